What follows belongs to an exercise in optimizing a design on an open flow for small area, a short achievable clock period and few clock cycles per item; a production flow would make more cautious choices. RTL that was checked went through simulation tests only; none was proved equivalent to the original. Runs are listed by start time; runs that overlapped did not see each other's results, and the first one shown may already differ from the original design. Not every run is shown, and edits may drop behaviour that the tests do not exercise. For runs 2, 4, 7 to 11, 17 to 25, 29, 30 and 35, only the layout was checked, not whether the RTL still works. Power figures rest on the tool's default switching activity, not on a simulated workload.

==> flow/design.v <==
module bubble_sort_unit(
    input wire       CLK,
    input wire       RST,
    input wire       start_i,
    input wire  [8-1:0] in_data0_i,
    input wire  [8-1:0] in_data1_i,
    input wire  [8-1:0] in_data2_i,
    input wire  [8-1:0] in_data3_i,
    input wire  [8-1:0] in_data4_i,
    input wire  [8-1:0] in_data5_i,
    input wire  [8-1:0] in_data6_i,
    input wire  [8-1:0] in_data7_i,
    input wire  [8-1:0] in_data8_i,
    output wire [8-1:0] out_data0_o,
    output wire [8-1:0] out_data1_o,
    output wire [8-1:0] out_data2_o,
    output wire [8-1:0] out_data3_o,
    output wire [8-1:0] out_data4_o,
    output wire [8-1:0] out_data5_o,
    output wire [8-1:0] out_data6_o,
    output wire [8-1:0] out_data7_o,
    output wire [8-1:0] out_data8_o,
    output reg valid_o
);
    reg     [8-1:0] data0_r, data1_r, data2_r, data3_r, data4_r, data5_r, data6_r, data7_r, data8_r;
    wire    [8-1:0] data0_w, data1_w, data2_w, data3_w, data4_w, data5_w, data6_w, data7_w, data8_w;
    assign data0_w = data0_r;
    assign data1_w = data1_r;
    assign data2_w = data2_r;
    assign data3_w = data3_r;
    assign data4_w = data4_r;
    assign data5_w = data5_r;
    assign data6_w = data6_r;
    assign data7_w = data7_r;
    assign data8_w = data8_r;
    assign out_data0_o = data0_r;
    assign out_data1_o = data1_r;
    assign out_data2_o = data2_r;
    assign out_data3_o = data3_r;
    assign out_data4_o = data4_r;
    assign out_data5_o = data5_r;
    assign out_data6_o = data6_r;
    assign out_data7_o = data7_r;
    assign out_data8_o = data8_r;
    wire [2:0]  count_i_w;
    wire        increment_i_w;
    wire        clear_i_w;
    reg         increment_i_r, clear_i_r;
    assign increment_i_w    = increment_i_r;
    assign clear_i_w        = clear_i_r;
    counter_3_bit counter_i (
        .CLK(CLK),
        .RST(RST),
        .increment_i(increment_i_w),
        .clear_i(clear_i_w),
        .count_o(count_i_w)
    );
    wire [2:0] count_j_w;
    wire increment_j_w;
    wire clear_j_w;
    reg increment_j_r, clear_j_r;
    assign increment_j_w = increment_j_r;
    assign clear_j_w = clear_j_r;
    counter_3_bit counter_j (
        .CLK(CLK),
        .RST(RST),
        .increment_i(increment_j_w),
        .clear_i(clear_j_w),
        .count_o(count_j_w)
    );
    reg [1:0] state_r, next_state_r;
    wire [1:0] state_w, next_state_w;
    assign state_w = state_r;
    assign next_state_w = next_state_r;
    localparam IDLE = 2'b00;
    localparam SORT = 2'b01;
    localparam DONE = 2'b10;
    always @(posedge CLK or negedge RST) begin
        if (!RST) begin
            state_r <= IDLE;
        end else begin
            state_r <= next_state_w;
        end
    end
    always @(state_w or start_i or count_i_w or count_j_w) begin
        case (state_w)
            IDLE: begin
                if (start_i) begin
                    next_state_r = SORT;
                end else begin
                    next_state_r = IDLE;
                end
            end
            SORT: begin
                if ((count_i_w==3'd7) && (count_j_w == 3'd0)) begin
                    next_state_r = DONE;
                end else begin
                    next_state_r = SORT;
                end
            end
            DONE: begin
                if (!start_i) begin
                    next_state_r = IDLE;
                end else begin
                    next_state_r = DONE;
                end
            end
            default: begin
                next_state_r = IDLE;
            end
        endcase
    end
    wire [3:0] last_j_w;
    assign last_j_w = 3'd7 - count_i_w;
    wire swap_w;
    reg  swap_r;
    assign swap_w = swap_r;
    wire init_input_w;
    reg  init_input_r;
    assign init_input_w = init_input_r;
    always @(state_w or count_j_w or last_j_w) begin
        case (state_w)
            IDLE: begin
                valid_o         = 1'b0;
                increment_i_r   = 1'b0;
                increment_j_r   = 1'b0;
                clear_i_r       = 1'b1;
                clear_j_r       = 1'b1;
                swap_r          = 1'b0;
                init_input_r    = 1'b1;
            end
            SORT: begin
                valid_o         = 1'b0;
                swap_r          = 1'b1;
                init_input_r    = 1'b0;
                if (count_j_w == last_j_w) begin
                    increment_i_r   = 1'b1;
                    increment_j_r   = 1'b0;
                    clear_i_r       = 1'b0;
                    clear_j_r       = 1'b1;
                end
                else begin
                    increment_i_r   = 1'b0;
                    increment_j_r   = 1'b1;
                    clear_i_r       = 1'b0;
                    clear_j_r       = 1'b0;
                end
            end
            DONE: begin
                valid_o         = 1'b1;
                init_input_r    = 1'b0;
                increment_i_r   = 1'b0;
                increment_j_r   = 1'b0;
                clear_i_r       = 1'b1;
                clear_j_r       = 1'b1;
                swap_r          = 1'b0;
            end
            default: begin
                valid_o         = 1'b0;
                init_input_r    = 1'b0;
                increment_i_r   = 1'b0;
                increment_j_r   = 1'b0;
                clear_i_r       = 1'b0;
                clear_j_r       = 1'b0;
                swap_r          = 1'b0;
            end
        endcase
    end
    wire [8-1:0] swap_in_j_w, swap_in_j_incr_w;
    assign swap_in_j_w =       (count_j_w == 3'd0) ? data0_w : 
                               (count_j_w == 3'd1) ? data1_w :
                               (count_j_w == 3'd2) ? data2_w :
                               (count_j_w == 3'd3) ? data3_w :
                               (count_j_w == 3'd4) ? data4_w :
                               (count_j_w == 3'd5) ? data5_w :
                               (count_j_w == 3'd6) ? data6_w : 
                                                     data7_w ;
    assign swap_in_j_incr_w =  (count_j_w == 3'd0) ? data1_w : 
                               (count_j_w == 3'd1) ? data2_w :
                               (count_j_w == 3'd2) ? data3_w :
                               (count_j_w == 3'd3) ? data4_w :
                               (count_j_w == 3'd4) ? data5_w :
                               (count_j_w == 3'd5) ? data6_w :
                               (count_j_w == 3'd6) ? data7_w : 
                                                     data8_w ;
    wire [8-1:0] max_w, min_w;
    compare_two compare_i (
        .a_i(swap_in_j_w),
        .b_i(swap_in_j_incr_w),
        .max_o(max_w),
        .min_o(min_w)
    );
    always @(posedge CLK or negedge RST) begin
        if(!RST) begin
            data0_r <= 8'b0;
            data1_r <= 8'b0;
            data2_r <= 8'b0;
            data3_r <= 8'b0;
            data4_r <= 8'b0;
            data5_r <= 8'b0;
            data6_r <= 8'b0;
            data7_r <= 8'b0;
            data8_r <= 8'b0;
        end
        else begin
            if (init_input_w) begin
                data0_r <= in_data0_i;
                data1_r <= in_data1_i;
                data2_r <= in_data2_i;
                data3_r <= in_data3_i;
                data4_r <= in_data4_i;
                data5_r <= in_data5_i;
                data6_r <= in_data6_i;
                data7_r <= in_data7_i;
                data8_r <= in_data8_i;
            end
            else begin
                if(swap_w) begin
                    case (count_j_w)
                        3'd0: begin
                            data0_r <= min_w;
                            data1_r <= max_w;
                            data2_r <= data2_w;
                            data3_r <= data3_w;
                            data4_r <= data4_w;
                            data5_r <= data5_w;
                            data6_r <= data6_w;
                            data7_r <= data7_w;
                            data8_r <= data8_w;
                        end
                        3'd1: begin
                            data0_r <= data0_w;
                            data1_r <= min_w;
                            data2_r <= max_w;
                            data3_r <= data3_w;
                            data4_r <= data4_w;
                            data5_r <= data5_w;
                            data6_r <= data6_w;
                            data7_r <= data7_w;
                            data8_r <= data8_w;
                        end
                        3'd2: begin
                            data0_r <= data0_w;
                            data1_r <= data1_w;
                            data2_r <= min_w;
                            data3_r <= max_w;
                            data4_r <= data4_w;
                            data5_r <= data5_w;
                            data6_r <= data6_w;
                            data7_r <= data7_w;
                            data8_r <= data8_w;
                        end
                        3'd3: begin
                            data0_r <= data0_w;
                            data1_r <= data1_w;
                            data2_r <= data2_w;
                            data3_r <= min_w;
                            data4_r <= max_w;
                            data5_r <= data5_w;
                            data6_r <= data6_w;
                            data7_r <= data7_w;
                            data8_r <= data8_w;
                        end
                        3'd4: begin
                            data0_r <= data0_w;
                            data1_r <= data1_w;
                            data2_r <= data2_w;
                            data3_r <= data3_w;
                            data4_r <= min_w;
                            data5_r <= max_w;
                            data6_r <= data6_w;
                            data7_r <= data7_w;
                            data8_r <= data8_w;
                        end
                        3'd5: begin
                            data0_r <= data0_w;
                            data1_r <= data1_w;
                            data2_r <= data2_w;
                            data3_r <= data3_w;
                            data4_r <= data4_w;
                            data5_r <= min_w;
                            data6_r <= max_w;
                            data7_r <= data7_w;
                            data8_r <= data8_w;
                        end
                        3'd6: begin
                            data0_r <= data0_w;
                            data1_r <= data1_w;
                            data2_r <= data2_w;
                            data3_r <= data3_w;
                            data4_r <= data4_w;
                            data5_r <= data5_w;
                            data6_r <= min_w;
                            data7_r <= max_w;
                            data8_r <= data8_w;
                        end
                        3'd7: begin
                            data0_r <= data0_w;
                            data1_r <= data1_w;
                            data2_r <= data2_w;
                            data3_r <= data3_w;
                            data4_r <= data4_w;
                            data5_r <= data5_w;
                            data6_r <= data6_w;
                            data7_r <= min_w;
                            data8_r <= max_w;
                        end
                        default: begin
                            data0_r <= data0_w;
                            data1_r <= data1_w;
                            data2_r <= data2_w;
                            data3_r <= data3_w;
                            data4_r <= data4_w;
                            data5_r <= data5_w;
                            data6_r <= data6_w;
                            data7_r <= data7_w;
                            data8_r <= data8_w;
                        end
                    endcase
                end
                else begin
                    data0_r <= data0_w;
                    data1_r <= data1_w;
                    data2_r <= data2_w;
                    data3_r <= data3_w;
                    data4_r <= data4_w;
                    data5_r <= data5_w;
                    data6_r <= data6_w;
                    data7_r <= data7_w;
                    data8_r <= data8_w;
                end
            end
        end
    end
endmodule
module compare_two(
    input wire [8-1:0] a_i,
    input wire [8-1:0] b_i,
    output wire [8-1:0] max_o,
    output wire [8-1:0] min_o
);
    assign max_o = (a_i > b_i) ? a_i : b_i;
    assign min_o = (a_i < b_i) ? a_i : b_i;
endmodule
module counter_3_bit(
    input wire CLK,
    input wire RST,
    input wire increment_i,
    input wire clear_i,
    output wire [2:0] count_o
);
    reg [2:0] count_r;
    assign count_o = count_r;
    always @(posedge CLK or negedge RST) begin
        if (!RST) begin
            count_r <= 3'b000;
        end else begin
            if (clear_i) begin
                count_r <= 3'b000;
            end else begin
                if (increment_i) begin
                    count_r <= count_o + 3'b001;
                end
                else begin
                    count_r <= count_o;
                end
            end
        end
    end
endmodule
==> flow/run.sh <==
#!/bin/bash
# synth_recipe.tcl (not shown) runs the flow's synth.tcl, then flattens the netlist and writes it again
# the make line also repeats each setting of config.mk as NAME=value (left out here)
make -C /OpenROAD-flow-scripts/flow DESIGN_CONFIG=/design/flow/config.mk WORK_HOME=/design/flow/orfs CLKGATE_MAP_FILE= SYNTH_SCRIPT=/design/flow/synth_recipe.tcl finish
==> flow/config.mk <==
export PLATFORM = sky130hd
export DESIGN_NAME = bubble_sort_unit
export DESIGN_NICKNAME = bubble_sort_unit
export VERILOG_FILES = /design/flow/design.v
export SDC_FILE = /design/flow/constraint.sdc
export NUM_CORES = 4
export LEC_CHECK = 0
export CAP_MARGIN = 20
export CORE_MARGIN = 2
export CORE_UTILIZATION = 40
export SLEW_MARGIN = 20
==> flow/constraint.sdc <==
create_clock -name core_clock -period 5.0 [get_ports {CLK}]
set_input_delay 1.0000 -clock core_clock [delete_from_list [all_inputs] [get_ports {CLK}]]
set_output_delay 1.0000 -clock core_clock [all_outputs]
set_load 0.01 [all_outputs]
==> flow_summary.toml, run 1 <==
[route]
wl_met2_um = 13300
num_vias = 7837
ant_nets = 0
dr.max_layer_used = "met4"
drt-initial-drc-count = 774
wl_met1_um = 13400
dr.pass1.iters = 5
vias_per_cell = 6.53
drc = 0
detail_route.wl_per_cell_um = 25.5
wl_met3_um = 3030
drt_wl_total_um = 30600

[grt]
grt_antenna_before_repair = 0
grt_use_total_pct = 33.9
grt_max_degree = 84
grt_pass1_vias = 7664
grt_pass1_wl_um = 46200
grt_overflow = 0

[critical_path]
cp.required_ns = 5.16
cp_cell_sequence = "inv_1, ha_2, or3_4, o21ai_2, o221ai_1, mux2i_2, inv_2, ha_1, and3_4, a221oi_2, o21a_1, buf_4, nor3_2, nor2_2, a221oi_1"
crit_path_end_kind = "flop"
path_delay_family = "compound AO/OA/AOI/OAI gates"
path_buf_inv = 3
slowest_delay_ns = 0.53
worst_path_max_delay_cell = "or3_4"
cp.arrival_ns = 4.85
path_max_fanout = 24
start_kind = "flop"
worst-setup-path-type = "reg2reg"

[finish]
final_cells = 1201
syn_to_final_growth_pct = 29.9
num-nets-final = 1067
final_cell_mix = "146 x clkdlybuf4s50_1, 85 x nand2_1, 79 x dfrtp_1, 66 x nor2_1, 58 x a21oi_1"
diodes = 0
fill_cells = 1610
final_common_cell = "clkdlybuf4s50_1"
drive_gt1_share_pct = 12.5

[synthesis]
synth_top_family_by_area = "compound AO/OA/AOI/OAI gates"
synth_compound_area_share_pct = 33.9
syn_area_um2 = 6800
synth_fa_ha_area_share_pct = 2.94
async_flop_share_pct = 100
synth-simple-area-share_pct = 23.8
synth_ff_type = "dfrtp_1"
seq_area_frac_synth_pct = 29.4
yosysUniqueCellTypes = 85
ys_warn_count = 2
avgSynthCellArea_um2 = 8.07
syn_inst = 843
muxShareOfSynthArea_pct = 2.57
synth_edf_count = 0
ys_ff_latch = 80
synth_xor_area_share_pct = 0.386
syn-num-nets = 934

[clock_network]
cts_root_buf = "clkbuf_16"
cts.sinks = 80
clk_path_buf_depth = 2
clock_latency_ns = 0.36
hold_buffers = 0
path_clk_slew_ns = 0.07
numCtsBuffers = 9
cts_tree = "yes"
htreeDepth = 3

[min_path]
hp-class = "reg2reg"

[floorplan]
start_util_pct = 41.0
die_area_um2 = 18100
die_y_um = 134
core-area_um2 = 16600
fp-row-count = 47
io_pins = 148
die_w_um = 134

[sta]
setup_tns_ns = 0
hold_viol = 0
fin_skew_ns = 0.0121
fin_crit_ns = 4.68
fmax_mhz = 214
whs_ns = 0.562
rsz0062_at_grt = "no"
post-route-period-util_pct = 93.6
timing.final.max_slew_violations = 0
setup_viol = 0
worstMarginPinSlew_ns = 1.12
relSlewSlack_pct = 24.5

[placement]
port_buffers = 147
placedCellCount = 1184
place.gp.congestion = 0.986
hpwl_um = 23100

[flow_run]
drv_cap = 0

[outcome]
status = "no timing/DRC/antenna violations"
[worst paths after layout]
check,slack (ns),cells past startpoint,startpoint,to
min in group asynchronous,0.62,1,RST,data8_r[6]
setup / recovery,0.32,15,counter_j.count_r[0],data4_r[3]
setup reg to reg,0.32,15,counter_j.count_r[0],data4_r[3]
hold / removal,0.56,1,counter_i.count_r[0],counter_i.count_r[0]
max in group asynchronous,3.39,2,RST,counter_j.count_r[2]
hold reg to reg,0.56,1,counter_i.count_r[0],counter_i.count_r[0]
[Yosys cell counts (4+ instances only)]
cell      count  share of area, %
inv_2         5              0.28
o31ai_1      12               1.3
nor4_1        4              0.37
o22a_1        4              0.51
o22ai_1      50               4.6
o221a_2       4              0.66
mux2_2        4              0.66
a32o_1        5              0.74
nand3b_1     11               1.2
clkbuf_1     25               1.4
a21o_1        7              0.77
nand2_1      85               4.7
nor2b_1      19               1.7
or2_2         8              0.74
and3_1       11               1.0
or3_1         7              0.64
a21oi_2       7              0.90
a211oi_1     12               1.3
ha_1         16               2.9
o211ai_1      9              0.99
nor3b_1       8              0.88
a311oi_1      6              0.77
and2_1        5              0.46
dfrtp_1      80                29
a31oi_1      11               1.0
buf_2        21               1.5
nor2_1       70               3.9
a221oi_1     43               5.5
mux2i_1       8               1.2
nand2b_1     22               2.0
buf_4        13               1.4
nand3_1      22               1.6
o21ai_0      32               2.4
a22o_1        5              0.64
inv_1        30               1.7
a21oi_1      58               4.3
nor3_1       23               1.7
[repair_timing]
action                                  in CTS  in global routing
gates resized for setup                      0                  5
buffers inserted                             0                  1
endpoints found under the setup margin       0                 18
[final cells by class]
| cell class | instances | area, µm² | area share [%] |
|---|---|---|---|
| inverter | 35 | 131 | 1.49 |
| sequential | 80 | 2000 | 22.7 |
| multi-input combinational | 663 | 4360 | 49.3 |
| clock buffer | 10 | 239 | 2.70 |
| timing repair buffer | 187 | 1780 | 20.2 |
| clock inverter | 6 | 51.3 | 0.580 |
| tap | 220 | 275 | 3.11 |
[state kept, by name, summed over array words and instances, names as in the netlist]
name,cells
data0_r,8
data1_r,8
data2_r,8
data3_r,8
data4_r,8
data5_r,8
data6_r,8
data7_r,8
data8_r,8
counter_i.count_r,3
counter_j.count_r,3
state_r,2
[kinds of logic after synthesis]
| family | after synthesis |
|---|---|
| AOI/OAI and AO/OA | 314 |
| adders and majority gates | 16 |
| buffers and inverters | 100 |
| muxes | 15 |
| DFF | 80 |
| and+or+nand+nor | 315 |
| xor gates and xnor gates | 3 |
[stage by stage]
stage                     utilization, %  worst slack (ns)  instance area [µm²]
after global routing                53.3           0.00373                 8840
final                               53.3             0.318                 8840
after global placement              51.4             0.383                 8520
after floorplan                        -              1.11                 6800
after CTS                           53.2             0.144                 8810
after detailed placement            51.4             0.187                 8520
[layer usage]
metal / track usage, % / vias up
met5: 0 / -
met4: 12.4 / 0
met3: 6.42 / 59
met2: 49.7 / 467
met1: 49.3 / 3837
li1: - / 3474
Testbench counts, summed over its fixed seeds: cycles 93,592, items 2,400.
Power of run 1 is not shown: default switching activity piles up to over one toggle a cycle in this logic, so the estimate is an artifact.
==> run 2, diff against run 1 <==
==> flow/design.v (replaced) <==
module bubble_sort_unit(
    input wire       CLK,
    input wire       RST,
    input wire       start_i,
    input wire  [8-1:0] in_data0_i,
    input wire  [8-1:0] in_data1_i,
    input wire  [8-1:0] in_data2_i,
    input wire  [8-1:0] in_data3_i,
    input wire  [8-1:0] in_data4_i,
    input wire  [8-1:0] in_data5_i,
    input wire  [8-1:0] in_data6_i,
    input wire  [8-1:0] in_data7_i,
    input wire  [8-1:0] in_data8_i,
    output wire [8-1:0] out_data0_o,
    output wire [8-1:0] out_data1_o,
    output wire [8-1:0] out_data2_o,
    output wire [8-1:0] out_data3_o,
    output wire [8-1:0] out_data4_o,
    output wire [8-1:0] out_data5_o,
    output wire [8-1:0] out_data6_o,
    output wire [8-1:0] out_data7_o,
    output wire [8-1:0] out_data8_o,
    output wire valid_o
);
    localparam W = 8;
    localparam IDLE = 2'd0;
    localparam SORT = 2'd1;
    localparam DONE = 2'd2;
    reg [1:0] state_r;
    reg [1:0] pass_r;
    reg [W-1:0] d_r [0:8];
    wire load_w = (state_r == IDLE);
    wire [W-1:0] in_w [0:8];
    assign in_w[0] = in_data0_i;
    assign in_w[1] = in_data1_i;
    assign in_w[2] = in_data2_i;
    assign in_w[3] = in_data3_i;
    assign in_w[4] = in_data4_i;
    assign in_w[5] = in_data5_i;
    assign in_w[6] = in_data6_i;
    assign in_w[7] = in_data7_i;
    assign in_w[8] = in_data8_i;
    wire [W-1:0] a_w [0:8];
    wire [W-1:0] m_w [0:8];
    wire [W-1:0] b_w [0:8];
    wire [3:0]   swap_b_w;
    genvar i;
    generate
        for (i = 0; i < 8; i = i + 2) begin : layer_a
            wire s = d_r[i] > d_r[i+1];
            assign a_w[i]   = s ? d_r[i+1] : d_r[i];
            assign a_w[i+1] = s ? d_r[i]   : d_r[i+1];
        end
        assign a_w[8] = d_r[8];
        for (i = 0; i < 9; i = i + 1) begin : sel
            assign m_w[i] = load_w ? in_w[i] : a_w[i];
        end
        assign b_w[0] = m_w[0];
        for (i = 1; i < 9; i = i + 2) begin : layer_b
            wire s = m_w[i] > m_w[i+1];
            assign swap_b_w[i/2] = s;
            assign b_w[i]   = s ? m_w[i+1] : m_w[i];
            assign b_w[i+1] = s ? m_w[i]   : m_w[i+1];
        end
        for (i = 0; i < 9; i = i + 1) begin : regs
            always @(posedge CLK) d_r[i] <= b_w[i];
        end
    endgenerate
    wire sorted_w = ~|swap_b_w;
    always @(posedge CLK or negedge RST) begin
        if (!RST) begin
            state_r <= IDLE;
            pass_r  <= 2'd0;
        end else begin
            case (state_r)
                IDLE: begin
                    pass_r <= 2'd0;
                    if (start_i) state_r <= SORT;
                end
                SORT: begin
                    pass_r <= pass_r + 2'd1;
                    if (sorted_w || pass_r == 2'd3) state_r <= DONE;
                end
                default: begin
                    if (!start_i) state_r <= IDLE;
                end
            endcase
        end
    end
    assign valid_o = (state_r == DONE);
    assign out_data0_o = d_r[0];
    assign out_data1_o = d_r[1];
    assign out_data2_o = d_r[2];
    assign out_data3_o = d_r[3];
    assign out_data4_o = d_r[4];
    assign out_data5_o = d_r[5];
    assign out_data6_o = d_r[6];
    assign out_data7_o = d_r[7];
    assign out_data8_o = d_r[8];
endmodule
==> flow_summary.toml, run 2 <==
[outcome]
status = "no timing/DRC/antenna violations"

[sta]
worstMarginPinSlew_ns = 0.878
timing.final.max_slew_violations = 0
rsz0062_at_grt = "no"
setup_viol = 0
relSlewSlack_pct = 41.5
fin_crit_ns = 4.44
hold_viol = 0
fmax_mhz = 225
fin_skew_ns = 0.00815
post-route-period-util_pct = 88.9
setup_tns_ns = 0

[synthesis]
avgSynthCellArea_um2 = 8.58
synth_area_leaders = "dfxtp_1 21%, ha_1 13%, mux2_2 4.8%"
synth_edf_count = 8
netlist.area_leader.share_pct = 20.8
syn_inst = 718
async_flop_share_pct = 5.26
synth_commonest_cells = "68 x nor2_1, 65 x ha_1, 64 x dfxtp_1, 58 x o21ai_0, 50 x inv_1"
seq_area_frac_synth_pct = 26.3
yosysTopAreaCell = "dfxtp_1"
syn_area_um2 = 6160
synth_ff_type = "dfxtp_1"
ys_warn_count = 2
yosysUniqueCellTypes = 64
yosysMostFrequentCell = "nor2_1"
ys_ff_latch = 76
syn-num-nets = 858

[flow_run]
drv_cap = 0

[clock_network]
post_cts_buffers = 0
cts.sinks = 76
path_clk_slew_ns = 0.06
htreeDepth = 3
cts_root_buf = "clkbuf_16"
clk_path_buf_depth = 2
cts_tree = "yes"
cts_resized = 0
clock_latency_ns = 0.35
hold_buffers = 0
numCtsBuffers = 9

[route]
dr.pass1.iters = 5
drt-initial-drc-count = 330
vias_per_cell = 5.85
ant_nets = 0
drt_wl_total_um = 18800
drc = 0
detail_route.wl_per_cell_um = 18.1
num_vias = 6093

[finish]
largest_reg_flops = 72
final_area_um2 = 8050
final_cell_mix = "147 x clkdlybuf4s50_1, 67 x nor2_1, 65 x ha_1, 64 x dfxtp_1, 58 x o21ai_0"
largestRegisters = "d_r (72), pass_r (2), state_r (2)"
fin_util_pct = 53.1
drive_gt1_share_pct = 12.7
syn_to_final_growth_pct = 30.7
final_common_cell = "clkdlybuf4s50_1"
diodes = 0
largest_register = "d_r"
num-nets-final = 988

[grt]
grt_max_degree = 34
grt_antenna_before_repair = 0
grt_pass1_wl_um = 30300
grt_overflow = 0
grt_pass1_vias = 6016
grt_use_total_pct = 23.0

[floorplan]
core-area_um2 = 15100
die_w_um = 128
io_pins = 148
die_y_um = 128
start_util_pct = 40.7
fp-row-count = 45
die_area_um2 = 16400

[critical_path]
cp.required_ns = 5.23
crit_path_end_kind = "flop"
path_max_fanout = 24
cp.arrival_ns = 4.67
start_kind = "flop"
worst-setup-path-type = "reg2reg"

[placement]
place_area_um2 = 7740
place.gp.congestion = 0.881
port_buffers = 147
hpwl_um = 14600

[min_path]
hp-class = "reg2reg"
==> run 2: worst max-delay path, stage by stage (launching register included) <==
cell and delay, ns:
dfxtp_1 0.42, inv_1 0.08, ha_1 0.30, o21ai_0 0.19, a21oi_1 0.12, o21a_2 0.28
o21a_1 0.33, a221oi_1 0.50, nor2_1 0.11, ha_1 0.34, and4b_1 0.20, a211oi_1 0.23
o221ai_1 0.15, o21ai_1 0.39, buf_4 0.36, o21ai_0 0.12, o32ai_1 0.19
==> run 2: layout make-up <==
type                       count  area [µm²]
clock buffer                  11         253
sequential                    76        1620
tap                          188         235
clock inverter                 5        50.0
multi-input combinational    552        4140
inverter                      50         188
fill                        1370        7100
timing repair buffer         159        1560
==> run 2: worst paths after layout <==
path	start	endpoint	slack [ns]	cells after the start
worst max-delay path	d_r[3][2]	d_r[4][5]	0.56	16
worst min-delay path	pass_r[0]	pass_r[0]	0.50	1
worst max register to register	d_r[3][2]	d_r[4][5]	0.56	16
worst min register to register	pass_r[0]	pass_r[0]	0.50	1
max in group asynchronous	RST	pass_r[0]	3.89	1
min in group asynchronous	RST	pass_r[1]	0.89	1
==> run 2: per-stage QoR <==
| step | cells | setup WS [ns] | hold WS (ns) |
|---|---|---|---|
| after floorplan | 718 | 1.40 | 0.457 |
| after global placement | 1025 | 0.724 | 0.478 |
| after detailed placement | 1025 | 0.594 | 0.498 |
| after CTS | 1041 | 0.563 | 0.504 |
| after global routing | 1041 | 0.232 | 0.564 |
| final | 1041 | 0.555 | 0.503 |
==> run 2: kinds of logic after synthesis <==
logic type | synth area share (%)
AO/OA/AOI/OAI | 32.8
multiplexers | 5.41
buffers and inverters | 6.64
flip-flops | 26.3
AND/OR/NAND/NOR | 15.6
adder cells (fa/ha/maj) | 13.2
==> run 2: per-layer routing <==
layer / track usage [%] / wire (µm) / vias up
li1: - / - / 2979
met1: 29.6 / 8470 / 2891
met2: 37.9 / 8850 / 188
met3: 5.43 / 1010 / 35
met4: 8.08 / 482 / 0
met5: 0 / 0 / -
Power of run 2 is left out for the same reason.
==> run 3, diff against run 2 <==
--- a/flow/design.v
+++ b/flow/design.v
@@ -27,7 +27,7 @@
     localparam SORT = 2'd1;
     localparam DONE = 2'd2;
     reg [1:0] state_r;
-    reg [1:0] pass_r;
+    reg       phase_r;
     reg [W-1:0] d_r [0:8];
     wire load_w = (state_r == IDLE);
     wire [W-1:0] in_w [0:8];
@@ -40,46 +40,42 @@
     assign in_w[6] = in_data6_i;
     assign in_w[7] = in_data7_i;
     assign in_w[8] = in_data8_i;
-    wire [W-1:0] a_w [0:8];
-    wire [W-1:0] m_w [0:8];
-    wire [W-1:0] b_w [0:8];
-    wire [3:0]   swap_b_w;
+    wire [7:0] gt_w;
+    wire [8:0] take_r_w, take_l_w;
     genvar i;
     generate
-        for (i = 0; i < 8; i = i + 2) begin : layer_a
-            wire s = d_r[i] > d_r[i+1];
-            assign a_w[i]   = s ? d_r[i+1] : d_r[i];
-            assign a_w[i+1] = s ? d_r[i]   : d_r[i+1];
+        for (i = 0; i < 8; i = i + 1) begin : cmp
+            assign gt_w[i] = d_r[i] > d_r[i+1];
+            assign take_r_w[i]   = gt_w[i] & (phase_r == i[0]);
+            assign take_l_w[i+1] = gt_w[i] & (phase_r == i[0]);
         end
-        assign a_w[8] = d_r[8];
-        for (i = 0; i < 9; i = i + 1) begin : sel
-            assign m_w[i] = load_w ? in_w[i] : a_w[i];
-        end
-        assign b_w[0] = m_w[0];
-        for (i = 1; i < 9; i = i + 2) begin : layer_b
-            wire s = m_w[i] > m_w[i+1];
-            assign swap_b_w[i/2] = s;
-            assign b_w[i]   = s ? m_w[i+1] : m_w[i];
-            assign b_w[i+1] = s ? m_w[i]   : m_w[i+1];
-        end
+        assign take_r_w[8] = 1'b0;
+        assign take_l_w[0] = 1'b0;
         for (i = 0; i < 9; i = i + 1) begin : regs
-            always @(posedge CLK) d_r[i] <= b_w[i];
+            always @(posedge CLK) begin
+                if (load_w)
+                    d_r[i] <= in_w[i];
+                else if (take_r_w[i])
+                    d_r[i] <= d_r[(i+1) % 9];
+                else if (take_l_w[i])
+                    d_r[i] <= d_r[(i+8) % 9];
+            end
         end
     endgenerate
-    wire sorted_w = ~|swap_b_w;
+    wire sorted_w = ~|gt_w;
     always @(posedge CLK or negedge RST) begin
         if (!RST) begin
             state_r <= IDLE;
-            pass_r  <= 2'd0;
+            phase_r <= 1'b0;
         end else begin
             case (state_r)
                 IDLE: begin
-                    pass_r <= 2'd0;
+                    phase_r <= 1'b0;
                     if (start_i) state_r <= SORT;
                 end
                 SORT: begin
-                    pass_r <= pass_r + 2'd1;
-                    if (sorted_w || pass_r == 2'd3) state_r <= DONE;
+                    phase_r <= ~phase_r;
+                    if (sorted_w) state_r <= DONE;
                 end
                 default: begin
                     if (!start_i) state_r <= IDLE;
==> flow_summary.toml, run 3 <==
[floorplan]
start_util_pct = 40.5
io_pins = 148
fp-row-count = 42
die_w_um = 119
core-area_um2 = 13100
die_area_um2 = 14200
die_y_um = 119

[flow_run]
drv_cap = 0

[sta]
setup_viol = 0
post-route-period-util_pct = 58.6
worstMarginPinSlew_ns = 1.06
hold_viol = 0
timing.final.max_slew_violations = 0
fin_crit_ns = 2.93
fmax_mhz = 341
rsz0062_at_grt = "no"
setup_tns_ns = 0
relSlewSlack_pct = 29.4
fin_skew_ns = 0.00857

[placement]
port_buffers = 147
placedCellCount = 856
hpwl_um = 12600
place.gp.congestion = 0.827

[critical_path]
crit_path_end_kind = "flop"
cp.arrival_ns = 2.93
cp.required_ns = 5.00
start_kind = "flop"
path_max_fanout = 10
worst-setup-path-type = "reg2reg"

[outcome]
status = "no timing/DRC/antenna violations"

[grt]
grt_max_degree = 97
grt_pass1_vias = 4700
grt_overflow = 0
grt_antenna_before_repair = 0
grt_use_total_pct = 23.7
grt_pass1_wl_um = 25800

[finish]
largest_register = "d_r"
diodes = 0
num-nets-final = 832
fin_util_pct = 55.5
final_cells = 874
largestRegisters = "d_r (72), state_r (2), phase_r (1)"
final_common_cell = "clkdlybuf4s50_1"
syn_to_final_growth_pct = 37.2
largest_reg_flops = 72
fill_cells = 1141
final_cell_mix = "147 x clkdlybuf4s50_1, 72 x edfxtp_1, 68 x inv_1, 64 x ha_1, 63 x nand2_1"
drive_gt1_share_pct = 4.58

[clock_network]
post_cts_buffers = 0
cts_root_buf = "clkbuf_16"
numCtsBuffers = 9
cts_tree = "yes"
clock_latency_ns = 0.35
path_clk_slew_ns = 0.06
cts.sinks = 75
cts_resized = 0
clk_path_buf_depth = 2
hold_buffers = 0
htreeDepth = 3

[synthesis]
syn_area_um2 = 5300
synth_ff_type = "edfxtp_1"
yosysTopAreaCell = "edfxtp_1"
seq_area_frac_synth_pct = 42.2
synth_area_leaders = "edfxtp_1 41%, ha_1 15%, mux2i_1 11%"
async_flop_share_pct = 4.00
synth_edf_count = 72
syn_inst = 551
avgSynthCellArea_um2 = 9.61
yosysMostFrequentCell = "edfxtp_1"
synth_commonest_cells = "72 x edfxtp_1, 68 x inv_1, 64 x ha_1, 63 x nand2_1, 59 x o21ai_0"
yosysUniqueCellTypes = 28
syn-num-nets = 690
netlist.area_leader.share_pct = 40.8
ys_warn_count = 2
ys_ff_latch = 75

[route]
ant_nets = 0
num_vias = 4637
drt_wl_total_um = 16300
dr.pass1.iters = 4
vias_per_cell = 5.31
drc = 0
drt-initial-drc-count = 252
detail_route.wl_per_cell_um = 18.6

[min_path]
hp-class = "reg2reg"
[run 3: cell types whose count changed after synthesis, sizes merged, moves of 19 or more]
cell	change
dfxtp	-64
edfxtp	+64
mux2i	+52
nor2	-48
o22ai	-28
mux2	-26
a21o	-25
a221oi	-23
o32ai	-20
nand2	+19
[run 3: kinds of logic (layout without fill, tap and decap cells)]
group,Yosys count,after routing,synth area share (%)
AOI/OAI and AO/OA,135,135,13.9
muxes,56,56,10.6
adders and majority gates,65,65,15.3
DFF,75,75,42.2
and+or+nand+nor,129,129,11.1
buffers and inverters,91,238,6.94
[run 3: critical path: stages, from the launching register on]
cell and delay [ns]:
edfxtp_1 0.48, inv_1 0.08, ha_1 0.29, nor2b_1 0.12
o211ai_1 0.08, a21o_1 0.19, a211oi_2 0.86, or3_1 0.48
[run 3: path summary, 6_finish.rpt]
check / from / to / slack (ns) / depth (start not counted)
worst min-delay path: state_r[1] / state_r[1] / 0.59 / 2
worst min register to register: state_r[1] / state_r[1] / 0.59 / 2
worst max-delay path: d_r[6][1] / d_r[6][5] / 2.07 / 7
max in group asynchronous: RST / phase_r / 4.01 / 1
worst max register to register: d_r[6][1] / d_r[6][5] / 2.07 / 7
min in group asynchronous: RST / state_r[0] / 0.84 / 1
[run 3: final cells by class]
class | count | area, µm² | area share [%]
clock inverters | 7 | 92.6 | 1.27
multi-input cells | 385 | 2710 | 37.3
well taps | 176 | 220 | 3.03
clock buffers | 9 | 225 | 3.10
inverters | 68 | 255 | 3.51
flip-flops and latches | 75 | 2240 | 30.8
repair buffers | 154 | 1520 | 21.0
[run 3: stage by stage]
step	hold slack [ns]	setup WS, ns	instance area [µm²]
final	0.594	2.07	7270
after global routing	0.634	1.91	7270
after CTS	0.586	1.82	7250
after detailed placement	0.571	1.83	6930
after global placement	0.569	1.94	6930
after floorplan	0.481	2.47	5300
[run 3: routing by layer]
metal	track usage, %	share of wire, %	up-vias
li1	-	-	2261
met1	31.1	44	2218
met2	38.5	48	141
met3	5.36	6.2	17
met4	8.26	1.9	0
met5	0	0	-
Testbench counts for the RTL of run 3, summed over its fixed seeds: cycles 26,749, items 2,400.
Power of run 3 is not shown: the default activity estimate is doubtful for this run.
==> run 4, diff against run 3 <==
==> flow/design.v (replaced) <==
module bubble_sort_unit(
    input wire       CLK,
    input wire       RST,
    input wire       start_i,
    input wire  [8-1:0] in_data0_i,
    input wire  [8-1:0] in_data1_i,
    input wire  [8-1:0] in_data2_i,
    input wire  [8-1:0] in_data3_i,
    input wire  [8-1:0] in_data4_i,
    input wire  [8-1:0] in_data5_i,
    input wire  [8-1:0] in_data6_i,
    input wire  [8-1:0] in_data7_i,
    input wire  [8-1:0] in_data8_i,
    output wire [8-1:0] out_data0_o,
    output wire [8-1:0] out_data1_o,
    output wire [8-1:0] out_data2_o,
    output wire [8-1:0] out_data3_o,
    output wire [8-1:0] out_data4_o,
    output wire [8-1:0] out_data5_o,
    output wire [8-1:0] out_data6_o,
    output wire [8-1:0] out_data7_o,
    output wire [8-1:0] out_data8_o,
    output wire valid_o
);
    localparam W = 8;
    reg held_r;
    reg [W-1:0] d_r [0:8];
    wire [W-1:0] in_w [0:8];
    assign in_w[0] = in_data0_i;
    assign in_w[1] = in_data1_i;
    assign in_w[2] = in_data2_i;
    assign in_w[3] = in_data3_i;
    assign in_w[4] = in_data4_i;
    assign in_w[5] = in_data5_i;
    assign in_w[6] = in_data6_i;
    assign in_w[7] = in_data7_i;
    assign in_w[8] = in_data8_i;
    wire [W-1:0] x_w [0:8];
    wire [8:0]   before_w [0:8];
    wire [3:0]   rank_w [0:8];
    wire [W-1:0] out_w [0:8];
    genvar i, j, k;
    generate
        for (i = 0; i < 9; i = i + 1) begin : val
            assign x_w[i] = held_r ? d_r[i] : in_w[i];
            always @(posedge CLK) d_r[i] <= x_w[i];
        end
        for (i = 0; i < 9; i = i + 1) begin : cmp_i
            for (j = 0; j < 9; j = j + 1) begin : cmp_j
                if (j < i) begin : lo
                    assign before_w[i][j] = ~before_w[j][i];
                end else if (j == i) begin : eq
                    assign before_w[i][j] = 1'b0;
                end else begin : hi
                    assign before_w[i][j] = x_w[j] < x_w[i];
                end
            end
            assign rank_w[i] = before_w[i][0] + before_w[i][1] + before_w[i][2]
                             + before_w[i][3] + before_w[i][4] + before_w[i][5]
                             + before_w[i][6] + before_w[i][7] + before_w[i][8];
        end
        for (k = 0; k < 9; k = k + 1) begin : pick
            wire [W-1:0] term [0:8];
            for (i = 0; i < 9; i = i + 1) begin : src
                assign term[i] = (rank_w[i] == k) ? x_w[i] : {W{1'b0}};
            end
            assign out_w[k] = term[0] | term[1] | term[2] | term[3] | term[4]
                            | term[5] | term[6] | term[7] | term[8];
        end
    endgenerate
    always @(posedge CLK or negedge RST) begin
        if (!RST) held_r <= 1'b0;
        else      held_r <= start_i;
    end
    assign valid_o = start_i & RST;
    assign out_data0_o = out_w[0];
    assign out_data1_o = out_w[1];
    assign out_data2_o = out_w[2];
    assign out_data3_o = out_w[3];
    assign out_data4_o = out_w[4];
    assign out_data5_o = out_w[5];
    assign out_data6_o = out_w[6];
    assign out_data7_o = out_w[7];
    assign out_data8_o = out_w[8];
endmodule
==> flow_summary.toml, run 4 <==
[synthesis]
netlist.area_leader.share_pct = 24.0
seq_area_frac_synth_pct = 10.1
synth_edf_count = 0
ys_ff_latch = 73
avgSynthCellArea_um2 = 8.43
async_flop_share_pct = 1.37
syn_inst = 1724
yosysMostFrequentCell = "ha_1"
synth_ff_type = "dfxtp_1"
yosysUniqueCellTypes = 74
synth_commonest_cells = "279 x ha_1, 164 x nor2_1, 157 x nor3_1, 95 x a221oi_1, 88 x a21o_1"
syn-num-nets = 2114
syn_area_um2 = 14500
synth_area_leaders = "ha_1 24%, dfxtp_1 9.9%, a221oi_1 5.7%"
ys_warn_count = 2
yosysTopAreaCell = "ha_1"

[outcome]
tool.error = "[ERROR GRT-0232] Routing congestion too high. Check the congestion heatmap in the GUI."
lastStage = "global routing"
status = "aborted with a tool error"

[sta]
worstEndpointType = "top-level output"
grt-worst-endpoint = "out_data4_o[5]"

[floorplan]
io_pins = 148
die_y_um = 195
die_w_um = 195
start_util_pct = 40.7
fp-row-count = 69

[clock_network]
cts.sinks = 73
htreeDepth = 3
hold_buffers = 0
clk_path_buf_depth = 2
numCtsBuffers = 9
cts_root_buf = "clkbuf_16"

[placement]
place_area_um2 = 22200
port_buffers = 147
placedCellCount = 2876
place.gp.congestion = 1.19
hpwl_um = 82600

[grt]
grt_max_degree = 16
grt_overflow = 14
grt_use_total_pct = 73.3
run 4: cell types whose count changed after synthesis, moves of 54 or more:
cell / before / now
ha_1: 64 / 279
nor3_1: 0 / 157
nor2_1: 21 / 164
a221oi_1: 0 / 95
a21o_1: 3 / 88
a22oi_1: 0 / 83
dfxtp_1: 0 / 72
edfxtp_1: 72 / 0
o21ai_0: 59 / 5
run 4: worst max-delay path by stage:
stage                           to  cells after the start  slack, ns
floorplan           out_data4_o[5]                     18      -1.67
detailed placement  out_data1_o[3]                     22      -3.47
CTS                 out_data4_o[6]                     25      -2.47
global placement    out_data1_o[3]                     19      -3.37
run 4: repair_timing:
action,4_1_cts
gates resized for setup,892
cloned,6
endpoints found under the setup margin,72
hold endpoints to repair,0
buffers inserted,162
pin swaps,236
run 4: stage by stage:
step | worst slack, ns | hold slack (ns) | util [%]
CTS | -2.47 | 0.563 | 74.5
global placement | -3.37 | 0.539 | 62.2
floorplan | -1.67 | 0.558 | -
detailed placement | -3.47 | 0.539 | 62.2
run 4: kinds of logic after synthesis:
kind of cell | Yosys count | synth area share (%)
and+or+nand+nor | 582 | 19.8
AOI/OAI and AO/OA | 523 | 28.4
adders and majority gates | 315 | 29.0
buffers and inverters | 164 | 4.91
DFF | 73 | 10.1
muxes | 67 | 7.77
run 4: metal layers:
| layer | GRT overflow | global-route usage, % |
|---|---|---|
| met4 | 7 | 69.4 |
| met1 | 1 | 73.8 |
| met2 | 6 | 88.3 |
| met3 | 0 | 60.4 |
| met5 | 0 | 34.5 |
==> run 5, diff against run 4 <==
==> flow/design.v: back to that of run 3 <==
--- a/flow/config.mk
+++ b/flow/config.mk
@@ -5,7 +5,9 @@
 export SDC_FILE = /design/flow/constraint.sdc
 export NUM_CORES = 4
 export LEC_CHECK = 0
+export ABC_CLOCK_PERIOD_IN_PS = 2000
 export CAP_MARGIN = 20
 export CORE_MARGIN = 2
 export CORE_UTILIZATION = 40
+export SETUP_SLACK_MARGIN = 3.0
 export SLEW_MARGIN = 20
==> flow_summary.toml, run 5 <==
[outcome]
status = "no timing/DRC/antenna violations"

[finish]
diodes = 0
num-nets-final = 1016
largest_register = "d_r"
syn_to_final_growth_pct = 74.9
fill_cells = 944
multi_input_area_um2 = 3190
final_common_cell = "buf_4"
drive_gt1_share_pct = 39.4
final_cell_mix = "115 x buf_4, 109 x buf_6, 74 x clkdlybuf4s50_1, 72 x edfxtp_1, 63 x nand2_1"
register_area_um2 = 2240
largestRegisters = "d_r (72), state_r (2), phase_r (1)"
largest_reg_flops = 72

[min_path]
hold_end = "state_r[1]"
hp-class = "reg2reg"
hold_start = "state_r[1]"
hold_depth = 3

[sta]
relSlewSlack_pct = 30.4
fin_skew_ns = 0.00597
worstMarginPinSlew_ns = 1.04
timing.final.max_slew_violations = 0
setup_tns_ns = 0
fin_crit_ns = 2.39
fmax_mhz = 418
hold_viol = 0
setup_viol = 0
post-route-period-util_pct = 47.9
rsz0062_at_grt = "yes"

[critical_path]
start_kind = "flop"
path_max_fanout = 6
ff2ff_path_depth = 9
cp.required_ns = 5.07
rr_endpoint = "d_r[6][1]"
cp.arrival_ns = 2.47
worst-setup-path-type = "reg2reg"
r2r_slack_ns = 2.61
r2r-start = "d_r[7][1]"
crit_path_end_kind = "flop"

[synthesis]
seq_area_frac_synth_pct = 42.2
netlist.area_leader.share_pct = 40.8
synth_area_leaders = "edfxtp_1 41%, ha_1 15%, mux2i_1 11%"
yosysUniqueCellTypes = 28
async_flop_share_pct = 4.00
ys_warn_count = 2
synth_edf_count = 72
synth_commonest_cells = "72 x edfxtp_1, 68 x inv_1, 64 x ha_1, 63 x nand2_1, 59 x o21ai_0"
yosysTopAreaCell = "edfxtp_1"
yosysMostFrequentCell = "edfxtp_1"
syn-num-nets = 690
avgSynthCellArea_um2 = 9.61
synth_ff_type = "edfxtp_1"
ys_ff_latch = 75
syn_inst = 551
syn_area_um2 = 5300

[flow_run]
drv_cap = 0

[clock_network]
hold_buffers = 0
htreeDepth = 3
cts.sinks = 75
cts_tree = "yes"
clk_path_buf_depth = 2
numCtsBuffers = 9
clock_latency_ns = 0.35
path_clk_slew_ns = 0.06
cts_root_buf = "clkbuf_16"

[grt]
grt_use_total_pct = 27.0
grt_antenna_before_repair = 0
grt_max_degree = 38
grt_pass1_wl_um = 29400
grt_overflow = 0
grt_pass1_vias = 5448

[floorplan]
start_util_pct = 40.5
core-area_um2 = 13100
die_y_um = 119
die_w_um = 119
fp-row-count = 42
io_pins = 148
die_area_um2 = 14200

[route]
drc = 0
drt-initial-drc-count = 416
num_vias = 5566
dr.pass1.iters = 5
vias_per_cell = 5.27
detail_route.wl_per_cell_um = 19.2
ant_nets = 0
drt_wl_total_um = 20300

[placement]
hpwl_um = 12700
place.gp.congestion = 0.868
port_buffers = 147
[run 5: cell count changes after synthesis, sizes merged, moves of 72 or more]
cell	delta
a221oi	-95
nor2	-144
a21o	-85
nor3	-158
dfxtp	-72
a22oi	-83
edfxtp	+72
ha	-215
[run 5: kinds of logic after synthesis]
group | after synthesis | share of synthesized area, %
AOI/OAI and AO/OA | 135 | 13.9
muxes | 56 | 10.6
buffers and inverters | 91 | 6.94
and+or+nand+nor | 129 | 11.1
DFF | 75 | 42.2
adders and majority gates | 65 | 15.3
[run 5: cell type report]
type / count / area share (%)
inverters: 68 / 2.78
repair buffers: 337 / 33.0
flip-flops and latches: 75 / 24.2
multi-input cells: 386 / 34.4
well taps: 176 / 2.38
clock inverters: 3 / 0.689
clock buffers: 12 / 2.55
[run 5: worst max-delay path by stage]
stage	start	to	depth (start not counted)
floorplan	d_r[7][1]	d_r[6][0]	8
global placement	d_r[4][1]	d_r[3][2]	7
detailed placement	d_r[4][1]	d_r[3][2]	7
CTS	d_r[5][1]	d_r[5][5]	9
global route	d_r[5][1]	d_r[5][5]	9
finish	d_r[7][1]	d_r[6][1]	9
[run 5: what timing repair did]
action                                  in CTS  in global routing
endpoints found under the hold margin        0                  0
pin swaps                                   21                 30
gates resized for setup                    377                105
buffers inserted                           151                 33
endpoints found under the setup margin     203                193
gates cloned                                 2                  0
[run 5: per-stage QoR]
stage	cell area, µm²	hold slack [ns]	setup WS [ns]	util (%)	cells
4_1_cts	8650	0.620	2.69	66.1	1024
3_3_place_gp	7000	0.570	2.06	53.5	856
5_1_grt	9270	0.701	2.54	70.8	1057
3_5_place_dp	7000	0.565	1.95	53.5	856
6_report	9270	0.676	2.61	70.8	1057
2_1_floorplan	5360	0.481	2.90	-	551
[run 5: worst max-delay path, cell delays in order, from the launching register on]
cell	delay, ns
edfxtp_1	0.50
inv_2	0.11
ha_4	0.28
nor2b_4	0.12
o211ai_1	0.09
a21o_1	0.22
a211oi_4	0.31
buf_6	0.19
mux2i_1	0.21
a21oi_1	0.09
[run 5: per-layer routing]
metal / GRT usage [%] / wire [µm]
met5: 0 / 0
met4: 8.56 / 522
met3: 4.93 / 1260
met2: 44.9 / 9800
met1: 35.6 / 8700
Testbench counts for the RTL of run 5, summed over its fixed seeds: cycles 26,749, items 2,400.
Power of run 5 is not shown: the default activity estimate is doubtful for this run.
==> run 6, diff against run 5 <==
==> flow/flow/run.sh (new file) <==
#!/bin/bash
# The standard layout, with the port buffers made from the smallest buffer cell.
set -euo pipefail
bash standard.sh 'BUFFER_PORTS_ARGS=-buffer_cell sky130_fd_sc_hd__buf_1' finish > standard_flow.log 2>&1
==> flow/standard.sh (new file) <==
#!/bin/bash
# synth_recipe.tcl (not shown) runs the flow's synth.tcl, then flattens the netlist and writes it again
# the make line also repeats each setting of config.mk as NAME=value (left out here)
make -C /OpenROAD-flow-scripts/flow DESIGN_CONFIG=/design/flow/config.mk WORK_HOME=/design/flow/orfs CLKGATE_MAP_FILE= SYNTH_SCRIPT=/design/flow/synth_recipe.tcl "${@:-finish}"
--- a/flow/config.mk
+++ b/flow/config.mk
@@ -5,9 +5,7 @@
 export SDC_FILE = /design/flow/constraint.sdc
 export NUM_CORES = 4
 export LEC_CHECK = 0
-export ABC_CLOCK_PERIOD_IN_PS = 2000
 export CAP_MARGIN = 20
 export CORE_MARGIN = 2
 export CORE_UTILIZATION = 40
-export SETUP_SLACK_MARGIN = 3.0
 export SLEW_MARGIN = 20
removed: flow/run.sh
==> flow_summary.toml, run 6 <==
[grt]
grt_pass1_wl_um = 24400
grt_overflow = 0
grt_antenna_before_repair = 0
grt_pass1_vias = 4614
grt_max_degree = 67
grt_use_total_pct = 22.3

[sta]
fin_crit_ns = 2.93
post-route-period-util_pct = 58.7
worst_slack_ns = 2.07
setup_viol = 0
whs_ns = 0.460
fin_skew_ns = 0.00588
rsz0062_at_grt = "no"
fmax_mhz = 341
hold_viol = 0
timing.final.max_slew_violations = 0
worstMarginPinSlew_ns = 1.05
setup_tns_ns = 0
relSlewSlack_pct = 29.8

[outcome]
status = "no timing/DRC/antenna violations"

[finish]
diodes = 0
final_cell_mix = "147 x buf_1, 72 x edfxtp_1, 68 x inv_1, 64 x ha_1, 63 x nand2_1"
drive_gt1_share_pct = 4.02
num-nets-final = 831
fill_cells = 1262
multi_input_area_um2 = 2720
largestRegisters = "d_r (72), state_r (2), phase_r (1)"
register_area_um2 = 2240
final_common_cell = "buf_1"
largest_register = "d_r"
fin_util_pct = 48.4
syn_to_final_growth_pct = 19.6
largest_reg_flops = 72

[synthesis]
avgSynthCellArea_um2 = 9.61
syn-num-nets = 690
netlist.area_leader.share_pct = 40.8
seq_area_frac_synth_pct = 42.2
synth_edf_count = 72
synth_area_leaders = "edfxtp_1 41%, ha_1 15%, mux2i_1 11%"
yosysTopAreaCell = "edfxtp_1"
yosysUniqueCellTypes = 28
synth_commonest_cells = "72 x edfxtp_1, 68 x inv_1, 64 x ha_1, 63 x nand2_1, 59 x o21ai_0"
synth_ff_type = "edfxtp_1"
yosysMostFrequentCell = "edfxtp_1"
syn_inst = 551
ys_warn_count = 2
ys_ff_latch = 75
async_flop_share_pct = 4.00
syn_area_um2 = 5300

[critical_path]
r2r_slack_ns = 2.07
crit_path_end_kind = "flop"
path_max_fanout = 10
ff2ff_path_depth = 5
rr_endpoint = "d_r[7][2]"
r2r-start = "d_r[6][6]"
worst-setup-path-type = "reg2reg"
setup.worst_path.end = "d_r[7][2]"
cp.required_ns = 5.00
crit_start = "d_r[6][6]"
cp.arrival_ns = 2.93
start_kind = "flop"

[clock_network]
cts_resized = 0
clock_latency_ns = 0.35
hold_buffers = 0
numCtsBuffers = 9
cts_tree = "yes"
cts_root_buf = "clkbuf_16"
post_cts_buffers = 0
path_clk_slew_ns = 0.06
htreeDepth = 3
cts.sinks = 75
clk_path_buf_depth = 2

[route]
drt_wl_total_um = 15500
dr.pass1.iters = 5
num_vias = 4704
detail_route.wl_per_cell_um = 17.7
ant_nets = 0
drc = 0
drt-initial-drc-count = 224
vias_per_cell = 5.39

[floorplan]
fp-row-count = 42
core-area_um2 = 13100
die_area_um2 = 14200
io_pins = 148
die_w_um = 119
die_y_um = 119
start_util_pct = 40.5

[placement]
port_buffers = 147
hpwl_um = 11900
dp_slack_ns = 1.87
place.gp.congestion = 0.845

[flow_run]
drv_cap = 0

[min_path]
hp-class = "in2async"
## run 6: cell counts after synthesis
No cell type changed its count.
## run 6: routing by layer
layer | share of wire (%) | global-route usage [%]
met4 | 2.2 | 6.40
met3 | 7.4 | 6.66
met2 | 46 | 35.3
met5 | 0 | 0
met1 | 44 | 29.6
## run 6: kinds of logic (layout without fill, tap and decap cells)
kind of cell / Yosys count / in the layout / share of synthesized area (%)
buf+inv: 91 / 237 / 6.94
fa+ha+maj: 65 / 65 / 15.3
simple gates: 129 / 129 / 11.1
flops: 75 / 75 / 42.2
compound gates: 135 / 135 / 13.9
mux: 56 / 56 / 10.6
## run 6: worst max-delay path, cell delays in order (launching register included)
cell,delay [ns]
edfxtp_1,0.53
ha_1,0.38
nand4_1,0.15
a21o_1,0.22
a211oi_2,0.81
or3_1,0.49
## run 6: how the worst min path moves through the flow
stage / cells past startpoint / startpoint / slack, ns / endpoint
2_1_floorplan: 2 / state_r[1] / 0.48 / state_r[1]
3_3_place_gp: 2 / state_r[1] / 0.56 / state_r[1]
3_5_place_dp: 2 / state_r[1] / 0.57 / state_r[1]
4_1_cts: 1 / RST / 0.45 / phase_r
5_1_grt: 1 / RST / 0.47 / state_r[0]
6_report: 1 / RST / 0.46 / state_r[1]
## run 6: final cells by class
cell class                 count  area share [%]
multi-input combinational    385            42.9
sequential                    75            35.3
timing repair buffer         153            9.42
inverter                      68            4.03
clock buffer                   9            3.56
tap                          176            3.48
clock inverter                 7            1.30
## run 6: stage by stage
stage / cells / area (µm²)
2_1_floorplan: 551 / 5300
3_3_place_gp: 853 / 6000
3_5_place_dp: 854 / 6000
4_1_cts: 870 / 6310
5_1_grt: 873 / 6330
6_report: 873 / 6330
Power of run 6 is not shown: the default activity estimate is doubtful for this run.
==> run 7, diff against run 6 <==
==> flow/design.v (replaced) <==
module bubble_sort_unit(
    input wire       CLK,
    input wire       RST,
    input wire       start_i,
    input wire  [8-1:0] in_data0_i,
    input wire  [8-1:0] in_data1_i,
    input wire  [8-1:0] in_data2_i,
    input wire  [8-1:0] in_data3_i,
    input wire  [8-1:0] in_data4_i,
    input wire  [8-1:0] in_data5_i,
    input wire  [8-1:0] in_data6_i,
    input wire  [8-1:0] in_data7_i,
    input wire  [8-1:0] in_data8_i,
    output wire [8-1:0] out_data0_o,
    output wire [8-1:0] out_data1_o,
    output wire [8-1:0] out_data2_o,
    output wire [8-1:0] out_data3_o,
    output wire [8-1:0] out_data4_o,
    output wire [8-1:0] out_data5_o,
    output wire [8-1:0] out_data6_o,
    output wire [8-1:0] out_data7_o,
    output wire [8-1:0] out_data8_o,
    output wire valid_o
);
    localparam W = 8;
    reg         busy_r;
    reg         phase_r;
    reg [W-1:0] d_r [0:8];
    reg [7:0]   gt_r;
    wire [W-1:0] in_w [0:8];
    assign in_w[0] = in_data0_i;
    assign in_w[1] = in_data1_i;
    assign in_w[2] = in_data2_i;
    assign in_w[3] = in_data3_i;
    assign in_w[4] = in_data4_i;
    assign in_w[5] = in_data5_i;
    assign in_w[6] = in_data6_i;
    assign in_w[7] = in_data7_i;
    assign in_w[8] = in_data8_i;
    wire [8:0]   take_r_w, take_l_w;
    wire [W-1:0] nx_w [0:8];
    genvar i;
    generate
        for (i = 0; i < 8; i = i + 1) begin : sw
            assign take_r_w[i]   = gt_r[i] & (phase_r == i[0]);
            assign take_l_w[i+1] = gt_r[i] & (phase_r == i[0]);
        end
        assign take_r_w[8] = 1'b0;
        assign take_l_w[0] = 1'b0;
        for (i = 0; i < 9; i = i + 1) begin : regs
            assign nx_w[i] = !busy_r      ? in_w[i] :
                             take_r_w[i]  ? d_r[(i+1) % 9] :
                             take_l_w[i]  ? d_r[(i+8) % 9] :
                                            d_r[i];
            always @(posedge CLK) d_r[i] <= nx_w[i];
        end
        for (i = 0; i < 8; i = i + 1) begin : cmp
            always @(posedge CLK) gt_r[i] <= nx_w[i] > nx_w[i+1];
        end
    endgenerate
    always @(posedge CLK or negedge RST) begin
        if (!RST) begin
            busy_r  <= 1'b0;
            phase_r <= 1'b0;
        end else begin
            busy_r  <= start_i;
            phase_r <= busy_r & ~phase_r;
        end
    end
    assign valid_o = busy_r & ~|gt_r;
    assign out_data0_o = d_r[0];
    assign out_data1_o = d_r[1];
    assign out_data2_o = d_r[2];
    assign out_data3_o = d_r[3];
    assign out_data4_o = d_r[4];
    assign out_data5_o = d_r[5];
    assign out_data6_o = d_r[6];
    assign out_data7_o = d_r[7];
    assign out_data8_o = d_r[8];
endmodule
==> flow_summary.toml, run 7 <==
[clock_network]
post_cts_buffers = 0
cts.sinks = 82
cts_tree = "yes"
numCtsBuffers = 9
htreeDepth = 3
clk_path_buf_depth = 2
hold_buffers = 0
clock_latency_ns = 0.35
path_clk_slew_ns = 0.06
cts_root_buf = "clkbuf_16"
cts_resized = 0

[synthesis]
syn_area_um2 = 6470
synth_edf_count = 0
synth_ff_type = "dfxtp_1"
synth_area_leaders = "dfxtp_1 25%, mux2i_1 18%, ha_1 8.5%"
seq_area_frac_synth_pct = 25.5
syn-num-nets = 836
yosysUniqueCellTypes = 57
async_flop_share_pct = 2.44
netlist.area_leader.share_pct = 24.7
avgSynthCellArea_um2 = 9.03
ys_warn_count = 2
synth_commonest_cells = "119 x mux2i_1, 80 x dfxtp_1, 67 x inv_1, 58 x a21oi_1, 44 x ha_1"
yosysTopAreaCell = "dfxtp_1"
yosysMostFrequentCell = "mux2i_1"
ys_ff_latch = 82
syn_inst = 717

[critical_path]
worst-setup-path-type = "reg2reg"
cp.arrival_ns = 3.46
cp_common_cell = "a21o_1"
cp.required_ns = 5.23
crit_path_end_kind = "flop"
path_delay_family = "compound AO/OA/AOI/OAI gates"
path_max_fanout = 74
slowest_delay_ns = 0.97
cp_cell_sequence = "nand2b_1, o22ai_1, or3_1, o21ai_0, inv_1, ha_1, a21o_1, a21o_1, a21o_1, a211o_1, a31oi_1, a211oi_1"
start_kind = "flop"
path_buf_inv = 1
worst_path_max_delay_cell = "dfrtp_4"

[power]
p_int_mw = 2.27
power.switching_mw = 1.68
p_sw_share_pct = 42.6
seqPwrFrac_pct = 32.9
clock_power_share_pct = 17.4
powerDensity_nw_per_um2 = 535
ir_drop_v = 0.000198
p_leak_nw = 3.32
combPwrFrac_pct = 49.7

[finish]
final_cell_mix = "147 x buf_1, 119 x mux2i_1, 80 x dfxtp_1, 67 x inv_1, 58 x a21oi_1"
largest_reg_flops = 72
largest_register = "d_r"
fill_cells = 1631
drive_gt1_share_pct = 8.82
final_area_um2 = 7380
multi_input_area_um2 = 4310
largestRegisters = "d_r (72), gt_r (8)"
num-nets-final = 953
final_common_cell = "buf_1"
diodes = 0
syn_to_final_growth_pct = 14.0
register_area_um2 = 1660

[sta]
relSlewSlack_pct = 31.6
rsz0062_at_grt = "no"
hold_viol = 0
setup_viol = 0
post-route-period-util_pct = 64.6
worstMarginPinSlew_ns = 1.02
setup_tns_ns = 0
fin_skew_ns = 0.00670
timing.final.max_slew_violations = 0
fin_crit_ns = 3.23
fmax_mhz = 310

[floorplan]
start_util_pct = 40.9
core-area_um2 = 15800
die_area_um2 = 17200
fp-row-count = 46
die_w_um = 131
io_pins = 148
die_y_um = 131

[grt]
grt_pass1_vias = 5435
grt_overflow = 0
grt_max_degree = 114
grt_pass1_wl_um = 27300
grt_use_total_pct = 19.2
grt_antenna_before_repair = 0

[route]
num_vias = 5447
vias_per_cell = 5.16
drt-initial-drc-count = 363
drt_wl_total_um = 16300
detail_route.wl_per_cell_um = 15.5
ant_nets = 0
drc = 0
dr.pass1.iters = 4

[min_path]
hp-class = "in2async"

[placement]
hpwl_um = 12500
port_buffers = 147
place_area_um2 = 7070
place.gp.congestion = 0.789

[flow_run]
drv_cap = 0

[outcome]
status = "no timing/DRC/antenna violations"
-- run 7: cell types whose count changed in the layout (fill, tap and decap cells not counted), moves of 26 or more --
cell	before	now
dfxtp_1	0	80
a211oi_1	0	36
edfxtp_1	72	0
mux2i_1	56	119
o21ai_0	59	14
mux2_2	0	39
nor2b_1	9	35
nand2_1	63	12
-- run 7: through the flow --
step | power (mW) | instances | utilization [%] | setup slack [ns] | hold WS [ns]
after floorplan | 2.79 | 717 | - | 2.00 | 0.591
after global placement | 3.25 | 1039 | 44.7 | 1.81 | 0.574
after detailed placement | 3.27 | 1039 | 44.7 | 1.79 | 0.585
after CTS | 3.97 | 1055 | 46.6 | 1.78 | 0.431
after global routing | 4.30 | 1055 | 46.6 | 1.54 | 0.446
final | 3.95 | 1055 | 46.6 | 1.77 | 0.437
-- run 7: path summary, 6_finish.rpt --
| check | startpoint | to | slack, ns | cells past startpoint |
|---|---|---|---|---|
| setup reg to reg | phase_r | gt_r[2] | 1.77 | 12 |
| hold reg to reg | d_r[8][1] | d_r[8][1] | 0.59 | 2 |
| setup / recovery | phase_r | gt_r[2] | 1.77 | 12 |
| max in group asynchronous | RST | phase_r | 4.41 | 1 |
| min in group core_clock | d_r[8][1] | d_r[8][1] | 0.59 | 2 |
| hold / removal | RST | busy_r | 0.44 | 1 |
-- run 7: worst register-to-register path: cells and delay by family (launching register included) --
kind / cells / cell delay [ns]
buf+inv: 1 / 0.08
simple gates: 2 / 0.61
compound gates: 8 / 1.20
fa+ha+maj: 1 / 0.28
flops: 1 / 0.97
-- run 7: routing by layer --
layer  share of wire (%)  GRT usage [%]
met5                   0              0
met4                 1.3           5.86
met3                 4.5           3.86
met2                  45           29.9
met1                  50           26.7
-- run 7: logic make-up (layout without fill, tap and decap cells) --
| kind of cell | after synthesis | count (layout) | share of synthesized area (%) |
|---|---|---|---|
| DFF | 82 | 82 | 25.5 |
| buffers and inverters | 110 | 232 | 7.87 |
| AOI/OAI and AO/OA | 166 | 166 | 16.8 |
| adders and majority gates | 53 | 53 | 10.0 |
| and+or+nand+nor | 115 | 115 | 9.74 |
| xor gates and xnor gates | 28 | 28 | 3.79 |
| muxes | 163 | 163 | 26.3 |
-- run 7: layout make-up --
cell class,instances,share of cell area (%)
flip-flops and latches,82,22.5
inverters,67,3.41
repair buffers,149,7.85
clock inverters,5,0.712
well taps,216,3.66
clock buffers,11,3.43
multi-input cells,525,58.4
-- run 7: power groups by stage --
stage	logic, mW	registers (mW)	clock network, mW
final	1.96	1.30	0.686
after global routing	2.22	1.36	0.726
after CTS	1.97	1.30	0.701
after detailed placement	1.96	1.31	0
after global placement	1.94	1.31	0
after floorplan	1.69	1.10	0
==> run 8, diff against run 7 <==
--- a/flow/design.v
+++ b/flow/design.v
@@ -39,6 +39,25 @@
     assign in_w[8] = in_data8_i;
     wire [8:0]   take_r_w, take_l_w;
     wire [W-1:0] nx_w [0:8];
+    function automatic gt8(input [7:0] a, input [7:0] b);
+        reg [7:0] g1, e1;
+        reg [3:0] g2, e2;
+        reg [1:0] g3, e3;
+        integer n;
+        begin
+            g1 = a & ~b;
+            e1 = ~(a ^ b);
+            for (n = 0; n < 4; n = n + 1) begin
+                g2[n] = g1[2*n+1] | (e1[2*n+1] & g1[2*n]);
+                e2[n] = e1[2*n+1] & e1[2*n];
+            end
+            for (n = 0; n < 2; n = n + 1) begin
+                g3[n] = g2[2*n+1] | (e2[2*n+1] & g2[2*n]);
+                e3[n] = e2[2*n+1] & e2[2*n];
+            end
+            gt8 = g3[1] | (e3[1] & g3[0]);
+        end
+    endfunction
     genvar i;
     generate
         for (i = 0; i < 8; i = i + 1) begin : sw
@@ -55,7 +74,7 @@
             always @(posedge CLK) d_r[i] <= nx_w[i];
         end
         for (i = 0; i < 8; i = i + 1) begin : cmp
-            always @(posedge CLK) gt_r[i] <= nx_w[i] > nx_w[i+1];
+            always @(posedge CLK) gt_r[i] <= gt8(nx_w[i], nx_w[i+1]);
         end
     endgenerate
     always @(posedge CLK or negedge RST) begin
==> flow_summary.toml, run 8 <==
[synthesis]
async_flop_share_pct = 2.44
synth_area_leaders = "dfxtp_1 27%, mux2i_1 16%, ha_1 10%"
synth_commonest_cells = "94 x mux2i_1, 80 x dfxtp_1, 64 x a21oi_1, 58 x inv_1, 48 x ha_1"
syn_inst = 661
seq_area_frac_synth_pct = 27.8
yosysTopAreaCell = "dfxtp_1"
yosysUniqueCellTypes = 45
yosysMostFrequentCell = "mux2i_1"
syn_area_um2 = 5930
syn-num-nets = 784
ys_ff_latch = 82
ys_warn_count = 2
netlist.area_leader.share_pct = 27.0
synth_ff_type = "dfxtp_1"
avgSynthCellArea_um2 = 8.97
synth_edf_count = 0

[finish]
register_area_um2 = 1660
largest_reg_flops = 72
drive_gt1_share_pct = 10.3
num-nets-final = 904
largest_register = "d_r"
final_cell_mix = "147 x buf_1, 94 x mux2i_1, 80 x dfxtp_1, 64 x a21oi_1, 58 x inv_1"
final_common_cell = "buf_1"
fill_cells = 1483
syn_to_final_growth_pct = 14.7
final_area_um2 = 6800
multi_input_area_um2 = 3830
diodes = 0
largestRegisters = "d_r (72), gt_r (8)"

[grt]
grt_overflow = 0
grt_max_degree = 61
grt_use_total_pct = 18.8
grt_pass1_wl_um = 24400
grt_antenna_before_repair = 0
grt_pass1_vias = 5000

[clock_network]
hold_buffers = 0
post_cts_buffers = 0
cts_tree = "yes"
path_clk_slew_ns = 0.07
clock_latency_ns = 0.34
numCtsBuffers = 9
cts.sinks = 82
clk_path_buf_depth = 2
cts_resized = 0
htreeDepth = 3
cts_root_buf = "clkbuf_16"

[critical_path]
worst_path_max_delay_cell = "dfrtp_4"
cp.arrival_ns = 2.12
crit_start = "busy_r"
worst-setup-path-type = "reg2out"
r2r-start = "phase_r"
setup.worst_path.end = "valid_o"
cp_cell_sequence = "inv_2, nor4_1, buf_1"
slowest_delay_ns = 0.87
ff2ff_path_depth = 9
cp.required_ns = 4.00
start_kind = "flop"
r2r_slack_ns = 1.99
path_max_fanout = 53
rr_endpoint = "gt_r[0]"
crit_path_end_kind = "primary output"

[route]
num_vias = 5169
vias_per_cell = 5.33
drc = 0
ant_nets = 0
drt-initial-drc-count = 213
detail_route.wl_per_cell_um = 15.8
dr.pass1.iters = 4
drt_wl_total_um = 15400

[sta]
hold_viol = 0
rsz0062_at_grt = "no"
fmax_mhz = 320
setup_viol = 0
timing.final.max_slew_violations = 0
setup_tns_ns = 0
post-route-period-util_pct = 62.4
worstMarginPinSlew_ns = 1.02
fin_crit_ns = 3.12
fin_skew_ns = 0.0110
relSlewSlack_pct = 31.8

[floorplan]
fp-row-count = 44
io_pins = 148
core-area_um2 = 14500
die_w_um = 126
die_y_um = 126
start_util_pct = 40.8
die_area_um2 = 15800

[power]
powerDensity_nw_per_um2 = 532
ir_drop_v = 0.000201
p_leak_nw = 3.02

[flow_run]
drv_cap = 0

[min_path]
hp-class = "in2async"

[placement]
port_buffers = 147
hpwl_um = 11800
place_area_um2 = 6510
place.gp.congestion = 0.833

[outcome]
status = "no timing/DRC/antenna violations"
run 8: changes by cell type after synthesis, sizes merged, moves of 6 or more:
cell    delta
a211oi    +10
o22ai      +6
maj3       -7
a21oi     +12
nor2b     +10
a21o      -20
mux2i     -27
xor2      -10
xnor2     -12
inv        -6
run 8: worst min path at each step:
stage              start   endpoint  slack [ns]  depth (start not counted)
2_1_floorplan  d_r[7][0]  d_r[8][0]        0.57                          2
5_1_grt              RST     busy_r        0.46                          1
3_5_place_dp   d_r[0][7]  d_r[0][7]        0.58                          2
4_1_cts              RST     busy_r        0.45                          1
6_report             RST     busy_r        0.46                          1
3_3_place_gp   d_r[0][1]  d_r[0][1]        0.58                          2
run 8: kinds of logic after synthesis:
group	count (synthesis)	synth area share, %
AOI/OAI and AO/OA	161	17.6
xor gates and xnor gates	6	0.886
adders and majority gates	50	10.5
buffers and inverters	102	7.60
DFF	82	27.8
muxes	139	24.4
and+or+nand+nor	121	11.1
run 8: report_power, final:
group	switching, mW	internal [mW]	leakage [nW]	total [mW]
clock	0.259	0.362	0.139	0.620
sequential	0.446	0.853	0.697	1.30
combinational	0.834	0.866	2.19	1.70
total	1.54	2.08	3.02	3.62
run 8: stage by stage:
step | utilization [%] | hold slack (ns) | worst slack (ns) | instances | total power [mW]
after floorplan | - | 0.571 | 2.52 | 661 | 2.56
after global placement | 44.8 | 0.577 | 2.16 | 953 | 2.94
after detailed placement | 44.8 | 0.584 | 1.99 | 953 | 2.99
after CTS | 46.7 | 0.454 | 1.86 | 969 | 3.64
after global routing | 46.8 | 0.464 | 1.73 | 970 | 3.95
final | 46.8 | 0.457 | 1.88 | 970 | 3.62
run 8: worst max-delay path: cells and delay by family (launching register included):
kind / cells / cell delay [ns]
flops: 1 / 0.87
buf+inv: 2 / 0.48
simple gates: 1 / 0.42
run 8: layout make-up:
cell class                      instances  share of cell area (%)
Inverter                               61                    3.37
Multi-Input combinational cell        477                    56.3
Sequential cell                        82                    24.4
Tap cell                              184                    3.38
Clock buffer                           13                    3.83
Clock inverter                          3                   0.221
Timing Repair Buffer                  150                    8.55
run 8: metal layers:
layer  part of all wire, %  vias to the layer above  GRT usage [%]
li1                      -                     2614              -
met4                   1.2                        0           5.17
met2                    45                      115           30.3
met1                    49                     2426           25.4
met3                   5.0                       14           4.29
met5                     0                        -              0
==> run 9, diff against run 8 <==
--- a/flow/config.mk
+++ b/flow/config.mk
@@ -8,4 +8,5 @@
 export CAP_MARGIN = 20
 export CORE_MARGIN = 2
 export CORE_UTILIZATION = 40
+export SETUP_SLACK_MARGIN = 2.6
 export SLEW_MARGIN = 20
==> flow_summary.toml, run 9 <==
[synthesis]
netlist.area_leader.share_pct = 27.0
yosysTopAreaCell = "dfxtp_1"
synth_area_leaders = "dfxtp_1 27%, mux2i_1 16%, ha_1 10%"
synth_ff_type = "dfxtp_1"
synth_commonest_cells = "94 x mux2i_1, 80 x dfxtp_1, 64 x a21oi_1, 58 x inv_1, 48 x ha_1"
async_flop_share_pct = 2.44
yosysUniqueCellTypes = 45
yosysMostFrequentCell = "mux2i_1"
syn_inst = 661
syn_area_um2 = 5930
avgSynthCellArea_um2 = 8.97
ys_warn_count = 2
ys_ff_latch = 82
synth_edf_count = 0
syn-num-nets = 784
seq_area_frac_synth_pct = 27.8

[critical_path]
crit_path_end_kind = "primary output"
cp.required_ns = 4.00
worst-setup-path-type = "reg2out"
slowest_delay_ns = 0.36
start_kind = "flop"
r2r_slack_ns = 2.68
worst_path_max_delay_cell = "dfxtp_4"
path_max_fanout = 2
cp.arrival_ns = 1.43
cp_cell_sequence = "nor4_4, nand2_1, nor4_2, buf_2"

[sta]
setup_tns_ns = 0
relSlewSlack_pct = 63.4
setup_viol = 0
hold_viol = 0
timing.final.max_slew_violations = 0
worstMarginPinSlew_ns = 0.549
fin_crit_ns = 2.43
rsz0062_at_grt = "yes"
post-route-period-util_pct = 48.6
fin_skew_ns = 0.00468
fmax_mhz = 412

[power]
p_leak_nw = 3.17
finalPower_mw = 3.91
powerDensity_nw_per_um2 = 547
ir_drop_v = 0.000224

[placement]
port_buffers = 147
placedCellCount = 954
place.gp.congestion = 0.875
hpwl_um = 11700
place_area_um2 = 6530

[floorplan]
die_w_um = 126
core-area_um2 = 14500
io_pins = 148
fp-row-count = 44
die_area_um2 = 15800
die_y_um = 126
start_util_pct = 40.8

[clock_network]
clock_latency_ns = 0.34
htreeDepth = 3
cts_tree = "yes"
clk_path_buf_depth = 2
numCtsBuffers = 9
cts_root_buf = "clkbuf_16"
cts.sinks = 82
hold_buffers = 0
path_clk_slew_ns = 0.06

[route]
detail_route.wl_per_cell_um = 16.8
drt_wl_total_um = 16600
dr.pass1.iters = 5
vias_per_cell = 5.37
num_vias = 5285
ant_nets = 0
drc = 0
drt-initial-drc-count = 256

[finish]
drive_gt1_share_pct = 14.8
final_common_cell = "buf_1"
final_area_um2 = 7140
syn_to_final_growth_pct = 20.5
num-nets-final = 918
final_cell_mix = "146 x buf_1, 94 x mux2i_1, 72 x dfxtp_1, 62 x a21oi_1, 58 x inv_1"
largest_register = "d_r"
fill_cells = 1408
diodes = 0
final_cells = 984
largestRegisters = "d_r (72), gt_r (8)"
largest_reg_flops = 72

[grt]
grt_overflow = 0
grt_antenna_before_repair = 0
grt_pass1_vias = 5307
grt_max_degree = 36
grt_use_total_pct = 20.5
grt_pass1_wl_um = 26200

[min_path]
hp-class = "in2async"

[flow_run]
drv_cap = 0

[outcome]
status = "no timing/DRC/antenna violations"
==> run 9: cell types whose count changed in the layout (fill, tap and decap cells not counted), moves of 3 or more <==
cell,change
a211oi_2,+7
buf_4,+4
a211oi_1,-7
dfxtp_1,-8
buf_6,+7
dfxtp_4,+7
bufinv_16,+3
==> run 9: through the flow <==
stage	utilization (%)	hold WS [ns]	setup WS [ns]
floorplan	-	0.571	2.63
global placement	44.9	0.570	2.18
detailed placement	44.9	0.592	2.17
CTS	48.4	0.433	2.49
global route	49.2	0.431	2.48
finish	49.2	0.436	2.57
==> run 9: final timing paths <==
kind,to,from,depth (start not counted)
setup / recovery,valid_o,gt_r[3],4
hold / removal,busy_r,RST,1
setup reg to reg,gt_r[3],gt_r[2],11
hold reg to reg,d_r[8][0],d_r[7][0],2
max in group asynchronous,phase_r,RST,1
min in group core_clock,d_r[8][0],d_r[7][0],2
==> run 9: timing repair <==
item	CTS	global route
setup endpoints to repair	9	9
pin swaps	0	1
gates resized for setup	21	21
buffers inserted	11	3
==> run 9: power by group <==
part,switching (mW),internal [mW]
clock network,0.276,0.486
registers,0.367,0.874
logic,0.990,0.917
==> run 9: area by class of cell <==
type,count,area [µm²],area share [%]
multi-input cells,477,3910,54.7
flip-flops and latches,82,1690,23.6
repair buffers,164,759,10.6
well taps,184,230,3.22
clock buffers,10,229,3.20
inverters,61,229,3.20
clock inverters,6,105,1.47
==> run 9: kinds of logic after synthesis <==
group / synth area share [%]
adder cells (fa/ha/maj): 10.5
multiplexers: 24.4
XOR/XNOR: 0.886
buffers and inverters: 7.60
AND/OR/NAND/NOR: 11.1
flip-flops: 27.8
AO/OA/AOI/OAI: 17.6
==> run 9: worst max-delay path, delay by kind of cell, from the launching register on <==
| kind | cells | cell delay [ns] |
|---|---|---|
| and+or+nand+nor | 3 | 0.55 |
| buffers and inverters | 1 | 0.19 |
| DFF | 1 | 0.36 |
==> run 9: routing by layer <==
layer	GRT usage, %	routed length [µm]
met1	27.1	7990
met2	32.8	7490
met3	5.31	832
met4	6.33	261
met5	0	0
==> run 10, diff against run 9 <==
--- a/flow/design.v
+++ b/flow/design.v
@@ -23,10 +23,13 @@
     output wire valid_o
 );
     localparam W = 8;
-    reg         busy_r;
-    reg         phase_r;
+    localparam IDLE = 2'd0;
+    localparam SORT = 2'd1;
+    localparam DONE = 2'd2;
+    reg [1:0] state_r;
+    reg [1:0] pass_r;
     reg [W-1:0] d_r [0:8];
-    reg [7:0]   gt_r;
+    wire load_w = (state_r == IDLE);
     wire [W-1:0] in_w [0:8];
     assign in_w[0] = in_data0_i;
     assign in_w[1] = in_data1_i;
@@ -37,8 +40,10 @@
     assign in_w[6] = in_data6_i;
     assign in_w[7] = in_data7_i;
     assign in_w[8] = in_data8_i;
-    wire [8:0]   take_r_w, take_l_w;
-    wire [W-1:0] nx_w [0:8];
+    wire [W-1:0] a_w [0:8];
+    wire [W-1:0] m_w [0:8];
+    wire [W-1:0] b_w [0:8];
+    wire [3:0]   swap_b_w;
     function automatic gt8(input [7:0] a, input [7:0] b);
         reg [7:0] g1, e1;
         reg [3:0] g2, e2;
@@ -60,33 +65,48 @@
     endfunction
     genvar i;
     generate
-        for (i = 0; i < 8; i = i + 1) begin : sw
-            assign take_r_w[i]   = gt_r[i] & (phase_r == i[0]);
-            assign take_l_w[i+1] = gt_r[i] & (phase_r == i[0]);
+        for (i = 0; i < 8; i = i + 2) begin : layer_a
+            wire s = gt8(d_r[i], d_r[i+1]);
+            assign a_w[i]   = s ? d_r[i+1] : d_r[i];
+            assign a_w[i+1] = s ? d_r[i]   : d_r[i+1];
         end
-        assign take_r_w[8] = 1'b0;
-        assign take_l_w[0] = 1'b0;
+        assign a_w[8] = d_r[8];
+        for (i = 0; i < 9; i = i + 1) begin : sel
+            assign m_w[i] = load_w ? in_w[i] : a_w[i];
+        end
+        assign b_w[0] = m_w[0];
+        for (i = 1; i < 9; i = i + 2) begin : layer_b
+            wire s = gt8(m_w[i], m_w[i+1]);
+            assign swap_b_w[i/2] = s;
+            assign b_w[i]   = s ? m_w[i+1] : m_w[i];
+            assign b_w[i+1] = s ? m_w[i]   : m_w[i+1];
+        end
         for (i = 0; i < 9; i = i + 1) begin : regs
-            assign nx_w[i] = !busy_r      ? in_w[i] :
-                             take_r_w[i]  ? d_r[(i+1) % 9] :
-                             take_l_w[i]  ? d_r[(i+8) % 9] :
-                                            d_r[i];
-            always @(posedge CLK) d_r[i] <= nx_w[i];
-        end
-        for (i = 0; i < 8; i = i + 1) begin : cmp
-            always @(posedge CLK) gt_r[i] <= gt8(nx_w[i], nx_w[i+1]);
+            always @(posedge CLK) d_r[i] <= b_w[i];
         end
     endgenerate
+    wire sorted_w = ~|swap_b_w;
     always @(posedge CLK or negedge RST) begin
         if (!RST) begin
-            busy_r  <= 1'b0;
-            phase_r <= 1'b0;
+            state_r <= IDLE;
+            pass_r  <= 2'd0;
         end else begin
-            busy_r  <= start_i;
-            phase_r <= busy_r & ~phase_r;
+            case (state_r)
+                IDLE: begin
+                    pass_r <= 2'd0;
+                    if (start_i) state_r <= SORT;
+                end
+                SORT: begin
+                    pass_r <= pass_r + 2'd1;
+                    if (sorted_w || pass_r == 2'd3) state_r <= DONE;
+                end
+                default: begin
+                    if (!start_i) state_r <= IDLE;
+                end
+            endcase
         end
     end
-    assign valid_o = busy_r & ~|gt_r;
+    assign valid_o = (state_r == DONE);
     assign out_data0_o = d_r[0];
     assign out_data1_o = d_r[1];
     assign out_data2_o = d_r[2];
--- a/flow/config.mk
+++ b/flow/config.mk
@@ -8,5 +8,4 @@
 export CAP_MARGIN = 20
 export CORE_MARGIN = 2
 export CORE_UTILIZATION = 40
-export SETUP_SLACK_MARGIN = 2.6
 export SLEW_MARGIN = 20
==> flow_summary.toml, run 10 <==
[outcome]
status = "no timing/DRC/antenna violations"

[critical_path]
crit_path_end_kind = "flop"
slowest_delay_ns = 0.57
path_max_fanout = 16
r2r-start = "d_r[5][3]"
cp.required_ns = 5.23
cp_cell_sequence = "inv_1, ha_1, or3_1, a31oi_1, o21ai_1, a21oi_4, mux2i_1, o21ai_0, ha_1, a21o_1, a21oi_1, nor2_1, nor2_1, nand2_1, a21oi_1, a41oi_2, a31o_1"
cp.arrival_ns = 4.59
path_buf_inv = 1
ff2ff_path_depth = 17
worst_path_max_delay_cell = "a21oi_4"
r2r_slack_ns = 0.64
path_delay_family = "compound AO/OA/AOI/OAI gates"
rr_endpoint = "state_r[0]"
start_kind = "flop"
worst-setup-path-type = "reg2reg"

[clock_network]
cts_root_buf = "clkbuf_16"
cts.sinks = 76
hold_buffers = 0
post_cts_buffers = 0
htreeDepth = 3
clock_latency_ns = 0.34
cts_tree = "yes"
path_clk_slew_ns = 0.07
clk_path_buf_depth = 2
numCtsBuffers = 9
cts_resized = 0

[synthesis]
yosysTopAreaCell = "dfxtp_1"
syn_area_um2 = 5250
netlist.area_leader.share_pct = 24.4
seq_area_frac_synth_pct = 30.9
avgSynthCellArea_um2 = 8.52
synth_edf_count = 8
synth_ff_type = "dfxtp_1"
syn_inst = 616
ys_ff_latch = 76
synth_commonest_cells = "93 x nand2_1, 89 x o21ai_0, 74 x mux2i_1, 64 x dfxtp_1, 62 x inv_1"
syn-num-nets = 748
ys_warn_count = 2
synth_area_leaders = "dfxtp_1 24%, mux2i_1 14%, ha_1 14%"
async_flop_share_pct = 5.26
yosysMostFrequentCell = "nand2_1"
yosysUniqueCellTypes = 51

[flow_run]
drv_cap = 0

[route]
drt-initial-drc-count = 180
drt_wl_total_um = 14100
vias_per_cell = 5.13
drc = 0
detail_route.wl_per_cell_um = 15.2
dr.pass1.iters = 4
ant_nets = 0
num_vias = 4777

[grt]
grt_pass1_vias = 4826
grt_overflow = 0
grt_max_degree = 58
grt_pass1_wl_um = 23300
grt_use_total_pct = 20.4
grt_antenna_before_repair = 0

[sta]
timing.final.max_slew_violations = 0
setup_viol = 0
worst_slack_ns = 0.642
rsz0062_at_grt = "no"
fin_skew_ns = 0.00902
relSlewSlack_pct = 53.6
fmax_mhz = 229
post-route-period-util_pct = 87.2
setup_tns_ns = 0
worstMarginPinSlew_ns = 0.695
fin_crit_ns = 4.36
hold_viol = 0

[finish]
drive_gt1_share_pct = 6.59
register_area_um2 = 1620
largestRegisters = "d_r (72), pass_r (2), state_r (2)"
fill_cells = 1294
largest_register = "d_r"
diodes = 0
multi_input_area_um2 = 3290
final_common_cell = "buf_1"
syn_to_final_growth_pct = 20.7
num-nets-final = 886
final_cell_mix = "147 x buf_1, 93 x nand2_1, 89 x o21ai_0, 74 x mux2i_1, 64 x dfxtp_1"
largest_reg_flops = 72

[floorplan]
core-area_um2 = 12700
io_pins = 148
die_w_um = 119
fp-row-count = 41
start_util_pct = 41.2
die_area_um2 = 14100
die_y_um = 119

[min_path]
hp-class = "in2async"

[placement]
place.gp.congestion = 0.868
port_buffers = 147
hpwl_um = 11300
dp_slack_ns = 0.670
## run 10: cell count changes in the layout (fill, tap and decap cells not counted), sizes merged, moves of 27 or more
| cell | change |
|---|---|
| o21ai | +86 |
| nand2 | +76 |
| nor2b | -44 |
| a211oi | -43 |
| a21oi | -42 |
| mux2 | -27 |
## run 10: area by class of cell
class / instances / area share [%]
Clock buffer: 12 / 4.56
Clock inverter: 4 / 1.17
Timing Repair Buffer: 154 / 9.74
Inverter: 62 / 3.67
Tap cell: 172 / 3.40
Sequential cell: 76 / 25.6
Multi-Input combinational cell: 451 / 51.9
## run 10: kinds of logic (layout without fill, tap and decap cells)
family	after synthesis	count (layout)	synth area share, %
AOI/OAI and AO/OA	155	155	17.5
and+or+nand+nor	144	144	12.3
muxes	95	95	19.1
buffers and inverters	89	232	6.63
DFF	76	76	30.9
adders and majority gates	57	57	13.6
## run 10: how the worst max path moves through the flow
stage	startpoint	to	slack (ns)	depth (start not counted)
2_1_floorplan	d_r[3][2]	d_r[2][3]	0.92	17
3_3_place_gp	d_r[3][2]	state_r[0]	0.78	17
3_5_place_dp	d_r[3][2]	state_r[0]	0.67	17
4_1_cts	d_r[5][3]	d_r[5][1]	0.65	15
5_1_grt	d_r[5][2]	state_r[0]	0.22	17
6_report	d_r[5][3]	state_r[0]	0.64	17
## run 10: metal layers
layer | part of all wire, % | GRT usage (%) | vias to the layer above | wire [µm]
met2 | 46 | 34.4 | 134 | 6540
li1 | - | - | 2437 | -
met3 | 6.1 | 5.50 | 18 | 862
met5 | 0 | 0 | - | 0
met4 | 1.5 | 5.43 | 0 | 216
met1 | 46 | 25.5 | 2188 | 6490
## run 10: metrics by stage
step	area (µm²)	util, %	hold WS, ns	cells
after floorplan	5250	-	0.457	616
after global placement	5970	46.9	0.480	915
after detailed placement	5970	46.9	0.496	915
after CTS	6330	49.8	0.483	931
after global routing	6330	49.8	0.485	931
final	6330	49.8	0.487	931
Power of run 10 is left out: the tool's default activity adds up to more than one toggle a clock period on the data nets, which glitch-free logic cannot reach.
==> run 11, diff against run 10 <==
--- a/flow/config.mk
+++ b/flow/config.mk
@@ -8,4 +8,5 @@
 export CAP_MARGIN = 20
 export CORE_MARGIN = 2
 export CORE_UTILIZATION = 40
+export SETUP_SLACK_MARGIN = 2.0
 export SLEW_MARGIN = 20
==> flow_summary.toml, run 11 <==
[synthesis]
syn_inst = 616
syn-num-nets = 748
synth_ff_type = "dfxtp_1"
ys_ff_latch = 76
async_flop_share_pct = 5.26
netlist.area_leader.share_pct = 24.4
synth_edf_count = 8
synth_commonest_cells = "93 x nand2_1, 89 x o21ai_0, 74 x mux2i_1, 64 x dfxtp_1, 62 x inv_1"
seq_area_frac_synth_pct = 30.9
yosysUniqueCellTypes = 51
yosysTopAreaCell = "dfxtp_1"
syn_area_um2 = 5250
avgSynthCellArea_um2 = 8.52
synth_area_leaders = "dfxtp_1 24%, mux2i_1 14%, ha_1 14%"
yosysMostFrequentCell = "nand2_1"
ys_warn_count = 2

[finish]
largest_register = "d_r"
largestRegisters = "d_r (72), pass_r (2), state_r (2)"
drive_gt1_share_pct = 32.1
fin_util_pct = 62.4
final_common_cell = "buf_1"
largest_reg_flops = 72
diodes = 0
fill_cells = 1129
final_area_um2 = 7940
syn_to_final_growth_pct = 51.3
final_cell_mix = "147 x buf_1, 91 x nand2_1, 61 x mux2i_1, 53 x buf_4, 52 x inv_1"
num-nets-final = 977

[route]
vias_per_cell = 5.26
ant_nets = 0
num_vias = 5373
dr.pass1.iters = 4
detail_route.wl_per_cell_um = 16.7
drt_wl_total_um = 17100
drt-initial-drc-count = 213
drc = 0

[floorplan]
die_y_um = 119
core-area_um2 = 12700
start_util_pct = 41.2
fp-row-count = 41
io_pins = 148
die_area_um2 = 14100
die_w_um = 119

[critical_path]
rr_endpoint = "d_r[5][1]"
ff2ff_path_depth = 17
r2r-start = "d_r[5][1]"
cp.arrival_ns = 3.84
r2r_slack_ns = 1.39
crit_path_end_kind = "flop"
cp_cell_sequence = "inv_2, ha_4, or3_4, a31oi_4, o21ai_2, a21oi_4, buf_12, mux2i_4, o21ai_2, ha_1, nand4_1, nor2_4, o211ai_1, mux2i_2, buf_4, a21o_4, mux2_4"
path_max_fanout = 8
worst_path_max_delay_cell = "or3_4"
slowest_delay_ns = 0.39
start_kind = "flop"
cp_common_cell = "o21ai_2"
worst-setup-path-type = "reg2reg"
cp.required_ns = 5.23

[sta]
post-route-period-util_pct = 72.2
hold_viol = 0
setup_tns_ns = 0
fin_skew_ns = 0.00660
worstMarginPinSlew_ns = 0.815
setup_viol = 0
timing.final.max_slew_violations = 0
relSlewSlack_pct = 45.7
fin_crit_ns = 3.61
rsz0062_at_grt = "yes"
fmax_mhz = 277

[clock_network]
cts.sinks = 76
clk_path_buf_depth = 2
numCtsBuffers = 9
path_clk_slew_ns = 0.06
cts_tree = "yes"
hold_buffers = 0
clock_latency_ns = 0.35
cts_root_buf = "clkbuf_16"
htreeDepth = 3

[outcome]
status = "no timing/DRC/antenna violations"

[grt]
grt_pass1_wl_um = 26300
grt_overflow = 0
grt_use_total_pct = 23.1
grt_antenna_before_repair = 0
grt_max_degree = 60
grt_pass1_vias = 5395

[placement]
port_buffers = 147
place.gp.congestion = 0.859
hpwl_um = 11200
place_area_um2 = 6110

[flow_run]
drv_cap = 0

[min_path]
hp-class = "in2async"
## run 11: changes by cell type in the layout (fill, tap and decap cells not counted), moves of 20 or more
| cell | change |
|---|---|
| buf_4 | +47 |
| dfxtp_1 | -26 |
| o21ai_0 | -66 |
| buf_6 | +36 |
| dfxtp_2 | +20 |
| o21ai_2 | +27 |
| o21ai_1 | +38 |
## run 11: area by class of cell
class | count | area [µm²] | area share [%]
clock buffers | 10 | 229 | 2.88
clock inverters | 6 | 111 | 1.40
inverters | 62 | 235 | 2.96
multi-input cells | 454 | 4010 | 50.5
flip-flops and latches | 76 | 1670 | 21.0
well taps | 172 | 215 | 2.71
repair buffers | 242 | 1470 | 18.5
## run 11: logic make-up (layout without fill, tap and decap cells)
kind of cell	after synthesis	count (layout)	synth area share (%)
fa+ha+maj	57	57	13.6
simple gates	144	144	12.3
mux	95	95	19.1
flops	76	76	30.9
compound gates	155	158	17.5
buf+inv	89	320	6.63
## run 11: what timing repair did
item	in CTS	in global routing
setup endpoints to repair	66	66
hold endpoints to repair	0	0
pin swaps	41	34
gates cloned	5	1
setup buffers	66	19
resized for setup	129	86
## run 11: layer usage
layer	global-route usage, %	vias to the layer above	wire (µm)
met5	0	-	0
met4	10.3	0	418
met3	4.97	36	977
met2	40.3	154	8610
met1	27.1	2534	7050
li1	-	2649	-
## run 11: worst max path at each step
| stage | start | to | slack [ns] | cells past startpoint |
|---|---|---|---|---|
| 2_1_floorplan | d_r[3][2] | d_r[2][3] | 1.38 | 17 |
| 3_3_place_gp | d_r[2][2] | state_r[0] | 0.79 | 15 |
| 3_5_place_dp | d_r[2][2] | state_r[0] | 0.74 | 15 |
| 4_1_cts | d_r[5][2] | state_r[0] | 1.41 | 18 |
| 5_1_grt | d_r[5][1] | state_r[0] | 1.21 | 18 |
| 6_report | d_r[5][1] | d_r[5][1] | 1.39 | 17 |
## run 11: critical path: cells and delay by family, from the launching register on
family | cells | cell delay (ns)
adders and majority gates | 2 | 0.46
buffers and inverters | 3 | 0.37
AOI/OAI and AO/OA | 6 | 0.86
DFF | 1 | 0.35
muxes | 3 | 0.74
and+or+nand+nor | 3 | 0.71
## run 11: metrics by stage
step | setup WS [ns] | instances | hold slack [ns]
2_1_floorplan | 1.38 | 616 | 0.457
3_3_place_gp | 0.791 | 915 | 0.474
3_5_place_dp | 0.737 | 915 | 0.493
4_1_cts | 1.41 | 1002 | 0.484
5_1_grt | 1.21 | 1022 | 0.497
6_report | 1.39 | 1022 | 0.481
Power of run 11 is left out for the same reason.
==> run 12, diff against run 11 <==
==> flow/design.v (replaced) <==
module bubble_sort_unit(
    input wire       CLK,
    input wire       RST,
    input wire       start_i,
    input wire  [8-1:0] in_data0_i,
    input wire  [8-1:0] in_data1_i,
    input wire  [8-1:0] in_data2_i,
    input wire  [8-1:0] in_data3_i,
    input wire  [8-1:0] in_data4_i,
    input wire  [8-1:0] in_data5_i,
    input wire  [8-1:0] in_data6_i,
    input wire  [8-1:0] in_data7_i,
    input wire  [8-1:0] in_data8_i,
    output wire [8-1:0] out_data0_o,
    output wire [8-1:0] out_data1_o,
    output wire [8-1:0] out_data2_o,
    output wire [8-1:0] out_data3_o,
    output wire [8-1:0] out_data4_o,
    output wire [8-1:0] out_data5_o,
    output wire [8-1:0] out_data6_o,
    output wire [8-1:0] out_data7_o,
    output wire [8-1:0] out_data8_o,
    output wire valid_o
);
    localparam W = 8;
    reg         busy_r;
    reg         phase_r;
    reg [W-1:0] d_r [0:8];
    reg [7:0]   gt_r;
    wire [W-1:0] in_w [0:8];
    assign in_w[0] = in_data0_i;
    assign in_w[1] = in_data1_i;
    assign in_w[2] = in_data2_i;
    assign in_w[3] = in_data3_i;
    assign in_w[4] = in_data4_i;
    assign in_w[5] = in_data5_i;
    assign in_w[6] = in_data6_i;
    assign in_w[7] = in_data7_i;
    assign in_w[8] = in_data8_i;
    wire [8:0]   take_r_w, take_l_w;
    wire [W-1:0] nx_w [0:8];
    function automatic gt8(input [7:0] a, input [7:0] b);
        reg [7:0] g1, e1;
        reg [3:0] g2, e2;
        reg [1:0] g3, e3;
        integer n;
        begin
            g1 = a & ~b;
            e1 = ~(a ^ b);
            for (n = 0; n < 4; n = n + 1) begin
                g2[n] = g1[2*n+1] | (e1[2*n+1] & g1[2*n]);
                e2[n] = e1[2*n+1] & e1[2*n];
            end
            for (n = 0; n < 2; n = n + 1) begin
                g3[n] = g2[2*n+1] | (e2[2*n+1] & g2[2*n]);
                e3[n] = e2[2*n+1] & e2[2*n];
            end
            gt8 = g3[1] | (e3[1] & g3[0]);
        end
    endfunction
    genvar i;
    generate
        for (i = 0; i < 8; i = i + 1) begin : sw
            assign take_r_w[i]   = gt_r[i] & (phase_r == i[0]);
            assign take_l_w[i+1] = gt_r[i] & (phase_r == i[0]);
        end
        assign take_r_w[8] = 1'b0;
        assign take_l_w[0] = 1'b0;
        for (i = 0; i < 9; i = i + 1) begin : regs
            wire s_in = ~busy_r;
            wire s_r  = busy_r & take_r_w[i];
            wire s_l  = busy_r & take_l_w[i];
            wire s_h  = busy_r & ~take_r_w[i] & ~take_l_w[i];
            assign nx_w[i] = ({W{s_in}} & in_w[i])
                           | ({W{s_r}}  & d_r[(i+1) % 9])
                           | ({W{s_l}}  & d_r[(i+8) % 9])
                           | ({W{s_h}}  & d_r[i]);
            always @(posedge CLK) d_r[i] <= nx_w[i];
        end
        for (i = 0; i < 8; i = i + 1) begin : cmp
            always @(posedge CLK) gt_r[i] <= gt8(nx_w[i], nx_w[i+1]);
        end
    endgenerate
    always @(posedge CLK or negedge RST) begin
        if (!RST) begin
            busy_r  <= 1'b0;
            phase_r <= 1'b0;
        end else begin
            busy_r  <= start_i;
            phase_r <= busy_r & ~phase_r;
        end
    end
    assign valid_o = busy_r & ~|gt_r;
    assign out_data0_o = d_r[0];
    assign out_data1_o = d_r[1];
    assign out_data2_o = d_r[2];
    assign out_data3_o = d_r[3];
    assign out_data4_o = d_r[4];
    assign out_data5_o = d_r[5];
    assign out_data6_o = d_r[6];
    assign out_data7_o = d_r[7];
    assign out_data8_o = d_r[8];
endmodule
--- a/flow/config.mk
+++ b/flow/config.mk
@@ -8,5 +8,4 @@
 export CAP_MARGIN = 20
 export CORE_MARGIN = 2
 export CORE_UTILIZATION = 40
-export SETUP_SLACK_MARGIN = 2.0
 export SLEW_MARGIN = 20
==> flow_summary.toml, run 12 <==
[outcome]
status = "no timing/DRC/antenna violations"

[synthesis]
netlist.area_leader.share_pct = 31.4
seq_area_frac_synth_pct = 32.4
yosysUniqueCellTypes = 40
synth_area_leaders = "dfxtp_1 31%, ha_1 14%, a221o_1 7.9%"
ys_warn_count = 2
async_flop_share_pct = 2.44
ys_ff_latch = 82
syn-num-nets = 755
synth_commonest_cells = "93 x inv_1, 80 x dfxtp_1, 61 x nand2_1, 56 x ha_1, 43 x o21ai_0"
synth_ff_type = "dfxtp_1"
syn_area_um2 = 5100
synth_edf_count = 0
yosysTopAreaCell = "dfxtp_1"
syn_inst = 624
yosysMostFrequentCell = "inv_1"
avgSynthCellArea_um2 = 8.17

[finish]
fill_cells = 1317
final_cell_mix = "147 x buf_1, 93 x inv_1, 80 x dfxtp_1, 61 x nand2_1, 56 x ha_1"
largestRegisters = "d_r (72), gt_r (8)"
num-nets-final = 876
largest_reg_flops = 72
diodes = 0
largest_register = "d_r"
syn_to_final_growth_pct = 18.0
drive_gt1_share_pct = 2.53
final_common_cell = "buf_1"
final_area_um2 = 6010

[power]
p_int_mw = 1.75
clock_power_share_pct = 22.7
p_sw_share_pct = 41.8
powerDensity_nw_per_um2 = 500
combPwrFrac_pct = 39.9
ir_drop_v = 0.000193
p_leak_nw = 2.75
seqPwrFrac_pct = 37.4
power.switching_mw = 1.26

[clock_network]
post_cts_buffers = 0
clock_latency_ns = 0.35
cts_resized = 0
hold_buffers = 0
htreeDepth = 3
clk_path_buf_depth = 2
cts_tree = "yes"
cts_root_buf = "clkbuf_16"
numCtsBuffers = 9
path_clk_slew_ns = 0.06
cts.sinks = 82

[sta]
relSlewSlack_pct = 35.4
hold_viol = 0
setup_viol = 0
fmax_mhz = 311
post-route-period-util_pct = 64.4
setup_tns_ns = 0
fin_skew_ns = 0.00719
timing.final.max_slew_violations = 0
worstMarginPinSlew_ns = 0.969
rsz0062_at_grt = "no"
fin_crit_ns = 3.22

[critical_path]
r2r-start = "busy_r"
slowest_delay_ns = 0.80
path_max_fanout = 44
cp_cell_sequence = "nor2b_1, and2_1, nand2_1, o21ai_0, a221oi_1, ha_1, a21oi_1, o21ai_0, a2111oi_0, a2bb2oi_1"
start_kind = "flop"
worst_path_max_delay_cell = "dfrtp_2"
ff2ff_path_depth = 10
path_buf_inv = 0
cp.required_ns = 5.22
path_delay_family = "compound AO/OA/AOI/OAI gates"
crit_path_end_kind = "flop"
worst-setup-path-type = "reg2reg"
r2r_slack_ns = 1.78
rr_endpoint = "gt_r[4]"
cp_common_cell = "o21ai_0"
cp.arrival_ns = 3.44
cp.depth = 10

[route]
vias_per_cell = 5.63
num_vias = 5192
drt_wl_total_um = 16100
detail_route.wl_per_cell_um = 17.4
drc = 0
dr.pass1.iters = 5
drt-initial-drc-count = 437
ant_nets = 0

[floorplan]
die_w_um = 117
core-area_um2 = 12500
start_util_pct = 40.7
die_y_um = 117
io_pins = 148
die_area_um2 = 13700
fp-row-count = 41

[placement]
port_buffers = 147
hpwl_um = 12600
place.gp.congestion = 0.878
place_area_um2 = 5710

[grt]
grt_use_total_pct = 23.5
grt_pass1_vias = 4997
grt_overflow = 0
grt_pass1_wl_um = 24900
grt_antenna_before_repair = 0
grt_max_degree = 45

[flow_run]
drv_cap = 0

[min_path]
hp-class = "in2async"
-- run 12: area by class of cell --
cell class                      instances  area [µm²]  share of cell area (%)
Inverter                               93         349                    5.81
Clock inverter                          4        51.3                   0.853
Tap cell                              172         215                    3.58
Multi-Input combinational cell        410        2930                    48.7
Clock buffer                           12         246                    4.10
Timing Repair Buffer                  149         567                    9.43
Sequential cell                        82        1650                    27.5
-- run 12: cells by family after synthesis --
kind of cell | count (synthesis) | synth area share (%)
multiplexers | 15 | 2.95
AND/OR/NAND/NOR | 134 | 12.1
flip-flops | 82 | 32.4
adder cells (fa/ha/maj) | 56 | 13.7
AO/OA/AOI/OAI | 205 | 28.7
buffers and inverters | 132 | 10.1
-- run 12: worst register-to-register path: cells and delay by family (launching register included) --
kind | cells | cell delay (ns)
AOI/OAI and AO/OA | 6 | 0.98
and+or+nand+nor | 3 | 0.96
DFF | 1 | 0.80
adders and majority gates | 1 | 0.35
-- run 12: how the worst max path moves through the flow --
stage                     startpoint      end  slack, ns
after global placement        busy_r  gt_r[0]       1.91
after CTS                     busy_r  gt_r[4]       1.77
after global routing          busy_r  gt_r[4]       1.43
after detailed placement      busy_r  gt_r[4]       1.79
final                         busy_r  gt_r[4]       1.78
after floorplan              phase_r  gt_r[4]       2.39
-- run 12: metrics by stage --
step / std cells / utilization (%) / setup slack [ns] / power, mW / hold slack (ns)
2_1_floorplan: 624 / - / 2.39 / 1.89 / 0.521
3_3_place_gp: 906 / 45.7 / 1.91 / 2.29 / 0.533
3_5_place_dp: 906 / 45.7 / 1.79 / 2.32 / 0.549
4_1_cts: 922 / 48.0 / 1.77 / 3.01 / 0.449
5_1_grt: 922 / 48.0 / 1.43 / 3.23 / 0.450
6_report: 922 / 48.0 / 1.78 / 3.00 / 0.440
-- run 12: metal layers --
metal  routed length, µm  GRT usage (%)
met5                   0              0
met4                 295           8.47
met3                 906           3.50
met2                7710           40.8
met1                7160           29.8
-- run 12: power groups by stage --
stage / logic, mW / clock network [mW] / registers (mW)
4_1_cts: 1.20 / 0.689 / 1.12
3_5_place_dp: 1.19 / 0 / 1.13
3_3_place_gp: 1.16 / 0 / 1.13
2_1_floorplan: 0.804 / 0 / 1.09
5_1_grt: 1.37 / 0.715 / 1.15
6_report: 1.20 / 0.682 / 1.12
Testbench counts for the RTL of run 12, summed over its fixed seeds: cycles 24,349, items 2,400.
==> run 13, diff against run 12 <==
--- a/flow/config.mk
+++ b/flow/config.mk
@@ -8,4 +8,5 @@
 export CAP_MARGIN = 20
 export CORE_MARGIN = 2
 export CORE_UTILIZATION = 40
+export SETUP_SLACK_MARGIN = 2.6
 export SLEW_MARGIN = 20
==> flow_summary.toml, run 13 <==
[clock_network]
cts_tree = "yes"
clock_latency_ns = 0.35
hold_buffers = 0
path_clk_slew_ns = 0.06
htreeDepth = 3
cts_root_buf = "clkbuf_16"
cts.sinks = 82
clk_path_buf_depth = 2
numCtsBuffers = 9

[route]
drt-initial-drc-count = 581
ant_nets = 0
num_vias = 5697
drt_wl_total_um = 18700
drc = 0
vias_per_cell = 5.83
detail_route.wl_per_cell_um = 19.1
dr.pass1.iters = 6

[finish]
num-nets-final = 932
syn_to_final_growth_pct = 39.4
drive_gt1_share_pct = 19.4
fin_util_pct = 56.7
largestRegisters = "d_r (72), gt_r (8)"
diodes = 0
largest_register = "d_r"
final_cell_mix = "146 x buf_1, 87 x inv_1, 78 x dfxtp_1, 61 x nand2_1, 43 x ha_1"
final_area_um2 = 7100
fill_cells = 1197
final_common_cell = "buf_1"
largest_reg_flops = 72

[synthesis]
yosysTopAreaCell = "dfxtp_1"
syn-num-nets = 755
ys_ff_latch = 82
seq_area_frac_synth_pct = 32.4
synth_area_leaders = "dfxtp_1 31%, ha_1 14%, a221o_1 7.9%"
async_flop_share_pct = 2.44
netlist.area_leader.share_pct = 31.4
syn_area_um2 = 5100
yosysUniqueCellTypes = 40
syn_inst = 624
synth_commonest_cells = "93 x inv_1, 80 x dfxtp_1, 61 x nand2_1, 56 x ha_1, 43 x o21ai_0"
ys_warn_count = 2
yosysMostFrequentCell = "inv_1"
synth_ff_type = "dfxtp_1"
avgSynthCellArea_um2 = 8.17
synth_edf_count = 0

[sta]
fmax_mhz = 411
setup_tns_ns = 0
fin_crit_ns = 2.44
rsz0062_at_grt = "yes"
post-route-period-util_pct = 48.7
fin_skew_ns = 0.00411
setup_viol = 0
whs_ns = 0.438
relSlewSlack_pct = 61.4
hold_viol = 0
worstMarginPinSlew_ns = 0.578
timing.final.max_slew_violations = 0

[grt]
grt_pass1_wl_um = 27800
grt_use_total_pct = 26.5
grt_overflow = 0
grt_max_degree = 42
grt_antenna_before_repair = 0
grt_pass1_vias = 5376

[power]
powerDensity_nw_per_um2 = 488
ir_drop_v = 0.000189
p_leak_nw = 3.16
finalPower_mw = 3.47

[placement]
port_buffers = 147
hpwl_um = 12700
place.gp.congestion = 0.887
place_area_um2 = 5770

[critical_path]
crit_start = "busy_r"
r2r_slack_ns = 2.56
r2r-start = "busy_r"
worst-setup-path-type = "reg2reg"
path_max_fanout = 13
cp.required_ns = 5.22
ff2ff_path_depth = 10
cp.arrival_ns = 2.66
start_kind = "flop"
rr_endpoint = "gt_r[2]"
setup.worst_path.end = "gt_r[2]"
crit_path_end_kind = "flop"

[flow_run]
drv_cap = 0

[outcome]
status = "no timing/DRC/antenna violations"

[floorplan]
io_pins = 148
start_util_pct = 40.7
fp-row-count = 41
die_y_um = 117
die_area_um2 = 13700
core-area_um2 = 12500
die_w_um = 117

[min_path]
hp-class = "in2async"
==> run 13: cell counts after synthesis <==
No cell type changed its count.
==> run 13: critical path, stage by stage, from the launching register on <==
cell and delay, ns:
dfrtp_4 0.53, buf_6 0.16, buf_6 0.16, buf_12 0.16, o21ai_1 0.27, a221oi_4 0.06, buf_4 0.16, ha_1 0.30
a211o_1 0.29, a31oi_1 0.14, o21ai_1 0.08
==> run 13: worst min-delay path by stage <==
stage              start   endpoint  cells past startpoint
3_5_place_dp   d_r[0][0]  d_r[0][0]                      2
3_3_place_gp   d_r[0][0]  d_r[0][0]                      2
6_report             RST     busy_r                      1
4_1_cts              RST     busy_r                      1
2_1_floorplan    phase_r    phase_r                      1
5_1_grt              RST     busy_r                      1
==> run 13: per-stage QoR <==
step | setup slack, ns | std cells
3_5_place_dp | 1.74 | 906
3_3_place_gp | 1.89 | 906
4_1_cts | 2.57 | 963
6_report | 2.56 | 978
5_1_grt | 2.47 | 978
2_1_floorplan | 2.52 | 624
==> run 13: per-layer routing <==
layer	vias up	track usage, %	wire length [µm]
li1	2652	-	-
met1	2731	32.0	7680
met2	276	48.1	9400
met3	38	4.12	1240
met4	0	8.63	375
met5	-	0	0
==> run 13: cells by family after synthesis <==
family | count (synthesis) | synth area share [%]
DFF | 82 | 32.4
and+or+nand+nor | 134 | 12.1
adders and majority gates | 56 | 13.7
buffers and inverters | 132 | 10.1
AOI/OAI and AO/OA | 205 | 28.7
muxes | 15 | 2.95
==> run 13: area by class of cell <==
| type | instances | area (µm²) | share of cell area [%] |
|---|---|---|---|
| Multi-Input combinational cell | 418 | 3540 | 49.8 |
| Sequential cell | 82 | 1660 | 23.4 |
| Timing Repair Buffer | 197 | 1050 | 14.8 |
| Inverter | 93 | 357 | 5.02 |
| Clock buffer | 14 | 274 | 3.86 |
| Tap cell | 172 | 215 | 3.03 |
| Clock inverter | 2 | 10.0 | 0.141 |
==> run 13: report_power, final <==
part,switching (mW),internal [mW]
Sequential,0.326,0.845
Clock,0.276,0.376
Combinational,0.873,0.774
Total,1.47,1.99
==> run 13: what timing repair did <==
action                                  4_1_cts  5_1_grt
pin swaps                                    40       21
endpoints found under the setup margin        9        9
gates resized for setup                      89       48
endpoints found under the hold margin         0        0
buffers inserted                             33       13
gates cloned                                  8        2
==> run 14, diff against run 13 <==
==> flow/flow/run.sh (replaced) <==
#!/bin/bash
# The standard layout, with the port buffers made from the smallest buffer
# cell and a clock tree of smaller buffers without dummy loads.
set -euo pipefail
bash standard.sh \
  'BUFFER_PORTS_ARGS=-buffer_cell sky130_fd_sc_hd__buf_1' \
  'CTS_ARGS=-sink_clustering_enable -repair_clock_nets -dont_use_dummy_load -buf_list sky130_fd_sc_hd__clkbuf_8' \
  finish > standard_flow.log 2>&1
--- a/flow/config.mk
+++ b/flow/config.mk
@@ -8,5 +8,5 @@
 export CAP_MARGIN = 20
 export CORE_MARGIN = 2
 export CORE_UTILIZATION = 40
-export SETUP_SLACK_MARGIN = 2.6
+export SETUP_SLACK_MARGIN = 2.0
 export SLEW_MARGIN = 20
==> flow_summary.toml, run 14 <==
[outcome]
status = "no timing/DRC/antenna violations"

[critical_path]
crit_path_end_kind = "flop"
worst-setup-path-type = "reg2reg"
start_kind = "flop"
cp.arrival_ns = 3.02
slowest_delay_ns = 0.52
path_max_fanout = 15
cp.required_ns = 5.24
worst_path_max_delay_cell = "dfrtp_4"
cp_cell_sequence = "nor2b_1, and2_1, nand2_1, o21ai_0, a221o_1, ha_1, a21oi_1, nor2_1, a211oi_1, o21ai_1"

[clock_network]
cts_root_buf = "clkbuf_8"
numCtsBuffers = 9
cts_tree = "yes"
cts.sinks = 82
path_clk_slew_ns = 0.08
hold_buffers = 0
clock_latency_ns = 0.37
clk_path_buf_depth = 2
htreeDepth = 3

[route]
dr.pass1.iters = 6
drc = 0
vias_per_cell = 5.67
detail_route.wl_per_cell_um = 17.7
num_vias = 5202
ant_nets = 0
drt_wl_total_um = 16300
drt-initial-drc-count = 438

[synthesis]
ys_warn_count = 2
yosysMostFrequentCell = "inv_1"
async_flop_share_pct = 2.44
synth_area_leaders = "dfxtp_1 31%, ha_1 14%, a221o_1 7.9%"
syn-num-nets = 755
synth_ff_type = "dfxtp_1"
synth_compound_area_share_pct = 28.7
synth_xor_area_share_pct = 0
yosysTopAreaCell = "dfxtp_1"
synth_top_family_by_area = "compound AO/OA/AOI/OAI gates"
syn_inst = 624
synth_commonest_cells = "93 x inv_1, 80 x dfxtp_1, 61 x nand2_1, 56 x ha_1, 43 x o21ai_0"
avgSynthCellArea_um2 = 8.17
ys_ff_latch = 82
yosysUniqueCellTypes = 40
syn_area_um2 = 5100
synth-simple-area-share_pct = 12.1
seq_area_frac_synth_pct = 32.4
muxShareOfSynthArea_pct = 2.95
synth_edf_count = 0
synth_fa_ha_area_share_pct = 13.7
netlist.area_leader.share_pct = 31.4

[sta]
post-route-period-util_pct = 55.7
fmax_mhz = 359
timing.final.max_slew_violations = 0
rsz0062_at_grt = "no"
whs_ns = 0.432
setup_viol = 0
fin_skew_ns = 0.0200
setup_tns_ns = 0
hold_viol = 0
worstMarginPinSlew_ns = 0.583
relSlewSlack_pct = 61.1
fin_crit_ns = 2.79

[floorplan]
die_w_um = 117
start_util_pct = 40.7
fp-row-count = 41
die_y_um = 117
io_pins = 148
die_area_um2 = 13700
core-area_um2 = 12500

[grt]
grt_overflow = 0
grt_pass1_vias = 5002
grt_antenna_before_repair = 0
grt_max_degree = 45
grt_pass1_wl_um = 24800
grt_use_total_pct = 23.4

[placement]
place.gp.congestion = 0.878
place_area_um2 = 5710
placedCellCount = 906
port_buffers = 147
hpwl_um = 12600

[finish]
largest_register = "d_r"
final_common_cell = "buf_1"
final_cell_mix = "147 x buf_1, 93 x inv_1, 80 x dfxtp_1, 61 x nand2_1, 56 x ha_1"
largest_reg_flops = 72
num-nets-final = 878
final_cells = 917
final_area_um2 = 5880
syn_to_final_growth_pct = 15.4
drive_gt1_share_pct = 3.09
diodes = 0
largestRegisters = "d_r (72), gt_r (8)"

[power]
p_leak_nw = 2.68
ir_drop_v = 0.000185
powerDensity_nw_per_um2 = 463
finalPower_mw = 2.72

[flow_run]
drv_cap = 0

[min_path]
hp-class = "in2async"
==> run 14: cell types whose count changed in the layout (fill, tap and decap cells not counted), moves of 7 or more <==
cell,delta
a21oi_1,+8
a221oi_2,-12
o21ai_0,+17
buf_4,-33
o21ai_1,-11
ha_4,-11
a221oi_1,+16
a21oi_2,-7
and3_4,-10
buf_6,-8
clkbuf_16,-10
ha_1,+13
==> run 14: critical path, delay by kind of cell, from the launching register on <==
family	cells	cell delay, ns
AND/OR/NAND/NOR	4	1.02
flip-flops	1	0.52
AO/OA/AOI/OAI	5	0.88
adder cells (fa/ha/maj)	1	0.25
==> run 14: repair_timing <==
action | in CTS | in global routing
endpoints found under the setup margin | 7 | 6
setup buffers | 0 | 2
resized for setup | 6 | 3
pin swaps | 0 | 0
==> run 14: logic make-up (layout without fill, tap and decap cells) <==
| group | count (synthesis) | in the layout |
|---|---|---|
| AO/OA/AOI/OAI | 205 | 205 |
| AND/OR/NAND/NOR | 134 | 134 |
| buffers and inverters | 132 | 253 |
| flip-flops | 82 | 82 |
| adder cells (fa/ha/maj) | 56 | 56 |
| multiplexers | 15 | 15 |
==> run 14: per-stage QoR <==
stage               utilization (%)  setup slack, ns
floorplan                         -             2.39
global placement               45.7             1.91
detailed placement             45.7             1.79
CTS                            46.8             2.03
global route                   47.0             2.02
finish                         47.0             2.21
==> run 14: path summary, 6_finish.rpt <==
check / to / depth (start not counted) / startpoint / slack, ns
worst max register to register: gt_r[2] / 10 / busy_r / 2.21
max in group asynchronous: busy_r / 1 / RST / 4.41
worst max-delay path: gt_r[2] / 10 / busy_r / 2.21
worst min register to register: d_r[0][0] / 2 / d_r[0][0] / 0.56
worst min-delay path: busy_r / 1 / RST / 0.43
min in group core_clock: d_r[0][0] / 2 / d_r[0][0] / 0.56
==> run 14: cell type report <==
| class | count | area [µm²] |
|---|---|---|
| Sequential cell | 82 | 1660 |
| Clock buffer | 9 | 124 |
| Multi-Input combinational cell | 410 | 2950 |
| Inverter | 93 | 349 |
| Timing Repair Buffer | 151 | 589 |
| Tap cell | 172 | 215 |
| Fill cell | 1335 | 6640 |
==> run 14: report_power, final <==
| group | switching [mW] | internal [mW] |
|---|---|---|
| Combinational | 0.699 | 0.512 |
| Clock | 0.228 | 0.161 |
| Sequential | 0.281 | 0.842 |
| Total | 1.21 | 1.52 |
==> run 14: metal layers <==
metal	vias to the layer above	routed length, µm	global-route usage [%]
li1	2512	-	-
met3	20	967	3.35
met1	2455	7270	29.7
met5	-	0	0
met2	215	7810	40.5
met4	0	209	8.86
==> run 15, diff against run 14 <==
--- a/flow/config.mk
+++ b/flow/config.mk
@@ -8,5 +8,5 @@
 export CAP_MARGIN = 20
 export CORE_MARGIN = 2
 export CORE_UTILIZATION = 40
-export SETUP_SLACK_MARGIN = 2.0
+export SETUP_SLACK_MARGIN = 2.3
 export SLEW_MARGIN = 20
==> flow_summary.toml, run 15 <==
[outcome]
status = "no timing/DRC/antenna violations"

[min_path]
hp-class = "in2async"

[finish]
final_cell_mix = "147 x buf_1, 93 x inv_1, 80 x dfxtp_1, 61 x nand2_1, 56 x ha_1"
num-nets-final = 885
diodes = 0
drive_gt1_share_pct = 5.72
final_cells = 924
fill_cells = 1333
fin_util_pct = 47.9
largest_register = "d_r"
final_common_cell = "buf_1"
largestRegisters = "d_r (72), gt_r (8)"
largest_reg_flops = 72
syn_to_final_growth_pct = 17.7

[sta]
rsz0062_at_grt = "yes"
fmax_mhz = 389
relSlewSlack_pct = 62.6
setup_viol = 0
worstMarginPinSlew_ns = 0.560
hold_viol = 0
timing.final.max_slew_violations = 0
whs_ns = 0.427
fin_crit_ns = 2.57
setup_tns_ns = 0
fin_skew_ns = 0.0221
post-route-period-util_pct = 51.4

[clock_network]
clock_latency_ns = 0.38
clk_path_buf_depth = 2
htreeDepth = 3
cts_tree = "yes"
numCtsBuffers = 9
cts.sinks = 82
path_clk_slew_ns = 0.09
hold_buffers = 0
cts_root_buf = "clkbuf_8"

[critical_path]
r2r_slack_ns = 2.43
r2r-start = "busy_r"
crit_path_end_kind = "flop"
crit_start = "busy_r"
cp.required_ns = 5.27
cp.arrival_ns = 2.84
ff2ff_path_depth = 9
start_kind = "flop"
rr_endpoint = "gt_r[6]"
worst-setup-path-type = "reg2reg"
path_max_fanout = 35
setup.worst_path.end = "gt_r[6]"

[power]
finalPower_mw = 2.78
p_int_mw = 1.55
p_leak_nw = 2.74
seqPwrFrac_pct = 40.5
combPwrFrac_pct = 45.5
p_sw_share_pct = 44.3
power.switching_mw = 1.23
clock_power_share_pct = 14.0
ir_drop_v = 0.000186
powerDensity_nw_per_um2 = 464

[route]
num_vias = 5241
drt-initial-drc-count = 388
drt_wl_total_um = 16500
vias_per_cell = 5.67
ant_nets = 0
dr.pass1.iters = 5
detail_route.wl_per_cell_um = 17.8
drc = 0

[placement]
placedCellCount = 906
hpwl_um = 12600
place.gp.congestion = 0.878
port_buffers = 147

[floorplan]
core-area_um2 = 12500
die_w_um = 117
start_util_pct = 40.7
io_pins = 148
fp-row-count = 41
die_y_um = 117
die_area_um2 = 13700

[grt]
busiest_layer = "met2"
grt_util_met2_pct = 41.0
grt_pass1_vias = 5041
grt_overflow = 0
grt_max_degree = 39
grtUsageMet3_pct = 3.45
met1_usage_pct = 30.1
grt_antenna_before_repair = 0
grt_pass1_wl_um = 25200
grt_use_total_pct = 23.9

[synthesis]
seq_area_frac_synth_pct = 32.4
netlist.area_leader.share_pct = 31.4
synth_ff_type = "dfxtp_1"
async_flop_share_pct = 2.44
yosysUniqueCellTypes = 40
syn_area_um2 = 5100
avgSynthCellArea_um2 = 8.17
yosysTopAreaCell = "dfxtp_1"
ys_warn_count = 2
synth_area_leaders = "dfxtp_1 31%, ha_1 14%, a221o_1 7.9%"
synth_commonest_cells = "93 x inv_1, 80 x dfxtp_1, 61 x nand2_1, 56 x ha_1, 43 x o21ai_0"
syn-num-nets = 755
synth_edf_count = 0
yosysMostFrequentCell = "inv_1"
ys_ff_latch = 82
syn_inst = 624

[flow_run]
drv_cap = 0
## run 15: cell counts after synthesis
No cell type changed its count.
## run 15: per-layer routing
| metal | wire length, µm | vias to the layer above | part of all wire [%] |
|---|---|---|---|
| met5 | 0 | - | 0 |
| li1 | - | 2526 | - |
| met2 | 7940 | 220 | 48 |
| met3 | 1120 | 29 | 6.8 |
| met1 | 7030 | 2466 | 43 |
| met4 | 365 | 0 | 2.2 |
## run 15: logic make-up (layout without fill, tap and decap cells)
logic type / count (synthesis) / in the layout / synth area share [%]
AOI/OAI and AO/OA: 205 / 205 / 28.7
and+or+nand+nor: 134 / 134 / 12.1
buffers and inverters: 132 / 260 / 10.1
DFF: 82 / 82 / 32.4
adders and majority gates: 56 / 56 / 13.7
muxes: 15 / 15 / 2.95
## run 15: worst min path at each step
stage	end	slack (ns)
4_1_cts	busy_r	0.43
3_3_place_gp	d_r[0][0]	0.53
3_5_place_dp	d_r[0][0]	0.55
6_report	busy_r	0.43
2_1_floorplan	phase_r	0.52
5_1_grt	busy_r	0.44
## run 15: power groups by stage
stage | sequential (mW) | combinational, mW | clock, mW
finish | 1.13 | 1.27 | 0.390
global route | 1.15 | 1.44 | 0.420
CTS | 1.12 | 1.21 | 0.396
detailed placement | 1.13 | 1.19 | 0
global placement | 1.13 | 1.16 | 0
floorplan | 1.09 | 0.804 | 0
## run 15: worst max-delay path, stage by stage, from the launching register on
cell and delay (ns):
dfrtp_4 0.52, buf_4 0.25, and3_1 0.28, a221o_1 0.41, inv_1 0.07, ha_1 0.23, a21oi_1 0.13, o21ai_0 0.15
a2111oi_2 0.33, a21oi_1 0.11
## run 15: metrics by stage
stage / instance area [µm²] / worst slack [ns]
final: 6000 / 2.43
after global routing: 6000 / 2.19
after CTS: 5890 / 2.27
after detailed placement: 5710 / 1.79
after global placement: 5710 / 1.91
after floorplan: 5100 / 2.39
## run 15: repair_timing
action | in CTS | in global routing
cloned | 0 | 0
resized for setup | 12 | 20
endpoints found under the setup margin | 8 | 8
buffers inserted | 2 | 7
pin swaps | 0 | 5
## run 15: final cells by class
type                       count  area (µm²)  area share [%]
clock buffer                   9         124            2.07
inverter                      93         349            5.82
multi-input combinational    410        3010            50.2
sequential                    82        1660            27.6
tap                          172         215            3.59
timing repair buffer         158         639            10.7
==> run 16, diff against run 15 <==
--- a/flow/config.mk
+++ b/flow/config.mk
@@ -8,5 +8,5 @@
 export CAP_MARGIN = 20
 export CORE_MARGIN = 2
 export CORE_UTILIZATION = 40
-export SETUP_SLACK_MARGIN = 2.3
+export SETUP_SLACK_MARGIN = 2.6
 export SLEW_MARGIN = 20
==> flow_summary.toml, run 16 <==
[finish]
final_common_cell = "buf_1"
fill_cells = 1236
drive_gt1_share_pct = 15.1
num-nets-final = 916
diodes = 0
final_cell_mix = "146 x buf_1, 89 x inv_1, 80 x dfxtp_1, 61 x nand2_1, 49 x ha_1"
largestRegisters = "d_r (72), gt_r (8)"
largest_reg_flops = 72
syn_to_final_growth_pct = 32.6
largest_register = "d_r"

[floorplan]
die_w_um = 117
core-area_um2 = 12500
fp-row-count = 41
io_pins = 148
die_area_um2 = 13700
die_y_um = 117
start_util_pct = 40.7

[sta]
worst_slack_ns = 2.60
timing.final.max_slew_violations = 0
rsz0062_at_grt = "yes"
setup_viol = 0
relSlewSlack_pct = 60.9
fmax_mhz = 417
worstMarginPinSlew_ns = 0.587
post-route-period-util_pct = 48.0
fin_crit_ns = 2.40
setup_tns_ns = 0
fin_skew_ns = 0.0108
hold_viol = 0

[synthesis]
yosysMostFrequentCell = "inv_1"
synth_top_family_by_area = "compound AO/OA/AOI/OAI gates"
synth_ff_type = "dfxtp_1"
syn-num-nets = 755
seq_area_frac_synth_pct = 32.4
async_flop_share_pct = 2.44
syn_area_um2 = 5100
yosysUniqueCellTypes = 40
ys_warn_count = 2
synth_area_leaders = "dfxtp_1 31%, ha_1 14%, a221o_1 7.9%"
netlist.area_leader.share_pct = 31.4
avgSynthCellArea_um2 = 8.17
muxShareOfSynthArea_pct = 2.95
synth_fa_ha_area_share_pct = 13.7
yosysTopAreaCell = "dfxtp_1"
synth_edf_count = 0
syn_inst = 624
ys_ff_latch = 82
synth_xor_area_share_pct = 0
synth-simple-area-share_pct = 12.1
synth_compound_area_share_pct = 28.7
synth_commonest_cells = "93 x inv_1, 80 x dfxtp_1, 61 x nand2_1, 56 x ha_1, 43 x o21ai_0"

[placement]
port_buffers = 147
place.gp.congestion = 0.887
dp_slack_ns = 1.74
hpwl_um = 12700

[route]
drc = 0
detail_route.wl_per_cell_um = 18.5
drt-initial-drc-count = 402
vias_per_cell = 5.75
num_vias = 5490
dr.pass1.iters = 5
ant_nets = 0
drt_wl_total_um = 17700

[critical_path]
cp.arrival_ns = 1.40
crit_path_end_kind = "primary output"
rr_endpoint = "gt_r[1]"
worst-setup-path-type = "reg2out"
path_max_fanout = 3
ff2ff_path_depth = 9
start_kind = "flop"
r2r_slack_ns = 2.60
cp.required_ns = 4.00
r2r-start = "busy_r"

[grt]
grt_antenna_before_repair = 0
grt_overflow = 0
grt_pass1_vias = 5196
grt_max_degree = 30
grt_use_total_pct = 25.3
grt_pass1_wl_um = 26700

[power]
ir_drop_v = 0.000177
clock_power_share_pct = 12.8
finalPower_mw = 3.06
seqPwrFrac_pct = 37.7
powerDensity_nw_per_um2 = 453
p_leak_nw = 3.03
p_int_mw = 1.70
combPwrFrac_pct = 49.6
power.switching_mw = 1.36
p_sw_share_pct = 44.4

[clock_network]
htreeDepth = 3
path_clk_slew_ns = 0.07
cts_root_buf = "clkbuf_8"
cts.sinks = 82
clock_latency_ns = 0.37
cts_tree = "yes"
numCtsBuffers = 9
clk_path_buf_depth = 2

[flow_run]
drv_cap = 0

[min_path]
hp-class = "in2async"

[outcome]
status = "no timing/DRC/antenna violations"
==> run 16: cell counts after synthesis <==
No cell type changed its count.
==> run 16: metal layers <==
layer	track usage [%]	up-vias	wire length, µm
met3	3.76	30	1200
met1	30.7	2629	7280
met2	46.0	229	8930
met4	8.00	0	302
met5	0	-	0
li1	-	2602	-
==> run 16: cells by family (layout without fill, tap and decap cells) <==
family                     Yosys count  in the layout
adders and majority gates           56             56
AOI/OAI and AO/OA                  205            205
DFF                                 82             82
muxes                               15             15
and+or+nand+nor                    134            137
buffers and inverters              132            288
==> run 16: metrics by stage <==
| step | util (%) | hold WS [ns] | instance area [µm²] | instances |
|---|---|---|---|---|
| after floorplan | - | 0.521 | 5190 | 624 |
| after global routing | 54.0 | 0.419 | 6760 | 955 |
| after detailed placement | 46.1 | 0.545 | 5770 | 906 |
| after CTS | 51.1 | 0.423 | 6390 | 941 |
| after global placement | 46.1 | 0.539 | 5770 | 906 |
| final | 54.0 | 0.414 | 6760 | 955 |
==> run 16: area by class of cell <==
cell class / instances / area [µm²] / area share, %
Tap cell: 172 / 215 / 3.19
Inverter: 93 / 357 / 5.28
Sequential cell: 82 / 1660 / 24.5
Timing Repair Buffer: 186 / 1040 / 15.4
Multi-Input combinational cell: 413 / 3360 / 49.7
Clock buffer: 9 / 124 / 1.83
==> run 16: worst max path at each step <==
stage / from / to / slack [ns] / depth (start not counted)
after floorplan: phase_r / gt_r[4] / 2.52 / 13
after global placement: busy_r / gt_r[4] / 1.89 / 10
after detailed placement: busy_r / gt_r[4] / 1.74 / 10
after CTS: busy_r / gt_r[1] / 2.57 / 9
after global routing: phase_r / gt_r[4] / 2.49 / 11
final: gt_r[1] / valid_o / 2.60 / 3
==> run 16: critical path, cell delays in order (launching register included) <==
cell and delay (ns):
dfxtp_1 0.35, nor4_2 0.32, and4_4 0.26, buf_6 0.10
==> run 16: repair_timing <==
item	CTS	global route
hold buffers	0	0
hold endpoints to repair	0	0
pin swaps	16	23
gates cloned	4	4
setup endpoints to repair	9	9
setup buffers	22	10
gates resized for setup	77	33
==> run 16: power by group through the flow <==
stage / Clock [mW] / Sequential (mW) / Combinational, mW
2_1_floorplan: 0 / 1.09 / 0.832
3_3_place_gp: 0 / 1.13 / 1.18
3_5_place_dp: 0 / 1.14 / 1.21
4_1_cts: 0.398 / 1.13 / 1.39
5_1_grt: 0.421 / 1.17 / 1.68
6_report: 0.391 / 1.15 / 1.52
==> run 17, diff against run 16 <==
--- a/flow/design.v
+++ b/flow/design.v
@@ -27,6 +27,7 @@
     reg         phase_r;
     reg [W-1:0] d_r [0:8];
     reg [7:0]   gt_r;
+    reg         sorted_r;
     wire [W-1:0] in_w [0:8];
     assign in_w[0] = in_data0_i;
     assign in_w[1] = in_data1_i;
@@ -37,8 +38,6 @@
     assign in_w[6] = in_data6_i;
     assign in_w[7] = in_data7_i;
     assign in_w[8] = in_data8_i;
-    wire [8:0]   take_r_w, take_l_w;
-    wire [W-1:0] nx_w [0:8];
     function automatic gt8(input [7:0] a, input [7:0] b);
         reg [7:0] g1, e1;
         reg [3:0] g2, e2;
@@ -58,6 +57,11 @@
             gt8 = g3[1] | (e3[1] & g3[0]);
         end
     endfunction
+    wire [8:0]   take_r_w, take_l_w;
+    wire [W-1:0] nx_w [0:8];
+    wire [6:0]   gt2_w;
+    wire [5:0]   gt3_w;
+    wire [7:0]   gt_sort_w, gt_in_w, gt_nx_w;
     genvar i;
     generate
         for (i = 0; i < 8; i = i + 1) begin : sw
@@ -77,10 +81,29 @@
                            | ({W{s_h}}  & d_r[i]);
             always @(posedge CLK) d_r[i] <= nx_w[i];
         end
-        for (i = 0; i < 8; i = i + 1) begin : cmp
-            always @(posedge CLK) gt_r[i] <= gt8(nx_w[i], nx_w[i+1]);
+        for (i = 0; i < 7; i = i + 1) begin : cmp2
+            assign gt2_w[i] = gt8(d_r[i], d_r[i+2]);
+        end
+        for (i = 0; i < 6; i = i + 1) begin : cmp3
+            assign gt3_w[i] = gt8(d_r[i], d_r[i+3]);
+        end
+        for (i = 0; i < 8; i = i + 1) begin : nxt
+            if (i == 0) begin : first
+                assign gt_sort_w[i] = (phase_r != i[0]) & (gt_r[0] | gt2_w[0]);
+            end else if (i == 7) begin : last
+                assign gt_sort_w[i] = (phase_r != i[0]) & (gt_r[7] | gt2_w[6]);
+            end else begin : mid
+                assign gt_sort_w[i] = (phase_r != i[0]) &
+                    (gt_r[i] | gt2_w[i] | gt2_w[i-1] | gt3_w[i-1]);
+            end
+            assign gt_in_w[i] = gt8(in_w[i], in_w[i+1]);
+            assign gt_nx_w[i] = busy_r ? gt_sort_w[i] : gt_in_w[i];
         end
     endgenerate
+    always @(posedge CLK) begin
+        gt_r     <= gt_nx_w;
+        sorted_r <= ~|gt_nx_w;
+    end
     always @(posedge CLK or negedge RST) begin
         if (!RST) begin
             busy_r  <= 1'b0;
@@ -90,7 +113,7 @@
             phase_r <= busy_r & ~phase_r;
         end
     end
-    assign valid_o = busy_r & ~|gt_r;
+    assign valid_o = busy_r & sorted_r;
     assign out_data0_o = d_r[0];
     assign out_data1_o = d_r[1];
     assign out_data2_o = d_r[2];
--- a/flow/config.mk
+++ b/flow/config.mk
@@ -8,5 +8,4 @@
 export CAP_MARGIN = 20
 export CORE_MARGIN = 2
 export CORE_UTILIZATION = 40
-export SETUP_SLACK_MARGIN = 2.6
 export SLEW_MARGIN = 20
==> flow_summary.toml, run 17 <==
[outcome]
status = "no timing/DRC/antenna violations"

[clock_network]
path_clk_slew_ns = 0.07
cts_resized = 0
cts_tree = "yes"
cts_root_buf = "clkbuf_8"
numCtsBuffers = 9
clock_latency_ns = 0.39
hold_buffers = 0
htreeDepth = 3
post_cts_buffers = 0
cts.sinks = 83
clk_path_buf_depth = 2

[sta]
post-route-period-util_pct = 56.8
worstMarginPinSlew_ns = 0.828
fin_crit_ns = 2.84
fmax_mhz = 352
setup_viol = 0
fin_skew_ns = 0.0289
rsz0062_at_grt = "no"
relSlewSlack_pct = 44.8
hold_viol = 0
timing.final.max_slew_violations = 0
whs_ns = 0.402
setup_tns_ns = 0

[synthesis]
seq_area_frac_synth_pct = 24.5
netlist.area_leader.share_pct = 27.0
ys_warn_count = 2
yosysMostFrequentCell = "ha_1"
synth_area_leaders = "ha_1 27%, dfxtp_1 24%, nand2_1 7.4%"
syn_inst = 838
synth_ff_type = "dfxtp_1"
syn-num-nets = 1060
syn_area_um2 = 6820
synth_commonest_cells = "147 x ha_1, 134 x nand2_1, 112 x inv_1, 81 x a21oi_1, 81 x dfxtp_1"
avgSynthCellArea_um2 = 8.14
ys_ff_latch = 83
async_flop_share_pct = 2.41
yosysUniqueCellTypes = 55
yosysTopAreaCell = "ha_1"
synth_edf_count = 0

[critical_path]
path_delay_family = "compound AO/OA/AOI/OAI gates"
path_buf_inv = 1
slowest_delay_ns = 0.52
crit_start = "d_r[4][5]"
cp.arrival_ns = 3.13
path_max_fanout = 7
worst-setup-path-type = "reg2reg"
crit_path_end_kind = "flop"
start_kind = "flop"
cp.required_ns = 5.29
r2r-start = "d_r[4][5]"
cp_cell_sequence = "inv_1, ha_1, a2111oi_2, nand2_1, o22ai_1, nand4_1, a221o_1, or4_1, nor4_2"
worst_path_max_delay_cell = "dfxtp_1"

[route]
dr.pass1.iters = 6
dr.max_layer_used = "met4"
detail_route.wl_per_cell_um = 18.1
wl_met1_um = 9670
ant_nets = 0
drc = 0
wl_met3_um = 1140
vias_per_cell = 5.71
drt-initial-drc-count = 586
drt_wl_total_um = 21500
num_vias = 6810
wl_met2_um = 10400

[placement]
hpwl_um = 16700
port_buffers = 147
place.gp.congestion = 0.877
place_area_um2 = 7590

[grt]
grt_pass1_vias = 6454
grt_use_total_pct = 24.2
grt_pass1_wl_um = 34300
grt_antenna_before_repair = 0
grt_overflow = 0
grt_max_degree = 70

[power]
p_leak_nw = 3.70
finalPower_mw = 2.37
powerDensity_nw_per_um2 = 307
ir_drop_v = 0.000136

[finish]
largest_reg_flops = 72
final_cell_mix = "147 x ha_1, 147 x buf_1, 134 x nand2_1, 111 x inv_1"
final_area_um2 = 7710
syn_to_final_growth_pct = 13.1
num-nets-final = 1197
fill_cells = 1754
largest_register = "d_r"
drive_gt1_share_pct = 2.57
diodes = 0
largestRegisters = "d_r (72), gt_r (8)"

[floorplan]
die_y_um = 135
die_w_um = 135
core-area_um2 = 16600
die_area_um2 = 18100
fp-row-count = 47
start_util_pct = 41.0
io_pins = 148

[min_path]
hp-class = "in2async"

[flow_run]
drv_cap = 0
-- run 17: cell types whose count changed in the layout (fill, tap and decap cells not counted), moves of 19 or more --
cell / change
nand4b_1: +20
a222oi_1: +40
nand2_1: +73
inv_1: +22
buf_4: -19
ha_1: +98
a221o_1: -24
a21oi_1: +52
a221oi_1: -21
-- run 17: per-stage QoR --
| stage | util, % | setup WS [ns] | cells |
|---|---|---|---|
| after floorplan | - | 2.21 | 838 |
| after global placement | 45.5 | 1.81 | 1183 |
| after detailed placement | 45.6 | 1.83 | 1184 |
| after CTS | 46.3 | 2.16 | 1193 |
| after global routing | 46.3 | 1.97 | 1193 |
| final | 46.3 | 2.16 | 1193 |
-- run 17: worst register-to-register path: stages (launching register included) --
cell	delay [ns]
dfxtp_1	0.52
inv_1	0.12
ha_1	0.34
a2111oi_2	0.30
nand2_1	0.09
o22ai_1	0.26
nand4_1	0.15
a221o_1	0.36
or4_1	0.48
nor4_2	0.14
-- run 17: layout make-up --
class	count	area (µm²)	area share, %
Inverter	114	428	5.55
Tap cell	220	275	3.57
Clock buffer	9	124	1.61
Timing Repair Buffer	153	597	7.74
Sequential cell	83	1670	21.7
Multi-Input combinational cell	614	4610	59.8
-- run 17: worst paths after layout --
path	end	slack [ns]	depth (start not counted)
hold / removal	busy_r	0.40	1
setup / recovery	sorted_r	2.16	9
max in group asynchronous	busy_r	4.45	1
min in group core_clock	d_r[8][7]	0.51	2
setup reg to reg	sorted_r	2.16	9
hold reg to reg	d_r[8][7]	0.51	2
-- run 17: cells by family (layout without fill, tap and decap cells) --
kind of cell,Yosys count,after routing,synth area share [%]
mux,8,8,1.17
fa+ha+maj,147,147,27.0
compound gates,224,224,23.3
flops,83,83,24.5
simple gates,235,235,16.2
buf+inv,141,276,7.87
-- run 17: metal layers --
layer | GRT usage [%] | vias to the layer above
met1 | 30.6 | 3184
met4 | 6.08 | 0
met5 | 0 | -
li1 | - | 3373
met2 | 42.8 | 228
met3 | 4.24 | 25
-- run 17: report_power, final --
group          switching, mW  internal [mW]  total [mW]
clock                  0.247          0.162       0.408
combinational          0.554          0.413       0.967
sequential             0.220          0.772       0.992
==> run 18, diff against run 17 <==
==> flow/design.v (replaced) <==
module bubble_sort_unit(
    input wire       CLK,
    input wire       RST,
    input wire       start_i,
    input wire  [8-1:0] in_data0_i,
    input wire  [8-1:0] in_data1_i,
    input wire  [8-1:0] in_data2_i,
    input wire  [8-1:0] in_data3_i,
    input wire  [8-1:0] in_data4_i,
    input wire  [8-1:0] in_data5_i,
    input wire  [8-1:0] in_data6_i,
    input wire  [8-1:0] in_data7_i,
    input wire  [8-1:0] in_data8_i,
    output wire [8-1:0] out_data0_o,
    output wire [8-1:0] out_data1_o,
    output wire [8-1:0] out_data2_o,
    output wire [8-1:0] out_data3_o,
    output wire [8-1:0] out_data4_o,
    output wire [8-1:0] out_data5_o,
    output wire [8-1:0] out_data6_o,
    output wire [8-1:0] out_data7_o,
    output wire [8-1:0] out_data8_o,
    output wire valid_o
);
    localparam W = 8;
    reg         busy_r;
    reg         phase_r;
    reg [W-1:0] d_r [0:8];
    reg [7:0]   swap_r;
    reg         sorted_r;
    wire [W-1:0] in_w [0:8];
    assign in_w[0] = in_data0_i;
    assign in_w[1] = in_data1_i;
    assign in_w[2] = in_data2_i;
    assign in_w[3] = in_data3_i;
    assign in_w[4] = in_data4_i;
    assign in_w[5] = in_data5_i;
    assign in_w[6] = in_data6_i;
    assign in_w[7] = in_data7_i;
    assign in_w[8] = in_data8_i;
    function automatic gt8(input [7:0] a, input [7:0] b);
        reg [7:0] g1, e1;
        reg [3:0] g2, e2;
        reg [1:0] g3, e3;
        integer n;
        begin
            g1 = a & ~b;
            e1 = ~(a ^ b);
            for (n = 0; n < 4; n = n + 1) begin
                g2[n] = g1[2*n+1] | (e1[2*n+1] & g1[2*n]);
                e2[n] = e1[2*n+1] & e1[2*n];
            end
            for (n = 0; n < 2; n = n + 1) begin
                g3[n] = g2[2*n+1] | (e2[2*n+1] & g2[2*n]);
                e3[n] = e2[2*n+1] & e2[2*n];
            end
            gt8 = g3[1] | (e3[1] & g3[0]);
        end
    endfunction
    wire [W-1:0] nx_w [0:8];
    wire [7:0]   gt_w;
    wire         phase_nx_w = busy_r & ~phase_r;
    genvar i;
    generate
        for (i = 0; i < 9; i = i + 1) begin : regs
            wire s_r = (i < 8) ? swap_r[i % 8]     : 1'b0;
            wire s_l = (i > 0) ? swap_r[(i + 7) % 8] : 1'b0;
            wire s_h = busy_r & ~s_r & ~s_l;
            assign nx_w[i] = ({W{~busy_r}} & in_w[i])
                           | ({W{s_r}}     & d_r[(i+1) % 9])
                           | ({W{s_l}}     & d_r[(i+8) % 9])
                           | ({W{s_h}}     & d_r[i]);
            always @(posedge CLK) d_r[i] <= nx_w[i];
        end
        for (i = 0; i < 8; i = i + 1) begin : cmp
            assign gt_w[i] = gt8(nx_w[i], nx_w[i+1]);
            always @(posedge CLK)
                swap_r[i] <= start_i & gt_w[i] & (phase_nx_w == i[0]);
        end
    endgenerate
    always @(posedge CLK) sorted_r <= ~|gt_w;
    always @(posedge CLK or negedge RST) begin
        if (!RST) begin
            busy_r  <= 1'b0;
            phase_r <= 1'b0;
        end else begin
            busy_r  <= start_i;
            phase_r <= phase_nx_w;
        end
    end
    assign valid_o = busy_r & sorted_r;
    assign out_data0_o = d_r[0];
    assign out_data1_o = d_r[1];
    assign out_data2_o = d_r[2];
    assign out_data3_o = d_r[3];
    assign out_data4_o = d_r[4];
    assign out_data5_o = d_r[5];
    assign out_data6_o = d_r[6];
    assign out_data7_o = d_r[7];
    assign out_data8_o = d_r[8];
endmodule
--- a/flow/config.mk
+++ b/flow/config.mk
@@ -8,4 +8,5 @@
 export CAP_MARGIN = 20
 export CORE_MARGIN = 2
 export CORE_UTILIZATION = 40
+export SETUP_SLACK_MARGIN = 2.7
 export SLEW_MARGIN = 20
==> flow_summary.toml, run 18 <==
[grt]
grt_max_degree = 21
grt_util_met2_pct = 43.0
grt_use_total_pct = 26.1
grt_overflow = 0
grt_pass1_vias = 4805
busiest_layer = "met2"
grt_pass1_wl_um = 26100
met1_usage_pct = 35.1
grtUsageMet3_pct = 3.80
grt_antenna_before_repair = 0

[sta]
worstMarginPinSlew_ns = 0.631
post-route-period-util_pct = 56.5
timing.final.max_slew_violations = 0
setup_viol = 0
whs_ns = 0.393
rsz0062_at_grt = "yes"
fin_crit_ns = 2.82
setup_tns_ns = 0
fmax_mhz = 354
hold_viol = 0
relSlewSlack_pct = 57.5
fin_skew_ns = 0.0197

[placement]
port_buffers = 147
hpwl_um = 12000
placedCellCount = 766
place.gp.congestion = 0.893

[critical_path]
worst_path_max_delay_cell = "dfrtp_2"
path_delay_family = "compound AO/OA/AOI/OAI gates"
path_max_fanout = 6
rr_endpoint = "sorted_r"
cp.arrival_ns = 3.13
cp.required_ns = 5.31
cp_cell_sequence = "buf_12, nor3b_4, buf_6, a221oi_2, inv_1, ha_4, a211oi_2, a211oi_2, a311oi_2, nand3_1, a2111oi_2, and4_1"
r2r_slack_ns = 2.18
worst-setup-path-type = "reg2reg"
crit_path_end_kind = "flop"
cp_common_cell = "a211oi_2"
start_kind = "flop"
slowest_delay_ns = 0.48
r2r-start = "busy_r"
ff2ff_path_depth = 12
path_buf_inv = 3

[synthesis]
synth_compound_area_share_pct = 32.0
syn-num-nets = 631
ys_warn_count = 2
synth_fa_ha_area_share_pct = 14.7
ys_ff_latch = 83
synth_area_leaders = "dfxtp_1 34%, ha_1 15%, a22o_1 9.7%"
yosysTopAreaCell = "dfxtp_1"
synth_xor_area_share_pct = 0
yosysMostFrequentCell = "dfxtp_1"
seq_area_frac_synth_pct = 35.0
synth_edf_count = 0
synth_top_family_by_area = "compound AO/OA/AOI/OAI gates"
muxShareOfSynthArea_pct = 0
netlist.area_leader.share_pct = 34.0
yosysUniqueCellTypes = 46
syn_inst = 500
avgSynthCellArea_um2 = 9.54
syn_area_um2 = 4770
async_flop_share_pct = 2.41
synth-simple-area-share_pct = 10.4
synth_commonest_cells = "81 x dfxtp_1, 64 x inv_1, 56 x ha_1, 53 x a22o_1, 30 x a221o_1"
synth_ff_type = "dfxtp_1"

[finish]
largest_register = "d_r"
num-nets-final = 814
diodes = 0
syn_to_final_growth_pct = 39.5
largestRegisters = "d_r (72), swap_r (8)"
final_common_cell = "buf_1"
final_cells = 824
largest_reg_flops = 72
drive_gt1_share_pct = 22.5
final_cell_mix = "146 x buf_1, 73 x dfxtp_1, 58 x inv_1, 53 x a22o_1, 44 x ha_1"
fill_cells = 1006

[clock_network]
cts.sinks = 83
numCtsBuffers = 9
cts_root_buf = "clkbuf_8"
cts_tree = "yes"
clk_path_buf_depth = 2
clock_latency_ns = 0.37
path_clk_slew_ns = 0.09
htreeDepth = 3
hold_buffers = 0

[power]
p_int_mw = 2.37
p_leak_nw = 2.85
ir_drop_v = 0.000261
clock_power_share_pct = 8.6
powerDensity_nw_per_um2 = 678
finalPower_mw = 4.52
power.switching_mw = 2.14
p_sw_share_pct = 47.4
combPwrFrac_pct = 58.2
seqPwrFrac_pct = 33.2

[route]
drt-initial-drc-count = 410
dr.pass1.iters = 17
drc = 0
ant_nets = 0
detail_route.wl_per_cell_um = 20.4
num_vias = 4835
drt_wl_total_um = 16800
vias_per_cell = 5.87

[floorplan]
die_y_um = 113
core-area_um2 = 11500
die_area_um2 = 12800
io_pins = 148
start_util_pct = 41.4
die_w_um = 113
fp-row-count = 39

[outcome]
status = "no timing/DRC/antenna violations"

[flow_run]
drv_cap = 0

[min_path]
hp-class = "in2async"
-- run 18: cell count changes in the layout (fill, tap and decap cells not counted), moves of 18 or more --
cell,previous run,this run
nand4b_1,20,0
ha_1,147,44
a21oi_1,81,12
nor2_1,34,9
nand2_1,134,22
buf_6,0,18
inv_1,111,58
a222oi_1,40,0
buf_4,6,25
a22o_1,1,53
-- run 18: metal layers --
layer	part of all wire, %	routed length (µm)	vias up
li1	-	-	2291
met1	44	7430	2334
met2	48	8060	180
met3	5.7	951	30
met4	2.2	377	0
met5	0	0	-
-- run 18: layout make-up --
cell class / count / area (µm²) / area share [%]
well taps: 143 / 179 / 2.69
clock buffers: 9 / 124 / 1.86
flip-flops and latches: 83 / 1690 / 25.3
repair inverters: 1 / 6.26 / 0.0939
inverters: 65 / 251 / 3.78
multi-input cells: 326 / 3260 / 49.0
repair buffers: 197 / 1150 / 17.2
-- run 18: timing repair --
action | in CTS | in global routing
cloned | 5 | 0
pin swaps | 33 | 14
setup endpoints to repair | 10 | 11
gates resized for setup | 77 | 36
setup buffers | 32 | 12
-- run 18: power groups by stage --
stage               sequential (mW)  clock (mW)  combinational (mW)
floorplan                      1.30           0                1.43
global placement               1.44           0                1.99
detailed placement             1.44           0                2.03
CTS                            1.47       0.391                2.43
global route                   1.54       0.424                2.88
finish                         1.50       0.390                2.63
-- run 18: stage by stage --
stage,util (%),instance area (µm²),setup slack (ns)
after floorplan,-,4890,2.16
after global placement,47.8,5510,1.75
after detailed placement,47.8,5510,1.76
after CTS,55.7,6420,2.19
after global routing,57.8,6660,2.00
final,57.8,6660,2.18
-- run 18: cells by family after synthesis --
| kind of cell | Yosys count |
|---|---|
| buffers and inverters | 91 |
| AO/OA/AOI/OAI | 186 |
| AND/OR/NAND/NOR | 84 |
| adder cells (fa/ha/maj) | 56 |
| flip-flops | 83 |
-- run 18: worst max path at each step --
stage | start | end | slack, ns | depth (start not counted)
final | busy_r | sorted_r | 2.18 | 12
after global routing | busy_r | sorted_r | 2.00 | 12
after CTS | busy_r | sorted_r | 2.19 | 11
after detailed placement | swap_r[2] | sorted_r | 1.76 | 10
after global placement | swap_r[2] | sorted_r | 1.75 | 10
after floorplan | in_data7_i[5] | sorted_r | 2.16 | 9
==> run 19, diff against run 18 <==
--- a/flow/config.mk
+++ b/flow/config.mk
@@ -8,5 +8,5 @@
 export CAP_MARGIN = 20
 export CORE_MARGIN = 2
 export CORE_UTILIZATION = 40
-export SETUP_SLACK_MARGIN = 2.7
+export SETUP_SLACK_MARGIN = 2.3
 export SLEW_MARGIN = 20
==> flow_summary.toml, run 19 <==
[floorplan]
die_w_um = 113
io_pins = 148
fp-row-count = 39
die_y_um = 113
die_area_um2 = 12800
core-area_um2 = 11500
start_util_pct = 41.4

[grt]
grt_use_total_pct = 24.9
grt_antenna_before_repair = 0
grt_pass1_wl_um = 24900
grt_pass1_vias = 4678
grt_overflow = 0
grt_max_degree = 24

[power]
ir_drop_v = 0.000231
power.switching_mw = 1.94
p_sw_share_pct = 48.2
clock_power_share_pct = 9.6
p_leak_nw = 2.58
p_int_mw = 2.08
powerDensity_nw_per_um2 = 677
combPwrFrac_pct = 53.8
seqPwrFrac_pct = 36.6
finalPower_mw = 4.02

[finish]
final_cells = 787
num-nets-final = 777
largest_reg_flops = 72
largest_register = "d_r"
drive_gt1_share_pct = 11.2
final_cell_mix = "147 x buf_1, 73 x dfxtp_1, 63 x inv_1, 54 x ha_1, 53 x a22o_1"
final_common_cell = "buf_1"
diodes = 0
syn_to_final_growth_pct = 24.4
largestRegisters = "d_r (72), swap_r (8)"

[synthesis]
synth_ff_type = "dfxtp_1"
ys_ff_latch = 83
syn_inst = 500
yosysUniqueCellTypes = 46
avgSynthCellArea_um2 = 9.54
syn-num-nets = 631
synth_commonest_cells = "81 x dfxtp_1, 64 x inv_1, 56 x ha_1, 53 x a22o_1, 30 x a221o_1"
netlist.area_leader.share_pct = 34.0
yosysMostFrequentCell = "dfxtp_1"
synth_edf_count = 0
synth_area_leaders = "dfxtp_1 34%, ha_1 15%, a22o_1 9.7%"
yosysTopAreaCell = "dfxtp_1"
ys_warn_count = 2
seq_area_frac_synth_pct = 35.0
async_flop_share_pct = 2.41
syn_area_um2 = 4770

[sta]
timing.final.max_slew_violations = 0
whs_ns = 0.398
setup_tns_ns = 0
rsz0062_at_grt = "yes"
relSlewSlack_pct = 59.5
setup_viol = 0
post-route-period-util_pct = 57.5
fmax_mhz = 348
worstMarginPinSlew_ns = 0.601
fin_crit_ns = 2.88
fin_skew_ns = 0.0166
hold_viol = 0

[clock_network]
numCtsBuffers = 9
clock_latency_ns = 0.37
cts.sinks = 83
path_clk_slew_ns = 0.08
clk_path_buf_depth = 2
htreeDepth = 3
cts_tree = "yes"
cts_root_buf = "clkbuf_8"

[placement]
placedCellCount = 766
hpwl_um = 12000
port_buffers = 147
place.gp.congestion = 0.889

[outcome]
status = "no timing/DRC/antenna violations"

[critical_path]
start_kind = "input port"
crit_path_end_kind = "flop"
r2r-start = "busy_r"
cp.arrival_ns = 3.19
path_max_fanout = 2
crit_start = "in_data1_i[2]"
cp.required_ns = 5.31
worst-setup-path-type = "in2reg"

[route]
ant_nets = 0
drt_wl_total_um = 15900
drc = 0
dr.pass1.iters = 15
vias_per_cell = 5.86
drt-initial-drc-count = 335
num_vias = 4615
detail_route.wl_per_cell_um = 20.2

[min_path]
hp-class = "in2async"

[flow_run]
drv_cap = 0
run 19: layout make-up:
type	instances	area [µm²]
well taps	143	179
inverters	65	246
fillers	1125	5580
flip-flops and latches	83	1690
clock buffers	9	124
repair buffers	161	732
multi-input cells	326	2970
run 19: what timing repair did:
action                                  CTS  global route
gates cloned                              2             0
endpoints found under the setup margin    8             5
hold buffers                              0             0
buffers inserted                          8             2
resized for setup                        28            20
pin swaps                                 4             7
run 19: cells by family after synthesis:
| kind of cell | synth area share, % |
|---|---|
| AOI/OAI and AO/OA | 32.0 |
| adders and majority gates | 14.7 |
| buffers and inverters | 7.81 |
| DFF | 35.0 |
| and+or+nand+nor | 10.4 |
run 19: worst paths after layout:
| path | slack [ns] | endpoint | depth (start not counted) |
|---|---|---|---|
| worst min register to register | 0.44 | phase_r | 1 |
| min in group core_clock | 0.44 | phase_r | 1 |
| worst max register to register | 2.14 | sorted_r | 11 |
| worst max-delay path | 2.12 | sorted_r | 11 |
| worst min-delay path | 0.40 | phase_r | 1 |
| max in group asynchronous | 4.46 | busy_r | 1 |
run 19: per-layer routing:
| metal | wire (µm) | vias up | global-route usage, % |
|---|---|---|---|
| met2 | 7710 | 160 | 41.8 |
| met4 | 220 | 0 | 8.78 |
| met5 | 0 | - | 0 |
| met3 | 809 | 15 | 3.86 |
| li1 | - | 2217 | - |
| met1 | 7120 | 2223 | 32.4 |
run 19: worst max-delay path, stage by stage:
cell and delay, ns:
buf_1 0.07, a22o_1 0.22, a221o_1 0.27, buf_4 0.14
ha_1 0.29, o21ai_2 0.14, a211oi_1 0.12, a311oi_2 0.31
nand3_1 0.17, a2111oi_4 0.22, and4_1 0.22
run 19: power groups by stage:
stage / logic, mW / registers (mW) / clock network [mW]
floorplan: 1.38 / 1.29 / 0
global placement: 1.93 / 1.43 / 0
detailed placement: 1.96 / 1.43 / 0
CTS: 2.04 / 1.44 / 0.397
global route: 2.42 / 1.51 / 0.417
finish: 2.16 / 1.47 / 0.386
run 19: per-stage QoR:
stage          cell area [µm²]  util [%]  worst slack (ns)
2_1_floorplan             4820         -              2.16
3_3_place_gp              5440      47.2              1.70
3_5_place_dp              5440      47.2              1.67
4_1_cts                   5790      50.3              2.13
5_1_grt                   5930      51.5              1.98
6_report                  5930      51.5              2.12
==> run 20, diff against run 19 <==
--- a/flow/design.v
+++ b/flow/design.v
@@ -24,10 +24,10 @@
 );
     localparam W = 8;
     reg         busy_r;
-    reg         phase_r;
+    reg         done_r;
+    reg [1:0]   pass_r;
     reg [W-1:0] d_r [0:8];
-    reg [7:0]   swap_r;
-    reg         sorted_r;
+    reg [3:0]   swap_a_r;
     wire [W-1:0] in_w [0:8];
     assign in_w[0] = in_data0_i;
     assign in_w[1] = in_data1_i;
@@ -57,38 +57,54 @@
             gt8 = g3[1] | (e3[1] & g3[0]);
         end
     endfunction
-    wire [W-1:0] nx_w [0:8];
-    wire [7:0]   gt_w;
-    wire         phase_nx_w = busy_r & ~phase_r;
+    wire [W-1:0] m_w [0:8];
+    wire [W-1:0] b_w [0:8];
+    wire [3:0]   swap_b_w;
+    wire [3:0]   swap_a_nx_w;
     genvar i;
     generate
+        for (i = 0; i < 9; i = i + 1) begin : layer_a
+            if (i == 8) begin : lone
+                assign m_w[i] = busy_r ? d_r[8] : in_w[8];
+            end else begin : pair
+                wire s = swap_a_r[i / 2];
+                wire h = busy_r & ~s;
+                assign m_w[i] = ({W{~busy_r}} & in_w[i])
+                              | ({W{s}}       & d_r[i ^ 1])
+                              | ({W{h}}       & d_r[i]);
+            end
+        end
+        assign b_w[0] = m_w[0];
+        for (i = 1; i < 9; i = i + 2) begin : layer_b
+            wire s = gt8(m_w[i], m_w[i+1]);
+            assign swap_b_w[i/2] = s;
+            assign b_w[i]   = s ? m_w[i+1] : m_w[i];
+            assign b_w[i+1] = s ? m_w[i]   : m_w[i+1];
+        end
         for (i = 0; i < 9; i = i + 1) begin : regs
-            wire s_r = (i < 8) ? swap_r[i % 8]     : 1'b0;
-            wire s_l = (i > 0) ? swap_r[(i + 7) % 8] : 1'b0;
-            wire s_h = busy_r & ~s_r & ~s_l;
-            assign nx_w[i] = ({W{~busy_r}} & in_w[i])
-                           | ({W{s_r}}     & d_r[(i+1) % 9])
-                           | ({W{s_l}}     & d_r[(i+8) % 9])
-                           | ({W{s_h}}     & d_r[i]);
-            always @(posedge CLK) d_r[i] <= nx_w[i];
+            always @(posedge CLK) d_r[i] <= b_w[i];
         end
-        for (i = 0; i < 8; i = i + 1) begin : cmp
-            assign gt_w[i] = gt8(nx_w[i], nx_w[i+1]);
-            always @(posedge CLK)
-                swap_r[i] <= start_i & gt_w[i] & (phase_nx_w == i[0]);
+        assign swap_a_nx_w[0] = gt8(m_w[0], m_w[1]) | gt8(m_w[0], m_w[2]);
+        for (i = 1; i < 4; i = i + 1) begin : next_a
+            assign swap_a_nx_w[i] =
+                  gt8(m_w[2*i-1], m_w[2*i+1]) | gt8(m_w[2*i-1], m_w[2*i+2])
+                | gt8(m_w[2*i],   m_w[2*i+1]) | gt8(m_w[2*i],   m_w[2*i+2]);
         end
     endgenerate
-    always @(posedge CLK) sorted_r <= ~|gt_w;
+    always @(posedge CLK) swap_a_r <= {4{start_i}} & swap_a_nx_w;
+    wire sorted_w = ~|swap_b_w | (pass_r == 2'd3);
     always @(posedge CLK or negedge RST) begin
         if (!RST) begin
-            busy_r  <= 1'b0;
-            phase_r <= 1'b0;
+            busy_r <= 1'b0;
+            done_r <= 1'b0;
+            pass_r <= 2'd0;
         end else begin
-            busy_r  <= start_i;
-            phase_r <= phase_nx_w;
+            busy_r <= start_i;
+            done_r <= start_i & (done_r | (busy_r & sorted_w));
+            pass_r <= busy_r ? pass_r + 2'd1 : 2'd0;
         end
     end
-    assign valid_o = busy_r & sorted_r;
+    assign valid_o = done_r;
     assign out_data0_o = d_r[0];
     assign out_data1_o = d_r[1];
     assign out_data2_o = d_r[2];
--- a/flow/config.mk
+++ b/flow/config.mk
@@ -8,5 +8,5 @@
 export CAP_MARGIN = 20
 export CORE_MARGIN = 2
 export CORE_UTILIZATION = 40
-export SETUP_SLACK_MARGIN = 2.3
+export SETUP_SLACK_MARGIN = 1.8
 export SLEW_MARGIN = 20
==> flow_summary.toml, run 20 <==
[sta]
setup_tns_ns = 0
relSlewSlack_pct = 49.1
fin_crit_ns = 3.10
worstMarginPinSlew_ns = 0.764
fin_skew_ns = 0.0214
rsz0062_at_grt = "yes"
fmax_mhz = 322
timing.final.max_slew_violations = 0
hold_viol = 0
post-route-period-util_pct = 62.0
setup_viol = 0

[synthesis]
synth_ff_type = "dfxtp_1"
synth_commonest_cells = "114 x ha_1, 76 x dfxtp_1, 69 x nor2b_1, 55 x mux2i_1, 52 x a21oi_1"
synth_area_leaders = "dfxtp_1 23%, ha_1 22%, mux2i_1 8.4%"
async_flop_share_pct = 5.00
netlist.area_leader.share_pct = 23.3
yosysUniqueCellTypes = 55
yosysMostFrequentCell = "ha_1"
avgSynthCellArea_um2 = 9.46
yosysTopAreaCell = "dfxtp_1"
ys_ff_latch = 80
seq_area_frac_synth_pct = 24.9
ys_warn_count = 2
synth_edf_count = 0
syn_area_um2 = 6520
syn-num-nets = 878
syn_inst = 689

[grt]
grt_pass1_vias = 5582
grt_antenna_before_repair = 0
grt_max_degree = 35
grt_use_total_pct = 21.9
grt_pass1_wl_um = 30200
grt_overflow = 0

[critical_path]
cp_cell_sequence = "buf_4, nor2b_4, a221o_1, inv_1, ha_1, and3_1, o21ai_0, o311a_1, o41a_1, buf_4, and3_4, a41o_1"
worst-setup-path-type = "reg2reg"
path_delay_family = "compound AO/OA/AOI/OAI gates"
crit_path_end_kind = "flop"
slowest_delay_ns = 0.55
r2r_slack_ns = 1.90
path_max_fanout = 9
cp_common_cell = "buf_4"
rr_endpoint = "done_r"
worst_path_max_delay_cell = "dfrtp_4"
start_kind = "flop"
cp.required_ns = 5.32
ff2ff_path_depth = 12
r2r-start = "busy_r"
path_buf_inv = 3
cp.arrival_ns = 3.42

[finish]
num-nets-final = 1042
largest_reg_flops = 72
final_cell_mix = "147 x buf_1, 114 x ha_1, 72 x dfxtp_1, 67 x nor2b_1, 55 x mux2i_1"
largest_register = "d_r"
multi_input_area_um2 = 4530
syn_to_final_growth_pct = 17.0
largestRegisters = "d_r (72), swap_a_r (4), pass_r (2)"
register_area_um2 = 1630
diodes = 0
fill_cells = 1634
drive_gt1_share_pct = 10.9
final_common_cell = "buf_1"

[route]
wl_met1_um = 9860
drt_wl_total_um = 19000
wl_met3_um = 893
ant_nets = 0
drc = 0
drt-initial-drc-count = 363
wl_met2_um = 8110
detail_route.wl_per_cell_um = 17.8
num_vias = 5853
vias_per_cell = 5.49
dr.pass1.iters = 5
dr.max_layer_used = "met4"

[clock_network]
cts_root_buf = "clkbuf_8"
clk_path_buf_depth = 2
path_clk_slew_ns = 0.08
htreeDepth = 3
cts_tree = "yes"
clock_latency_ns = 0.38
hold_buffers = 0
cts.sinks = 80
numCtsBuffers = 9

[placement]
hpwl_um = 14700
place.gp.congestion = 0.888
port_buffers = 147

[floorplan]
fp-row-count = 46
die_y_um = 132
core-area_um2 = 15900
start_util_pct = 41.0
die_area_um2 = 17300
die_w_um = 132
io_pins = 148

[min_path]
hp-class = "in2async"

[outcome]
status = "no timing/DRC/antenna violations"

[flow_run]
drv_cap = 0
## run 20: cell types whose count changed after synthesis, moves of 19 or more
cell / before / now
a21oi_1: 22 / 52
a22o_1: 53 / 0
ha_1: 56 / 114
mux2i_1: 0 / 55
nor2_1: 9 / 28
nor2b_1: 19 / 69
## run 20: final cells by class
cell class / count / share of cell area (%)
clock buffer: 9 / 1.62
timing repair buffer: 184 / 11.5
multi-input combinational: 526 / 59.4
inverter: 52 / 2.62
tap: 216 / 3.54
sequential: 80 / 21.4
## run 20: worst max path at each step
stage                       start        end  slack, ns  depth (start not counted)
floorplan           in_data6_i[7]  d_r[6][1]       1.81                         11
global route               busy_r     done_r       1.78                         11
finish                     busy_r     done_r       1.90                         12
CTS                        busy_r  d_r[6][6]       1.81                         12
global placement           busy_r  d_r[2][6]       1.32                          9
detailed placement    swap_a_r[3]  d_r[6][6]       1.35                         11
## run 20: cells by family (layout without fill, tap and decap cells)
| family | Yosys count | after routing | share of synthesized area, % |
|---|---|---|---|
| compound gates | 186 | 186 | 23.3 |
| xor+xnor | 2 | 2 | 0.269 |
| fa+ha+maj | 118 | 118 | 22.5 |
| buf+inv | 83 | 245 | 6.16 |
| flops | 80 | 80 | 24.9 |
| mux | 56 | 56 | 8.62 |
| simple gates | 164 | 164 | 14.3 |
## run 20: per-layer routing
metal / vias to the layer above / GRT usage [%]
li1: 2937 / -
met1: 2727 / 32.3
met2: 176 / 33.1
met3: 13 / 3.86
met4: 0 / 4.59
met5: - / 0
## run 20: worst register-to-register path, stage by stage, from the launching register on
cell and delay, ns:
dfrtp_4 0.55, buf_4 0.17, nor2b_4 0.15, a221o_1 0.40
inv_1 0.14, ha_1 0.27, and3_1 0.17, o21ai_0 0.23
o311a_1 0.29, o41a_1 0.19, buf_4 0.14, and3_4 0.17
a41o_1 0.18
## run 20: per-stage QoR
| step | instances | hold WS [ns] | utilization (%) | area (µm²) | setup WS, ns |
|---|---|---|---|---|---|
| 5_1_grt | 1067 | 0.458 | 48.0 | 7630 | 1.78 |
| 3_5_place_dp | 1031 | 0.425 | 45.4 | 7220 | 1.35 |
| 3_3_place_gp | 1031 | 0.426 | 45.4 | 7220 | 1.32 |
| 2_1_floorplan | 689 | 0.409 | - | 6520 | 1.81 |
| 4_1_cts | 1052 | 0.431 | 47.1 | 7480 | 1.81 |
| 6_report | 1067 | 0.447 | 48.0 | 7630 | 1.90 |
## run 20: repair_timing
item	in CTS	in global routing
resized for setup	14	14
setup endpoints to repair	65	42
buffers inserted	12	15
endpoints found under the hold margin	0	0
pin swaps	0	8
Power of run 20 is not shown: the default activity estimate is doubtful for this run.
==> run 21, diff against run 20 <==
--- a/flow/config.mk
+++ b/flow/config.mk
@@ -8,5 +8,5 @@
 export CAP_MARGIN = 20
 export CORE_MARGIN = 2
 export CORE_UTILIZATION = 40
-export SETUP_SLACK_MARGIN = 1.8
+export SETUP_SLACK_MARGIN = 2.2
 export SLEW_MARGIN = 20
==> flow_summary.toml, run 21 <==
[outcome]
status = "no timing/DRC/antenna violations"

[finish]
largest_register = "d_r"
syn_to_final_growth_pct = 26.3
final_cell_mix = "147 x buf_1, 104 x ha_1, 72 x dfxtp_1, 66 x nor2b_1, 53 x mux2i_1"
largestRegisters = "d_r (72), swap_a_r (4), pass_r (2)"
fin_util_pct = 51.8
largest_reg_flops = 72
final_common_cell = "buf_1"
diodes = 0
drive_gt1_share_pct = 19.8
num-nets-final = 1070

[grt]
grt_use_total_pct = 22.5
grt_max_degree = 26
grt_pass1_vias = 6006
grt_antenna_before_repair = 0
grt_pass1_wl_um = 31400
grt_overflow = 0

[critical_path]
path_delay_family = "compound AO/OA/AOI/OAI gates"
worst_path_max_delay_cell = "dfrtp_4"
path_buf_inv = 3
cp.required_ns = 5.23
slowest_delay_ns = 0.55
cp.arrival_ns = 3.13
crit_path_end_kind = "flop"
worst-setup-path-type = "reg2reg"
path_max_fanout = 7
start_kind = "flop"
cp_cell_sequence = "buf_12, nor2b_4, a221o_1, ha_4, and4_4, nand2_4, o311a_1, o41a_1, buf_6, buf_4, nor2_2, a21oi_1"

[clock_network]
cts.sinks = 80
cts_root_buf = "clkbuf_8"
cts_tree = "yes"
htreeDepth = 3
hold_buffers = 0
path_clk_slew_ns = 0.08
numCtsBuffers = 9
clk_path_buf_depth = 2
clock_latency_ns = 0.38

[synthesis]
synth_area_leaders = "dfxtp_1 23%, ha_1 22%, mux2i_1 8.4%"
syn-num-nets = 878
synth_edf_count = 0
avgSynthCellArea_um2 = 9.46
seq_area_frac_synth_pct = 24.9
ys_warn_count = 2
ys_ff_latch = 80
syn_area_um2 = 6520
syn_inst = 689
synth_ff_type = "dfxtp_1"
yosysUniqueCellTypes = 55
async_flop_share_pct = 5.00
netlist.area_leader.share_pct = 23.3
yosysMostFrequentCell = "ha_1"
synth_commonest_cells = "114 x ha_1, 76 x dfxtp_1, 69 x nor2b_1, 55 x mux2i_1, 52 x a21oi_1"
yosysTopAreaCell = "dfxtp_1"

[route]
dr.pass1.iters = 5
vias_per_cell = 5.55
detail_route.wl_per_cell_um = 18.1
ant_nets = 0
drt_wl_total_um = 19800
drc = 0
num_vias = 6078
drt-initial-drc-count = 304

[floorplan]
fp-row-count = 46
die_y_um = 132
core-area_um2 = 15900
io_pins = 148
die_w_um = 132
die_area_um2 = 17300
start_util_pct = 41.0

[flow_run]
drv_cap = 0

[sta]
hold_viol = 0
setup_tns_ns = 0
fin_skew_ns = 0.0221
post-route-period-util_pct = 58.0
timing.final.max_slew_violations = 0
setup_viol = 0
fmax_mhz = 345
worstMarginPinSlew_ns = 0.754
relSlewSlack_pct = 49.7
fin_crit_ns = 2.90
rsz0062_at_grt = "yes"

[placement]
port_buffers = 147
hpwl_um = 14900
place.gp.congestion = 0.878

[min_path]
hp-class = "in2async"
[run 21: cell counts after synthesis]
No cell type changed its count.
[run 21: timing repair]
action	4_1_cts	5_1_grt
pin swaps	22	8
gates resized for setup	39	39
endpoints found under the setup margin	69	66
setup buffers	41	12
gates cloned	1	3
[run 21: path summary, 6_finish.rpt]
path	from	cells past startpoint	endpoint	slack, ns
worst min-delay path	RST	1	pass_r[1]	0.46
min in group core_clock	pass_r[0]	1	pass_r[0]	0.46
worst max register to register	busy_r	12	d_r[3][1]	2.10
max in group asynchronous	RST	1	busy_r	4.30
worst min register to register	pass_r[0]	1	pass_r[0]	0.46
worst max-delay path	busy_r	12	d_r[3][1]	2.10
[run 21: kinds of logic after synthesis]
family | count (synthesis) | share of synthesized area [%]
XOR/XNOR | 2 | 0.269
adder cells (fa/ha/maj) | 118 | 22.5
multiplexers | 56 | 8.62
buffers and inverters | 83 | 6.16
flip-flops | 80 | 24.9
AO/OA/AOI/OAI | 186 | 23.3
AND/OR/NAND/NOR | 164 | 14.3
[run 21: per-layer routing]
| layer | share of wire [%] | global-route usage (%) | up-vias |
|---|---|---|---|
| met5 | 0 | 0 | - |
| met4 | 1.8 | 7.31 | 0 |
| met3 | 4.1 | 3.63 | 25 |
| met2 | 48 | 37.6 | 138 |
| met1 | 46 | 29.5 | 2923 |
| li1 | - | - | 2992 |
[run 21: through the flow]
step / setup WS (ns) / instance area, µm² / cells / hold slack (ns)
finish: 2.10 / 8230 / 1095 / 0.457
global route: 2.01 / 8230 / 1095 / 0.467
CTS: 2.16 / 7960 / 1080 / 0.451
detailed placement: 1.29 / 7340 / 1029 / 0.464
global placement: 1.33 / 7340 / 1029 / 0.429
floorplan: 1.93 / 6670 / 689 / 0.409
[run 21: worst register-to-register path, stage by stage (launching register included)]
cell and delay (ns):
dfrtp_4 0.55, buf_12 0.16, nor2b_4 0.14, a221o_1 0.42
ha_4 0.30, and4_4 0.24, nand2_4 0.06, o311a_1 0.32
o41a_1 0.15, buf_6 0.15, buf_4 0.14, nor2_2 0.09
a21oi_1 0.05
[run 21: cell type report]
class	instances	area, µm²
Clock buffer	9	124
Fill cell	1545	7650
Inverter	52	203
Multi-Input combinational cell	528	4870
Sequential cell	80	1640
Tap cell	216	270
Timing Repair Buffer	210	1130
Power of run 21 is not shown: the default activity estimate is doubtful for this run.
==> run 22, diff against run 21 <==
--- a/flow/design.v
+++ b/flow/design.v
@@ -39,22 +39,22 @@
     assign in_w[7] = in_data7_i;
     assign in_w[8] = in_data8_i;
     function automatic gt8(input [7:0] a, input [7:0] b);
-        reg [7:0] g1, e1;
-        reg [3:0] g2, e2;
-        reg [1:0] g3, e3;
+        reg [7:0] g1, l1;
+        reg [3:0] g2, l2;
+        reg [1:0] g3, l3;
         integer n;
         begin
             g1 = a & ~b;
-            e1 = ~(a ^ b);
+            l1 = ~a & b;
             for (n = 0; n < 4; n = n + 1) begin
-                g2[n] = g1[2*n+1] | (e1[2*n+1] & g1[2*n]);
-                e2[n] = e1[2*n+1] & e1[2*n];
+                g2[n] = g1[2*n+1] | (~l1[2*n+1] & g1[2*n]);
+                l2[n] = l1[2*n+1] | (~g1[2*n+1] & l1[2*n]);
             end
             for (n = 0; n < 2; n = n + 1) begin
-                g3[n] = g2[2*n+1] | (e2[2*n+1] & g2[2*n]);
-                e3[n] = e2[2*n+1] & e2[2*n];
+                g3[n] = g2[2*n+1] | (~l2[2*n+1] & g2[2*n]);
+                l3[n] = l2[2*n+1] | (~g2[2*n+1] & l2[2*n]);
             end
-            gt8 = g3[1] | (e3[1] & g3[0]);
+            gt8 = g3[1] | (~l3[1] & g3[0]);
         end
     endfunction
     wire [W-1:0] m_w [0:8];
==> flow_summary.toml, run 22 <==
[grt]
grt_use_total_pct = 25.9
grt_pass1_wl_um = 33600
grt_antenna_before_repair = 0
grt_overflow = 0
grt_max_degree = 30
grt_pass1_vias = 6333

[critical_path]
start_kind = "flop"
path_delay_family = "compound AO/OA/AOI/OAI gates"
slowest_delay_ns = 0.52
r2r_slack_ns = 2.09
path_buf_inv = 4
cp.required_ns = 5.32
worst-setup-path-type = "reg2reg"
path_max_fanout = 9
crit_path_end_kind = "flop"
cp.arrival_ns = 3.23
worst_path_max_delay_cell = "dfrtp_4"
cp_cell_sequence = "buf_8, nor2b_4, buf_6, buf_16, buf_4, a221o_2, a222oi_1, o21ai_2, o21ai_4, mux2i_1"

[placement]
port_buffers = 147
hpwl_um = 14100
place.gp.congestion = 0.943
dp_slack_ns = 1.21
place_area_um2 = 6750

[synthesis]
synth_ff_type = "dfxtp_1"
yosysMostFrequentCell = "dfxtp_1"
yosysTopAreaCell = "dfxtp_1"
syn_area_um2 = 6110
synth_commonest_cells = "76 x dfxtp_1, 75 x nor2b_1, 55 x nor2_1, 53 x a21oi_1, 44 x a221o_1"
syn-num-nets = 778
avgSynthCellArea_um2 = 8.71
syn_inst = 702
synth_edf_count = 0
synth_area_leaders = "dfxtp_1 25%, nor2b_1 7.7%, a221o_1 7.2%"
ys_warn_count = 2
ys_ff_latch = 80
async_flop_share_pct = 5.00
netlist.area_leader.share_pct = 24.9
seq_area_frac_synth_pct = 26.5
yosysUniqueCellTypes = 70

[sta]
rsz0062_at_grt = "yes"
worstMarginPinSlew_ns = 0.802
relSlewSlack_pct = 46.5
setup_viol = 0
worst_slack_ns = 2.09
timing.final.max_slew_violations = 0
whs_ns = 0.428
setup_tns_ns = 0
post-route-period-util_pct = 58.2
hold_viol = 0
fmax_mhz = 344
fin_skew_ns = 0.0284
fin_crit_ns = 2.91

[finish]
final_cell_mix = "147 x buf_1, 90 x buf_4, 75 x dfxtp_1, 58 x nor2b_1, 52 x nor2_1"
final_area_um2 = 8640
final_common_cell = "buf_1"
diodes = 0
syn_to_final_growth_pct = 41.2
largestRegisters = "d_r (72), swap_a_r (4), pass_r (2)"
largest_reg_flops = 72
drive_gt1_share_pct = 29.3
largest_register = "d_r"
num-nets-final = 1003

[power]
combPwrFrac_pct = 70.1
power.switching_mw = 3.11
powerDensity_nw_per_um2 = 732
p_leak_nw = 3.21
finalPower_mw = 6.32
p_int_mw = 3.21
clock_power_share_pct = 6.2
p_sw_share_pct = 49.1
ir_drop_v = 0.000393
seqPwrFrac_pct = 23.7

[clock_network]
numCtsBuffers = 9
clock_latency_ns = 0.39
htreeDepth = 3
cts_root_buf = "clkbuf_8"
cts_tree = "yes"
clk_path_buf_depth = 2
path_clk_slew_ns = 0.09
cts.sinks = 80

[floorplan]
fp-row-count = 45
start_util_pct = 40.5
io_pins = 148
core-area_um2 = 15100
die_y_um = 128
die_w_um = 128
die_area_um2 = 16300

[route]
drc = 0
drt_wl_total_um = 22900
ant_nets = 0
detail_route.wl_per_cell_um = 20.5
num_vias = 7060
vias_per_cell = 6.34
drt-initial-drc-count = 518
dr.pass1.iters = 5

[flow_run]
drv_cap = 0

[outcome]
status = "no timing/DRC/antenna violations"

[min_path]
hp-class = "in2async"
## run 22: routing by layer
layer  wire length, µm  GRT usage (%)
met2             11000           43.5
met5                 0              0
met4               744           8.14
met3              1700           5.15
met1              9410           33.5
## run 22: metrics by stage
stage | utilization, % | cells
after global routing | 57.2 | 1113
after detailed placement | 44.7 | 998
after global placement | 44.7 | 998
after floorplan | - | 702
final | 57.2 | 1113
after CTS | 52.1 | 1062
## run 22: cell families (layout without fill, tap and decap cells)
logic type	Yosys count	after routing	synth area share, %
adder cells (fa/ha/maj)	27	27	4.62
multiplexers	51	51	8.53
AND/OR/NAND/NOR	198	203	16.6
AO/OA/AOI/OAI	282	283	37.5
buffers and inverters	64	281	6.16
flip-flops	80	80	26.5
## run 22: repair_timing
| action | CTS | global route |
|---|---|---|
| buffers inserted | 47 | 46 |
| pin swaps | 36 | 42 |
| setup endpoints to repair | 62 | 61 |
| hold buffers | 0 | 0 |
| gates cloned | 8 | 5 |
| resized for setup | 76 | 76 |
| hold endpoints to repair | 0 | 0 |
## run 22: cell type report
class | instances | area, µm²
Inverter | 8 | 30.0
Sequential cell | 80 | 1630
Tap cell | 188 | 235
Timing Repair Buffer | 264 | 1730
Fill cell | 1334 | 6450
Clock buffer | 9 | 124
Multi-Input combinational cell | 564 | 4880
## run 22: final timing paths
path,startpoint,cells past startpoint,endpoint
max,busy_r,10,d_r[2][4]
min,RST,1,busy_r
max reg2reg,busy_r,10,d_r[2][4]
min reg2reg,pass_r[0],1,pass_r[0]
max in group asynchronous,RST,1,busy_r
min in group core_clock,pass_r[0],1,pass_r[0]
## run 22: worst register-to-register path, stage by stage, from the launching register on
cell	delay, ns
dfrtp_4	0.52
buf_8	0.15
nor2b_4	0.14
buf_6	0.12
buf_16	0.13
buf_4	0.13
a221o_2	0.42
a222oi_1	0.39
o21ai_2	0.19
o21ai_4	0.40
mux2i_1	0.24
## run 22: power by group through the flow
stage | Clock [mW] | Combinational (mW) | Sequential (mW)
2_1_floorplan | 0 | 2.46 | 1.42
4_1_cts | 0.404 | 3.88 | 1.44
6_report | 0.391 | 4.43 | 1.50
5_1_grt | 0.422 | 4.75 | 1.55
3_3_place_gp | 0 | 3.27 | 1.37
3_5_place_dp | 0 | 3.32 | 1.39
==> run 23, diff against run 22 <==
--- a/flow/config.mk
+++ b/flow/config.mk
@@ -8,5 +8,5 @@
 export CAP_MARGIN = 20
 export CORE_MARGIN = 2
 export CORE_UTILIZATION = 40
-export SETUP_SLACK_MARGIN = 2.2
+export SETUP_SLACK_MARGIN = 1.8
 export SLEW_MARGIN = 20
==> flow_summary.toml, run 23 <==
[critical_path]
worst_path_max_delay_cell = "or4b_1"
path_delay_family = "simple AND/OR/NAND/NOR gates"
cp.arrival_ns = 3.41
worst-setup-path-type = "reg2reg"
cp_cell_sequence = "buf_4, nor2b_1, buf_4, a221oi_1, buf_4, nor2_1, or4b_1, a31oi_4, nor2_4, buf_4, nor2_1, a21oi_1"
start_kind = "flop"
cp.required_ns = 5.23
slowest_delay_ns = 0.59
path_max_fanout = 25
cp_common_cell = "buf_4"
path_buf_inv = 4
crit_path_end_kind = "flop"

[clock_network]
cts_tree = "yes"
path_clk_slew_ns = 0.08
numCtsBuffers = 9
clock_latency_ns = 0.38
cts_root_buf = "clkbuf_8"
hold_buffers = 0
cts.sinks = 80
htreeDepth = 3
clk_path_buf_depth = 2

[min_path]
hp-class = "reg2reg"

[synthesis]
yosysTopAreaCell = "dfxtp_1"
ys_ff_latch = 80
async_flop_share_pct = 5.00
yosysMostFrequentCell = "dfxtp_1"
synth_area_leaders = "dfxtp_1 25%, nor2b_1 7.7%, a221o_1 7.2%"
seq_area_frac_synth_pct = 26.5
avgSynthCellArea_um2 = 8.71
syn-num-nets = 778
synth_commonest_cells = "76 x dfxtp_1, 75 x nor2b_1, 55 x nor2_1, 53 x a21oi_1, 44 x a221o_1"
synth_ff_type = "dfxtp_1"
netlist.area_leader.share_pct = 24.9
syn_inst = 702
synth_edf_count = 0
ys_warn_count = 2
syn_area_um2 = 6110
yosysUniqueCellTypes = 70

[sta]
fmax_mhz = 314
setup_tns_ns = 0
hold_viol = 0
rsz0062_at_grt = "yes"
fin_crit_ns = 3.18
post-route-period-util_pct = 63.7
worstMarginPinSlew_ns = 1.07
setup_viol = 0
relSlewSlack_pct = 29.0
timing.final.max_slew_violations = 0
fin_skew_ns = 0.0197

[floorplan]
die_y_um = 128
start_util_pct = 40.5
die_w_um = 128
core-area_um2 = 15100
io_pins = 148
die_area_um2 = 16300
fp-row-count = 45

[route]
drt_wl_total_um = 19400
dr.pass1.iters = 6
num_vias = 6408
detail_route.wl_per_cell_um = 18.8
drc = 0
drt-initial-drc-count = 430
ant_nets = 0
vias_per_cell = 6.19

[finish]
final_cell_mix = "147 x buf_1, 74 x dfxtp_1, 73 x nor2b_1, 55 x nor2_1, 53 x a21oi_1"
fin_util_pct = 47.7
largest_register = "d_r"
drive_gt1_share_pct = 13.7
diodes = 0
largestRegisters = "d_r (72), swap_a_r (4), pass_r (2)"
syn_to_final_growth_pct = 17.8
largest_reg_flops = 72
final_common_cell = "buf_1"
num-nets-final = 926

[grt]
grt_antenna_before_repair = 0
grt_max_degree = 44
grt_pass1_vias = 5700
grt_overflow = 0
grt_pass1_wl_um = 30400
grt_use_total_pct = 23.2

[placement]
hpwl_um = 13700
place.gp.congestion = 0.869
port_buffers = 147

[outcome]
status = "no timing/DRC/antenna violations"

[flow_run]
drv_cap = 0

[power]
p_leak_nw = 2.59
powerDensity_nw_per_um2 = 750
ir_drop_v = 0.000321
run 23: cell counts after synthesis:
Identical to the previous run, type by type.
run 23: area by class of cell:
cell class | count | area, µm²
sequential | 80 | 1630
multi-input combinational | 561 | 4300
timing repair buffer | 190 | 891
tap | 188 | 235
fill | 1508 | 7890
inverter | 8 | 30.0
clock buffer | 9 | 124
run 23: routing by layer:
layer / routed length, µm / vias to the layer above / track usage (%)
li1: - / 3080 / -
met1: 8890 / 3071 / 31.1
met2: 8910 / 229 / 37.5
met3: 1280 / 28 / 5.40
met4: 361 / 0 / 6.53
met5: 0 / - / 0
run 23: repair_timing:
| action | 4_1_cts | 5_1_grt |
|---|---|---|
| pin swaps | 3 | 4 |
| gates resized for setup | 13 | 14 |
| cloned | 3 | 0 |
| buffers inserted | 5 | 14 |
| setup endpoints to repair | 60 | 51 |
run 23: logic make-up after synthesis:
group | after synthesis | synth area share [%]
AOI/OAI and AO/OA | 282 | 37.5
DFF | 80 | 26.5
adders and majority gates | 27 | 4.62
muxes | 51 | 8.53
and+or+nand+nor | 198 | 16.6
buffers and inverters | 64 | 6.16
run 23: final timing paths:
check	start	to	slack, ns	cells past startpoint
setup / recovery	busy_r	d_r[6][6]	1.82	12
hold / removal	pass_r[0]	pass_r[0]	0.43	1
setup reg to reg	busy_r	d_r[6][6]	1.82	12
hold reg to reg	pass_r[0]	pass_r[0]	0.43	1
max in group asynchronous	RST	busy_r	4.36	1
min in group asynchronous	RST	done_r	0.44	1
run 23: metrics by stage:
step	worst slack [ns]	instances	hold slack (ns)	instance area (µm²)	power, mW
global route	1.75	1036	0.443	7200	5.81
floorplan	2.04	702	0.409	6110	3.84
finish	1.82	1036	0.429	7200	5.40
CTS	1.81	1022	0.434	7010	5.20
global placement	1.29	1005	0.429	6740	4.65
detailed placement	1.24	1005	0.425	6740	4.66
run 23: where the power goes:
group          switching, mW  leakage (nW)  internal (mW)  total [mW]
Sequential             0.426         0.691          0.976        1.40
Combinational           2.05          1.83           1.56        3.61
Clock                  0.227        0.0647          0.161       0.388
==> run 24, diff against run 23 <==
--- a/flow/design.v
+++ b/flow/design.v
@@ -27,7 +27,8 @@
     reg         done_r;
     reg [1:0]   pass_r;
     reg [W-1:0] d_r [0:8];
-    reg [3:0]   swap_a_r;
+    reg [3:0]   swap_a_r, keep_a_r;
+    reg         load_r;
     wire [W-1:0] in_w [0:8];
     assign in_w[0] = in_data0_i;
     assign in_w[1] = in_data1_i;
@@ -65,13 +66,11 @@
     generate
         for (i = 0; i < 9; i = i + 1) begin : layer_a
             if (i == 8) begin : lone
-                assign m_w[i] = busy_r ? d_r[8] : in_w[8];
+                assign m_w[i] = load_r ? in_w[8] : d_r[8];
             end else begin : pair
-                wire s = swap_a_r[i / 2];
-                wire h = busy_r & ~s;
-                assign m_w[i] = ({W{~busy_r}} & in_w[i])
-                              | ({W{s}}       & d_r[i ^ 1])
-                              | ({W{h}}       & d_r[i]);
+                assign m_w[i] = ({W{load_r}}          & in_w[i])
+                              | ({W{swap_a_r[i / 2]}} & d_r[i ^ 1])
+                              | ({W{keep_a_r[i / 2]}} & d_r[i]);
             end
         end
         assign b_w[0] = m_w[0];
@@ -91,15 +90,20 @@
                 | gt8(m_w[2*i],   m_w[2*i+1]) | gt8(m_w[2*i],   m_w[2*i+2]);
         end
     endgenerate
-    always @(posedge CLK) swap_a_r <= {4{start_i}} & swap_a_nx_w;
+    always @(posedge CLK) begin
+        swap_a_r <= {4{start_i}} &  swap_a_nx_w;
+        keep_a_r <= {4{start_i}} & ~swap_a_nx_w;
+    end
     wire sorted_w = ~|swap_b_w | (pass_r == 2'd3);
     always @(posedge CLK or negedge RST) begin
         if (!RST) begin
             busy_r <= 1'b0;
+            load_r <= 1'b1;
             done_r <= 1'b0;
             pass_r <= 2'd0;
         end else begin
             busy_r <= start_i;
+            load_r <= ~start_i;
             done_r <= start_i & (done_r | (busy_r & sorted_w));
             pass_r <= busy_r ? pass_r + 2'd1 : 2'd0;
         end
==> flow_summary.toml, run 24 <==
[outcome]
status = "no timing/DRC/antenna violations"

[critical_path]
worst_path_max_delay_cell = "dfxtp_1"
cp_cell_sequence = "a222oi_1, nand2b_1, o221ai_1, o221ai_1, or4_1, or4_4, and2_1"
r2r_slack_ns = 1.85
path_max_fanout = 20
cp.arrival_ns = 3.43
ff2ff_path_depth = 7
cp_common_cell = "o221ai_1"
cp.required_ns = 5.27
crit_path_end_kind = "flop"
start_kind = "flop"
rr_endpoint = "swap_a_r[3]"
worst-setup-path-type = "reg2reg"
slowest_delay_ns = 0.84
r2r-start = "swap_a_r[3]"

[clock_network]
cts_root_buf = "clkbuf_8"
path_clk_slew_ns = 0.08
htreeDepth = 3
clock_latency_ns = 0.37
numCtsBuffers = 9
clk_path_buf_depth = 2
cts.sinks = 85
cts_tree = "yes"

[grt]
grt_overflow = 0
grt_pass1_vias = 5984
grt_antenna_before_repair = 0
grt_max_degree = 39
grt_use_total_pct = 25.1
grt_pass1_wl_um = 32100

[route]
drt_wl_total_um = 21100
detail_route.wl_per_cell_um = 19.5
ant_nets = 0
drt-initial-drc-count = 711
num_vias = 6724
drc = 0
vias_per_cell = 6.20
dr.pass1.iters = 7

[floorplan]
die_w_um = 126
start_util_pct = 41.0
die_y_um = 126
core-area_um2 = 14600
die_area_um2 = 15900
fp-row-count = 44
io_pins = 148

[placement]
hpwl_um = 14400
port_buffers = 147
place.gp.congestion = 0.861

[finish]
largest_register = "d_r"
syn_to_final_growth_pct = 19.5
final_common_cell = "buf_1"
multi_input_area_um2 = 3910
drive_gt1_share_pct = 9.77
largest_reg_flops = 72
final_cell_mix = "147 x buf_1, 85 x nand2_1, 79 x dfxtp_1, 64 x nor2_1, 62 x a21oi_1"
num-nets-final = 979
fill_cells = 1463
diodes = 0
register_area_um2 = 1730
largestRegisters = "d_r (72), keep_a_r (4), swap_a_r (4)"

[synthesis]
seq_area_frac_synth_pct = 28.9
yosysTopAreaCell = "dfxtp_1"
synth_ff_type = "dfxtp_1"
synth_commonest_cells = "85 x nand2_1, 80 x dfxtp_1, 64 x nor2_1, 63 x a21oi_1, 53 x a222oi_1"
avgSynthCellArea_um2 = 8.01
yosysUniqueCellTypes = 68
async_flop_share_pct = 5.88
yosysMostFrequentCell = "nand2_1"
ys_warn_count = 2
syn_area_um2 = 5980
synth_edf_count = 0
synth_area_leaders = "dfxtp_1 27%, a222oi_1 8.9%, maj3_1 6.4%"
ys_ff_latch = 85
netlist.area_leader.share_pct = 26.8
syn_inst = 746
syn-num-nets = 822

[sta]
hold_viol = 0
setup_viol = 0
fmax_mhz = 317
rsz0062_at_grt = "yes"
post-route-period-util_pct = 63.1
fin_crit_ns = 3.15
relSlewSlack_pct = 28.6
setup_tns_ns = 0
fin_skew_ns = 0.0172
timing.final.max_slew_violations = 0
worstMarginPinSlew_ns = 1.07

[min_path]
hold_start = "pass_r[0]"
hold_end = "pass_r[0]"
hp-class = "reg2reg"
hold_depth = 1

[power]
finalPower_mw = 5.00
powerDensity_nw_per_um2 = 700
p_leak_nw = 2.78
ir_drop_v = 0.000397

[flow_run]
drv_cap = 0
==> run 24: cell count changes in the layout (fill, tap and decap cells not counted), sizes merged, moves of 12 or more <==
cell and change:
maj3 +12, a221o -42, mux2i -12, inv +14
buf +12, a222oi +50, nor2b -58, and2 +15
nand2b +19, a221oi -54, a22oi +20, nand2 +45
o22ai -14
==> run 24: kinds of logic (layout without fill, tap and decap cells) <==
kind of cell / after synthesis / after routing / share of synthesized area (%)
flip-flops: 85 / 85 / 28.9
AND/OR/NAND/NOR: 243 / 243 / 19.4
multiplexers: 37 / 37 / 6.41
adder cells (fa/ha/maj): 39 / 39 / 6.57
buffers and inverters: 80 / 235 / 5.92
AO/OA/AOI/OAI: 262 / 262 / 32.8
==> run 24: critical path: cells and delay by family (launching register included) <==
kind / cells / cell delay, ns
AOI/OAI and AO/OA: 3 / 0.84
DFF: 1 / 0.84
and+or+nand+nor: 4 / 1.37
==> run 24: final cells by class <==
| cell class | count | area share [%] |
|---|---|---|
| inverter | 22 | 1.16 |
| clock buffer | 9 | 1.73 |
| multi-input combinational | 581 | 54.8 |
| timing repair buffer | 204 | 14.9 |
| tap | 184 | 3.22 |
| sequential | 85 | 24.3 |
==> run 24: metrics by stage <==
stage	area, µm²	std cells	hold slack (ns)	worst slack (ns)	util, %
2_1_floorplan	5980	746	0.409	1.58	-
3_3_place_gp	6740	1050	0.423	1.43	46.2
3_5_place_dp	6740	1050	0.424	1.40	46.2
4_1_cts	6950	1066	0.442	1.81	47.7
5_1_grt	7140	1085	0.465	1.73	49.0
6_report	7140	1085	0.444	1.85	49.0
==> run 24: worst max path at each step <==
stage / end / cells past startpoint / from
global route: swap_a_r[3] / 7 / swap_a_r[3]
floorplan: swap_a_r[3] / 8 / in_data6_i[7]
global placement: swap_a_r[3] / 9 / in_data5_i[7]
CTS: swap_a_r[3] / 9 / load_r
detailed placement: swap_a_r[3] / 9 / in_data5_i[7]
finish: swap_a_r[3] / 7 / swap_a_r[3]
==> run 24: where the power goes <==
part | switching (mW) | internal (mW) | leakage, nW
sequential | 0.408 | 1.02 | 0.735
combinational | 1.86 | 1.32 | 1.98
clock | 0.234 | 0.161 | 0.0647
==> run 24: repair_timing <==
item / 4_1_cts / 5_1_grt
hold buffers: 0 / 0
buffers inserted: 7 / 17
endpoints found under the setup margin: 21 / 32
cloned: 0 / 1
pin swaps: 1 / 9
resized for setup: 1 / 5
==> run 24: metal layers <==
metal / global-route usage, % / share of wire [%] / vias up
met4: 8.08 / 2.0 / 0
met1: 34.3 / 44 / 3185
li1: - / - / 3195
met3: 4.16 / 7.3 / 34
met2: 40.6 / 47 / 310
met5: 0 / 0 / -
==> run 25, diff against run 24 <==
--- a/flow/config.mk
+++ b/flow/config.mk
@@ -8,5 +8,5 @@
 export CAP_MARGIN = 20
 export CORE_MARGIN = 2
 export CORE_UTILIZATION = 40
-export SETUP_SLACK_MARGIN = 1.8
+export SETUP_SLACK_MARGIN = 2.2
 export SLEW_MARGIN = 20
==> flow_summary.toml, run 25 <==
[outcome]
status = "no timing/DRC/antenna violations"

[finish]
drive_gt1_share_pct = 22.2
final_common_cell = "buf_1"
largest_register = "d_r"
final_cell_mix = "145 x buf_1, 91 x buf_4, 82 x nand2_1, 73 x dfxtp_1, 58 x nor2_1"
syn_to_final_growth_pct = 34.4
num-nets-final = 1036
final_area_um2 = 8040
diodes = 0
register_area_um2 = 1740
fill_cells = 1379
multi_input_area_um2 = 4260
largest_reg_flops = 72
fin_util_pct = 55.1
largestRegisters = "d_r (72), keep_a_r (4), swap_a_r (4)"

[clock_network]
numCtsBuffers = 9
cts_root_buf = "clkbuf_8"
htreeDepth = 3
clk_path_buf_depth = 2
path_clk_slew_ns = 0.07
cts.sinks = 85
cts_tree = "yes"
clock_latency_ns = 0.38
hold_buffers = 0

[sta]
setup_tns_ns = 0
fin_skew_ns = 0.0208
fmax_mhz = 312
rsz0062_at_grt = "yes"
setup_viol = 0
post-route-period-util_pct = 64.2
worstMarginPinSlew_ns = 1.10
hold_viol = 0
timing.final.max_slew_violations = 0
whs_ns = 0.442
fin_crit_ns = 3.21
relSlewSlack_pct = 26.6

[critical_path]
worst_path_max_delay_cell = "or4_4"
start_kind = "input port"
slowest_delay_ns = 0.55
crit_path_end_kind = "flop"
cp_common_cell = "or4_4"
r2r_slack_ns = 1.81
cp.arrival_ns = 3.47
crit_start = "in_data5_i[7]"
r2r-start = "load_r"
path_max_fanout = 2
cp_cell_sequence = "buf_6, a222oi_1, buf_4, nand2_2, a22o_1, or4b_1, or4_4, or4_4, and2_1"
worst-setup-path-type = "in2reg"
cp.required_ns = 5.26

[synthesis]
yosysMostFrequentCell = "nand2_1"
syn-num-nets = 822
yosysUniqueCellTypes = 68
synth_area_leaders = "dfxtp_1 27%, a222oi_1 8.9%, maj3_1 6.4%"
syn_inst = 746
yosysTopAreaCell = "dfxtp_1"
avgSynthCellArea_um2 = 8.01
synth_edf_count = 0
synth_ff_type = "dfxtp_1"
seq_area_frac_synth_pct = 28.9
netlist.area_leader.share_pct = 26.8
ys_warn_count = 2
async_flop_share_pct = 5.88
synth_commonest_cells = "85 x nand2_1, 80 x dfxtp_1, 64 x nor2_1, 63 x a21oi_1, 53 x a222oi_1"
ys_ff_latch = 85
syn_area_um2 = 5980

[min_path]
hp-class = "reg2reg"
hold_start = "pass_r[0]"

[floorplan]
die_area_um2 = 15900
start_util_pct = 41.0
die_y_um = 126
die_w_um = 126
core-area_um2 = 14600
io_pins = 148
fp-row-count = 44

[grt]
grt_use_total_pct = 28.5
grt_pass1_wl_um = 36500
grt_antenna_before_repair = 0
grt_overflow = 0
grt_pass1_vias = 6739
grt_max_degree = 28

[power]
finalPower_mw = 5.92
combPwrFrac_pct = 68.8
clock_power_share_pct = 7.0
ir_drop_v = 0.000339
powerDensity_nw_per_um2 = 736
seqPwrFrac_pct = 24.3
p_leak_nw = 3.16
p_int_mw = 3.00
power.switching_mw = 2.91
p_sw_share_pct = 49.2

[route]
drt-initial-drc-count = 810
ant_nets = 0
dr.pass1.iters = 8
drt_wl_total_um = 24100
vias_per_cell = 6.38
drc = 0
num_vias = 7284
detail_route.wl_per_cell_um = 21.1

[flow_run]
drv_cap = 0

[placement]
port_buffers = 147
place_area_um2 = 6820
hpwl_um = 15000
place.gp.congestion = 0.864
==> run 25: cell counts after synthesis <==
Identical to the previous run, type by type.
==> run 25: area by class of cell <==
cell class	instances	area share [%]
Sequential cell	85	21.7
Timing Repair Buffer	257	19.9
Clock buffer	9	1.54
Inverter	22	1.03
Tap cell	184	2.87
Multi-Input combinational cell	585	53.0
==> run 25: critical path: cells and delay by family <==
family                 cells  cell delay (ns)
AO/OA/AOI/OAI              2             0.51
buffers and inverters      2             0.28
AND/OR/NAND/NOR            5             1.68
==> run 25: power by group through the flow <==
| stage | Clock (mW) | Sequential [mW] | Combinational, mW |
|---|---|---|---|
| final | 0.411 | 1.43 | 4.07 |
| after detailed placement | 0 | 1.43 | 3.17 |
| after global routing | 0.440 | 1.48 | 4.37 |
| after CTS | 0.415 | 1.41 | 3.65 |
| after floorplan | 0 | 1.40 | 2.33 |
| after global placement | 0 | 1.42 | 3.12 |
==> run 25: cell families after synthesis <==
group	share of synthesized area [%]
muxes	6.41
buffers and inverters	5.92
and+or+nand+nor	19.4
adders and majority gates	6.57
DFF	28.9
AOI/OAI and AO/OA	32.8
==> run 25: final timing paths <==
path                               end  cells past startpoint
setup / recovery           swap_a_r[3]                      9
hold / removal               pass_r[0]                      1
setup reg to reg           swap_a_r[3]                      9
hold reg to reg              pass_r[0]                      1
max in group asynchronous       load_r                      1
min in group asynchronous       done_r                      1
==> run 25: per-stage QoR <==
stage          std cells  worst slack [ns]
2_1_floorplan        746              1.58
3_3_place_gp        1046              1.30
3_5_place_dp        1047              1.21
4_1_cts             1111              1.82
5_1_grt             1142              1.72
6_report            1142              1.79
==> run 25: routing by layer <==
metal	part of all wire, %	GRT usage [%]
met5	0	0
met4	3.0	10.9
met1	42	36.7
met3	6.2	3.82
met2	49	48.7
==> run 25: what timing repair did <==
item                                    4_1_cts  5_1_grt
gates cloned                                  6        1
resized for setup                            26       43
setup buffers                                49       30
endpoints found under the setup margin       67       65
pin swaps                                    28       22
==> run 26, diff against run 25 <==
--- a/flow/design.v
+++ b/flow/design.v
@@ -24,8 +24,6 @@
 );
     localparam W = 8;
     reg         busy_r;
-    reg         done_r;
-    reg [1:0]   pass_r;
     reg [W-1:0] d_r [0:8];
     reg [3:0]   swap_a_r, keep_a_r;
     reg         load_r;
@@ -60,7 +58,6 @@
     endfunction
     wire [W-1:0] m_w [0:8];
     wire [W-1:0] b_w [0:8];
-    wire [3:0]   swap_b_w;
     wire [3:0]   swap_a_nx_w;
     genvar i;
     generate
@@ -76,7 +73,6 @@
         assign b_w[0] = m_w[0];
         for (i = 1; i < 9; i = i + 2) begin : layer_b
             wire s = gt8(m_w[i], m_w[i+1]);
-            assign swap_b_w[i/2] = s;
             assign b_w[i]   = s ? m_w[i+1] : m_w[i];
             assign b_w[i+1] = s ? m_w[i]   : m_w[i+1];
         end
@@ -94,21 +90,16 @@
         swap_a_r <= {4{start_i}} &  swap_a_nx_w;
         keep_a_r <= {4{start_i}} & ~swap_a_nx_w;
     end
-    wire sorted_w = ~|swap_b_w | (pass_r == 2'd3);
     always @(posedge CLK or negedge RST) begin
         if (!RST) begin
             busy_r <= 1'b0;
             load_r <= 1'b1;
-            done_r <= 1'b0;
-            pass_r <= 2'd0;
         end else begin
             busy_r <= start_i;
             load_r <= ~start_i;
-            done_r <= start_i & (done_r | (busy_r & sorted_w));
-            pass_r <= busy_r ? pass_r + 2'd1 : 2'd0;
         end
     end
-    assign valid_o = done_r;
+    assign valid_o = busy_r & ~|swap_a_r;
     assign out_data0_o = d_r[0];
     assign out_data1_o = d_r[1];
     assign out_data2_o = d_r[2];
--- a/flow/config.mk
+++ b/flow/config.mk
@@ -8,5 +8,5 @@
 export CAP_MARGIN = 20
 export CORE_MARGIN = 2
 export CORE_UTILIZATION = 40
-export SETUP_SLACK_MARGIN = 2.2
+export SETUP_SLACK_MARGIN = 1.5
 export SLEW_MARGIN = 20
==> flow_summary.toml, run 26 <==
[critical_path]
rr_endpoint = "d_r[4][6]"
crit_path_end_kind = "flop"
ff2ff_path_depth = 12
worst_path_max_delay_cell = "dfstp_4"
r2r_slack_ns = 1.57
cp_cell_sequence = "buf_4, buf_6, a222oi_1, buf_4, nor2b_1, maj3_2, maj3_2, maj3_1, a221oi_2, a311oi_4, buf_4, mux2i_1"
start_kind = "flop"
path_max_fanout = 11
cp.required_ns = 5.22
r2r-start = "load_r"
worst-setup-path-type = "reg2reg"
cp_common_cell = "buf_4"
slowest_delay_ns = 0.71
cp.arrival_ns = 3.65

[synthesis]
seq_area_frac_synth_pct = 28.5
yosysMostFrequentCell = "nand2_1"
syn-num-nets = 766
netlist.area_leader.share_pct = 27.6
avgSynthCellArea_um2 = 8.40
ys_warn_count = 2
async_flop_share_pct = 2.44
yosysUniqueCellTypes = 55
ys_ff_latch = 82
synth_area_leaders = "dfxtp_1 28%, maj3_1 13%, mux2i_1 10%"
synth_ff_type = "dfxtp_1"
synth_edf_count = 0
synth_commonest_cells = "91 x nand2_1, 80 x dfxtp_1, 74 x maj3_1, 59 x mux2i_1, 44 x a222oi_1"
yosysTopAreaCell = "dfxtp_1"
syn_area_um2 = 5800
syn_inst = 691

[min_path]
hp-class = "in2async"

[placement]
port_buffers = 147
hpwl_um = 14000
place.gp.congestion = 0.903
placedCellCount = 988

[route]
dr.pass1.iters = 7
vias_per_cell = 6.06
detail_route.wl_per_cell_um = 19.1
ant_nets = 0
drt-initial-drc-count = 599
drt_wl_total_um = 19400
drc = 0
num_vias = 6178

[grt]
busiest_layer = "met2"
grt_util_met2_pct = 41.3
grt_pass1_wl_um = 29900
grtUsageMet3_pct = 5.88
grt_overflow = 0
grt_pass1_vias = 5813
met1_usage_pct = 28.8
grt_antenna_before_repair = 0
grt_use_total_pct = 23.7
grt_max_degree = 42

[floorplan]
die_w_um = 124
fp-row-count = 44
core-area_um2 = 14400
die_area_um2 = 15500
die_y_um = 124
start_util_pct = 40.4
io_pins = 148

[finish]
syn_to_final_growth_pct = 18.3
largest_reg_flops = 72
final_common_cell = "buf_1"
fill_cells = 1429
num-nets-final = 912
drive_gt1_share_pct = 9.10
diodes = 0
final_cells = 1019
largest_register = "d_r"
largestRegisters = "d_r (72), keep_a_r (4), swap_a_r (4)"
fin_util_pct = 47.8
final_cell_mix = "147 x buf_1, 90 x nand2_1, 77 x dfxtp_1, 70 x maj3_1, 59 x mux2i_1"

[outcome]
status = "no timing/DRC/antenna violations"

[power]
powerDensity_nw_per_um2 = 657
ir_drop_v = 0.000301
p_leak_nw = 2.64

[clock_network]
cts_tree = "yes"
numCtsBuffers = 9
path_clk_slew_ns = 0.09
clock_latency_ns = 0.39
cts.sinks = 82
htreeDepth = 3
clk_path_buf_depth = 2
cts_root_buf = "clkbuf_8"

[sta]
fin_crit_ns = 3.43
relSlewSlack_pct = 37.1
worstMarginPinSlew_ns = 0.944
setup_viol = 0
hold_viol = 0
rsz0062_at_grt = "yes"
setup_tns_ns = 0
timing.final.max_slew_violations = 0
fmax_mhz = 291
post-route-period-util_pct = 68.7
fin_skew_ns = 0.0239

[flow_run]
drv_cap = 0
## run 26: cell count changes after synthesis, moves of 7 or more
cell,change
mux2i_1,+29
nor2_1,-31
o211ai_1,-9
a22o_1,-8
o221ai_1,-9
o22ai_1,+8
inv_1,-11
a21oi_1,-26
a222oi_1,-9
maj3_1,+36
o21ai_0,+7
## run 26: area by class of cell
cell class / count / area (µm²) / area share, %
clock buffers: 9 / 124 / 1.80
multi-input cells: 545 / 3920 / 57.1
repair buffers: 189 / 892 / 13.0
inverters: 10 / 37.5 / 0.547
well taps: 184 / 230 / 3.35
flip-flops and latches: 82 / 1660 / 24.2
## run 26: routing by layer
metal  wire [µm]  up-vias
met4         371        0
met1        8470     2983
met5           0        -
li1            -     2927
met3        1180       31
met2        9430      237
## run 26: through the flow
stage | area, µm² | hold slack, ns | total power [mW] | setup slack [ns]
final | 6870 | 0.370 | 4.51 | 1.57
after CTS | 6720 | 0.359 | 4.44 | 1.48
after floorplan | 5820 | 0.522 | 3.21 | 1.51
after global placement | 6510 | 0.509 | 3.92 | 1.09
after global routing | 6870 | 0.356 | 4.84 | 1.43
after detailed placement | 6520 | 0.518 | 3.98 | 1.00
## run 26: cells by family (layout without fill, tap and decap cells)
kind of cell | Yosys count | after routing | synth area share (%)
compound gates | 199 | 199 | 25.4
fa+ha+maj | 77 | 77 | 13.3
buf+inv | 64 | 208 | 4.64
flops | 82 | 82 | 28.5
mux | 66 | 66 | 11.5
simple gates | 203 | 203 | 16.6
## run 26: repair_timing
action / in CTS / in global routing
hold buffers: 0 / 0
pin swaps: 5 / 8
setup buffers: 8 / 12
gates resized for setup: 4 / 9
setup endpoints to repair: 61 / 46
## run 26: critical path: cells and delay by family, from the launching register on
kind	cells	cell delay [ns]
compound gates	3	0.49
buf+inv	4	0.82
mux	1	0.13
flops	1	0.71
simple gates	1	0.13
fa+ha+maj	3	0.99
## run 26: worst max path at each step
stage / depth (start not counted) / endpoint / startpoint
after floorplan: 9 / d_r[4][0] / in_data3_i[0]
after global placement: 8 / keep_a_r[0] / load_r
after detailed placement: 9 / keep_a_r[3] / in_data6_i[1]
after CTS: 9 / keep_a_r[0] / load_r
after global routing: 10 / d_r[8][1] / load_r
final: 12 / d_r[4][6] / load_r
## run 26: power breakdown
group,internal (mW),total (mW),switching (mW)
logic,1.21,2.79,1.58
registers,0.967,1.33,0.361
clock network,0.161,0.390,0.228
Testbench counts for the RTL of run 26, summed over its fixed seeds: cycles 15,173, items 2,400.
==> run 27, diff against run 26 <==
--- a/flow/config.mk
+++ b/flow/config.mk
@@ -8,5 +8,5 @@
 export CAP_MARGIN = 20
 export CORE_MARGIN = 2
 export CORE_UTILIZATION = 40
-export SETUP_SLACK_MARGIN = 1.5
+export SETUP_SLACK_MARGIN = 1.8
 export SLEW_MARGIN = 20
==> flow_summary.toml, run 27 <==
[finish]
register_area_um2 = 1660
final_common_cell = "buf_1"
final_area_um2 = 7120
largestRegisters = "d_r (72), keep_a_r (4), swap_a_r (4)"
num-nets-final = 934
diodes = 0
largest_register = "d_r"
drive_gt1_share_pct = 13.3
final_cells = 1041
multi_input_area_um2 = 3960
largest_reg_flops = 72
syn_to_final_growth_pct = 22.7
final_cell_mix = "147 x buf_1, 91 x nand2_1, 74 x dfxtp_1, 61 x maj3_1, 58 x mux2i_1"
fill_cells = 1442

[power]
power.switching_mw = 2.21
p_sw_share_pct = 47.5
seqPwrFrac_pct = 28.5
p_leak_nw = 2.78
combPwrFrac_pct = 63.1
p_int_mw = 2.44
powerDensity_nw_per_um2 = 652
clock_power_share_pct = 8.4
ir_drop_v = 0.000304

[critical_path]
crit_path_end_kind = "flop"
rr_endpoint = "keep_a_r[0]"
r2r-start = "load_r"
path_max_fanout = 7
cp.arrival_ns = 3.47
ff2ff_path_depth = 9
worst-setup-path-type = "reg2reg"
cp.required_ns = 5.32
r2r_slack_ns = 1.85
start_kind = "flop"

[placement]
hpwl_um = 13800
placedCellCount = 987
place_area_um2 = 6530
port_buffers = 147
dp_slack_ns = 1.10
place.gp.congestion = 0.874

[clock_network]
clk_path_buf_depth = 2
cts.sinks = 82
clock_latency_ns = 0.37
cts_root_buf = "clkbuf_8"
htreeDepth = 3
path_clk_slew_ns = 0.09
numCtsBuffers = 9
cts_tree = "yes"

[floorplan]
die_area_um2 = 15500
die_y_um = 124
die_w_um = 124
core-area_um2 = 14400
fp-row-count = 44
start_util_pct = 40.4
io_pins = 148

[synthesis]
ys_warn_count = 2
synth_edf_count = 0
synth-simple-area-share_pct = 16.6
synth_compound_area_share_pct = 25.4
syn-num-nets = 766
yosysTopAreaCell = "dfxtp_1"
synth_commonest_cells = "91 x nand2_1, 80 x dfxtp_1, 74 x maj3_1, 59 x mux2i_1, 44 x a222oi_1"
syn_area_um2 = 5800
ys_ff_latch = 82
synth_top_family_by_area = "compound AO/OA/AOI/OAI gates"
avgSynthCellArea_um2 = 8.40
yosysUniqueCellTypes = 55
synth_fa_ha_area_share_pct = 13.3
seq_area_frac_synth_pct = 28.5
synth_area_leaders = "dfxtp_1 28%, maj3_1 13%, mux2i_1 10%"
synth_xor_area_share_pct = 0
syn_inst = 691
muxShareOfSynthArea_pct = 11.5
yosysMostFrequentCell = "nand2_1"
synth_ff_type = "dfxtp_1"
async_flop_share_pct = 2.44
netlist.area_leader.share_pct = 27.6

[sta]
timing.final.max_slew_violations = 0
worstMarginPinSlew_ns = 0.928
setup_viol = 0
worst_slack_ns = 1.85
fin_skew_ns = 0.0214
rsz0062_at_grt = "yes"
fmax_mhz = 318
post-route-period-util_pct = 62.9
fin_crit_ns = 3.15
relSlewSlack_pct = 38.1
hold_viol = 0
setup_tns_ns = 0

[grt]
grt_util_met2_pct = 41.2
grt_use_total_pct = 24.6
grt_pass1_wl_um = 31300
grtUsageMet3_pct = 5.84
grt_max_degree = 28
met1_usage_pct = 31.4
grt_antenna_before_repair = 0
grt_pass1_vias = 6110
grt_overflow = 0
busiest_layer = "met2"

[outcome]
status = "no timing/DRC/antenna violations"

[route]
num_vias = 6301
drc = 0
ant_nets = 0
vias_per_cell = 6.05
dr.pass1.iters = 8
drt-initial-drc-count = 668
drt_wl_total_um = 19900
detail_route.wl_per_cell_um = 19.1

[flow_run]
drv_cap = 0

[min_path]
hp-class = "in2async"
run 27: cell types whose count changed in the layout (fill, tap and decap cells not counted), sizes merged:
cell,change
buf,+23
clkdlybuf4s18,-1
run 27: through the flow:
stage / util, % / power [mW] / hold slack (ns)
3_3_place_gp: 45.5 / 3.94 / 0.506
6_report: 49.6 / 4.64 / 0.411
2_1_floorplan: - / 3.25 / 0.522
3_5_place_dp: 45.5 / 4.00 / 0.511
5_1_grt: 49.6 / 4.99 / 0.387
4_1_cts: 47.6 / 4.50 / 0.393
run 27: cells by family after synthesis:
logic type,Yosys count
multiplexers,66
adder cells (fa/ha/maj),77
AND/OR/NAND/NOR,203
AO/OA/AOI/OAI,199
flip-flops,82
buffers and inverters,64
run 27: area by class of cell:
type                            count  share of cell area, %
Inverter                           10                  0.527
Multi-Input combinational cell    545                   55.6
Sequential cell                    82                   23.4
Tap cell                          184                   3.23
Clock buffer                        9                   1.74
Timing Repair Buffer              211                   15.6
run 27: worst max-delay path by stage:
stage / from / to / slack, ns
2_1_floorplan: in_data3_i[0] / d_r[4][0] / 1.57
3_3_place_gp: in_data4_i[0] / d_r[4][0] / 1.21
3_5_place_dp: in_data4_i[0] / d_r[3][1] / 1.10
4_1_cts: load_r / keep_a_r[0] / 1.77
5_1_grt: load_r / keep_a_r[3] / 1.75
6_report: load_r / keep_a_r[0] / 1.85
run 27: worst max-delay path, stage by stage, from the launching register on:
cell,delay (ns)
dfstp_4,0.72
buf_6,0.16
a222oi_1,0.14
nor2b_2,0.21
maj3_1,0.35
maj3_1,0.38
maj3_2,0.32
maj3_2,0.33
a211oi_4,0.32
and2_1,0.16
run 27: repair_timing:
| item | 4_1_cts | 5_1_grt |
|---|---|---|
| pin swaps | 11 | 15 |
| hold buffers | 0 | 0 |
| cloned | 0 | 1 |
| resized for setup | 6 | 18 |
| endpoints found under the setup margin | 62 | 62 |
| setup buffers | 18 | 23 |
run 27: power groups by stage:
stage          Combinational [mW]  Clock, mW  Sequential (mW)
2_1_floorplan                1.94          0             1.31
3_3_place_gp                 2.63          0             1.31
3_5_place_dp                 2.67          0             1.33
4_1_cts                      2.79      0.402             1.31
5_1_grt                      3.20      0.425             1.37
6_report                     2.93      0.390             1.32
run 27: metal layers:
layer	routed length (µm)	up-vias
met5	0	-
met4	399	0
met3	1320	38
met2	9470	267
met1	8730	3022
li1	-	2974
==> run 28, diff against run 27 <==
--- a/flow/config.mk
+++ b/flow/config.mk
@@ -8,5 +8,5 @@
 export CAP_MARGIN = 20
 export CORE_MARGIN = 2
 export CORE_UTILIZATION = 40
-export SETUP_SLACK_MARGIN = 1.8
+export SETUP_SLACK_MARGIN = 2.0
 export SLEW_MARGIN = 20
==> flow_summary.toml, run 28 <==
[sta]
setup_tns_ns = 0
post-route-period-util_pct = 62.1
timing.final.max_slew_violations = 0
fin_skew_ns = 0.0237
fmax_mhz = 322
hold_viol = 0
fin_crit_ns = 3.11
worst_slack_ns = 1.89
setup_viol = 0
worstMarginPinSlew_ns = 1.01
relSlewSlack_pct = 32.7
rsz0062_at_grt = "yes"

[critical_path]
cp.arrival_ns = 3.43
crit_path_end_kind = "flop"
start_kind = "input port"
path_max_fanout = 4
cp.required_ns = 5.33
worst-setup-path-type = "in2reg"

[finish]
syn_to_final_growth_pct = 26.4
largest_register = "d_r"
diodes = 0
final_common_cell = "buf_1"
final_area_um2 = 7330
largestRegisters = "d_r (72), keep_a_r (4), swap_a_r (4)"
num-nets-final = 948
drive_gt1_share_pct = 16.8
largest_reg_flops = 72
final_cell_mix = "147 x buf_1, 91 x nand2_1, 74 x dfxtp_1, 67 x buf_4, 56 x mux2i_1"
fin_util_pct = 51.0

[synthesis]
async_flop_share_pct = 2.44
synth_commonest_cells = "91 x nand2_1, 80 x dfxtp_1, 74 x maj3_1, 59 x mux2i_1, 44 x a222oi_1"
synth_ff_type = "dfxtp_1"
yosysTopAreaCell = "dfxtp_1"
syn_inst = 691
syn_area_um2 = 5800
synth_area_leaders = "dfxtp_1 28%, maj3_1 13%, mux2i_1 10%"
yosysMostFrequentCell = "nand2_1"
netlist.area_leader.share_pct = 27.6
ys_warn_count = 2
avgSynthCellArea_um2 = 8.40
syn-num-nets = 766
seq_area_frac_synth_pct = 28.5
synth_edf_count = 0
ys_ff_latch = 82
yosysUniqueCellTypes = 55

[clock_network]
clk_path_buf_depth = 2
path_clk_slew_ns = 0.09
cts.sinks = 82
cts_root_buf = "clkbuf_8"
hold_buffers = 0
numCtsBuffers = 9
cts_tree = "yes"
htreeDepth = 3
clock_latency_ns = 0.38

[route]
dr.pass1.iters = 7
drt-initial-drc-count = 523
vias_per_cell = 6.05
drc = 0
detail_route.wl_per_cell_um = 19.6
ant_nets = 0
num_vias = 6381
drt_wl_total_um = 20700

[floorplan]
core-area_um2 = 14400
die_w_um = 124
io_pins = 148
start_util_pct = 40.4
fp-row-count = 44
die_y_um = 124
die_area_um2 = 15500

[outcome]
status = "no timing/DRC/antenna violations"

[grt]
grt_use_total_pct = 25.9
grt_max_degree = 28
grt_overflow = 0
grt_pass1_vias = 6241
grt_antenna_before_repair = 0
grt_pass1_wl_um = 32500

[flow_run]
drv_cap = 0

[power]
powerDensity_nw_per_um2 = 662
ir_drop_v = 0.000312
p_leak_nw = 2.88

[placement]
port_buffers = 147
place_area_um2 = 6580
place.gp.congestion = 0.930
dp_slack_ns = 1.14
hpwl_um = 14000

[min_path]
hp-class = "in2async"
## run 28: cell counts after synthesis
No cell type changed its count.
## run 28: report_power, final
part           leakage, nW  internal (mW)  switching (mW)  total (mW)
registers            0.696          0.968           0.356        1.32
clock network       0.0647          0.161           0.237       0.398
logic                 2.12           1.43            1.70        3.13
## run 28: worst paths after layout
path | from | endpoint | slack (ns) | depth (start not counted)
max reg2reg | load_r | keep_a_r[3] | 1.91 | 10
max in group asynchronous | RST | load_r | 4.41 | 1
max | in_data6_i[0] | keep_a_r[3] | 1.89 | 10
min | RST | busy_r | 0.38 | 1
min reg2reg | d_r[1][2] | d_r[0][2] | 0.53 | 2
min in group core_clock | d_r[1][2] | d_r[0][2] | 0.53 | 2
## run 28: area by class of cell
| type | count | area, µm² |
|---|---|---|
| well taps | 184 | 230 |
| multi-input cells | 546 | 4040 |
| clock buffers | 9 | 124 |
| fillers | 1424 | 7040 |
| flip-flops and latches | 82 | 1660 |
| inverters | 10 | 37.5 |
| repair buffers | 224 | 1230 |
## run 28: kinds of logic (layout without fill, tap and decap cells)
logic type | count (synthesis) | after routing | share of synthesized area, %
buf+inv | 64 | 243 | 4.64
fa+ha+maj | 77 | 78 | 13.3
simple gates | 203 | 203 | 16.6
mux | 66 | 66 | 11.5
compound gates | 199 | 199 | 25.4
flops | 82 | 82 | 28.5
## run 28: through the flow
step / std cells / hold slack [ns] / power, mW
global route: 1055 / 0.369 / 5.20
detailed placement: 989 / 0.512 / 4.05
finish: 1055 / 0.384 / 4.85
global placement: 989 / 0.509 / 3.98
floorplan: 691 / 0.525 / 3.29
CTS: 1038 / 0.375 / 4.68
## run 28: worst max-delay path, stage by stage
cell       delay (ns)
buf_1            0.08
a222oi_1         0.30
buf_4            0.19
and2b_1          0.17
maj3_2           0.29
maj3_2           0.30
maj3_2           0.30
a211o_1          0.29
a2111oi_4        0.34
and2_1           0.17
## run 28: what timing repair did
| action | in CTS | in global routing |
|---|---|---|
| gates resized for setup | 17 | 17 |
| pin swaps | 19 | 20 |
| setup endpoints to repair | 62 | 48 |
| cloned | 2 | 1 |
| setup buffers | 38 | 16 |
## run 28: layer usage
metal	vias up	share of wire (%)	track usage [%]
met5	-	0	0
met4	0	3.0	8.86
met3	47	6.9	6.53
met2	265	49	44.0
met1	3070	41	31.8
li1	2999	-	-
==> run 29, diff against run 28 <==
--- a/flow/design.v
+++ b/flow/design.v
@@ -37,25 +37,6 @@
     assign in_w[6] = in_data6_i;
     assign in_w[7] = in_data7_i;
     assign in_w[8] = in_data8_i;
-    function automatic gt8(input [7:0] a, input [7:0] b);
-        reg [7:0] g1, l1;
-        reg [3:0] g2, l2;
-        reg [1:0] g3, l3;
-        integer n;
-        begin
-            g1 = a & ~b;
-            l1 = ~a & b;
-            for (n = 0; n < 4; n = n + 1) begin
-                g2[n] = g1[2*n+1] | (~l1[2*n+1] & g1[2*n]);
-                l2[n] = l1[2*n+1] | (~g1[2*n+1] & l1[2*n]);
-            end
-            for (n = 0; n < 2; n = n + 1) begin
-                g3[n] = g2[2*n+1] | (~l2[2*n+1] & g2[2*n]);
-                l3[n] = l2[2*n+1] | (~g2[2*n+1] & l2[2*n]);
-            end
-            gt8 = g3[1] | (~l3[1] & g3[0]);
-        end
-    endfunction
     wire [W-1:0] m_w [0:8];
     wire [W-1:0] b_w [0:8];
     wire [3:0]   swap_a_nx_w;
@@ -72,18 +53,35 @@
         end
         assign b_w[0] = m_w[0];
         for (i = 1; i < 9; i = i + 2) begin : layer_b
-            wire s = gt8(m_w[i], m_w[i+1]);
+            wire s;
+            gt8 cmp_b (.a_i(m_w[i]), .b_i(m_w[i+1]), .gt_o(s));
             assign b_w[i]   = s ? m_w[i+1] : m_w[i];
             assign b_w[i+1] = s ? m_w[i]   : m_w[i+1];
         end
         for (i = 0; i < 9; i = i + 1) begin : regs
             always @(posedge CLK) d_r[i] <= b_w[i];
         end
-        assign swap_a_nx_w[0] = gt8(m_w[0], m_w[1]) | gt8(m_w[0], m_w[2]);
+        wire [7:0] c1_w;
+        wire [6:0] c2_w;
+        wire [5:0] c3_w;
+        for (i = 0; i < 8; i = i + 2) begin : cmp1
+            gt8 cmp (.a_i(m_w[i]), .b_i(m_w[i+1]), .gt_o(c1_w[i]));
+        end
+        for (i = 1; i < 8; i = i + 2) begin : cmp1b
+            assign c1_w[i] = 1'b0;
+        end
+        for (i = 0; i < 7; i = i + 1) begin : cmp2
+            gt8 cmp (.a_i(m_w[i]), .b_i(m_w[i+2]), .gt_o(c2_w[i]));
+        end
+        for (i = 1; i < 6; i = i + 2) begin : cmp3
+            gt8 cmp (.a_i(m_w[i]), .b_i(m_w[i+3]), .gt_o(c3_w[i]));
+        end
+        for (i = 0; i < 6; i = i + 2) begin : cmp3b
+            assign c3_w[i] = 1'b0;
+        end
+        assign swap_a_nx_w[0] = c1_w[0] | c2_w[0];
         for (i = 1; i < 4; i = i + 1) begin : next_a
-            assign swap_a_nx_w[i] =
-                  gt8(m_w[2*i-1], m_w[2*i+1]) | gt8(m_w[2*i-1], m_w[2*i+2])
-                | gt8(m_w[2*i],   m_w[2*i+1]) | gt8(m_w[2*i],   m_w[2*i+2]);
+            assign swap_a_nx_w[i] = c2_w[2*i-1] | c3_w[2*i-1] | c1_w[2*i] | c2_w[2*i];
         end
     endgenerate
     always @(posedge CLK) begin
@@ -110,3 +108,25 @@
     assign out_data7_o = d_r[7];
     assign out_data8_o = d_r[8];
 endmodule
+module gt8(
+    input  wire [7:0] a_i,
+    input  wire [7:0] b_i,
+    output wire       gt_o
+);
+    wire [7:0] g1 = a_i & ~b_i;
+    wire [7:0] l1 = ~a_i & b_i;
+    wire [3:0] g2, l2;
+    wire [1:0] g3, l3;
+    genvar n;
+    generate
+        for (n = 0; n < 4; n = n + 1) begin : lvl2
+            assign g2[n] = g1[2*n+1] | (~l1[2*n+1] & g1[2*n]);
+            assign l2[n] = l1[2*n+1] | (~g1[2*n+1] & l1[2*n]);
+        end
+        for (n = 0; n < 2; n = n + 1) begin : lvl3
+            assign g3[n] = g2[2*n+1] | (~l2[2*n+1] & g2[2*n]);
+            assign l3[n] = l2[2*n+1] | (~g2[2*n+1] & l2[2*n]);
+        end
+    endgenerate
+    assign gt_o = g3[1] | (~l3[1] & g3[0]);
+endmodule
--- a/flow/config.mk
+++ b/flow/config.mk
@@ -8,5 +8,6 @@
 export CAP_MARGIN = 20
 export CORE_MARGIN = 2
 export CORE_UTILIZATION = 40
-export SETUP_SLACK_MARGIN = 2.0
+export SETUP_SLACK_MARGIN = 2.1
 export SLEW_MARGIN = 20
+export SYNTH_HIERARCHICAL = 1
==> flow_summary.toml, run 29 <==
[outcome]
status = "no timing/DRC/antenna violations"

[grt]
grt_antenna_before_repair = 0
grt_use_total_pct = 23.9
grt_max_degree = 22
grt_pass1_vias = 6363
grt_pass1_wl_um = 33800
grt_overflow = 0

[finish]
diodes = 0
num-nets-final = 1085
final_common_cell = "inv_1"
largest_register = "d_r"
final_area_um2 = 8010
final_cell_mix = "173 x inv_1, 147 x buf_1, 82 x a222oi_1, 79 x dfxtp_1"
fill_cells = 1682
drive_gt1_share_pct = 18.8
largest_reg_flops = 72
largestRegisters = "d_r (72), keep_a_r (4), swap_a_r (4)"
fin_util_pct = 49.0
syn_to_final_growth_pct = 21.1

[clock_network]
path_clk_slew_ns = 0.08
cts_tree = "yes"
clock_latency_ns = 0.37
cts.sinks = 82
clk_path_buf_depth = 2
numCtsBuffers = 9
hold_buffers = 0
cts_root_buf = "clkbuf_8"
htreeDepth = 3

[synthesis]
ys_ff_latch = 82
yosysTopAreaCell = "dfxtp_1"
yosysMostFrequentCell = "inv_1"
synth_ff_type = "dfxtp_1"
synth_area_leaders = "dfxtp_1 24%, a222oi_1 12%, inv_1 11%"
synth_edf_count = 0
yosysUniqueCellTypes = 26
avgSynthCellArea_um2 = 8.25
syn_inst = 801
syn-num-nets = 876
ys_warn_count = 9
synth_commonest_cells = "199 x inv_1, 82 x a222oi_1, 80 x dfxtp_1, 72 x mux2i_1, 41 x nor2_1"
netlist.area_leader.share_pct = 24.2
syn_area_um2 = 6610
seq_area_frac_synth_pct = 25.0
async_flop_share_pct = 2.44

[sta]
worst_slack_ns = 2.22
relSlewSlack_pct = 52.9
worstMarginPinSlew_ns = 0.705
fin_skew_ns = 0.0281
setup_tns_ns = 0
fin_crit_ns = 2.78
timing.final.max_slew_violations = 0
setup_viol = 0
fmax_mhz = 359
hold_viol = 0
post-route-period-util_pct = 55.7
rsz0062_at_grt = "yes"

[floorplan]
start_util_pct = 40.4
die_y_um = 133
die_w_um = 133
io_pins = 148
fp-row-count = 47
die_area_um2 = 17600
core-area_um2 = 16300

[placement]
hpwl_um = 15700
dp_slack_ns = 1.44
place_area_um2 = 7280
place.gp.congestion = 0.849
port_buffers = 147

[critical_path]
path_max_fanout = 21
ff2ff_path_depth = 10
r2r-start = "load_r"
cp_cell_sequence = "buf_6, a222oi_1, buf_4, clkinvlp_4, nand2b_1, o22ai_1, a211o_1, o211ai_2, nor4_2, and2_1"
cp.required_ns = 5.29
path_buf_inv = 3
slowest_delay_ns = 0.56
rr_endpoint = "keep_a_r[2]"
worst-setup-path-type = "reg2reg"
r2r_slack_ns = 2.22
start_kind = "flop"
cp.arrival_ns = 3.08
worst_path_max_delay_cell = "dfstp_4"
crit_path_end_kind = "flop"
path_delay_family = "compound AO/OA/AOI/OAI gates"

[power]
powerDensity_nw_per_um2 = 664
ir_drop_v = 0.000512
p_leak_nw = 3.89

[route]
ant_nets = 0
detail_route.wl_per_cell_um = 17.9
num_vias = 7052
drt_wl_total_um = 22000
drc = 0
drt-initial-drc-count = 822
vias_per_cell = 5.74
dr.pass1.iters = 9

[flow_run]
drv_cap = 0

[min_path]
hp-class = "in2async"
==> run 29: worst register-to-register path, stage by stage, from the launching register on <==
cell and delay (ns):
dfstp_4 0.56, buf_6 0.19, a222oi_1 0.36, buf_4 0.23, clkinvlp_4 0.23, nand2b_1 0.23, o22ai_1 0.16, a211o_1 0.14
o211ai_2 0.11, nor4_2 0.35, and2_1 0.16
==> run 29: worst max path at each step <==
stage                  startpoint           to  slack, ns  depth (start not counted)
floorplan           in_data6_i[6]    d_r[5][6]       2.02                          9
global placement           load_r    d_r[4][5]       1.46                          9
detailed placement  in_data6_i[7]    d_r[5][1]       1.44                          8
CTS                        load_r    d_r[3][6]       2.10                          9
global route               load_r  keep_a_r[2]       2.05                          9
finish                     load_r  keep_a_r[2]       2.22                         10
==> run 29: logic make-up after synthesis <==
logic type,Yosys count,synth area share [%]
simple gates,158,15.1
compound gates,244,31.5
flops,82,25.0
fa+ha+maj,18,3.07
buf+inv,227,14.5
mux,72,10.9
==> run 29: Yosys stat by module (local to each module, per instance) <==
module	area (µm²)	flops+latches	copies in the design
gt8	169	0	18
bubble_sort_unit	3570	82	1
==> run 29: area by class of cell <==
class                           instances  area [µm²]  area share [%]
Multi-Input combinational cell        492        4020            50.3
Tap cell                              220         275            3.44
Timing Repair Buffer                  225        1160            14.5
Inverter                              199         758            9.47
Sequential cell                        82        1660            20.7
Clock buffer                            9         124            1.55
Timing Repair inverter                  1        5.00          0.0625
==> run 29: power breakdown <==
part           switching (mW)  internal, mW
clock network           0.221         0.161
logic                    2.02          1.58
registers               0.351         0.987
==> run 29: per-layer routing <==
| metal | routed length [µm] | global-route usage (%) | share of wire, % |
|---|---|---|---|
| met2 | 10100 | 37.9 | 46 |
| met1 | 9950 | 33.0 | 45 |
| met3 | 1480 | 3.30 | 6.7 |
| met4 | 489 | 9.14 | 2.2 |
| met5 | 0 | 0 | 0 |
==> run 29: stage by stage <==
stage / total power, mW / hold WS [ns] / cells
floorplan: 3.82 / 0.576 / 801
global placement: 4.56 / 0.574 / 1147
detailed placement: 4.58 / 0.564 / 1147
CTS: 5.15 / 0.389 / 1194
global route: 5.71 / 0.394 / 1228
finish: 5.32 / 0.409 / 1228
==> run 29: repair_timing <==
action,in CTS,in global routing
gates cloned,0,1
gates resized for setup,21,13
buffers inserted,38,33
pin swaps,20,23
hold endpoints to repair,0,0
setup endpoints to repair,71,55
==> run 30, diff against run 29 <==
--- a/flow/config.mk
+++ b/flow/config.mk
@@ -8,6 +8,6 @@
 export CAP_MARGIN = 20
 export CORE_MARGIN = 2
 export CORE_UTILIZATION = 40
-export SETUP_SLACK_MARGIN = 2.1
+export SETUP_SLACK_MARGIN = 2.4
 export SLEW_MARGIN = 20
 export SYNTH_HIERARCHICAL = 1
==> flow_summary.toml, run 30 <==
[grt]
grt_pass1_wl_um = 35100
grt_antenna_before_repair = 0
grt_use_total_pct = 24.9
grt_overflow = 0
grt_max_degree = 36
grt_pass1_vias = 6599

[sta]
hold_viol = 0
post-route-period-util_pct = 57.0
fmax_mhz = 351
relSlewSlack_pct = 57.0
worstMarginPinSlew_ns = 0.644
timing.final.max_slew_violations = 0
fin_crit_ns = 2.85
setup_tns_ns = 0
setup_viol = 0
rsz0062_at_grt = "yes"
fin_skew_ns = 0.0426

[synthesis]
synth_area_leaders = "dfxtp_1 24%, a222oi_1 12%, inv_1 11%"
synth_ff_type = "dfxtp_1"
synth_commonest_cells = "199 x inv_1, 82 x a222oi_1, 80 x dfxtp_1, 72 x mux2i_1, 41 x nor2_1"
async_flop_share_pct = 2.44
netlist.area_leader.share_pct = 24.2
ys_warn_count = 9
ys_ff_latch = 82
seq_area_frac_synth_pct = 25.0
yosysUniqueCellTypes = 26
syn-num-nets = 876
avgSynthCellArea_um2 = 8.25
yosysMostFrequentCell = "inv_1"
syn_area_um2 = 6610
syn_inst = 801
synth_edf_count = 0
yosysTopAreaCell = "dfxtp_1"

[route]
drt-initial-drc-count = 1072
wl_met2_um = 10800
dr.max_layer_used = "met4"
wl_met1_um = 9960
ant_nets = 0
dr.pass1.iters = 12
detail_route.wl_per_cell_um = 18.1
wl_met3_um = 1710
drt_wl_total_um = 22900
vias_per_cell = 5.72
num_vias = 7249
drc = 0

[flow_run]
drv_cap = 0

[finish]
diodes = 0
syn_to_final_growth_pct = 30.5
final_common_cell = "inv_1"
final_cell_mix = "154 x inv_1, 147 x buf_1, 103 x buf_4, 82 x a222oi_1, 76 x dfxtp_1"
largest_reg_flops = 72
largestRegisters = "d_r (72), keep_a_r (4), swap_a_r (4)"
final_area_um2 = 8630
num-nets-final = 1124
final_cells = 1267
fin_util_pct = 52.8
largest_register = "d_r"
drive_gt1_share_pct = 24.6

[placement]
hpwl_um = 16000
placedCellCount = 1145
place.gp.congestion = 0.849
port_buffers = 147
place_area_um2 = 7320

[power]
p_leak_nw = 4.08
ir_drop_v = 0.000255
finalPower_mw = 5.86
powerDensity_nw_per_um2 = 680

[floorplan]
fp-row-count = 47
die_y_um = 133
start_util_pct = 40.4
io_pins = 148
die_area_um2 = 17600
core-area_um2 = 16300
die_w_um = 133

[clock_network]
cts_root_buf = "clkbuf_8"
cts.sinks = 82
clk_path_buf_depth = 2
hold_buffers = 0
htreeDepth = 3
numCtsBuffers = 9
path_clk_slew_ns = 0.09
clock_latency_ns = 0.38
cts_tree = "yes"

[critical_path]
cp.required_ns = 5.29
setup.worst_path.end = "d_r[5][2]"
path_buf_inv = 5
r2r-start = "load_r"
r2r_slack_ns = 2.17
start_kind = "input port"
cp.depth = 11
path_max_fanout = 8
cp_cell_sequence = "buf_1, a222oi_1, buf_4, inv_8, nor2b_4, maj3_2, a211o_1, o211ai_4, buf_12, buf_16, mux2i_2"
crit_path_end_kind = "flop"
rr_endpoint = "d_r[5][2]"
crit_start = "in_data6_i[6]"
worst-setup-path-type = "in2reg"
cp.arrival_ns = 3.14
worst_path_max_delay_cell = "a222oi_1"
slowest_delay_ns = 0.37
path_delay_family = "compound AO/OA/AOI/OAI gates"
ff2ff_path_depth = 11

[outcome]
status = "no timing/DRC/antenna violations"

[min_path]
hp-class = "in2async"
run 30: changes by cell type in the layout (fill, tap and decap cells not counted), sizes merged:
| cell | before | now |
|---|---|---|
| inv | 196 | 186 |
| buf | 225 | 265 |
| clkinvlp | 3 | 13 |
| clkinv | 1 | 0 |
run 30: Yosys stat by module (local to each module, per instance):
module / cells inside / cell area [µm²] / times used
gt8: 26 / 169 / 18
bubble_sort_unit: 333 / 3570 / 1
run 30: final cells by class:
type                    count  area (µm²)
repair buffers            265        1610
inverters                 199         821
multi-input cells         492        4130
clock buffers               9         124
flip-flops and latches     82        1660
fillers                  1554        7720
well taps                 220         275
run 30: power breakdown:
group,leakage (nW),switching [mW],internal (mW)
Combinational,3.32,2.23,1.92
Sequential,0.696,0.357,0.989
Clock,0.0647,0.210,0.161
run 30: worst min path at each step:
stage                     cells past startpoint  slack [ns]         to
after floorplan                               2        0.58  d_r[0][0]
after global placement                        2        0.58  d_r[8][5]
after detailed placement                      2        0.58  d_r[0][0]
after CTS                                     1        0.43     busy_r
after global routing                          1        0.44     busy_r
final                                         1        0.44     busy_r
run 30: cell families after synthesis:
kind of cell | share of synthesized area [%]
adder cells (fa/ha/maj) | 3.07
AO/OA/AOI/OAI | 31.5
flip-flops | 25.0
AND/OR/NAND/NOR | 15.1
multiplexers | 10.9
buffers and inverters | 14.5
run 30: per-stage QoR:
step                      setup slack, ns  hold WS (ns)
after floorplan                      2.03         0.576
after global placement               1.33         0.579
after detailed placement             1.26         0.576
after CTS                            2.22         0.430
after global routing                 2.13         0.444
final                                2.15         0.443
run 30: routing by layer:
metal,up-vias,track usage (%)
met4,0,6.57
met1,3417,32.9
met2,345,42.4
li1,3450,-
met5,-,0
met3,37,3.56
run 30: repair_timing:
action | CTS | global route
hold endpoints to repair | 0 | 0
setup buffers | 93 | 18
setup endpoints to repair | 72 | 72
gates resized for setup | 54 | 19
cloned | 2 | 0
pin swaps | 59 | 20
==> run 31, diff against run 30 <==
==> flow/design.v: back to that of run 26 <==
==> flow/flow/run.sh (replaced) <==
#!/bin/bash
# The standard layout, with the port buffers made from the smallest buffer
# cell and a clock tree of smaller buffers without dummy loads.
set -euo pipefail
bash standard.sh \
  'BUFFER_PORTS_ARGS=-buffer_cell sky130_fd_sc_hd__buf_1' \
  'CTS_ARGS=-sink_clustering_enable -repair_clock_nets -dont_use_dummy_load -sink_clustering_size 24 -buf_list sky130_fd_sc_hd__clkbuf_8' \
  finish > standard_flow.log 2>&1
--- a/flow/config.mk
+++ b/flow/config.mk
@@ -8,6 +8,5 @@
 export CAP_MARGIN = 20
 export CORE_MARGIN = 2
 export CORE_UTILIZATION = 40
-export SETUP_SLACK_MARGIN = 2.4
+export SETUP_SLACK_MARGIN = 1.8
 export SLEW_MARGIN = 20
-export SYNTH_HIERARCHICAL = 1
==> flow_summary.toml, run 31 <==
[placement]
port_buffers = 147
hpwl_um = 13800
place.gp.congestion = 0.874
dp_slack_ns = 1.10
placedCellCount = 987

[synthesis]
netlist.area_leader.share_pct = 27.6
async_flop_share_pct = 2.44
synth_edf_count = 0
ys_warn_count = 2
synth_ff_type = "dfxtp_1"
yosysMostFrequentCell = "nand2_1"
ys_ff_latch = 82
synth_commonest_cells = "91 x nand2_1, 80 x dfxtp_1, 74 x maj3_1, 59 x mux2i_1, 44 x a222oi_1"
synth_area_leaders = "dfxtp_1 28%, maj3_1 13%, mux2i_1 10%"
avgSynthCellArea_um2 = 8.40
syn-num-nets = 766
syn_inst = 691
seq_area_frac_synth_pct = 28.5
yosysTopAreaCell = "dfxtp_1"
syn_area_um2 = 5800
yosysUniqueCellTypes = 55

[sta]
relSlewSlack_pct = 38.1
worstMarginPinSlew_ns = 0.928
fin_skew_ns = 0.0214
hold_viol = 0
setup_tns_ns = 0
worst_slack_ns = 1.85
rsz0062_at_grt = "yes"
timing.final.max_slew_violations = 0
fmax_mhz = 318
post-route-period-util_pct = 62.9
whs_ns = 0.411
fin_crit_ns = 3.15
setup_viol = 0

[floorplan]
io_pins = 148
core-area_um2 = 14400
die_y_um = 124
die_w_um = 124
fp-row-count = 44
die_area_um2 = 15500
start_util_pct = 40.4

[critical_path]
path_max_fanout = 7
worst_path_max_delay_cell = "dfstp_4"
slowest_delay_ns = 0.72
cp.arrival_ns = 3.47
cp.required_ns = 5.32
worst-setup-path-type = "reg2reg"
crit_path_end_kind = "flop"
r2r_slack_ns = 1.85
start_kind = "flop"
cp_cell_sequence = "buf_6, a222oi_1, nor2b_2, maj3_1, maj3_1, maj3_2, maj3_2, a211oi_4, and2_1"

[finish]
largestRegisters = "d_r (72), keep_a_r (4), swap_a_r (4)"
syn_to_final_growth_pct = 22.7
final_cells = 1041
largest_register = "d_r"
drive_gt1_share_pct = 13.3
num-nets-final = 934
final_cell_mix = "147 x buf_1, 91 x nand2_1, 74 x dfxtp_1, 61 x maj3_1, 58 x mux2i_1"
final_common_cell = "buf_1"
largest_reg_flops = 72
diodes = 0

[clock_network]
clk_path_buf_depth = 2
numCtsBuffers = 9
clock_latency_ns = 0.37
cts.sinks = 82
cts_tree = "yes"
htreeDepth = 3
path_clk_slew_ns = 0.09
cts_root_buf = "clkbuf_8"

[power]
powerDensity_nw_per_um2 = 652
p_leak_nw = 2.78
p_int_mw = 2.44
seqPwrFrac_pct = 28.5
clock_power_share_pct = 8.4
ir_drop_v = 0.000304
power.switching_mw = 2.21
p_sw_share_pct = 47.5
finalPower_mw = 4.64
combPwrFrac_pct = 63.1

[grt]
grt_pass1_vias = 6110
grt_antenna_before_repair = 0
grt_use_total_pct = 24.6
grt_max_degree = 28
grt_pass1_wl_um = 31300
grt_overflow = 0

[outcome]
status = "no timing/DRC/antenna violations"

[route]
drc = 0
num_vias = 6301
detail_route.wl_per_cell_um = 19.1
dr.pass1.iters = 8
drt_wl_total_um = 19900
ant_nets = 0
drt-initial-drc-count = 668
vias_per_cell = 6.05

[min_path]
hp-class = "in2async"

[flow_run]
drv_cap = 0
-- run 31: path summary, 6_finish.rpt --
kind / start / to / cells after the start
worst max-delay path: load_r / keep_a_r[0] / 9
worst min-delay path: RST / busy_r / 1
worst max register to register: load_r / keep_a_r[0] / 9
worst min register to register: d_r[1][2] / d_r[0][2] / 2
max in group asynchronous: RST / load_r / 1
min in group core_clock: d_r[1][2] / d_r[0][2] / 2
-- run 31: kinds of logic after synthesis --
logic type / share of synthesized area (%)
buffers and inverters: 4.64
AND/OR/NAND/NOR: 16.6
multiplexers: 11.5
adder cells (fa/ha/maj): 13.3
flip-flops: 28.5
AO/OA/AOI/OAI: 25.4
-- run 31: power by group through the flow --
stage / clock (mW) / sequential [mW] / combinational (mW)
2_1_floorplan: 0 / 1.31 / 1.94
3_3_place_gp: 0 / 1.31 / 2.63
3_5_place_dp: 0 / 1.33 / 2.67
4_1_cts: 0.402 / 1.31 / 2.79
5_1_grt: 0.425 / 1.37 / 3.20
6_report: 0.390 / 1.32 / 2.93
-- run 31: worst max-delay path, delay by kind of cell, from the launching register on --
kind	cells	cell delay [ns]
adders and majority gates	4	1.38
AOI/OAI and AO/OA	2	0.46
buffers and inverters	1	0.16
and+or+nand+nor	2	0.37
DFF	1	0.72
-- run 31: repair_timing --
item,4_1_cts,5_1_grt
cloned,0,1
gates resized for setup,6,18
pin swaps,11,15
setup endpoints to repair,62,62
hold buffers,0,0
setup buffers,18,23
-- run 31: layout make-up --
type | count | area (µm²)
fill | 1442 | 7250
multi-input combinational | 545 | 3960
sequential | 82 | 1660
timing repair buffer | 211 | 1110
tap | 184 | 230
clock buffer | 9 | 124
inverter | 10 | 37.5
-- run 31: routing by layer --
metal  wire [µm]  vias up  track usage (%)
met2        9470      267             41.2
li1            -     2974                -
met4         399        0             7.87
met1        8730     3022             31.4
met3        1320       38             5.84
met5           0        -                0
-- run 31: stage by stage --
step / utilization [%] / cell area, µm²
6_report: 49.6 / 7120
5_1_grt: 49.6 / 7120
4_1_cts: 47.6 / 6840
3_5_place_dp: 45.5 / 6530
3_3_place_gp: 45.5 / 6530
2_1_floorplan: - / 5850
Testbench counts for the RTL of run 31, summed over its fixed seeds: cycles 15,173, items 2,400.
==> run 32, diff against run 31 <==
--- a/flow/design.v
+++ b/flow/design.v
@@ -62,10 +62,11 @@
     genvar i;
     generate
         for (i = 0; i < 9; i = i + 1) begin : layer_a
+            wire ld = (i < 4) ? load_r : ~busy_r;
             if (i == 8) begin : lone
-                assign m_w[i] = load_r ? in_w[8] : d_r[8];
+                assign m_w[i] = ld ? in_w[8] : d_r[8];
             end else begin : pair
-                assign m_w[i] = ({W{load_r}}          & in_w[i])
+                assign m_w[i] = ({W{ld}}              & in_w[i])
                               | ({W{swap_a_r[i / 2]}} & d_r[i ^ 1])
                               | ({W{keep_a_r[i / 2]}} & d_r[i]);
             end
==> flow/flow/run.sh (replaced) <==
#!/bin/bash
# The standard layout, with the port buffers made from the smallest buffer
# cell and a clock tree of smaller buffers without dummy loads.
set -euo pipefail
bash standard.sh \
  'BUFFER_PORTS_ARGS=-buffer_cell sky130_fd_sc_hd__buf_1' \
  'CTS_ARGS=-sink_clustering_enable -repair_clock_nets -dont_use_dummy_load -buf_list sky130_fd_sc_hd__clkbuf_8' \
  finish > standard_flow.log 2>&1
==> flow_summary.toml, run 32 <==
[synthesis]
syn_inst = 750
yosysUniqueCellTypes = 59
syn-num-nets = 825
synth_ff_type = "dfxtp_1"
synth_commonest_cells = "91 x nand2_1, 80 x dfxtp_1, 57 x mux2i_1, 51 x clkbuf_1, 44 x nor2_1"
syn_area_um2 = 5970
synth_area_leaders = "dfxtp_1 27%, mux2i_1 9.6%, maj3_1 6.9%"
synth_edf_count = 0
ys_warn_count = 2
seq_area_frac_synth_pct = 27.7
avgSynthCellArea_um2 = 7.95
yosysMostFrequentCell = "nand2_1"
async_flop_share_pct = 2.44
netlist.area_leader.share_pct = 26.8
ys_ff_latch = 82
yosysTopAreaCell = "dfxtp_1"

[sta]
timing.final.max_slew_violations = 0
fin_crit_ns = 3.16
relSlewSlack_pct = 34.7
setup_viol = 0
rsz0062_at_grt = "yes"
hold_viol = 0
setup_tns_ns = 0
post-route-period-util_pct = 63.2
fin_skew_ns = 0.0200
fmax_mhz = 316
worst_slack_ns = 1.84
worstMarginPinSlew_ns = 0.980

[route]
wl_met2_um = 9420
vias_per_cell = 6.09
ant_nets = 0
drt-initial-drc-count = 602
num_vias = 6451
drt_wl_total_um = 20300
dr.pass1.iters = 8
detail_route.wl_per_cell_um = 19.2
wl_met3_um = 1410
drc = 0
wl_met1_um = 9100
dr.max_layer_used = "met4"

[grt]
grt_max_degree = 23
grt_pass1_vias = 6049
grt_antenna_before_repair = 0
grt_pass1_wl_um = 32000
grt_overflow = 0
grt_use_total_pct = 24.7

[clock_network]
clk_path_buf_depth = 2
cts.sinks = 82
hold_buffers = 0
path_clk_slew_ns = 0.08
cts_root_buf = "clkbuf_8"
cts_tree = "yes"
numCtsBuffers = 9
clock_latency_ns = 0.38
htreeDepth = 3

[critical_path]
slowest_delay_ns = 0.77
worst_path_max_delay_cell = "dfstp_4"
worst-setup-path-type = "reg2reg"
crit_path_end_kind = "flop"
cp_cell_sequence = "a222oi_1, buf_4, or3_1, maj3_1, maj3_1, maj3_1, o2bb2ai_1, nor4_1, and2_1"
cp.required_ns = 5.28
path_max_fanout = 21
cp_common_cell = "maj3_1"
cp.arrival_ns = 3.44
start_kind = "flop"

[floorplan]
io_pins = 148
die_w_um = 126
core-area_um2 = 14500
start_util_pct = 41.0
die_area_um2 = 15900
fp-row-count = 44
die_y_um = 126

[power]
powerDensity_nw_per_um2 = 648
p_leak_nw = 2.70
ir_drop_v = 0.000285

[placement]
hpwl_um = 14500
place.gp.congestion = 0.932
port_buffers = 147
dp_slack_ns = 1.20

[finish]
final_cell_mix = "147 x buf_1, 90 x nand2_1, 72 x dfxtp_1, 56 x mux2i_1, 44 x nor2_1"
drive_gt1_share_pct = 8.57
largestRegisters = "d_r (72), keep_a_r (4), swap_a_r (4)"
syn_to_final_growth_pct = 16.6
final_common_cell = "buf_1"
largest_register = "d_r"
largest_reg_flops = 72
diodes = 0
num-nets-final = 952

[outcome]
status = "no timing/DRC/antenna violations"

[flow_run]
drv_cap = 0

[min_path]
hp-class = "in2async"
==> run 32: cell count changes in the layout (fill, tap and decap cells not counted), moves of 9 or more <==
| cell | previous run | this run |
|---|---|---|
| buf_4 | 53 | 30 |
| maj3_1 | 61 | 41 |
| a222oi_1 | 44 | 29 |
| maj3_2 | 16 | 3 |
| nor2_1 | 33 | 44 |
| and3_1 | 0 | 10 |
| o21ai_0 | 18 | 28 |
| a211oi_1 | 4 | 13 |
| a221oi_1 | 0 | 9 |
| nor3_1 | 3 | 12 |
| o211ai_1 | 1 | 10 |
==> run 32: cell type report <==
class | count | area [µm²]
inverters | 16 | 60.1
flip-flops and latches | 82 | 1670
fillers | 1505 | 7580
repair buffers | 179 | 800
multi-input cells | 589 | 4070
well taps | 184 | 230
clock buffers | 9 | 124
==> run 32: repair_timing <==
action,CTS,global route
resized for setup,10,13
pin swaps,1,3
hold endpoints to repair,0,0
endpoints found under the setup margin,57,55
cloned,0,1
setup buffers,2,7
==> run 32: routing by layer <==
| layer | track usage (%) | vias to the layer above |
|---|---|---|
| met5 | 0 | - |
| met4 | 6.92 | 0 |
| met3 | 4.25 | 27 |
| met2 | 40.1 | 273 |
| met1 | 33.7 | 3026 |
| li1 | - | 3125 |
==> run 32: final timing paths <==
path	to	cells past startpoint	from	slack [ns]
max	keep_a_r[2]	9	load_r	1.84
min	busy_r	1	RST	0.41
max reg2reg	keep_a_r[2]	9	load_r	1.84
min reg2reg	d_r[0][1]	2	d_r[1][1]	0.53
max in group asynchronous	load_r	1	RST	4.37
min in group core_clock	d_r[0][1]	2	d_r[1][1]	0.53
==> run 32: per-stage QoR <==
step                      area (µm²)  instances  hold slack [ns]  util [%]  power (mW)
after floorplan                 5980        750            0.522         -        3.21
after global placement          6670       1040            0.510      45.9        3.98
after detailed placement        6670       1040            0.517      45.9        3.99
after CTS                       6840       1051            0.398      47.1        4.41
after global routing            6960       1059            0.391      47.9        4.85
final                           6960       1059            0.405      47.9        4.51
==> run 32: kinds of logic (layout without fill, tap and decap cells) <==
logic type,Yosys count,in the layout,share of synthesized area [%]
muxes,62,62,10.5
DFF,82,82,27.7
AOI/OAI and AO/OA,243,244,29.9
and+or+nand+nor,239,239,19.0
buffers and inverters,80,204,5.45
adders and majority gates,44,44,7.45
==> run 32: report_power, final <==
group	internal [mW]	switching [mW]
Clock	0.161	0.228
Combinational	1.15	1.64
Sequential	0.968	0.363
Total	2.28	2.23
==> run 32: critical path: cells and delay by family, from the launching register on <==
family	cells	cell delay, ns
AOI/OAI and AO/OA	2	0.37
and+or+nand+nor	3	0.57
buffers and inverters	1	0.18
adders and majority gates	3	1.15
DFF	1	0.77
Testbench counts for the RTL of run 32, summed over its fixed seeds: cycles 15,173, items 2,400.
==> run 33, diff against run 32 <==
--- a/flow/config.mk
+++ b/flow/config.mk
@@ -8,5 +8,5 @@
 export CAP_MARGIN = 20
 export CORE_MARGIN = 2
 export CORE_UTILIZATION = 40
-export SETUP_SLACK_MARGIN = 1.8
+export SETUP_SLACK_MARGIN = 2.0
 export SLEW_MARGIN = 20
==> flow_summary.toml, run 33 <==
[synthesis]
synth_ff_type = "dfxtp_1"
synth_edf_count = 0
avgSynthCellArea_um2 = 7.95
async_flop_share_pct = 2.44
netlist.area_leader.share_pct = 26.8
ys_warn_count = 2
synth_area_leaders = "dfxtp_1 27%, mux2i_1 9.6%, maj3_1 6.9%"
synth_commonest_cells = "91 x nand2_1, 80 x dfxtp_1, 57 x mux2i_1, 51 x clkbuf_1, 44 x nor2_1"
ys_ff_latch = 82
seq_area_frac_synth_pct = 27.7
yosysMostFrequentCell = "nand2_1"
syn-num-nets = 825
syn_inst = 750
syn_area_um2 = 5970
yosysTopAreaCell = "dfxtp_1"
yosysUniqueCellTypes = 59

[sta]
setup_viol = 0
rsz0062_at_grt = "yes"
fin_skew_ns = 0.0181
worst_slack_ns = 1.96
fmax_mhz = 329
worstMarginPinSlew_ns = 0.948
relSlewSlack_pct = 36.8
setup_tns_ns = 0
timing.final.max_slew_violations = 0
fin_crit_ns = 3.04
hold_viol = 0
post-route-period-util_pct = 60.8

[critical_path]
r2r_slack_ns = 2.01
cp.required_ns = 5.27
crit_path_end_kind = "flop"
path_buf_inv = 3
rr_endpoint = "keep_a_r[2]"
worst_path_max_delay_cell = "maj3_1"
slowest_delay_ns = 0.37
start_kind = "input port"
r2r-start = "load_r"
path_max_fanout = 2
worst-setup-path-type = "in2reg"
path_delay_family = "adder cells"
cp_cell_sequence = "buf_1, a222oi_1, buf_4, buf_4, or3_1, maj3_1, maj3_1, maj3_2, o2bb2ai_4, nor4_1, and2_1"
cp.arrival_ns = 3.32
crit_start = "in_data3_i[0]"
ff2ff_path_depth = 10

[finish]
multi_input_area_um2 = 4170
largest_register = "d_r"
num-nets-final = 963
fill_cells = 1481
drive_gt1_share_pct = 11.4
final_common_cell = "buf_1"
fin_util_pct = 49.2
largest_reg_flops = 72
final_cells = 1070
diodes = 0
final_cell_mix = "147 x buf_1, 90 x nand2_1, 73 x dfxtp_1, 56 x mux2i_1, 43 x nor2_1"
register_area_um2 = 1670
syn_to_final_growth_pct = 19.9
largestRegisters = "d_r (72), keep_a_r (4), swap_a_r (4)"

[floorplan]
core-area_um2 = 14500
io_pins = 148
die_area_um2 = 15900
die_w_um = 126
start_util_pct = 41.0
die_y_um = 126
fp-row-count = 44

[clock_network]
cts_root_buf = "clkbuf_8"
numCtsBuffers = 9
htreeDepth = 3
clk_path_buf_depth = 2
clock_latency_ns = 0.38
path_clk_slew_ns = 0.08
cts_tree = "yes"
cts.sinks = 82
hold_buffers = 0

[grt]
grt_overflow = 0
grt_max_degree = 29
grt_pass1_wl_um = 32300
grt_antenna_before_repair = 0
grt_pass1_vias = 6104
grt_use_total_pct = 25.2

[power]
finalPower_mw = 4.67
powerDensity_nw_per_um2 = 652
ir_drop_v = 0.000300
p_leak_nw = 2.78

[placement]
place.gp.congestion = 0.901
dp_slack_ns = 1.25
placedCellCount = 1037
port_buffers = 147
hpwl_um = 14500

[route]
detail_route.wl_per_cell_um = 19.5
num_vias = 6577
drt_wl_total_um = 20800
drt-initial-drc-count = 622
ant_nets = 0
dr.pass1.iters = 5
drc = 0
vias_per_cell = 6.15

[flow_run]
drv_cap = 0

[min_path]
hp-class = "in2async"

[outcome]
status = "no timing/DRC/antenna violations"
[run 33: cell counts after synthesis]
Identical to the previous run, type by type.
[run 33: layout make-up]
| class | count | share of cell area, % |
|---|---|---|
| tap | 184 | 3.22 |
| clock buffer | 9 | 1.73 |
| timing repair buffer | 189 | 12.6 |
| inverter | 16 | 0.839 |
| sequential | 82 | 23.3 |
| multi-input combinational | 590 | 58.3 |
[run 33: how the worst max path moves through the flow]
stage                       end  depth (start not counted)
CTS                 keep_a_r[2]                         11
finish              keep_a_r[2]                         11
global route        keep_a_r[2]                         11
detailed placement    d_r[3][0]                          9
global placement      d_r[3][0]                          9
floorplan             d_r[4][0]                          9
[run 33: power by group]
group / total (mW) / internal (mW) / switching (mW)
Sequential: 1.33 / 0.967 / 0.363
Combinational: 2.94 / 1.24 / 1.70
Clock: 0.395 / 0.161 / 0.234
Total: 4.67 / 2.37 / 2.30
[run 33: cell families after synthesis]
kind of cell	synth area share (%)
flops	27.7
fa+ha+maj	7.45
buf+inv	5.45
simple gates	19.0
mux	10.5
compound gates	29.9
[run 33: layer usage]
layer  up-vias  track usage, %  share of wire [%]
met1      3080            33.9                 44
met2       313            40.0                 46
li1       3139               -                  -
met5         -               0                  0
met4         0            9.18                3.1
met3        45            5.06                7.0
[run 33: per-stage QoR]
step / area (µm²) / hold slack (ns)
finish: 7160 / 0.385
global route: 7160 / 0.379
CTS: 7040 / 0.372
detailed placement: 6670 / 0.517
global placement: 6670 / 0.508
floorplan: 6030 / 0.522
[run 33: what timing repair did]
item                                    in CTS  in global routing
endpoints found under the setup margin      62                 55
pin swaps                                    7                  8
gates resized for setup                     16                 19
setup buffers                               19                  3
cloned                                       1                  1
==> run 34, diff against run 33 <==
--- a/flow/config.mk
+++ b/flow/config.mk
@@ -8,5 +8,5 @@
 export CAP_MARGIN = 20
 export CORE_MARGIN = 2
 export CORE_UTILIZATION = 40
-export SETUP_SLACK_MARGIN = 2.0
+export SETUP_SLACK_MARGIN = 2.2
 export SLEW_MARGIN = 20
==> flow_summary.toml, run 34 <==
[critical_path]
start_kind = "input port"
ff2ff_path_depth = 9
rr_endpoint = "d_r[3][5]"
crit_path_end_kind = "flop"
worst-setup-path-type = "in2reg"
r2r_slack_ns = 2.05
cp.required_ns = 5.23
path_max_fanout = 6
cp.arrival_ns = 3.25
r2r-start = "busy_r"

[clock_network]
cts_tree = "yes"
clk_path_buf_depth = 2
clock_latency_ns = 0.39
cts.sinks = 82
cts_root_buf = "clkbuf_8"
htreeDepth = 3
numCtsBuffers = 9
path_clk_slew_ns = 0.10

[grt]
grt_max_degree = 28
grtUsageMet3_pct = 3.87
grt_use_total_pct = 25.4
grt_overflow = 0
grt_pass1_vias = 6121
met1_usage_pct = 33.9
grt_antenna_before_repair = 0
grt_util_met2_pct = 41.6
busiest_layer = "met2"
grt_pass1_wl_um = 32500

[floorplan]
die_area_um2 = 15900
io_pins = 148
die_y_um = 126
die_w_um = 126
fp-row-count = 44
start_util_pct = 41.0
core-area_um2 = 14500

[route]
dr.pass1.iters = 8
detail_route.wl_per_cell_um = 19.7
ant_nets = 0
vias_per_cell = 6.20
drc = 0
drt_wl_total_um = 21300
num_vias = 6690
drt-initial-drc-count = 582

[flow_run]
drv_cap = 0

[synthesis]
yosysMostFrequentCell = "nand2_1"
synth_edf_count = 0
synth_ff_type = "dfxtp_1"
seq_area_frac_synth_pct = 27.7
async_flop_share_pct = 2.44
avgSynthCellArea_um2 = 7.95
syn_area_um2 = 5970
yosysTopAreaCell = "dfxtp_1"
syn_inst = 750
syn-num-nets = 825
synth_commonest_cells = "91 x nand2_1, 80 x dfxtp_1, 57 x mux2i_1, 51 x clkbuf_1, 44 x nor2_1"
ys_ff_latch = 82
netlist.area_leader.share_pct = 26.8
synth_area_leaders = "dfxtp_1 27%, mux2i_1 9.6%, maj3_1 6.9%"
ys_warn_count = 2
yosysUniqueCellTypes = 59

[sta]
rsz0062_at_grt = "yes"
timing.final.max_slew_violations = 0
setup_viol = 0
fin_skew_ns = 0.0300
hold_viol = 0
setup_tns_ns = 0
fmax_mhz = 331
relSlewSlack_pct = 35.6
worstMarginPinSlew_ns = 0.966
post-route-period-util_pct = 60.5
fin_crit_ns = 3.02

[finish]
final_common_cell = "buf_1"
num-nets-final = 972
largest_reg_flops = 72
final_area_um2 = 7320
diodes = 0
drive_gt1_share_pct = 14.9
final_cell_mix = "147 x buf_1, 90 x nand2_1, 72 x dfxtp_1, 55 x mux2i_1, 42 x nor2_1"
largestRegisters = "d_r (72), keep_a_r (4), swap_a_r (4)"
largest_register = "d_r"
syn_to_final_growth_pct = 22.8

[min_path]
hp-class = "in2async"

[placement]
place.gp.congestion = 0.929
port_buffers = 147
place_area_um2 = 6740
hpwl_um = 14900

[power]
p_leak_nw = 2.86
powerDensity_nw_per_um2 = 657
ir_drop_v = 0.000294

[outcome]
status = "no timing/DRC/antenna violations"
[run 34: changes by cell type in the layout (fill, tap and decap cells not counted), sizes merged]
| cell | previous run | this run |
|---|---|---|
| clkbuf | 9 | 10 |
| clkdlybuf4s15 | 0 | 1 |
| a21o | 3 | 4 |
| buf | 189 | 195 |
[run 34: stage by stage]
step,total power [mW],utilization (%),std cells,setup WS [ns],hold WS [ns]
6_report,4.81,50.4,1079,1.98,0.390
5_1_grt,5.15,50.4,1079,1.90,0.389
4_1_cts,4.62,49.0,1065,2.03,0.390
3_5_place_dp,4.05,46.4,1037,1.54,0.515
3_3_place_gp,4.03,46.4,1037,1.54,0.507
2_1_floorplan,3.30,-,750,1.69,0.522
[run 34: worst max-delay path, cell delays in order]
cell and delay, ns:
buf_1 0.08, a222oi_1 0.29, buf_4 0.18, nor3_2 0.04, maj3_2 0.31, maj3_2 0.33, maj3_2 0.33, a311oi_4 0.34
o22ai_4 0.19, mux2i_1 0.16
[run 34: worst max path at each step]
stage	end	startpoint	depth (start not counted)	slack [ns]
detailed placement	d_r[2][4]	in_data2_i[0]	9	1.54
floorplan	d_r[4][0]	in_data3_i[0]	9	1.69
finish	d_r[3][5]	in_data3_i[0]	10	1.98
global placement	swap_a_r[1]	in_data1_i[4]	9	1.54
global route	d_r[4][4]	in_data3_i[0]	10	1.90
CTS	d_r[4][4]	in_data3_i[0]	10	2.03
[run 34: cell families after synthesis]
family / after synthesis / synth area share (%)
and+or+nand+nor: 239 / 19.0
adders and majority gates: 44 / 7.45
DFF: 82 / 27.7
muxes: 62 / 10.5
buffers and inverters: 80 / 5.45
AOI/OAI and AO/OA: 243 / 29.9
[run 34: power breakdown]
group          switching (mW)  internal [mW]
logic                    1.76           1.32
clock network           0.239          0.161
registers               0.369          0.968
total                    2.36           2.45
[run 34: area by class of cell]
| class | count | area (µm²) |
|---|---|---|
| Inverter | 16 | 60.1 |
| Sequential cell | 82 | 1670 |
| Tap cell | 184 | 230 |
| Fill cell | 1479 | 7210 |
| Timing Repair Buffer | 197 | 986 |
| Clock buffer | 9 | 124 |
| Multi-Input combinational cell | 591 | 4250 |
[run 34: metal layers]
layer	part of all wire [%]	up-vias
li1	-	3182
met1	45	3173
met2	46	289
met3	6.2	46
met4	2.8	0
met5	0	-
[run 34: timing repair]
item                                    4_1_cts  5_1_grt
setup buffers                                18       10
resized for setup                            23       22
endpoints found under the setup margin       62       54
hold buffers                                  0        0
pin swaps                                     7       11
gates cloned                                  1        4
==> run 35, diff against run 34 <==
--- a/flow/design.v
+++ b/flow/design.v
@@ -37,25 +37,6 @@
     assign in_w[6] = in_data6_i;
     assign in_w[7] = in_data7_i;
     assign in_w[8] = in_data8_i;
-    function automatic gt8(input [7:0] a, input [7:0] b);
-        reg [7:0] g1, l1;
-        reg [3:0] g2, l2;
-        reg [1:0] g3, l3;
-        integer n;
-        begin
-            g1 = a & ~b;
-            l1 = ~a & b;
-            for (n = 0; n < 4; n = n + 1) begin
-                g2[n] = g1[2*n+1] | (~l1[2*n+1] & g1[2*n]);
-                l2[n] = l1[2*n+1] | (~g1[2*n+1] & l1[2*n]);
-            end
-            for (n = 0; n < 2; n = n + 1) begin
-                g3[n] = g2[2*n+1] | (~l2[2*n+1] & g2[2*n]);
-                l3[n] = l2[2*n+1] | (~g2[2*n+1] & l2[2*n]);
-            end
-            gt8 = g3[1] | (~l3[1] & g3[0]);
-        end
-    endfunction
     wire [W-1:0] m_w [0:8];
     wire [W-1:0] b_w [0:8];
     wire [3:0]   swap_a_nx_w;
@@ -73,18 +54,35 @@
         end
         assign b_w[0] = m_w[0];
         for (i = 1; i < 9; i = i + 2) begin : layer_b
-            wire s = gt8(m_w[i], m_w[i+1]);
+            wire s;
+            gt8 cmp_b (.a_i(m_w[i]), .b_i(m_w[i+1]), .gt_o(s));
             assign b_w[i]   = s ? m_w[i+1] : m_w[i];
             assign b_w[i+1] = s ? m_w[i]   : m_w[i+1];
         end
         for (i = 0; i < 9; i = i + 1) begin : regs
             always @(posedge CLK) d_r[i] <= b_w[i];
         end
-        assign swap_a_nx_w[0] = gt8(m_w[0], m_w[1]) | gt8(m_w[0], m_w[2]);
+        wire [7:0] c1_w;
+        wire [6:0] c2_w;
+        wire [5:0] c3_w;
+        for (i = 0; i < 8; i = i + 2) begin : cmp1
+            gt8 cmp (.a_i(m_w[i]), .b_i(m_w[i+1]), .gt_o(c1_w[i]));
+        end
+        for (i = 1; i < 8; i = i + 2) begin : cmp1b
+            assign c1_w[i] = 1'b0;
+        end
+        for (i = 0; i < 7; i = i + 1) begin : cmp2
+            gt8 cmp (.a_i(m_w[i]), .b_i(m_w[i+2]), .gt_o(c2_w[i]));
+        end
+        for (i = 1; i < 6; i = i + 2) begin : cmp3
+            gt8 cmp (.a_i(m_w[i]), .b_i(m_w[i+3]), .gt_o(c3_w[i]));
+        end
+        for (i = 0; i < 6; i = i + 2) begin : cmp3b
+            assign c3_w[i] = 1'b0;
+        end
+        assign swap_a_nx_w[0] = c1_w[0] | c2_w[0];
         for (i = 1; i < 4; i = i + 1) begin : next_a
-            assign swap_a_nx_w[i] =
-                  gt8(m_w[2*i-1], m_w[2*i+1]) | gt8(m_w[2*i-1], m_w[2*i+2])
-                | gt8(m_w[2*i],   m_w[2*i+1]) | gt8(m_w[2*i],   m_w[2*i+2]);
+            assign swap_a_nx_w[i] = c2_w[2*i-1] | c3_w[2*i-1] | c1_w[2*i] | c2_w[2*i];
         end
     endgenerate
     always @(posedge CLK) begin
@@ -111,3 +109,25 @@
     assign out_data7_o = d_r[7];
     assign out_data8_o = d_r[8];
 endmodule
+module gt8(
+    input  wire [7:0] a_i,
+    input  wire [7:0] b_i,
+    output wire       gt_o
+);
+    wire [7:0] g1 = a_i & ~b_i;
+    wire [7:0] l1 = ~a_i & b_i;
+    wire [3:0] g2, l2;
+    wire [1:0] g3, l3;
+    genvar n;
+    generate
+        for (n = 0; n < 4; n = n + 1) begin : lvl2
+            assign g2[n] = g1[2*n+1] | (~l1[2*n+1] & g1[2*n]);
+            assign l2[n] = l1[2*n+1] | (~g1[2*n+1] & l1[2*n]);
+        end
+        for (n = 0; n < 2; n = n + 1) begin : lvl3
+            assign g3[n] = g2[2*n+1] | (~l2[2*n+1] & g2[2*n]);
+            assign l3[n] = l2[2*n+1] | (~g2[2*n+1] & l2[2*n]);
+        end
+    endgenerate
+    assign gt_o = g3[1] | (~l3[1] & g3[0]);
+endmodule
--- a/flow/config.mk
+++ b/flow/config.mk
@@ -8,5 +8,6 @@
 export CAP_MARGIN = 20
 export CORE_MARGIN = 2
 export CORE_UTILIZATION = 40
-export SETUP_SLACK_MARGIN = 2.2
+export SETUP_SLACK_MARGIN = 2.1
 export SLEW_MARGIN = 20
+export SYNTH_HIERARCHICAL = 1
==> flow_summary.toml, run 35 <==
[sta]
hold_viol = 0
fin_crit_ns = 2.82
fin_skew_ns = 0.0332
relSlewSlack_pct = 56.2
worst_slack_ns = 2.18
setup_tns_ns = 0
whs_ns = 0.424
rsz0062_at_grt = "yes"
worstMarginPinSlew_ns = 0.656
timing.final.max_slew_violations = 0
fmax_mhz = 355
post-route-period-util_pct = 56.4
setup_viol = 0

[synthesis]
async_flop_share_pct = 2.44
yosysUniqueCellTypes = 35
ys_ff_latch = 82
synth_compound_area_share_pct = 32.1
seq_area_frac_synth_pct = 24.9
synth-simple-area-share_pct = 19.4
muxShareOfSynthArea_pct = 9.22
synth_xor_area_share_pct = 0
synth_fa_ha_area_share_pct = 3.05
synth_commonest_cells = "159 x inv_1, 82 x nand2_1, 80 x dfxtp_1, 58 x nor2_1"
syn_area_um2 = 6650
avgSynthCellArea_um2 = 7.89
syn-num-nets = 918
synth_edf_count = 0
synth_ff_type = "dfxtp_1"
netlist.area_leader.share_pct = 24.1
syn_inst = 843
yosysTopAreaCell = "dfxtp_1"
yosysMostFrequentCell = "inv_1"
synth_top_family_by_area = "compound AO/OA/AOI/OAI gates"
synth_area_leaders = "dfxtp_1 24%, inv_1 9.0%, mux2_2 7.1%"
ys_warn_count = 9

[critical_path]
ff2ff_path_depth = 8
path_max_fanout = 16
cp.arrival_ns = 3.08
cp.required_ns = 5.25
start_kind = "input port"
crit_path_end_kind = "flop"
crit_start = "in_data6_i[6]"
r2r-start = "busy_r"
worst-setup-path-type = "in2reg"

[route]
drc = 0
dr.pass1.iters = 10
drt_wl_total_um = 22600
vias_per_cell = 5.71
ant_nets = 0
detail_route.wl_per_cell_um = 18.4
drt-initial-drc-count = 701
num_vias = 7010

[finish]
num-nets-final = 1084
diodes = 0
largest_reg_flops = 72
fin_util_pct = 48.4
final_cell_mix = "151 x inv_1, 147 x buf_1, 77 x nand2_1, 75 x dfxtp_1, 58 x nor2_1"
largestRegisters = "d_r (72), keep_a_r (4), swap_a_r (4)"
largest_register = "d_r"
fill_cells = 1636
final_common_cell = "inv_1"
drive_gt1_share_pct = 19.2
syn_to_final_growth_pct = 19.5

[clock_network]
hold_buffers = 0
htreeDepth = 3
cts_tree = "yes"
numCtsBuffers = 9
path_clk_slew_ns = 0.08
clk_path_buf_depth = 2
cts.sinks = 82
clock_latency_ns = 0.38
cts_root_buf = "clkbuf_8"

[power]
powerDensity_nw_per_um2 = 698
ir_drop_v = 0.000335
p_leak_nw = 3.62
finalPower_mw = 5.54

[floorplan]
die_y_um = 133
start_util_pct = 40.5
die_area_um2 = 17700
io_pins = 148
fp-row-count = 47
core-area_um2 = 16400
die_w_um = 133

[placement]
hpwl_um = 16600
dp_slack_ns = 1.28
place.gp.congestion = 0.830
port_buffers = 147

[min_path]
hp-class = "in2async"

[grt]
grt_overflow = 0
grt_pass1_vias = 6526
grt_pass1_wl_um = 35200
grt_use_total_pct = 24.8
grt_max_degree = 33
grt_antenna_before_repair = 0

[outcome]
status = "no timing/DRC/antenna violations"

[flow_run]
drv_cap = 0
run 35: changes by cell type after synthesis, moves of 18 or more:
cell / previous run / this run
clkbuf_1: 51 / 14
or2b_2: 0 / 18
mux2i_1: 57 / 14
nand3b_1: 0 / 18
inv_1: 15 / 159
o21ai_0: 28 / 6
a31oi_1: 7 / 30
nor2b_4: 0 / 18
nor2b_1: 18 / 0
mux2_2: 5 / 42
maj3_1: 41 / 0
o211ai_2: 0 / 18
run 35: worst paths after layout:
check / end / slack (ns)
max: d_r[5][0] / 2.18
min: busy_r / 0.42
max reg2reg: d_r[5][0] / 2.25
min reg2reg: d_r[8][4] / 0.55
max in group asynchronous: load_r / 4.38
min in group core_clock: d_r[8][4] / 0.55
run 35: through the flow:
step / instances / cell area, µm²
finish: 1227 / 7950
global route: 1227 / 7950
CTS: 1213 / 7790
detailed placement: 1188 / 7450
global placement: 1188 / 7450
floorplan: 843 / 6760
run 35: per-module statistics from Yosys (local to each module, per instance):
module            cells inside  area [µm²]
bubble_sort_unit           375        3610
gt8                         26         169
run 35: final cells by class:
cell class,instances,area (µm²),share of cell area (%)
Tap cell,220,275,3.46
Timing Repair Buffer,185,895,11.3
Clock buffer,9,124,1.56
Multi-Input combinational cell,571,4380,55.1
Inverter,160,607,7.64
Sequential cell,82,1670,21.0
run 35: critical path, stage by stage:
cell      delay, ns
buf_1          0.09
a221o_4        0.48
nor2b_4        0.16
maj3_2         0.30
a211o_1        0.28
o211ai_2       0.15
buf_6          0.25
mux2_2         0.36
run 35: cells by family after synthesis:
kind of cell	Yosys count
AO/OA/AOI/OAI	267
buffers and inverters	190
flip-flops	82
AND/OR/NAND/NOR	230
adder cells (fa/ha/maj)	18
multiplexers	56
run 35: metal layers:
| metal | vias to the layer above | part of all wire, % | global-route usage, % |
|---|---|---|---|
| li1 | 3395 | - | - |
| met1 | 3333 | 44 | 31.7 |
| met2 | 251 | 48 | 42.6 |
| met3 | 31 | 5.6 | 4.18 |
| met4 | 0 | 2.1 | 7.41 |
| met5 | - | 0 | 0 |
run 35: power by group:
group	internal (mW)	leakage, nW	switching [mW]
registers	0.996	0.696	0.368
clock network	0.161	0.0647	0.228
logic	1.70	2.86	2.09
total	2.85	3.62	2.69
run 35: what timing repair did:
item,in CTS,in global routing
hold endpoints to repair,0,0
buffers inserted,16,14
pin swaps,11,7
resized for setup,22,13
setup endpoints to repair,70,57

[separate check: timing with driven ports]
In the flow no input, the clock included, has a driving cell. The finished layouts below were timed again as built, in two steps. Step 1: set_driving_cell puts a clkbuf_16 on CLK and a buf_2 on each other input, an assumption about the parent block. Step 2 times the ports against the registers' clock, not the clock port: input delays grow and output delays shrink by t, the midpoint of the rising clock arrivals with the driver on. Slacks: no drivers / after step 1 / after step 2; pairs: no drivers / after step 1.
run | t (ns) | slack for setup (ns) | hold slack, ns | clock arrival spread, ns | cell pins on the clock port's net
run 1 | 0.401 | 0.318 / 0.318 / 0.318 | 0.562 / 0.562 / 0.562 | 0.012 / 0.012 | 1
run 2 | 0.388 | 0.555 / 0.555 / 0.555 | 0.503 / 0.503 / 0.503 | 0.009 / 0.009 | 1
run 3 | 0.384 | 2.072 / 2.072 / 2.072 | 0.594 / 0.594 / 0.594 | 0.008 / 0.008 | 1
run 5 | 0.384 | 2.607 / 2.607 / 2.607 | 0.676 / 0.676 / 0.676 | 0.007 / 0.006 | 1
run 6 | 0.380 | 2.067 / 2.067 / 2.067 | 0.460 / 0.459 / 0.584 | 0.006 / 0.006 | 1
run 7 | 0.384 | 1.769 / 1.769 / 1.769 | 0.437 / 0.422 / 0.587 | 0.009 / 0.009 | 1
run 8 | 0.367 | 1.880 / 1.843 / 1.985 | 0.457 / 0.452 / 0.596 | 0.011 / 0.011 | 1
run 9 | 0.383 | 2.570 / 2.525 / 2.571 | 0.436 / 0.413 / 0.591 | 0.007 / 0.007 | 1
run 10 | 0.372 | 0.642 / 0.642 / 0.642 | 0.487 / 0.493 / 0.504 | 0.011 / 0.011 | 1
run 11 | 0.383 | 1.388 / 1.388 / 1.388 | 0.481 / 0.478 / 0.509 | 0.007 / 0.006 | 1
run 12 | 0.385 | 1.780 / 1.780 / 1.780 | 0.440 / 0.421 / 0.557 | 0.008 / 0.008 | 1
run 13 | 0.385 | 2.565 / 2.565 / 2.391 | 0.438 / 0.422 / 0.570 | 0.006 / 0.006 | 1
run 14 | 0.395 | 2.214 / 2.214 / 2.214 | 0.432 / 0.417 / 0.561 | 0.021 / 0.021 | 1
run 15 | 0.400 | 2.428 / 2.428 / 2.278 | 0.427 / 0.412 / 0.561 | 0.022 / 0.023 | 1
run 16 | 0.401 | 2.601 / 2.566 / 2.432 | 0.414 / 0.402 / 0.564 | 0.013 / 0.013 | 1
run 17 | 0.414 | 2.159 / 2.159 / 1.796 | 0.402 / 0.386 / 0.514 | 0.030 / 0.030 | 1
run 18 | 0.397 | 2.176 / 2.176 / 1.815 | 0.393 / 0.386 / 0.438 | 0.020 / 0.020 | 1
run 19 | 0.397 | 2.125 / 2.138 / 1.746 | 0.398 / 0.394 / 0.444 | 0.016 / 0.017 | 1
run 20 | 0.403 | 1.899 / 1.899 / 1.567 | 0.447 / 0.439 / 0.448 | 0.021 / 0.022 | 1
run 21 | 0.402 | 2.099 / 2.099 / 1.734 | 0.457 / 0.457 / 0.459 | 0.022 / 0.022 | 1
run 22 | 0.412 | 2.090 / 2.090 / 1.850 | 0.428 / 0.411 / 0.438 | 0.029 / 0.029 | 1
run 23 | 0.406 | 1.816 / 1.816 / 1.654 | 0.429 / 0.427 / 0.429 | 0.020 / 0.019 | 1
run 24 | 0.404 | 1.845 / 1.845 / 1.513 | 0.444 / 0.444 / 0.444 | 0.017 / 0.017 | 1
run 25 | 0.408 | 1.791 / 1.789 / 1.381 | 0.442 / 0.442 / 0.442 | 0.021 / 0.022 | 1
run 26 | 0.411 | 1.567 / 1.567 / 1.317 | 0.370 / 0.359 / 0.532 | 0.024 / 0.024 | 1
run 27 | 0.400 | 1.854 / 1.854 / 1.565 | 0.411 / 0.397 / 0.519 | 0.021 / 0.022 | 1
run 28 | 0.405 | 1.893 / 1.910 / 1.505 | 0.384 / 0.371 / 0.526 | 0.023 / 0.024 | 1
run 29 | 0.395 | 2.216 / 2.216 / 1.870 | 0.409 / 0.417 / 0.594 | 0.028 / 0.029 | 1
run 30 | 0.393 | 2.148 / 2.166 / 1.773 | 0.443 / 0.461 / 0.598 | 0.043 / 0.043 | 1
run 31 | 0.400 | 1.854 / 1.854 / 1.565 | 0.411 / 0.397 / 0.519 | 0.021 / 0.022 | 1
run 32 | 0.405 | 1.839 / 1.839 / 1.496 | 0.405 / 0.391 / 0.529 | 0.020 / 0.020 | 1
run 33 | 0.410 | 1.958 / 1.964 / 1.554 | 0.385 / 0.372 / 0.525 | 0.027 / 0.026 | 1
run 34 | 0.410 | 1.975 / 1.989 / 1.579 | 0.390 / 0.383 / 0.532 | 0.030 / 0.030 | 1
run 35 | 0.400 | 2.179 / 2.195 / 1.794 | 0.424 / 0.407 / 0.554 | 0.033 / 0.033 | 1
After both steps every run listed still meets setup and hold. The setup slack of run 25, which loses most, moves by -0.002 ns with the drivers and by -0.410 ns with both steps.
